This design comes from an exercise in tuning for a short achievable clock period and few clock cycles on the open sky130 flow, not from production work.
At most, simulation tests tie the RTL to the original design; equivalence was not proved.
The runs stand in the order in which they began. Some may have run side by side, so a run need not build on the results above it, and the first need not be the original design.
Some runs may be left out. An edit can pass the tests and still lose a function that they never use.
Only the layout flow was run in run 2; the RTL was not checked for function there.
Power figures rest on the tool's default switching activity, not on a simulated workload.

`run.sh`:
```
#!/bin/bash
# synth_recipe.tcl (not shown) runs the flow's synth.tcl, then flattens the netlist and writes it again
# the make line also repeats each setting of config.mk as NAME=value (left out here)
make -C /OpenROAD-flow-scripts/flow DESIGN_CONFIG=/design/flow/config.mk WORK_HOME=/design/flow/orfs CLKGATE_MAP_FILE= SYNTH_SCRIPT=/design/flow/synth_recipe.tcl finish
```
`config.mk`:
```
export PLATFORM = sky130hd
export DESIGN_NAME = riscv_core
export DESIGN_NICKNAME = riscv_core
export VERILOG_FILES = /design/flow/design.v
export SDC_FILE = /design/flow/constraint.sdc
export NUM_CORES = 4
export LEC_CHECK = 0
export CAP_MARGIN = 20
export CORE_MARGIN = 2
export CORE_UTILIZATION = 40
export PLACE_DENSITY = 0.6
export SLEW_MARGIN = 20
```
`constraint.sdc`:
```
create_clock -name core_clock -period 10.0 [get_ports {clk}]
set_input_delay 2.0000 -clock core_clock [delete_from_list [all_inputs] [get_ports {clk}]]
set_output_delay 2.0000 -clock core_clock [all_outputs]
set_load 0.01 [all_outputs]
```
`design.v`:
```
typedef enum logic [2:0] { R, I, S, B, U, J, NO_TYPE } instr_format_t;
typedef enum logic [3:0] {
    ADD,     
    SUB,     
    XOR,     
    OR,      
    AND,     
    SLL,     
    SRL,     
    SRA,     
    LT,      
    LTU,     
    EQ,      
    NEQ,     
    GE,      
    GEU,     
    NO_OP    
} alu_op_t;
typedef enum logic [3:0] {
    UNKNOWN,     
    MATH,        
    LOAD,        
    STORE,       
    BRANCH,      
    JAL,         
    JALR,        
    LUI,         
    ENV,         
    NONE         
} instr_type_t;
typedef enum logic [2:0] {
    BYTE,
    HALF,
    WORD,
    BYTE_UNSIGNED,
    HALF_UNSIGNED
} mem_type_t;
module arithmetic_logic_unit (
    input logic clk,
    input logic rst_n,
    input alu_op_t op,
    input logic signed [31:0] src1,
    input logic signed [31:0] src2,
    output logic signed [31:0] res
);
    always_ff @( posedge clk ) begin
        if (rst_n) begin
            case (op)
                ADD: res <= src1 + src2;
                SUB: res <= src1 - src2;
                XOR: res <= src1 ^ src2;
                OR: res <= src1 | src2;
                AND: res <= src1 & src2;
                SLL: res <= src1 << src2[4:0];
                SRL: res <= src1 >> src2[4:0];
                SRA: res <= src1 >>> src2[4:0];
                LT: res <= src1 < src2 ? 32'h1 : 32'h0;
                LTU: res <= $unsigned(src1) < $unsigned(src2) ? 32'h1 : 32'h0;
                EQ: res <= src1 == src2 ? 32'h1 : 32'h0;
                NEQ: res <= src1 != src2 ? 32'h1 : 32'h0;
                GE: res <= src1 >= src2 ? 32'h1 : 32'h0;
                GEU: res <= $unsigned(src1) >= $unsigned(src2) ? 32'h1 : 32'h0;
            endcase
        end else begin
            res <= 32'h0;
        end
    end
endmodule
module executor (
    input logic clk,
    input logic rst_n,
    input logic [31:0] in_addr,
    input instr_type_t in_instr_type,
    input mem_type_t in_mem_type,
    input alu_op_t in_op,
    input logic [4:0] in_dest,
    input logic [31:0] in_src1,
    input logic [31:0] in_src2,
    input logic [31:0] in_rs1_data,
    input logic [31:0] in_rs2_data,
    input logic [31:0] in_imm,
    output instr_type_t out_instr_type,
    output mem_type_t out_mem_type,
    output logic [4:0] out_dest,
    output logic [31:0] out_rs2_data,
    output logic [31:0] out_imm,
    output logic [31:0] out_res,
    output logic jmp,
    output logic [31:0] jmp_addr
);
    arithmetic_logic_unit alu (
        .clk(clk),
        .rst_n(rst_n),
        .op(in_op),
        .src1(in_src1),
        .src2(in_src2),
        .res(out_res)
    );
    logic [31:0] _addr;
    logic [31:0] _rs1_data;
    always_ff @( posedge clk ) begin
        if (rst_n) begin
            out_instr_type  <= jmp ? NONE : in_instr_type;
            out_mem_type    <= in_mem_type;
            out_dest        <= in_dest;
            out_rs2_data    <= in_rs2_data;
            out_imm         <= in_imm;
            _addr <= in_addr;
            _rs1_data <= in_rs1_data;
        end else begin
            out_instr_type  <= NONE;
        end
    end
    logic _res0;  
    assign _res0 = out_res[0];
    always_comb begin
        jmp = 1'b0;
        jmp_addr = _addr + out_imm;
        case (out_instr_type)
            BRANCH: jmp = _res0;
            JAL:    jmp = 1'b1;
            JALR: begin
                jmp = 1'b1;
                jmp_addr = _rs1_data + out_imm;
            end
        endcase
    end
endmodule
module instruction_decoder (
    input logic clk,
    input logic rst_n,
    input logic jmp,
    input logic [31:0] in_addr,
    input logic [31:0] in_instr,
    input instr_type_t in_instr_type,
    input instr_type_t id_instr_type,
    input logic [4:0] id_dest,
    input instr_type_t ex_instr_type,
    input logic [4:0] ex_dest,
    input instr_type_t mem_instr_type,
    input logic [4:0] mem_dest,
    output logic [31:0] out_addr,
    output instr_type_t out_instr_type,
    output mem_type_t out_mem_type,
    output alu_op_t out_op,
    output logic [4:0] out_dest,
    output logic [31:0] out_src1,
    output logic [31:0] out_src2,
    output logic [31:0] out_rs1_data,
    output logic [31:0] out_rs2_data,
    output logic [31:0] out_imm,
    output logic stall,
    output logic halt,
    output logic [4:0] reg_rd1_reg,
    output logic [4:0] reg_rd2_reg,
    input logic [31:0] reg_rd1_data,
    input logic [31:0] reg_rd2_data
);
    logic [6:0] opcode;
    instr_format_t instr_format;
    logic [2:0] funct3;
    logic [6:0] funct7;
    logic [4:0] rd, rs1, rs2;
    logic [31:0] imm;
    assign opcode = in_instr[6:0];
    assign funct3 = in_instr[14:12];
    assign funct7 = in_instr[31:25];
    assign rd = in_instr[11:7];
    always_comb begin
        case (opcode)
            7'b0110011: instr_format = R;
            7'b0010011,
            7'b0000011,
            7'b1100111,
            7'b1110011: instr_format = I;
            7'b0100011: instr_format = S;
            7'b1100011: instr_format = B;
            7'b0110111,
            7'b0010111: instr_format = U;
            7'b1101111: instr_format = J;
            default:    instr_format = NO_TYPE;
        endcase
    end
    logic [4:0] _rs1;
    assign _rs1 = in_instr[19:15];
    always_comb begin
        case (instr_format)
            R, I, S, B: rs1 = _rs1;
            default:    rs1 = 5'b0;
        endcase
    end
    logic [4:0] _rs2;
    assign _rs2 = in_instr[24:20];
    always_comb begin
        case (instr_format)
            R, S, B: rs2 = _rs2;
            default: rs2 = 5'b0;
        endcase
    end
    logic [11:0] _instr_31_20;
    logic  _instr_31;
    logic [4:0] _instr_11_7;
    logic [6:0] _instr_31_25;
    logic [3:0] _instr_11_8;
    logic [5:0] _instr_30_25;
    logic  _instr_7;
    logic [19:0] _instr_31_12;
    logic [9:0] _instr_30_21;
    logic  _instr_20;
    logic [7:0] _instr_19_12;
    assign _instr_31_20 = in_instr[31:20];
    assign _instr_31 = in_instr[31];
    assign _instr_11_7 = in_instr[11:7];
    assign _instr_31_25 = in_instr[31:25];
    assign _instr_11_8 = in_instr[11:8];
    assign _instr_30_25 = in_instr[30:25];
    assign _instr_7 = in_instr[7];
    assign _instr_31_12 = in_instr[31:12];
    assign _instr_30_21 = in_instr[30:21];
    assign _instr_20 = in_instr[20];
    assign _instr_19_12 = in_instr[19:12];
    always_comb begin
        case (instr_format)
            default: begin
                imm[11:0]   = _instr_31_20;
                imm[31:12]  = {20{_instr_31}};
            end
            S: begin
                imm[4:0]    = _instr_11_7;
                imm[11:5]   = _instr_31_25;
                imm[31:12]  = {20{_instr_31}};
            end
            B: begin
                imm[0]      = 1'b0;
                imm[4:1]    = _instr_11_8;
                imm[10:5]   = _instr_30_25;
                imm[11]     = _instr_7;
                imm[31:12]  = {20{_instr_31}};
            end
            U: begin
                imm[11:0]   = 12'h0;
                imm[31:12]  = _instr_31_12;
            end
            J: begin
                imm[0]      = 1'b0;
                imm[10:1]   = _instr_30_21;
                imm[11]     = _instr_20;
                imm[19:12]  = _instr_19_12;
                imm[31:20]  = {12{_instr_31}};
            end
        endcase  
    end
    assign reg_rd1_reg = rs1;
    assign reg_rd2_reg = rs2;
    instr_type_t instr_type;
    mem_type_t mem_type;
    alu_op_t op;
    logic [31:0] src1, src2;
    logic [6:0] imm_high;  
    assign imm_high = imm[11:5];
    always_comb begin
        instr_type = MATH;
        mem_type = BYTE;
        op = NO_OP;
        src1 = reg_rd1_data;
        src2 = reg_rd2_data;
        case (opcode)
            7'b0110011: begin  
                case (funct3)
                    3'h0: if (funct7 == 7'h00) op = ADD;
                        else if (funct7 == 7'h20) op = SUB;
                    3'h1: if (funct7 == 7'h00) op = SLL;
                    3'h2: if (funct7 == 7'h00) op = LT;
                    3'h3: if (funct7 == 7'h00) op = LTU;
                    3'h4: if (funct7 == 7'h00) op = XOR;
                    3'h5: if (funct7 == 7'h00) op = SRL;
                        else if (funct7 == 7'h20) op = SRA;
                    3'h6: if (funct7 == 7'h00) op = OR;
                    3'h7: if (funct7 == 7'h00) op = AND;
                endcase
            end 
            7'b0010011: begin  
                case (funct3)
                    3'h0: op = ADD;
                    3'h1: if (imm_high == 7'h00) op = SLL;
                    3'h2: op = LT;
                    3'h3: op = LTU;
                    3'h4: op = XOR;
                    3'h5: if (imm_high == 7'h00) op = SRL;
                        else if (imm_high == 7'h20) op = SRA;
                    3'h6: op = OR;
                    3'h7: op = AND;
                endcase
                src2 = imm;
                if (op == SLL || op == SRL || op == SRA) begin
                    src2[31:5] = {27{1'b0}};
                end
            end
            7'b0000011: begin  
                instr_type = LOAD;
                src2 = imm;
                op = ADD;
                case (funct3)
                    3'h0: mem_type = BYTE;
                    3'h1: mem_type = HALF;
                    3'h2: mem_type = WORD;
                    3'h4: mem_type = BYTE_UNSIGNED;
                    3'h5: mem_type = HALF_UNSIGNED;
                    default: op = NO_OP;
                endcase
            end
            7'b0100011: begin  
                instr_type = STORE;
                src2 = imm;
                op = ADD;
                case (funct3)
                    3'h0: mem_type = BYTE;
                    3'h1: mem_type = HALF;
                    3'h2: mem_type = WORD;
                    default: op = NO_OP;
                endcase
            end
            7'b1100011: begin  
                instr_type = BRANCH;
                case (funct3)
                    3'h0: op = EQ;
                    3'h1: op = NEQ;
                    3'h4: op = LT;
                    3'h5: op = GE;
                    3'h6: op = LTU;
                    3'h7: op = GEU;
                endcase
            end
            7'b1101111: begin  
                instr_type = JAL;
                op = ADD;
                src1 = in_addr;
                src2 = 32'h4;
            end
            7'b1100111: begin  
                instr_type = JALR;
                if (funct3 == 3'h0) op = ADD;
                src1 = in_addr;
                src2 = 32'h4;
            end
            7'b0110111: begin  
                instr_type = LUI;
                op = ADD;
            end
            7'b0010111: begin  
                op = ADD;
                src1 = in_addr;
                src2 = imm;
            end
            7'b1110011: begin  
                instr_type = ENV;
                if (funct3 == 3'h0 && imm < 32'h2) op = ADD;
            end
        endcase
    end
    always_ff @( posedge clk ) begin
        if (rst_n) begin
            out_addr        <= in_addr;
            out_instr_type  <= jmp || stall || in_instr_type == NONE ? NONE : instr_type;
            out_mem_type    <= mem_type;
            out_op          <= op;
            out_src1        <= src1;
            out_src2        <= src2;
            out_rs1_data    <= reg_rd1_data;
            out_rs2_data    <= reg_rd2_data;
            out_imm         <= imm;
            case (instr_format)
                R, I, U, J: out_dest <= rd;
                default:    out_dest <= 5'b0;
            endcase
            if (op == NO_OP) begin
                halt <= 1'b1;
            end
        end else begin
            halt <= 1'b0;
            out_instr_type <= NONE;
            out_op <= NO_OP;
        end
    end
    logic stall_rs1, stall_rs2;
    assign stall_rs1 = rs1 != 5'h0 && ((id_instr_type != NONE && rs1 == id_dest)
        || (ex_instr_type != NONE && rs1 == ex_dest)
        || (mem_instr_type != NONE && rs1 == mem_dest));
    assign stall_rs2 = rs2 != 5'h0 && ((id_instr_type != NONE && rs2 == id_dest)
        || (ex_instr_type != NONE && rs2 == ex_dest)
        || (mem_instr_type != NONE && rs2 == mem_dest));
    assign stall = stall_rs1 || stall_rs2;
endmodule
module instruction_fetcher (
    input logic clk,
    input logic rst_n,
    input logic stall,
    input logic jmp,
    input logic [31:0] jmp_addr,
    output logic [31:0] out_addr,
    output logic [31:0] out_instr,
    output instr_type_t out_instr_type,
    output logic [31:0] instr_rd_addr,
    input logic [31:0] instr_rd_data
);
    logic [31:0] pc;
    always_ff @( posedge clk ) begin
        if (rst_n) begin
            if (jmp) begin
                pc <= jmp_addr;
                out_instr_type <= NONE;
            end else if (!stall) begin
                pc <= pc + 4;
                out_addr <= pc;
                out_instr_type <= UNKNOWN;
            end
        end else begin
            pc <= 32'h0;
            out_instr_type <= NONE;
        end
    end
    assign instr_rd_addr = stall ? out_addr : pc;
    assign out_instr = instr_rd_data;
endmodule
module memory_access #(
    parameter SIZE = 1024
) (
    input logic clk,
    input logic rst_n,
    input instr_type_t in_instr_type,
    input mem_type_t in_mem_type,
    input logic [4:0] in_dest,
    input logic [31:0] in_rs2_data,
    input logic [31:0] in_imm,
    input logic [31:0] in_res,
    output instr_type_t out_instr_type,
    output mem_type_t out_mem_type,
    output logic [4:0] out_dest,
    output logic [31:0] out_imm,
    output logic [31:0] out_res,
    output logic [31:0] out_mem_rd,
    output logic halt,
    output logic [31:0] data_rd_addr,
    input logic [31:0] data_rd_data,
    output logic [1:0] data_wr,
    output logic [31:0] data_wr_addr,
    output logic [31:0] data_wr_data
);
    always_comb begin
        data_rd_addr = in_res;
        out_mem_rd = data_rd_data;
        data_wr_addr = in_res;
        data_wr_data = in_rs2_data;
        data_wr = 2'h0;
        if (in_instr_type == STORE) begin
            case (in_mem_type)
                BYTE: data_wr = 2'h1;
                HALF: data_wr = 2'h2;
                WORD: data_wr = 2'h3;
            endcase
        end
    end
    always_ff @( posedge clk ) begin
        if (rst_n) begin
            out_instr_type  <= in_instr_type;
            out_mem_type    <= in_mem_type;
            out_dest        <= in_dest;
            out_imm         <= in_imm;
            out_res         <= in_res;
            if ((in_instr_type == LOAD || in_instr_type == STORE) && in_res >= SIZE) begin
                halt <= 1'b1;        
            end
        end else begin
            halt <= 1'b0;
            out_instr_type <= NONE;
        end
    end
endmodule
module register_file (
    input logic clk,
    input logic rst_n,
    input logic [4:0] rd1_reg,
    input logic [4:0] rd2_reg,
    output logic [31:0] rd1_data,
    output logic [31:0] rd2_data,
    input logic wr_en,
    input logic [4:0] wr_reg,
    input logic [31:0] wr_data
);
    logic [31:0] regs [31:0];
    assign rd1_data = rd1_reg == 5'b0 ? 32'b0 : regs[rd1_reg];
    assign rd2_data = rd2_reg == 5'b0 ? 32'b0 : regs[rd2_reg];
    always_ff @( posedge clk ) begin
        if (wr_en && wr_reg != 5'b0) begin
            regs[wr_reg] <= wr_data;
        end
    end
endmodule
module register_writeback (
    input logic clk,
    input logic rst_n,
    input instr_type_t in_instr_type,
    input mem_type_t in_mem_type,
    input logic [4:0] in_dest,
    input logic [31:0] in_imm,
    input logic [31:0] in_res,
    input logic [31:0] in_mem_rd,
    output logic halt,
    output logic reg_wr_en,
    output logic [4:0] reg_wr_reg,
    output logic [31:0] reg_wr_data
);
    logic [7:0] _byte;  
    logic [15:0] _half;
    assign _byte = in_mem_rd[7:0];
    assign _half = in_mem_rd[15:0];
    logic signed [31:0] _mem_rd;
    always_comb begin
        case (in_mem_type)
            BYTE:           _mem_rd = $signed(_byte);
            HALF:           _mem_rd = $signed(_half);
            WORD:           _mem_rd = in_mem_rd;
            BYTE_UNSIGNED:  _mem_rd = $unsigned(_byte);
            HALF_UNSIGNED:  _mem_rd = $unsigned(_half);
            default:        _mem_rd = 32'h0;
        endcase
    end
    always_comb begin
        reg_wr_en = 1'b1;
        reg_wr_reg = in_dest;
        case (in_instr_type)
            MATH,
            JAL,
            JALR: reg_wr_data = in_res;
            LOAD: reg_wr_data = _mem_rd;
            LUI:  reg_wr_data = in_imm;
            default: begin
                reg_wr_en   = 1'b0;
                reg_wr_data = 32'h0;
            end
        endcase
    end
    always_ff @( posedge clk ) begin
        if (rst_n) begin
            if (in_instr_type == ENV) begin
                halt <= 1'b1;
            end
        end else begin
            halt <= 1'b0;
        end
    end
endmodule
module riscv_core #(
    parameter DATA_MEM_SIZE = 1024
) (
    input logic clk,
    input logic rst_n,
    output logic [31:0] instr_rd_addr,
    input logic [31:0] instr_rd_data,
    output logic [31:0] data_rd_addr,
    input logic [31:0] data_rd_data,
    output logic [1:0] data_wr,
    output logic [31:0] data_wr_addr,
    output logic [31:0] data_wr_data,
    output logic [2:0] halt
);    
    logic stall;
    logic jmp;
    logic [31:0] jmp_addr;
    instr_type_t ex_instr_type, mem_instr_type;
    logic [4:0] ex_dest, mem_dest;
    logic reg_wr_en;
    logic [4:0] reg_rd1_reg, reg_rd2_reg, reg_wr_reg;
    logic [31:0] reg_rd1_data, reg_rd2_data, reg_wr_data;
    register_file registers (
        .clk(clk),
        .rst_n(rst_n),
        .rd1_reg(reg_rd1_reg),
        .rd2_reg(reg_rd2_reg),
        .rd1_data(reg_rd1_data),
        .rd2_data(reg_rd2_data),
        .wr_en(reg_wr_en),
        .wr_reg(reg_wr_reg),
        .wr_data(reg_wr_data)
    );
    logic [31:0] if_addr;
    logic [31:0] if_instr;
    instr_type_t if_instr_type;
    instruction_fetcher instr_fetch (
        .clk(clk),
        .rst_n(rst_n),
        .stall(stall),
        .jmp(jmp),
        .jmp_addr(jmp_addr),
        .out_addr(if_addr),
        .out_instr(if_instr),
        .out_instr_type(if_instr_type),
        .instr_rd_addr(instr_rd_addr),
        .instr_rd_data(instr_rd_data)
    );
    logic [31:0] id_addr;
    instr_type_t id_instr_type;
    mem_type_t id_mem_type;
    alu_op_t id_op;
    logic [4:0] id_dest;
    logic [31:0] id_src1, id_src2, id_rs1_data, id_rs2_data, id_imm;
    logic id_halt;
    instruction_decoder id (
        .clk(clk),
        .rst_n(rst_n),
        .jmp(jmp),
        .in_addr(if_addr),
        .in_instr(if_instr),
        .in_instr_type(if_instr_type),
        .id_instr_type(id_instr_type),
        .id_dest(id_dest),
        .ex_instr_type(ex_instr_type),
        .ex_dest(ex_dest),
        .mem_instr_type(mem_instr_type),
        .mem_dest(mem_dest),
        .out_addr(id_addr),
        .out_instr_type(id_instr_type),
        .out_mem_type(id_mem_type),
        .out_op(id_op),
        .out_dest(id_dest),
        .out_src1(id_src1),
        .out_src2(id_src2),
        .out_rs1_data(id_rs1_data),
        .out_rs2_data(id_rs2_data),
        .out_imm(id_imm),
        .stall(stall),
        .halt(id_halt),
        .reg_rd1_reg(reg_rd1_reg),
        .reg_rd2_reg(reg_rd2_reg),
        .reg_rd1_data(reg_rd1_data),
        .reg_rd2_data(reg_rd2_data)
    );
    mem_type_t ex_mem_type;
    logic [31:0] ex_rs2_data, ex_imm, ex_res;
    executor ex (
        .clk(clk),
        .rst_n(rst_n),
        .in_addr(id_addr),
        .in_instr_type(id_instr_type),
        .in_mem_type(id_mem_type),
        .in_op(id_op),
        .in_dest(id_dest),
        .in_src1(id_src1),
        .in_src2(id_src2),
        .in_rs1_data(id_rs1_data),
        .in_rs2_data(id_rs2_data),
        .in_imm(id_imm),
        .out_instr_type(ex_instr_type),
        .out_mem_type(ex_mem_type),
        .out_dest(ex_dest),
        .out_rs2_data(ex_rs2_data),
        .out_imm(ex_imm),
        .out_res(ex_res),
        .jmp(jmp),
        .jmp_addr(jmp_addr)
    );
    mem_type_t mem_mem_type;
    logic [31:0] mem_imm, mem_res, mem_mem_rd;
    logic mem_halt;
    memory_access #(
        .SIZE(DATA_MEM_SIZE)
    ) mem (
        .clk(clk),
        .rst_n(rst_n),
        .in_instr_type(ex_instr_type),
        .in_mem_type(ex_mem_type),
        .in_dest(ex_dest),
        .in_rs2_data(ex_rs2_data),
        .in_imm(ex_imm),
        .in_res(ex_res),
        .out_instr_type(mem_instr_type),
        .out_mem_type(mem_mem_type),
        .out_dest(mem_dest),
        .out_imm(mem_imm),
        .out_res(mem_res),
        .out_mem_rd(mem_mem_rd),
        .halt(mem_halt),
        .data_rd_addr(data_rd_addr),
        .data_rd_data(data_rd_data),
        .data_wr(data_wr),
        .data_wr_addr(data_wr_addr),
        .data_wr_data(data_wr_data)
    );
    logic wb_halt;
    register_writeback wb (
        .clk(clk),
        .rst_n(rst_n),
        .in_instr_type(mem_instr_type),
        .in_mem_type(mem_mem_type),
        .in_dest(mem_dest),
        .in_imm(mem_imm),
        .in_res(mem_res),
        .in_mem_rd(mem_mem_rd),
        .halt(wb_halt),
        .reg_wr_en(reg_wr_en),
        .reg_wr_reg(reg_wr_reg),
        .reg_wr_data(reg_wr_data)
    );
    always_comb begin
        halt[0] = id_halt;
        halt[1] = mem_halt;
        halt[2] = wb_halt;
    end
endmodule
```
==> results of run 1 <==
[cell families (layout without fill, tap and decap cells)]
| group | Yosys count | in the layout | share of synthesized area [%] |
|---|---|---|---|
| mux | 576 | 576 | 10.1 |
| buf+inv | 697 | 846 | 3.78 |
| xor+xnor | 100 | 100 | 1.10 |
| simple gates | 1831 | 1831 | 10.5 |
| fa+ha+maj | 135 | 135 | 2.15 |
| compound gates | 1796 | 1796 | 15.1 |
| flops | 1548 | 1548 | 57.2 |
| other cells | 1 | 42 | 0.00470 |
[cell usage after synthesis (27+ instances only)]
library cell	count
sky130_fd_sc_hd__xnor2_1	79
sky130_fd_sc_hd__mux2_2	87
sky130_fd_sc_hd__edfxtp_1	1464
sky130_fd_sc_hd__a21oi_1	446
sky130_fd_sc_hd__o22ai_1	58
sky130_fd_sc_hd__mux2i_1	292
sky130_fd_sc_hd__a221o_1	59
sky130_fd_sc_hd__a31oi_1	141
sky130_fd_sc_hd__nor2_1	367
sky130_fd_sc_hd__a21o_1	40
sky130_fd_sc_hd__o21ai_0	313
sky130_fd_sc_hd__nor4_1	54
sky130_fd_sc_hd__buf_1	59
sky130_fd_sc_hd__and3_1	93
sky130_fd_sc_hd__nor3_1	75
sky130_fd_sc_hd__clkbuf_1	354
sky130_fd_sc_hd__a32oi_1	52
sky130_fd_sc_hd__buf_4	55
sky130_fd_sc_hd__buf_2	69
sky130_fd_sc_hd__ha_1	132
sky130_fd_sc_hd__nand2_1	802
sky130_fd_sc_hd__o211ai_1	55
sky130_fd_sc_hd__mux4_2	170
sky130_fd_sc_hd__nand4_1	27
sky130_fd_sc_hd__a211oi_1	131
sky130_fd_sc_hd__a221oi_1	92
sky130_fd_sc_hd__mux2_1	27
sky130_fd_sc_hd__nand3_1	185
sky130_fd_sc_hd__inv_1	139
sky130_fd_sc_hd__nand2b_1	34
sky130_fd_sc_hd__dfxtp_1	84
sky130_fd_sc_hd__a22o_1	47
sky130_fd_sc_hd__o221ai_1	70
sky130_fd_sc_hd__nor2b_1	64
sky130_fd_sc_hd__a22oi_1	33
[layout make-up]
class | count | area share, %
timing repair buffer | 399 | 3.96
clock buffer | 206 | 4.87
antenna | 10 | 0.0277
inverter | 147 | 0.617
tap | 2640 | 3.66
sequential | 1548 | 50.6
clock inverter | 94 | 1.10
multi-input combinational | 4470 | 35.2
[path summary, 6_finish.rpt]
path	endpoint
worst max-delay path	instr_rd_addr[17]
worst min-delay path	ex.out_imm[7]$_DFFE_PP_
worst max register to register	ex.alu.res[21]$_SDFFE_PN0P_
worst min register to register	ex.out_imm[7]$_DFFE_PP_
[where the power goes]
group	switching, uW	internal [uW]	total (uW)
sequential	167	7190	7360
combinational	1050	525	1580
clock	2740	3460	6200
total	3960	11200	15100
[worst reg2reg max path, delay by kind of cell (launching register included)]
family | cells | cell delay, ns
buffers and inverters | 3 | 0.90
AOI/OAI and AO/OA | 6 | 3.05
and+or+nand+nor | 3 | 0.24
xor gates and xnor gates | 1 | 0.21
adders and majority gates | 1 | 0.54
DFF | 1 | 0.32
[stage by stage]
stage	hold slack (ns)	utilization, %	area (sq um)
final	0.403	45.6	90300
after global routing	0.409	45.6	90200
after CTS	0.407	45.6	90200
after detailed placement	0.405	42.9	84800
after global placement	0.401	42.9	84800
after floorplan	0.400	-	79900
[routing by layer]
layer	share of wire (%)	wire length [microns]	GRT usage, %	vias up
met3	11	36300	6.97	1053
met4	7.0	23200	19.0	2
li1	-	-	-	26000
met5	0.0042	14	0	-
met1	36	121000	40.0	31500
met2	46	151000	49.9	4525
[cell usage in the layout (no fill, tap or decap), drive strengths merged, types with 114 or more instances in the layout]
cell	n
nand2	802
nor2	367
clkbuf	207
edfxtp	1464
a211oi	132
nand3	185
mux2i	292
o21ai	339
a21oi	447
mux2	114
a31oi	142
ha	132
mux4	170
buf	207
inv	150
clkdlybuf4s50	191
==> results.cfg, run 1 <==
[run_status]
status = complete, no violations

[place]
hpwlAfterDp_mm = 215
post-place-ws_ns = 1.03
place.port_buffers = 198
dp.cells = 9203
finalWeightedCongestion = 0.973

[timing]
pins_over_slew_limit = 0
final-setup-viol-count = 0
timing.slew.headroom_pct = 22.1
timing.fmax_mhz = 111
final_hold_viols = 0
final.period_utilization_pct = 90.3
worst_slack_ns = 0.966
transition_time_of_the_tightest_slew_check_pin_ns = 1.17
finalClockSkew_ns = 0.0599
grt_setup_unrepaired = no
post-route-min-period_ns = 9.03
final.setup.tns_ns = 0

[worst_setup_path]
path_class = in2out
critPathLaunch = instr_rd_data[4]
critPathSlowestCell = sky130_fd_sc_hd__clkdlybuf4s50_1
cp.arrival_ns = 7.03
timing.rr.start = id.out_src2[2]$_DFFE_PP_
critical_path_cell_count = 15
cp_cell_sequence = clkdlybuf4s50_1, and4b_4, and2_1, a21oi_4, ha_1, o311ai_4, buf_4, nand2_1, nor2_1, nor4_4, a21oi_4, nor2b_4, buf_4, mux2_1, clkdlybuf4s50_1
worst_setup_path_start_kind = primary input
required_ns = 8.00
worst-path-buf-inv = 4
cpPeakStageDelay_ns = 0.83
endpoint_kind = output port
crit_family = buffers and inverters
rrSetupSlack_ns = 4.57
worst-r2r-cell-count = 14
path_max_fanout = 35

[grt]
grt_start_max_net_pins = 168
grt_overflow = 0
grtUsageTotal_pct = 31.7
vias_in_the_first_global_route = 59500
grt_antenna_before_repair = 18
grt_first_pass_wirelength_mm = 459

[die]
dieHeight_microns = 451
die_w_microns = 451
core.rowCount = 163
initial_core_util_pct = 40.3
io_pins = 199
core_area_sq_um = 198000
die-area_sq_um = 203000

[power_and_ir_drop]
post-layout-total-power_uw = 15100
max-vdd-ir-drop_v = 0.000207
power-per-cell-area_nw_per_um2 = 168
power.leakage_uw = 0.0306

[clocking]
numClockSinks = 1548
number_of_buffers_added_by_the_clock_tree_synthesis_step = 167
level_count_of_the_clock_h_tree = 4
cts_hold_repair.buffers = 0
cts.repair_timing.setup_buffer_count = 0
cts.path.max_buffers = 3
clock_tree_from_tritoncts = built
clkLatencyLatePin_ns = 0.86
clk_root_buffer_cell = sky130_fd_sc_hd__clkbuf_16
clock_edge_transition_at_the_registers_on_the_reported_setup_and_hold_paths_ns = 0.06
post_cts_resize_count = 0

[cells_and_area]
largest_reg_flops = 1024
fillerInstances = 17800
area.growth.synth_to_final_pct = 13.2
final_net_count = 6934
layoutNonFillerInstCount = 9514
drive_above_1_share_pct = 12.0
regArea_sq_um = 45600
largest-register = registers.regs
multiInputGateArea_sq_um = 31800

[route]
totalWireLength_mm = 332
detailedRoute.firstPassIterationCount = 7
detailroute.via_count = 63100
routed_wire_length_per_instance_microns = 34.9
drt_iter0_markers = 9698
ant_nets = 0
drc = 0
drt-vias-per-instance = 6.63

[synthesis]
post_synth_inst_count = 6684
synth.avg_cell_area_sq_um = 11.9
netlist.area_leader.share_pct = 55.1
synthesis.yosys.warnings = 8
ys.flop_type = sky130_fd_sc_hd__edfxtp_1
top_cells_by_area_synth = sky130_fd_sc_hd__edfxtp_1 (55%), sky130_fd_sc_hd__mux4_2 (4.8%), sky130_fd_sc_hd__nand2_1 (3.8%), sky130_fd_sc_hd__mux2i_1 (3.7%), sky130_fd_sc_hd__a21oi_1 (2.8%)
post_synthesis_cell_area_sq_um = 79700
ys_seq_elements = 1548
synth_sequential_area_ratio_pct = 57.2
post_synth_edffs = 1464
leading_area_contributor_after_synthesis = sky130_fd_sc_hd__edfxtp_1
ys_async_sr_fraction_pct = 0
synthDistinctLibCells = 102

[hold_path]
worstHoldPathCells = 0
min-delay-start = id.out_imm[7]$_DFFE_PP_
hp-class = reg2reg

[job]
cap_violations = 0
Testbench counts, summed over its fixed seeds: cycles 112,371.
==> inputs of run 2 (changes only) <==
==> design.v (replaced) <==
module riscv_core #(
    parameter DATA_MEM_SIZE = 1024
) (
    input  logic        clk,
    input  logic        rst_n,
    output logic [31:0] instr_rd_addr,
    input  logic [31:0] instr_rd_data,
    output logic [31:0] data_rd_addr,
    input  logic [31:0] data_rd_data,
    output logic [1:0]  data_wr,
    output logic [31:0] data_wr_addr,
    output logic [31:0] data_wr_data,
    output logic [2:0]  halt
);
    logic [31:0] f_pc;
    logic        d_valid;
    logic [31:0] d_pc;
    logic        e_valid;
    logic [31:0] e_pc, e_a, e_b, e_sd, e_imm, e_target, e_link;
    logic [4:0]  e_rd;
    logic        e_fa_m, e_fa_w, e_fb_m, e_fb_w, e_fs_m, e_fs_w;
    logic        e_sub, e_sra;
    logic [8:0]  e_sel;       
    logic        e_br, e_jalr, e_pred, e_brskip, e_ld, e_st, e_env;
    logic [2:0]  e_f3;
    logic [31:0] m_res, m_addr, m_wdata;
    logic [1:0]  m_wr;
    logic [4:0]  m_rd;
    logic        m_ld, m_mem;
    logic [2:0]  m_f3;
    logic [31:0] w_res;
    logic [4:0]  w_rd;
    logic        w_ld;
    logic [2:0]  w_f3;
    logic        halt0, halt1, halt2;
    logic [31:0] rf [1:31];
    logic [31:0] ld_val, wb_val;
    always_comb begin
        case (w_f3)
            3'h0:    ld_val = {{24{data_rd_data[7]}}, data_rd_data[7:0]};
            3'h1:    ld_val = {{16{data_rd_data[15]}}, data_rd_data[15:0]};
            3'h4:    ld_val = {24'h0, data_rd_data[7:0]};
            3'h5:    ld_val = {16'h0, data_rd_data[15:0]};
            default: ld_val = data_rd_data;
        endcase
        wb_val = w_ld ? ld_val : w_res;
    end
    always_ff @(posedge clk) begin
        if (w_rd != 5'd0) rf[w_rd] <= wb_val;
    end
    logic [31:0] ins;
    assign ins = instr_rd_data;
    logic [6:0] opc;
    logic [2:0] f3;
    logic [6:0] f7;
    logic [4:0] rd, rs1, rs2;
    assign opc = ins[6:0];
    assign f3  = ins[14:12];
    assign f7  = ins[31:25];
    assign rd  = ins[11:7];
    assign rs1 = ins[19:15];
    assign rs2 = ins[24:20];
    logic is_lui, is_auipc, is_jal, is_jalr, is_br, is_ld, is_st, is_opi, is_op, is_sys;
    assign is_lui   = opc == 7'b0110111;
    assign is_auipc = opc == 7'b0010111;
    assign is_jal   = opc == 7'b1101111;
    assign is_jalr  = opc == 7'b1100111;
    assign is_br    = opc == 7'b1100011;
    assign is_ld    = opc == 7'b0000011;
    assign is_st    = opc == 7'b0100011;
    assign is_opi   = opc == 7'b0010011;
    assign is_op    = opc == 7'b0110011;
    assign is_sys   = opc == 7'b1110011;
    logic legal;
    always_comb begin
        legal = 1'b0;
        if (is_op) begin
            case (f3)
                3'h0, 3'h5: legal = f7 == 7'h00 || f7 == 7'h20;
                default:    legal = f7 == 7'h00;
            endcase
        end
        if (is_opi) begin
            case (f3)
                3'h1:    legal = f7 == 7'h00;
                3'h5:    legal = f7 == 7'h00 || f7 == 7'h20;
                default: legal = 1'b1;
            endcase
        end
        if (is_ld)  legal = f3 != 3'h3 && f3 != 3'h6 && f3 != 3'h7;
        if (is_st)  legal = f3 == 3'h0 || f3 == 3'h1 || f3 == 3'h2;
        if (is_br)  legal = f3 != 3'h2 && f3 != 3'h3;
        if (is_jalr) legal = f3 == 3'h0;
        if (is_jal || is_lui || is_auipc) legal = 1'b1;
        if (is_sys) legal = f3 == 3'h0 && ins[31:21] == 11'h0;
    end
    logic [31:0] imm_i, imm_s, imm_b, imm_u, imm_j, imm;
    assign imm_i = {{20{ins[31]}}, ins[31:20]};
    assign imm_s = {{20{ins[31]}}, ins[31:25], ins[11:7]};
    assign imm_b = {{19{ins[31]}}, ins[31], ins[7], ins[30:25], ins[11:8], 1'b0};
    assign imm_u = {ins[31:12], 12'h0};
    assign imm_j = {{11{ins[31]}}, ins[31], ins[19:12], ins[20], ins[30:21], 1'b0};
    always_comb begin
        if (is_st)                  imm = imm_s;
        else if (is_br)             imm = imm_b;
        else if (is_lui || is_auipc) imm = imm_u;
        else if (is_jal)            imm = imm_j;
        else                        imm = imm_i;
    end
    logic use1, use2, wen;
    assign use1 = is_op || is_opi || is_ld || is_st || is_br || is_jalr;
    assign use2 = is_op || is_st || is_br;
    assign wen  = (is_op || is_opi || is_ld || is_jal || is_jalr || is_lui || is_auipc) && rd != 5'd0;
    logic [31:0] rv1, rv2;
    always_comb begin
        rv1 = rf[rs1];
        if (rs1 == 5'd0) rv1 = 32'h0;
        else if (rs1 == w_rd) rv1 = wb_val;
        rv2 = rf[rs2];
        if (rs2 == 5'd0) rv2 = 32'h0;
        else if (rs2 == w_rd) rv2 = wb_val;
    end
    logic h1_e, h1_m, h2_e, h2_m;
    assign h1_e = use1 && rs1 != 5'd0 && e_valid && rs1 == e_rd;
    assign h1_m = use1 && rs1 != 5'd0 && rs1 == m_rd;
    assign h2_e = use2 && rs2 != 5'd0 && e_valid && rs2 == e_rd;
    assign h2_m = use2 && rs2 != 5'd0 && rs2 == m_rd;
    logic d_stall;
    assign d_stall = d_valid && ((h1_e && e_ld) || (h1_m && m_ld) || (h2_e && e_ld) || (h2_m && m_ld));
    logic [31:0] d_target;
    assign d_target = d_pc + (is_jal ? imm_j : imm_b);
    logic d_pred, d_redirect, off4;
    assign off4 = is_jal ? (imm_j == 32'd4) : (imm_b == 32'd4);
    assign d_pred = (is_jal || (is_br && ins[31])) && !off4;
    assign d_redirect = d_valid && d_pred;
    logic [31:0] a, b, sd;
    assign a  = e_fa_m ? m_res : e_fa_w ? w_res : e_a;
    assign b  = e_fb_m ? m_res : e_fb_w ? w_res : e_b;
    assign sd = e_fs_m ? m_res : e_fs_w ? w_res : e_sd;
    logic [31:0] sum, addr;
    assign sum  = e_sub ? a - b : a + b;
    assign addr = a + e_imm;
    logic [31:0] sll_r, sr_r;
    assign sll_r = a << b[4:0];
    assign sr_r  = $signed({e_sra & a[31], a}) >>> b[4:0];
    logic eq, lt, ltu;
    assign eq  = a == b;
    assign lt  = $signed(a) < $signed(b);
    assign ltu = a < b;
    logic [31:0] res;
    always_comb begin
        res = 32'h0;
        if (e_sel[0]) res = res | sum;
        if (e_sel[1]) res = res | (a ^ b);
        if (e_sel[2]) res = res | (a | b);
        if (e_sel[3]) res = res | (a & b);
        if (e_sel[4]) res = res | sll_r;
        if (e_sel[5]) res = res | sr_r;
        if (e_sel[6]) res = res | {31'h0, lt};
        if (e_sel[7]) res = res | {31'h0, ltu};
        if (e_sel[8]) res = res | e_link;
    end
    logic cond, taken;
    always_comb begin
        case (e_f3[2:1])
            2'b00:   cond = eq;
            2'b10:   cond = lt;
            default: cond = ltu;
        endcase
        taken = cond ^ e_f3[0];
    end
    logic e_redirect;
    logic [31:0] e_tgt;
    always_comb begin
        e_redirect = 1'b0;
        e_tgt = e_target;
        if (e_valid) begin
            if (e_jalr) begin
                e_redirect = 1'b1;
                e_tgt = addr;
            end else if (e_br && !e_brskip) begin
                if (e_pred && !taken) begin
                    e_redirect = 1'b1;
                    e_tgt = e_link;
                end else if (!e_pred && taken) begin
                    e_redirect = 1'b1;
                    e_tgt = e_target;
                end
            end
        end
    end
    always_ff @(posedge clk) begin
        if (!rst_n) begin
            f_pc    <= 32'h0;
            d_valid <= 1'b0;
            e_valid <= 1'b0;
            m_rd    <= 5'd0;
            m_wr    <= 2'd0;
            m_ld    <= 1'b0;
            m_mem   <= 1'b0;
            w_rd    <= 5'd0;
            w_ld    <= 1'b0;
            halt0   <= 1'b0;
            halt1   <= 1'b0;
            halt2   <= 1'b0;
        end else begin
            if (e_redirect)       f_pc <= e_tgt;
            else if (d_stall)     f_pc <= d_pc;
            else if (d_redirect)  f_pc <= d_target;
            else                  f_pc <= f_pc + 32'd4;
            d_valid <= !(e_redirect || d_stall || d_redirect);
            e_valid <= d_valid && !d_stall && !e_redirect;
            m_rd  <= e_valid ? e_rd : 5'd0;
            m_ld  <= e_valid && e_ld;
            m_mem <= e_valid && (e_ld || e_st);
            m_wr  <= (e_valid && e_st) ? (e_f3[1] ? 2'd3 : e_f3[0] ? 2'd2 : 2'd1) : 2'd0;
            w_rd <= m_rd;
            w_ld <= m_ld;
            if (d_valid && !legal) halt0 <= 1'b1;
            if (m_mem && m_addr[31:10] != 22'h0) halt1 <= 1'b1;
            if (e_valid && e_env) halt2 <= 1'b1;
        end
    end
    always_ff @(posedge clk) begin
        d_pc <= f_pc;
        e_pc     <= d_pc;
        e_link   <= d_pc + 32'd4;
        e_target <= d_target;
        e_imm    <= imm;
        e_rd     <= wen ? rd : 5'd0;
        e_a      <= is_lui ? 32'h0 : is_auipc ? d_pc : rv1;
        e_b      <= (is_op || is_br) ? rv2 : imm;
        e_sd     <= rv2;
        e_fa_m   <= use1 && h1_e;
        e_fa_w   <= use1 && !h1_e && h1_m;
        e_fb_m   <= (is_op || is_br) && h2_e;
        e_fb_w   <= (is_op || is_br) && !h2_e && h2_m;
        e_fs_m   <= h2_e;
        e_fs_w   <= !h2_e && h2_m;
        e_sub    <= is_op && f3 == 3'h0 && ins[30];
        e_sra    <= ins[30];
        e_sel[0] <= ((is_op || is_opi) && f3 == 3'h0) || is_lui || is_auipc;
        e_sel[1] <= (is_op || is_opi) && f3 == 3'h4;
        e_sel[2] <= (is_op || is_opi) && f3 == 3'h6;
        e_sel[3] <= (is_op || is_opi) && f3 == 3'h7;
        e_sel[4] <= (is_op || is_opi) && f3 == 3'h1;
        e_sel[5] <= (is_op || is_opi) && f3 == 3'h5;
        e_sel[6] <= (is_op || is_opi) && f3 == 3'h2;
        e_sel[7] <= (is_op || is_opi) && f3 == 3'h3;
        e_sel[8] <= is_jal || is_jalr;
        e_br     <= is_br;
        e_jalr   <= is_jalr;
        e_pred   <= d_pred;
        e_brskip <= off4;
        e_ld     <= is_ld;
        e_st     <= is_st;
        e_env    <= is_sys && legal;
        e_f3     <= f3;
        m_res   <= res;
        m_addr  <= addr;
        m_wdata <= sd;
        m_f3    <= e_f3;
        w_res <= m_res;
        w_f3  <= m_f3;
    end
    assign instr_rd_addr = f_pc;
    assign data_rd_addr  = m_addr;
    assign data_wr_addr  = m_addr;
    assign data_wr_data  = m_wdata;
    assign data_wr       = m_wr;
    assign halt          = {halt2, halt1, halt0};
endmodule
--- a/config.mk
+++ b/config.mk
@@ -5,8 +5,11 @@
 export SDC_FILE = /design/flow/constraint.sdc
 export NUM_CORES = 4
 export LEC_CHECK = 0
+export ABC_AREA = 0
+export ABC_CLOCK_PERIOD_IN_PS = 3000
 export CAP_MARGIN = 20
 export CORE_MARGIN = 2
 export CORE_UTILIZATION = 40
 export PLACE_DENSITY = 0.6
+export SETUP_SLACK_MARGIN = 5
 export SLEW_MARGIN = 20
==> run 2 against run 1 <==
- wire length shrank 17%
- combinational power grew 58%
- final cell count shrank 12%
- die area shrank 7.2%
- total power shrank 1.4%
- synthesized cell count shrank 15%
- clock power shrank 5.3%
- critical endpoint is now f_pc[20]$_SDFF_PN0_
- worst hold slack lost 0.069 ns
- maximum frequency grew 81%
- final area shrank 5.7%
- global-route usage shrank 2.9 points
- clock-buffer cell count grew 2
- still clean on timing, DRC and antenna
==> results.cfg, run 2 <==
[run_status]
status = complete, no violations

[worst_setup_path]
cpMostUsedCell = sky130_fd_sc_hd__a21oi_1
cp.arrival_ns = 5.72
path_max_fanout = 34
worst_setup_path_start_kind = primary input
cpPeakStageDelay_ns = 0.92
required_ns = 10.72
critPathLaunch = instr_rd_data[14]
timing.rr.start = e_fa_w$_DFF_P_
cp_cell_sequence = clkdlybuf4s50_1, or3_1, nor3_1, nand4_1, a22o_1, nand2_2, buf_4, a21oi_1, a21oi_1, o21ai_0, o221a_2
crit_family = buffers and inverters
path_class = in2reg
worst-path-buf-inv = 2
critPathSlowestCell = sky130_fd_sc_hd__clkdlybuf4s50_1
endpoint_kind = flop

[cells_and_area]
regArea_sq_um = 38600
largest_reg_flops = 992
finalInstanceArea_sq_um = 85200
multiInputGateArea_sq_um = 33900
fillerInstances = 16300
drive_above_1_share_pct = 21.2
mostFrequentLayoutCells = sky130_fd_sc_hd__edfxtp_1 (992), sky130_fd_sc_hd__mux4_2 (558), sky130_fd_sc_hd__dfxtp_1 (433)
largest-register = rf
layout_commonest_cell = sky130_fd_sc_hd__edfxtp_1
final_net_count = 5997
area.growth.synth_to_final_pct = 15.1

[power_and_ir_drop]
max-vdd-ir-drop_v = 0.000174
power-per-cell-area_nw_per_um2 = 175
power.leakage_uw = 0.0292

[route]
ant_nets = 0
totalWireLength_mm = 276
detailedRoute.firstPassIterationCount = 6
drt-vias-per-instance = 6.24
routed_wire_length_per_instance_microns = 33.0
detailroute.via_count = 52200
drc = 0
drt_iter0_markers = 6320

[grt]
grt_antenna_before_repair = 21
vias_in_the_first_global_route = 50600
grt_first_pass_wirelength_mm = 385
grt_overflow = 0
grtUsageTotal_pct = 28.8
grt_start_max_net_pins = 119

[die]
io_pins = 199
dieHeight_microns = 434
initial_core_util_pct = 40.3
die_w_microns = 434
core.rowCount = 157
die-area_sq_um = 188000
core_area_sq_um = 183000

[timing]
timing.slew.headroom_pct = 11.2
final-setup-viol-count = 0
final.period_utilization_pct = 50.0
final.setup.tns_ns = 0
grt_setup_unrepaired = yes
final_hold_viols = 0
hold_slack_ns = 0.334
transition_time_of_the_tightest_slew_check_pin_ns = 1.33
post-route-min-period_ns = 5.00
finalClockSkew_ns = 0.0737
pins_over_slew_limit = 0
timing.fmax_mhz = 200

[hold_path]
min-delay-start = m_f3[1]$_DFF_P_
hp-class = reg2reg

[place]
hpwlAfterDp_mm = 187
dpl-instance-area_sq_um = 78600
place.port_buffers = 198
finalWeightedCongestion = 1.03

[synthesis]
netlist.area_leader.share_pct = 40.3
post_synth_edffs = 992
synthMostInstantiatedCell = sky130_fd_sc_hd__edfxtp_1
ys_seq_elements = 1433
leading_area_contributor_after_synthesis = sky130_fd_sc_hd__edfxtp_1
synth_sequential_area_ratio_pct = 52.2
post_synthesis_cell_area_sq_um = 74000
synthDistinctLibCells = 104
top_cells_by_area_synth = sky130_fd_sc_hd__edfxtp_1 (40%), sky130_fd_sc_hd__mux4_2 (17%), sky130_fd_sc_hd__dfxtp_1 (12%), sky130_fd_sc_hd__mux2i_1 (4.3%), sky130_fd_sc_hd__ha_1 (2.7%)
top_cell_types_by_occurrence_after_synthesis = sky130_fd_sc_hd__edfxtp_1 (992), sky130_fd_sc_hd__mux4_2 (558), sky130_fd_sc_hd__nor2_1 (459)
synth.avg_cell_area_sq_um = 13.1
synthesis.yosys.warnings = 1
ys_async_sr_fraction_pct = 0
ys.flop_type = sky130_fd_sc_hd__edfxtp_1
post_synth_inst_count = 5649

[clocking]
clk_root_buffer_cell = sky130_fd_sc_hd__clkbuf_16
clock_tree_from_tritoncts = built
cts_hold_repair.buffers = 0
clock_edge_transition_at_the_registers_on_the_reported_setup_and_hold_paths_ns = 0.06
clkLatencyLatePin_ns = 0.83
cts.path.max_buffers = 3
number_of_buffers_added_by_the_clock_tree_synthesis_step = 155
numClockSinks = 1433
level_count_of_the_clock_h_tree = 4

[job]
cap_violations = 0
[run 2: logic make-up (layout without fill, tap and decap cells)]
group | after synthesis | in the layout | share of synthesized area, %
adder cells (fa/ha/maj) | 165 | 165 | 2.83
flip-flops | 1433 | 1433 | 52.2
buffers and inverters | 554 | 793 | 3.29
multiplexers | 922 | 922 | 22.0
XOR/XNOR | 172 | 172 | 2.04
AO/OA/AOI/OAI | 1164 | 1164 | 10.2
other | 0 | 9 | 0
AND/OR/NAND/NOR | 1239 | 1240 | 7.42
[run 2: timing repair]
| item | 4_1_cts | 5_1_grt |
|---|---|---|
| resized for setup | 97 | 83 |
| pin swaps | 14 | 34 |
| endpoints found under the setup margin | 58 | 47 |
| setup buffers | 19 | 38 |
| cloned | 4 | 4 |
[run 2: cell type report]
class	count	share of cell area, %
sequential	1433	45.4
multi-input combinational	3663	39.9
timing repair buffer	395	4.50
antenna	9	0.0264
inverter	118	0.524
clock buffer	208	5.03
tap	2464	3.62
clock inverter	72	1.07
[run 2: per-layer routing]
metal / track usage (%) / vias up / share of wire [%]
li1: - / 22100 / -
met1: 35.8 / 26700 / 37
met2: 47.2 / 2690 / 48
met3: 4.92 / 636 / 7.9
met4: 17.4 / 10 / 7.2
met5: 0 / - / 0.023
[run 2: worst register-to-register path, stage by stage (launching register included)]
cell and delay (ns):
sky130_fd_sc_hd__dfxtp_4 0.38, sky130_fd_sc_hd__buf_4 0.15, sky130_fd_sc_hd__mux2i_1 0.12, sky130_fd_sc_hd__o21a_2 0.29
sky130_fd_sc_hd__buf_4 0.16, sky130_fd_sc_hd__ha_1 0.37, sky130_fd_sc_hd__or2_1 0.31, sky130_fd_sc_hd__a221oi_2 0.30
sky130_fd_sc_hd__o22ai_1 0.26, sky130_fd_sc_hd__a2111oi_1 0.79, sky130_fd_sc_hd__nor3_1 0.34, sky130_fd_sc_hd__o311ai_0 0.43
sky130_fd_sc_hd__o21ai_0 0.18, sky130_fd_sc_hd__xnor2_1 0.15, sky130_fd_sc_hd__o21ai_0 0.61
[run 2: where the power goes]
group,total [uW],internal [uW],switching [uW]
combinational,2500,990,1510
sequential,6560,6440,119
clock,5870,3350,2520
total,14900,10800,4140
[run 2: worst paths after layout]
kind | endpoint | slack, ns | cells past startpoint
min | w_f3[1]$_DFF_P_ | 0.33 | 0
max reg2reg | m_res[25]$_DFF_P_ | 5.04 | 14
max | f_pc[20]$_SDFF_PN0_ | 5.00 | 11
min reg2reg | w_f3[1]$_DFF_P_ | 0.33 | 0
[run 2: stage by stage]
step                      worst slack, ns  std cells  power (uW)  utilization, %
after floorplan                      4.96       5649        8070               -
after global placement               3.00       8006        9060            42.8
after detailed placement             2.90       8008        9050            42.8
after CTS                            4.95       8311       14900            46.0
after global routing                 4.84       8354       15300            46.4
final                                5.00       8362       14900            46.4
==> inputs of run 3 (changes only) <==
==> design.v (replaced) <==
module riscv_core #(
    parameter DATA_MEM_SIZE = 1024
) (
    input  logic        clk,
    input  logic        rst_n,
    output logic [31:0] instr_rd_addr,
    input  logic [31:0] instr_rd_data,
    output logic [31:0] data_rd_addr,
    input  logic [31:0] data_rd_data,
    output logic [1:0]  data_wr,
    output logic [31:0] data_wr_addr,
    output logic [31:0] data_wr_data,
    output logic [2:0]  halt
);
    function automatic logic [31:0] ksadd(input logic [31:0] x, input logic [31:0] y, input logic ci);
        logic [31:0] g, p, gg, pp, g2, p2;
        g  = x & y;
        p  = x ^ y;
        gg = {g[31:1], g[0] | (p[0] & ci)};
        pp = p;
        for (int k = 1; k < 32; k = k * 2) begin
            g2 = gg;
            p2 = pp;
            for (int i = k; i < 32; i = i + 1) begin
                g2[i] = gg[i] | (pp[i] & gg[i-k]);
                p2[i] = pp[i] & pp[i-k];
            end
            gg = g2;
            pp = p2;
        end
        ksadd = p ^ {gg[30:0], ci};
    endfunction
    function automatic logic [2:0] cmp(input logic [31:0] x, input logic [31:0] y);
        logic [31:0] g, p, gg, pp, g2, p2, ny;
        logic c, ltu;
        ny = ~y;
        g  = x & ny;
        p  = x ^ ny;
        gg = {g[31:1], g[0] | p[0]};
        pp = p;
        for (int k = 1; k < 32; k = k * 2) begin
            g2 = gg;
            p2 = pp;
            for (int i = k; i < 32; i = i + 1) begin
                g2[i] = gg[i] | (pp[i] & gg[i-k]);
                p2[i] = pp[i] & pp[i-k];
            end
            gg = g2;
            pp = p2;
        end
        c   = gg[31];           
        ltu = !c;
        cmp = {x == y, (x[31] != y[31]) ? x[31] : ltu, ltu};
    endfunction
    logic [31:0] fa;
    logic        p_jalr;      
    logic        i_valid, i_hit;
    logic [1:0]  i_ctr;
    logic [31:0] i_pc, i_pn;
    logic        d_valid, d_hit;
    logic [1:0]  d_ctr;
    logic [31:0] d_pc, d_pn, d_pdiff, d_ins;
    logic        e_valid;
    logic [31:0] e_pc, e_a, e_b, e_bx, e_sd, e_imm, e_target, e_link, e_jcmp;
    logic [4:0]  e_rd;
    logic        e_fa, e_fb, e_fs;   
    logic        e_sub, e_sra;
    logic [8:0]  e_sel;       
    logic        e_br, e_jal, e_jalr, e_ld, e_st, e_env, e_auipc;
    logic [31:0] e_uval;      
    logic [31:0] e_unegd;     
    logic        e_hit, e_ptaken, e_off4;
    logic [1:0]  e_ctr;
    logic [2:0]  e_f3;
    logic [31:0] m_res, m_addr, m_wdata;
    logic [1:0]  m_wr;
    logic [4:0]  m_rd;
    logic        m_ld, m_mem;
    logic [2:0]  m_f3;
    logic [31:0] w_res;
    logic [4:0]  w_rd;
    logic        w_ld;
    logic [2:0]  w_f3;
    logic [31:0] x_val;
    logic [4:0]  x_rd;
    logic        halt0, halt1, halt2;
    logic [31:0] rf [1:31];
    logic [31:0] bt_v;
    logic [4:0]  bt_tag [0:31];
    logic [31:0] bt_tgt [0:31];
    logic        bt_j [0:31];
    logic [1:0]  bt_c [0:31];
    logic        u_v, u_j, u_jalr;
    logic [4:0]  u_idx, u_tag;
    logic [31:0] u_tgt;
    logic [1:0]  u_c;
    logic [31:0] fnext;
    logic [4:0]  fi;
    logic        f_hit, f_pt;
    assign fi    = fa[6:2];
    assign f_hit = bt_v[fi] && bt_tag[fi] == fa[11:7];
    assign f_pt  = f_hit && (bt_j[fi] || bt_c[fi][1]);
    assign fnext = f_pt ? bt_tgt[fi] : fa + 32'd4;
    logic [31:0] ld_val;
    always_comb begin
        case (w_f3)
            3'h0:    ld_val = {{24{data_rd_data[7]}}, data_rd_data[7:0]};
            3'h1:    ld_val = {{16{data_rd_data[15]}}, data_rd_data[15:0]};
            3'h4:    ld_val = {24'h0, data_rd_data[7:0]};
            3'h5:    ld_val = {16'h0, data_rd_data[15:0]};
            default: ld_val = data_rd_data;
        endcase
    end
    always_ff @(posedge clk) begin
        if (x_rd != 5'd0) rf[x_rd] <= x_val;
    end
    logic [31:0] ins;
    assign ins = d_ins;
    logic [6:0] opc;
    logic [2:0] f3;
    logic [6:0] f7;
    logic [4:0] rd, rs1, rs2;
    assign opc = ins[6:0];
    assign f3  = ins[14:12];
    assign f7  = ins[31:25];
    assign rd  = ins[11:7];
    assign rs1 = ins[19:15];
    assign rs2 = ins[24:20];
    logic is_lui, is_auipc, is_jal, is_jalr, is_br, is_ld, is_st, is_opi, is_op, is_sys;
    assign is_lui   = opc == 7'b0110111;
    assign is_auipc = opc == 7'b0010111;
    assign is_jal   = opc == 7'b1101111;
    assign is_jalr  = opc == 7'b1100111;
    assign is_br    = opc == 7'b1100011;
    assign is_ld    = opc == 7'b0000011;
    assign is_st    = opc == 7'b0100011;
    assign is_opi   = opc == 7'b0010011;
    assign is_op    = opc == 7'b0110011;
    assign is_sys   = opc == 7'b1110011;
    logic legal;
    always_comb begin
        legal = 1'b0;
        if (is_op) begin
            case (f3)
                3'h0, 3'h5: legal = f7 == 7'h00 || f7 == 7'h20;
                default:    legal = f7 == 7'h00;
            endcase
        end
        if (is_opi) begin
            case (f3)
                3'h1:    legal = f7 == 7'h00;
                3'h5:    legal = f7 == 7'h00 || f7 == 7'h20;
                default: legal = 1'b1;
            endcase
        end
        if (is_ld)  legal = f3 != 3'h3 && f3 != 3'h6 && f3 != 3'h7;
        if (is_st)  legal = f3 == 3'h0 || f3 == 3'h1 || f3 == 3'h2;
        if (is_br)  legal = f3 != 3'h2 && f3 != 3'h3;
        if (is_jalr) legal = f3 == 3'h0;
        if (is_jal || is_lui || is_auipc) legal = 1'b1;
        if (is_sys) legal = f3 == 3'h0 && ins[31:21] == 11'h0;
    end
    logic [31:0] imm_i, imm_s, imm_b, imm_u, imm_j, imm, imm_bj;
    assign imm_i = {{20{ins[31]}}, ins[31:20]};
    assign imm_s = {{20{ins[31]}}, ins[31:25], ins[11:7]};
    assign imm_b = {{19{ins[31]}}, ins[31], ins[7], ins[30:25], ins[11:8], 1'b0};
    assign imm_u = {ins[31:12], 12'h0};
    assign imm_j = {{11{ins[31]}}, ins[31], ins[19:12], ins[20], ins[30:21], 1'b0};
    assign imm_bj = is_jal ? imm_j : imm_b;
    always_comb begin
        if (is_st)                   imm = imm_s;
        else if (is_br)              imm = imm_b;
        else if (is_lui || is_auipc) imm = imm_u;
        else if (is_jal)             imm = imm_j;
        else                         imm = imm_i;
    end
    logic use1, use2, wen;
    assign use1 = is_op || is_opi || is_ld || is_st || is_br || is_jalr;
    assign use2 = is_op || is_st || is_br;
    assign wen  = (is_op || is_opi || is_ld || is_jal || is_jalr || is_lui || is_auipc) && rd != 5'd0;
    logic [31:0] wb_now, rv1, rv2;
    assign wb_now = w_ld ? ld_val : w_res;
    always_comb begin
        rv1 = rf[rs1];
        if (rs1 == 5'd0)       rv1 = 32'h0;
        else if (rs1 == m_rd)  rv1 = m_res;
        else if (rs1 == w_rd)  rv1 = wb_now;
        else if (rs1 == x_rd)  rv1 = x_val;
        rv2 = rf[rs2];
        if (rs2 == 5'd0)       rv2 = 32'h0;
        else if (rs2 == m_rd)  rv2 = m_res;
        else if (rs2 == w_rd)  rv2 = wb_now;
        else if (rs2 == x_rd)  rv2 = x_val;
    end
    logic h1_e, h2_e;
    assign h1_e = use1 && rs1 != 5'd0 && e_valid && rs1 == e_rd;
    assign h2_e = use2 && rs2 != 5'd0 && e_valid && rs2 == e_rd;
    logic [31:0] iw;
    logic [4:0]  i_rs1, i_rs2, ld_rd_d, ld_rd_e;
    logic        i_use1, i_use2, nh_e, nh_m, d_he, d_hm;
    assign iw     = instr_rd_data;
    assign i_rs1  = iw[19:15];
    assign i_rs2  = iw[24:20];
    assign i_use1 = iw[6:0] == 7'b0110011 || iw[6:0] == 7'b0010011 || iw[6:0] == 7'b0000011 ||
                    iw[6:0] == 7'b0100011 || iw[6:0] == 7'b1100011 || iw[6:0] == 7'b1100111;
    assign i_use2 = iw[6:0] == 7'b0110011 || iw[6:0] == 7'b0100011 || iw[6:0] == 7'b1100011;
    assign ld_rd_d = (d_valid && is_ld) ? rd : 5'd0;
    assign ld_rd_e = (e_valid && e_ld) ? e_rd : 5'd0;
    assign nh_e = (i_use1 && i_rs1 != 5'd0 && i_rs1 == ld_rd_d) || (i_use2 && i_rs2 != 5'd0 && i_rs2 == ld_rd_d);
    assign nh_m = (i_use1 && i_rs1 != 5'd0 && i_rs1 == ld_rd_e) || (i_use2 && i_rs2 != 5'd0 && i_rs2 == ld_rd_e);
    logic d_stall, d_refetch;
    assign d_stall = d_valid && (d_he || d_hm);
    assign d_refetch = d_stall && i_valid;
    logic pn_tgt, pn_link;
    assign pn_tgt  = d_pdiff == imm_bj;
    assign pn_link = d_pdiff == 32'd4;
    logic [31:0] d_bt, d_link, d_target;
    assign d_bt   = d_pc + imm_bj;
    assign d_link = d_pc + 32'd4;
    logic fuse, br_guess, off4, want_tgt, redir_any;
    assign fuse = is_jalr && rs1 != 5'd0 && e_valid && e_auipc && rs1 == e_rd &&
                  imm_i != e_unegd && !d_hit;
    assign br_guess = (rs1 == rs2) ? (f3 == 3'h0 || (f3[2] && f3[0])) : ins[31];
    assign off4 = imm_bj == 32'd4;
    always_comb begin
        want_tgt = 1'b0;
        if (is_jal)
            redir_any = !pn_tgt;
        else if (is_br) begin
            want_tgt = br_guess;
            redir_any = (!d_hit || !(pn_tgt || pn_link)) && (br_guess ? !pn_tgt : !pn_link);
        end else if (is_jalr)
            redir_any = fuse;
        else
            redir_any = !pn_link;
    end
    logic d_redirect;
    assign d_redirect = d_valid && !d_stall && redir_any;
    always_comb begin
        if (is_jalr)                 d_target = e_uval + imm_i;
        else if (is_jal || want_tgt) d_target = d_bt;
        else                         d_target = d_link;
    end
    logic [31:0] a, b, sd;
    assign a  = e_fa ? m_res : e_a;
    assign b  = e_fb ? m_res : e_b;
    assign sd = e_fs ? m_res : e_sd;
    logic [31:0] sum, addr, mx;
    assign mx = m_res ^ {32{e_sub}};
    always_comb begin
        case ({e_fa, e_fb})
            2'b00:   sum = e_a + e_bx + {31'h0, e_sub};
            2'b10:   sum = ksadd(m_res, e_bx, e_sub);
            2'b01:   sum = ksadd(e_a, mx, e_sub);
            default: sum = ksadd(m_res, mx, e_sub);
        endcase
    end
    assign addr = e_fa ? ksadd(m_res, e_imm, 1'b0) : e_a + e_imm;
    logic [31:0] sll_r, sr_r;
    assign sll_r = a << b[4:0];
    assign sr_r  = 32'($signed({e_sra & a[31], a}) >>> b[4:0]);
    logic [2:0] c00, c10, c01, c11, c;
    assign c00 = cmp(e_a, e_b);
    assign c10 = cmp(m_res, e_b);
    assign c01 = cmp(e_a, m_res);
    assign c11 = 3'b100;
    always_comb begin
        case ({e_fa, e_fb})
            2'b00:   c = c00;
            2'b10:   c = c10;
            2'b01:   c = c01;
            default: c = c11;
        endcase
    end
    logic eq, lt, ltu;
    assign {eq, lt, ltu} = c;
    logic [31:0] res;
    always_comb begin
        res = 32'h0;
        if (e_sel[0]) res = res | sum;
        if (e_sel[1]) res = res | (a ^ b);
        if (e_sel[2]) res = res | (a | b);
        if (e_sel[3]) res = res | (a & b);
        if (e_sel[4]) res = res | sll_r;
        if (e_sel[5]) res = res | sr_r;
        if (e_sel[6]) res = res | {31'h0, lt};
        if (e_sel[7]) res = res | {31'h0, ltu};
        if (e_sel[8]) res = res | e_link;
    end
    logic cond, taken;
    always_comb begin
        case (e_f3[2:1])
            2'b00:   cond = eq;
            2'b10:   cond = lt;
            default: cond = ltu;
        endcase
        taken = cond ^ e_f3[0];
    end
    logic jalr_ok, e_bmis, e_jmis, e_redirect;
    assign jalr_ok = e_fa ? (m_res == e_jcmp) : (e_a == e_jcmp);
    assign e_bmis  = e_valid && e_br && !e_off4 && (taken != e_ptaken);
    assign e_jmis  = e_valid && e_jalr && !jalr_ok;
    assign e_redirect = e_bmis || e_jmis;
    logic bt_upd;
    assign bt_upd = e_valid && (e_jal || e_jalr || (e_br && (taken || e_hit)));
    always_ff @(posedge clk) begin
        if (!rst_n) begin
            fa      <= 32'h0;
            p_jalr  <= 1'b0;
            i_valid <= 1'b0;
            d_valid <= 1'b0;
            e_valid <= 1'b0;
            m_rd    <= 5'd0;
            m_wr    <= 2'd0;
            m_ld    <= 1'b0;
            m_mem   <= 1'b0;
            w_rd    <= 5'd0;
            w_ld    <= 1'b0;
            x_rd    <= 5'd0;
            halt0   <= 1'b0;
            halt1   <= 1'b0;
            halt2   <= 1'b0;
            bt_v    <= 32'h0;
            u_v     <= 1'b0;
        end else begin
            if (e_bmis)          fa <= e_ptaken ? e_link : e_target;
            else if (p_jalr)     fa <= m_addr;
            else if (d_refetch)  fa <= i_pc;
            else if (d_redirect) fa <= d_target;
            else                 fa <= fnext;
            p_jalr  <= e_jmis;
            i_valid <= !(e_redirect || d_refetch || d_redirect);
            if (e_redirect)    d_valid <= 1'b0;
            else if (!d_stall) d_valid <= i_valid && !d_redirect;
            e_valid <= d_valid && !d_stall && !e_redirect;
            m_rd  <= e_valid ? e_rd : 5'd0;
            m_ld  <= e_valid && e_ld;
            m_mem <= e_valid && (e_ld || e_st);
            m_wr  <= (e_valid && e_st) ? (e_f3[1] ? 2'd3 : e_f3[0] ? 2'd2 : 2'd1) : 2'd0;
            w_rd <= m_rd;
            w_ld <= m_ld;
            x_rd <= w_rd;
            if (d_valid && !legal) halt0 <= 1'b1;
            if (m_mem && m_addr[31:10] != 22'h0) halt1 <= 1'b1;
            if (e_valid && e_env) halt2 <= 1'b1;
            u_v <= bt_upd;
            if (u_v) bt_v[u_idx] <= 1'b1;
        end
    end
    always_ff @(posedge clk) begin
        i_pc  <= fa;
        i_pn  <= fnext;
        i_hit <= f_hit;
        i_ctr <= bt_c[fi];
        if (!d_stall) begin
            d_he    <= nh_e;
            d_hm    <= nh_m;
            d_ins   <= instr_rd_data;
            d_pc    <= i_pc;
            d_pn    <= i_pn;
            d_pdiff <= i_pn - i_pc;
            d_hit   <= i_hit;
            d_ctr   <= i_ctr;
        end else begin
            d_he  <= 1'b0;
            d_hm  <= d_he;
        end
        e_pc      <= d_pc;
        e_link    <= d_link;
        e_target  <= d_bt;
        e_imm     <= imm;
        e_rd      <= wen ? rd : 5'd0;
        e_a       <= is_lui ? 32'h0 : is_auipc ? d_pc : rv1;
        e_b       <= (is_op || is_br) ? rv2 : imm;
        e_bx      <= (is_op && f3 == 3'h0 && ins[30]) ? ~rv2 : (is_op || is_br) ? rv2 : imm;
        e_sd      <= rv2;
        e_fa      <= h1_e;
        e_fb      <= (is_op || is_br) && h2_e;
        e_fs      <= h2_e;
        e_sub     <= is_op && f3 == 3'h0 && ins[30];
        e_sra     <= ins[30];
        e_sel[0]  <= ((is_op || is_opi) && f3 == 3'h0) || is_lui || is_auipc;
        e_sel[1]  <= (is_op || is_opi) && f3 == 3'h4;
        e_sel[2]  <= (is_op || is_opi) && f3 == 3'h6;
        e_sel[3]  <= (is_op || is_opi) && f3 == 3'h7;
        e_sel[4]  <= (is_op || is_opi) && f3 == 3'h1;
        e_sel[5]  <= (is_op || is_opi) && f3 == 3'h5;
        e_sel[6]  <= (is_op || is_opi) && f3 == 3'h2;
        e_sel[7]  <= (is_op || is_opi) && f3 == 3'h3;
        e_sel[8]  <= is_jal || is_jalr;
        e_br      <= is_br;
        e_jal     <= is_jal;
        e_jalr    <= is_jalr;
        e_ld      <= is_ld;
        e_st      <= is_st;
        e_env     <= is_sys && legal;
        e_f3      <= f3;
        e_hit     <= d_hit;
        e_ctr     <= d_ctr;
        e_ptaken  <= redir_any ? want_tgt : pn_tgt;
        e_off4    <= off4;
        e_jcmp    <= redir_any ? e_uval : d_pn - imm_i;
        e_auipc   <= is_auipc;
        e_uval    <= d_pc + imm_u;
        e_unegd   <= 32'd8 - imm_u;
        m_res   <= res;
        m_addr  <= addr;
        m_wdata <= sd;
        m_f3    <= e_f3;
        w_res <= m_res;
        w_f3  <= m_f3;
        x_val <= wb_now;
        u_idx  <= e_pc[6:2];
        u_tag  <= e_pc[11:7];
        u_tgt  <= e_target;
        u_jalr <= e_jalr;
        u_j    <= !e_br;
        if (!e_hit)       u_c <= taken ? 2'b10 : 2'b01;
        else if (taken)   u_c <= e_ctr == 2'b11 ? 2'b11 : e_ctr + 2'b01;
        else              u_c <= e_ctr == 2'b00 ? 2'b00 : e_ctr - 2'b01;
        if (u_v) begin
            bt_tag[u_idx] <= u_tag;
            bt_tgt[u_idx] <= u_jalr ? m_addr : u_tgt;
            bt_j[u_idx]   <= u_j;
            bt_c[u_idx]   <= u_c;
        end
    end
    assign instr_rd_addr = fa;
    assign data_rd_addr  = m_addr;
    assign data_wr_addr  = m_addr;
    assign data_wr_data  = m_wdata;
    assign data_wr       = m_wr;
    assign halt          = {halt2, halt1, halt0};
endmodule
==> flow/run.sh (new file) <==
#!/bin/bash
set -euo pipefail
export SETUP_SLACK_MARGIN=${MARGIN:-6.5}
export BUFFER_PORTS_ARGS="-buffer_cell sky130_fd_sc_hd__buf_4"
bash standard.sh > standard_flow.log 2>&1
==> standard.sh (new file) <==
#!/bin/bash
# synth_recipe.tcl (not shown) runs the flow's synth.tcl, then flattens the netlist and writes it again
# the make line also repeats each setting of config.mk as NAME=value (left out here)
make -C /OpenROAD-flow-scripts/flow DESIGN_CONFIG=/design/flow/config.mk WORK_HOME=/design/flow/orfs CLKGATE_MAP_FILE= SYNTH_SCRIPT=/design/flow/synth_recipe.tcl "${@:-finish}"
--- a/config.mk
+++ b/config.mk
@@ -11,5 +11,4 @@
 export CORE_MARGIN = 2
 export CORE_UTILIZATION = 40
 export PLACE_DENSITY = 0.6
-export SETUP_SLACK_MARGIN = 5
 export SLEW_MARGIN = 20
removed: run.sh
==> run 3 against run 2 <==
- final area up 120%
- first-iteration DRC count rose by 150%
- die area increased by 100%
- critical endpoint is now fa[15]$_SDFF_PN0_
==> results.cfg, run 3 <==
[clocking]
cts_hold_repair.buffers = 0
cts.path.max_buffers = 4
clock_edge_transition_at_the_registers_on_the_reported_setup_and_hold_paths_ns = 0.07
clk_root_buffer_cell = sky130_fd_sc_hd__clkbuf_16
level_count_of_the_clock_h_tree = 5
number_of_buffers_added_by_the_clock_tree_synthesis_step = 340
clock_tree_from_tritoncts = built
clkLatencyLatePin_ns = 0.96
numClockSinks = 3124

[timing]
timing.fmax_mhz = 238
pins_over_slew_limit = 0
final-setup-viol-count = 0
timing.slew.headroom_pct = 19.9
hold_slack_ns = 0.326
final.period_utilization_pct = 42.0
transition_time_of_the_tightest_slew_check_pin_ns = 1.19
finalClockSkew_ns = 0.0550
final_hold_viols = 0
post-route-min-period_ns = 4.20
final.setup.tns_ns = 0
grt_setup_unrepaired = yes

[synthesis]
ys.flop_type = sky130_fd_sc_hd__edfxtp_1
fraction_of_the_mapped_netlist_area_in_compound_gates_pct = 8.89
synthesis.yosys.warnings = 1
top_cells_by_area_synth = sky130_fd_sc_hd__edfxtp_1 (48%), sky130_fd_sc_hd__mux4_2 (14%), sky130_fd_sc_hd__dfxtp_1 (9.5%), sky130_fd_sc_hd__ha_1 (4.2%), sky130_fd_sc_hd__mux2i_1 (2.2%)
yosys-mux-area-fraction_pct = 17.7
synth.avg_cell_area_sq_um = 14.0
netlist.area_leader.share_pct = 47.6
yosys.area_share.xor_xnor_pct = 2.99
post_synthesis_cell_area_sq_um = 151000
synthMostInstantiatedCell = sky130_fd_sc_hd__edfxtp_1
top_cell_types_by_occurrence_after_synthesis = sky130_fd_sc_hd__edfxtp_1 (2403), sky130_fd_sc_hd__mux4_2 (961), sky130_fd_sc_hd__dfxtp_1 (721)
synth_top_family_by_area = multiplexers
ys_seq_elements = 3124
synth_adder_area_share_pct = 4.32
ys_async_sr_fraction_pct = 0
synth_sequential_area_ratio_pct = 57.2
synthDistinctLibCells = 98
leading_area_contributor_after_synthesis = sky130_fd_sc_hd__edfxtp_1
synth_simple_gate_area_share_pct = 6.24
post_synth_inst_count = 10800
post_synth_edffs = 2403

[route]
detailedRoute.firstPassIterationCount = 8
drt-vias-per-instance = 6.34
drt_iter0_markers = 15600
drc = 0
ant_nets = 0
totalWireLength_mm = 608
detailroute.via_count = 107000
routed_wire_length_per_instance_microns = 36.0

[place]
finalWeightedCongestion = 0.987
place.port_buffers = 198
hpwlAfterDp_mm = 381

[cells_and_area]
area.growth.synth_to_final_pct = 21.4
mostFrequentLayoutCells = sky130_fd_sc_hd__edfxtp_1 (2403), sky130_fd_sc_hd__mux4_2 (961), sky130_fd_sc_hd__buf_4 (700)
layout.core_utilization_pct = 48.9
largestRegisters = bt_tgt: 1024 flops, rf: 992 flops, bt_tag: 160 flops
largest-register = bt_tgt
final_net_count = 12200
largest_reg_flops = 1024
layout_commonest_cell = sky130_fd_sc_hd__edfxtp_1
drive_above_1_share_pct = 30.6

[die]
die-area_sq_um = 384000
initial_core_util_pct = 40.2
io_pins = 199
die_w_microns = 619
dieHeight_microns = 619
core.rowCount = 225
core_area_sq_um = 376000

[worst_setup_path]
path_max_fanout = 8
endpoint_kind = flop
required_ns = 10.83
worst_setup_path_start_kind = flop
path_class = reg2reg
cp.arrival_ns = 5.03

[grt]
vias_in_the_first_global_route = 104000
grt_first_pass_wirelength_mm = 829
grt_overflow = 0
grt_start_max_net_pins = 130
grt_antenna_before_repair = 50
grtUsageTotal_pct = 30.8

[hold_path]
hp-class = reg2reg

[power_and_ir_drop]
max-vdd-ir-drop_v = 0.000163
post-layout-total-power_uw = 33500
power-per-cell-area_nw_per_um2 = 182
power.leakage_uw = 0.0663

[run_status]
status = complete, no violations

[job]
cap_violations = 0
## run 3: cell count changes after synthesis, moves of 242 or more
cell	previous run	this run
sky130_fd_sc_hd__dfxtp_1	441	721
sky130_fd_sc_hd__edfxtp_1	992	2403
sky130_fd_sc_hd__mux4_2	558	961
sky130_fd_sc_hd__o21ai_0	235	522
sky130_fd_sc_hd__nand2_1	430	678
sky130_fd_sc_hd__ha_1	161	503
sky130_fd_sc_hd__inv_1	114	356
sky130_fd_sc_hd__a21oi_1	337	612
## run 3: logic make-up (layout without fill, tap and decap cells)
family | after synthesis | in the layout
fa+ha+maj | 516 | 516
flops | 3124 | 3124
buf+inv | 993 | 2055
simple gates | 2070 | 2072
mux | 1456 | 1457
compound gates | 2131 | 2131
xor+xnor | 518 | 518
other cells | 0 | 34
## run 3: area by class of cell
| cell class | instances | area (sq um) |
|---|---|---|
| repair inverters | 1 | 8.76 |
| inverters | 366 | 1460 |
| clock inverters | 170 | 1750 |
| clock buffers | 456 | 9390 |
| fillers | 31800 | 192000 |
| multi-input cells | 6694 | 66000 |
| flip-flops and latches | 3124 | 87100 |
| repair buffers | 1062 | 11900 |
| well taps | 4994 | 6250 |
| diodes | 34 | 85.1 |
## run 3: critical path, stage by stage, from the launching register on
cell,delay (ns)
sky130_fd_sc_hd__dfxtp_4,0.45
sky130_fd_sc_hd__ha_4,0.30
sky130_fd_sc_hd__nand4_1,0.13
sky130_fd_sc_hd__or4_4,0.53
sky130_fd_sc_hd__o22ai_4,0.15
sky130_fd_sc_hd__o31a_1,0.34
sky130_fd_sc_hd__o21ai_4,0.11
sky130_fd_sc_hd__buf_4,0.17
sky130_fd_sc_hd__o31ai_2,0.27
sky130_fd_sc_hd__nor2_1,0.12
sky130_fd_sc_hd__a211oi_4,0.26
sky130_fd_sc_hd__buf_12,0.18
sky130_fd_sc_hd__mux2i_4,0.30
sky130_fd_sc_hd__buf_12,0.19
sky130_fd_sc_hd__buf_8,0.12
sky130_fd_sc_hd__buf_12,0.10
sky130_fd_sc_hd__buf_16,0.14
sky130_fd_sc_hd__o2111ai_2,0.12
sky130_fd_sc_hd__o31ai_1,0.09
## run 3: path summary, 6_finish.rpt
kind                                          end  slack (ns)  cells past startpoint                  from
worst min register to register  u_tgt[29]$_DFF_P_        0.33                      0  e_target[29]$_DFF_P_
worst max register to register  fa[15]$_SDFF_PN0_        5.80                     18     e_a[9]$_SDFF_PP0_
worst max-delay path            fa[15]$_SDFF_PN0_        5.80                     18     e_a[9]$_SDFF_PP0_
worst min-delay path            u_tgt[29]$_DFF_P_        0.33                      0  e_target[29]$_DFF_P_
## run 3: report_power, final
group,switching [uW],internal (uW)
clock network,5470,7180
registers,526,14400
logic,3460,2490
total,9450,24000
## run 3: timing repair
action	in CTS	in global routing
setup endpoints to repair	497	409
cloned	59	16
setup buffers	338	202
pin swaps	186	194
resized for setup	1138	450
## run 3: per-layer routing
layer | wire (microns) | track usage, %
met5 | 215 | 0.278
met4 | 38900 | 16.7
met3 | 62100 | 5.88
met2 | 268000 | 46.4
met1 | 239000 | 42.2
## run 3: per-stage QoR
stage          instances  area (sq um)  worst slack (ns)
2_1_floorplan      10800        152000              6.12
3_3_place_gp       15600        160000              3.88
3_5_place_dp       15600        160000              3.74
4_1_cts            16600        180000              5.81
5_1_grt            16900        184000              5.74
6_report           16900        184000              5.80
Testbench counts for the RTL of run 3, summed over its fixed seeds: cycles 59,432.
==> inputs of run 4 (changes only) <==
--- a/design.v
+++ b/design.v
@@ -30,6 +30,24 @@
         end
         ksadd = p ^ {gg[30:0], ci};
     endfunction
+    function automatic logic [12:0] add12(input logic [11:0] x, input logic [11:0] y);
+        logic [11:0] g, p, gg, pp, g2, p2;
+        g  = x & y;
+        p  = x ^ y;
+        gg = g;
+        pp = p;
+        for (int k = 1; k < 12; k = k * 2) begin
+            g2 = gg;
+            p2 = pp;
+            for (int i = k; i < 12; i = i + 1) begin
+                g2[i] = gg[i] | (pp[i] & gg[i-k]);
+                p2[i] = pp[i] & pp[i-k];
+            end
+            gg = g2;
+            pp = p2;
+        end
+        add12 = {gg[11], p ^ {gg[10:0], 1'b0}};
+    endfunction
     function automatic logic [2:0] cmp(input logic [31:0] x, input logic [31:0] y);
         logic [31:0] g, p, gg, pp, g2, p2, ny;
         logic c, ltu;
@@ -52,14 +70,17 @@
         ltu = !c;
         cmp = {x == y, (x[31] != y[31]) ? x[31] : ltu, ltu};
     endfunction
-    logic [31:0] fa;
+    logic [31:0] fa_o;        
+    logic [31:0] fa;          
+    logic        fx;          
+    logic [31:0] t_full;      
     logic        p_jalr;      
     logic        i_valid, i_hit;
     logic [1:0]  i_ctr;
     logic [31:0] i_pc, i_pn;
-    logic        d_valid, d_hit;
+    logic        d_valid, d_hit, d_ired;
     logic [1:0]  d_ctr;
-    logic [31:0] d_pc, d_pn, d_pdiff, d_ins;
+    logic [31:0] d_pc, d_pn, d_pdiff, d_ins, d_immbj;
     logic        e_valid;
     logic [31:0] e_pc, e_a, e_b, e_bx, e_sd, e_imm, e_target, e_link, e_jcmp;
     logic [4:0]  e_rd;
@@ -86,6 +107,7 @@
     logic        halt0, halt1, halt2;
     logic [31:0] rf [1:31];
     logic [31:0] bt_v;
+    logic [31:0] bt_pt;       
     logic [4:0]  bt_tag [0:31];
     logic [31:0] bt_tgt [0:31];
     logic        bt_j [0:31];
@@ -94,13 +116,18 @@
     logic [4:0]  u_idx, u_tag;
     logic [31:0] u_tgt;
     logic [1:0]  u_c;
-    logic [31:0] fnext;
+    logic [31:0] fnext, fa_full, fa4, tf4, hv;
     logic [4:0]  fi;
     logic        f_hit, f_pt;
-    assign fi    = fa[6:2];
-    assign f_hit = bt_v[fi] && bt_tag[fi] == fa[11:7];
-    assign f_pt  = f_hit && (bt_j[fi] || bt_c[fi][1]);
-    assign fnext = f_pt ? bt_tgt[fi] : fa + 32'd4;
+    assign fi      = fa[6:2];
+    always_comb
+        for (int k = 0; k < 32; k++) hv[k] = bt_v[k] && bt_tag[k] == fa[11:7];
+    assign f_hit   = hv[fi];
+    assign f_pt    = hv[fi] && bt_pt[fi];
+    assign fa4     = fa + 32'd4;
+    assign tf4     = t_full + 32'd4;
+    assign fa_full = fx ? t_full : fa;
+    assign fnext   = f_pt ? bt_tgt[fi] : fx ? tf4 : fa4;
     logic [31:0] ld_val;
     always_comb begin
         case (w_f3)
@@ -166,7 +193,7 @@
     assign imm_b = {{19{ins[31]}}, ins[31], ins[7], ins[30:25], ins[11:8], 1'b0};
     assign imm_u = {ins[31:12], 12'h0};
     assign imm_j = {{11{ins[31]}}, ins[31], ins[19:12], ins[20], ins[30:21], 1'b0};
-    assign imm_bj = is_jal ? imm_j : imm_b;
+    assign imm_bj = d_immbj;
     always_comb begin
         if (is_st)                   imm = imm_s;
         else if (is_br)              imm = imm_b;
@@ -212,14 +239,40 @@
     assign d_stall = d_valid && (d_he || d_hm);
     assign d_refetch = d_stall && i_valid;
     logic pn_tgt, pn_link;
-    assign pn_tgt  = d_pdiff == imm_bj;
-    assign pn_link = d_pdiff == 32'd4;
+    assign pn_tgt  = d_ired || d_pdiff == imm_bj;
+    assign pn_link = !d_ired && d_pdiff == 32'd4;
+    logic        i_isjal, i_isbr, i_isjalr, i_guess, i_fuse, i_small, i_off4, i_redirect;
+    logic [31:0] i_immbj, i_immi, i_imm, i_tgt;
+    logic [12:0] s_b, s_j, s_i;
+    assign i_isjal  = iw[6:0] == 7'b1101111;
+    assign i_isbr   = iw[6:0] == 7'b1100011;
+    assign i_isjalr = iw[6:0] == 7'b1100111;
+    assign i_immbj  = i_isjal ? {{11{iw[31]}}, iw[31], iw[19:12], iw[20], iw[30:21], 1'b0} :
+                                {{19{iw[31]}}, iw[31], iw[7], iw[30:25], iw[11:8], 1'b0};
+    assign i_immi   = {{20{iw[31]}}, iw[31:20]};
+    assign i_guess  = (i_rs1 == i_rs2) ? (iw[14:12] == 3'h0 || (iw[14] && iw[12])) : iw[31];
+    assign i_fuse   = i_isjalr && iw[14:12] == 3'h0 && d_valid && is_auipc && rd != 5'd0 &&
+                      rd == i_rs1 && ins[31:12] == 20'h0;
+    assign i_imm    = i_isjalr ? i_immi : i_immbj;
+    assign s_b      = {1'b0, i_pc[11:0]} + {1'b0, iw[7], iw[30:25], iw[11:8], 1'b0};
+    assign s_j      = add12(i_pc[11:0], {iw[20], iw[30:21], 1'b0});
+    assign s_i      = add12(d_pc[11:0], iw[31:20]);
+    logic [31:0] t_b, t_j, t_i;
+    assign t_b   = {iw[31] ? (s_b[12] ? i_pc[31:12] : i_pc_hi_m) : (s_b[12] ? i_pc_hi_p : i_pc[31:12]), s_b[11:0]};
+    assign t_j   = {iw[31] ? (s_j[12] ? i_pc[31:12] : i_pc_hi_m) : (s_j[12] ? i_pc_hi_p : i_pc[31:12]), s_j[11:0]};
+    assign t_i   = {iw[31] ? (s_i[12] ? d_pc[31:12] : d_pc_hi_m) : (s_i[12] ? d_pc_hi_p : d_pc[31:12]), s_i[11:0]};
+    assign i_tgt = i_isjalr ? t_i : i_isjal ? t_j : t_b;
+    assign i_small  = i_imm[31:11] == 21'h0 || i_imm[31:11] == 21'h1fffff;
+    assign i_off4   = i_isjalr ? i_immi == 32'd8 : i_immbj == 32'd4;
+    assign i_redirect = i_valid && !i_hit && !d_stall && i_small && !i_off4 &&
+                        (i_isjal || (i_isbr && i_guess) || i_fuse);
+    logic [19:0] i_pc_hi_p, i_pc_hi_m, d_pc_hi_p, d_pc_hi_m;
     logic [31:0] d_bt, d_link, d_target;
     assign d_bt   = d_pc + imm_bj;
     assign d_link = d_pc + 32'd4;
     logic fuse, br_guess, off4, want_tgt, redir_any;
     assign fuse = is_jalr && rs1 != 5'd0 && e_valid && e_auipc && rs1 == e_rd &&
-                  imm_i != e_unegd && !d_hit;
+                  imm_i != e_unegd && !d_hit && !d_ired;
     assign br_guess = (rs1 == rs2) ? (f3 == 3'h0 || (f3[2] && f3[0])) : ins[31];
     assign off4 = imm_bj == 32'd4;
     always_comb begin
@@ -236,23 +289,30 @@
     end
     logic d_redirect;
     assign d_redirect = d_valid && !d_stall && redir_any;
+    logic [11:0] d_tlo;       
     always_comb begin
-        if (is_jalr)                 d_target = e_uval + imm_i;
-        else if (is_jal || want_tgt) d_target = d_bt;
-        else                         d_target = d_link;
+        if (is_jalr) begin
+            d_target = e_uval + imm_i;
+            d_tlo    = e_uval[11:0] + imm_i[11:0];
+        end else if (is_jal || want_tgt) begin
+            d_target = d_bt;
+            d_tlo    = d_pc[11:0] + imm_bj[11:0];
+        end else begin
+            d_target = d_link;
+            d_tlo    = d_pc[11:0] + 12'd4;
+        end
     end
     logic [31:0] a, b, sd;
     assign a  = e_fa ? m_res : e_a;
     assign b  = e_fb ? m_res : e_b;
     assign sd = e_fs ? m_res : e_sd;
-    logic [31:0] sum, addr, mx;
-    assign mx = m_res ^ {32{e_sub}};
+    logic [31:0] sum, addr;
     always_comb begin
         case ({e_fa, e_fb})
             2'b00:   sum = e_a + e_bx + {31'h0, e_sub};
             2'b10:   sum = ksadd(m_res, e_bx, e_sub);
-            2'b01:   sum = ksadd(e_a, mx, e_sub);
-            default: sum = ksadd(m_res, mx, e_sub);
+            2'b01:   sum = e_sub ? ksadd(e_a, ~m_res, 1'b1) : ksadd(e_a, m_res, 1'b0);
+            default: sum = e_sub ? 32'h0 : {m_res[30:0], 1'b0};
         endcase
     end
     assign addr = e_fa ? ksadd(m_res, e_imm, 1'b0) : e_a + e_imm;
@@ -301,11 +361,15 @@
     assign e_bmis  = e_valid && e_br && !e_off4 && (taken != e_ptaken);
     assign e_jmis  = e_valid && e_jalr && !jalr_ok;
     assign e_redirect = e_bmis || e_jmis;
+    logic sel_i;
+    assign sel_i = i_redirect && !e_bmis && !p_jalr && !d_refetch && !d_redirect;
     logic bt_upd;
     assign bt_upd = e_valid && (e_jal || e_jalr || (e_br && (taken || e_hit)));
     always_ff @(posedge clk) begin
         if (!rst_n) begin
             fa      <= 32'h0;
+            fa_o    <= 32'h0;
+            fx      <= 1'b0;
             p_jalr  <= 1'b0;
             i_valid <= 1'b0;
             d_valid <= 1'b0;
@@ -321,15 +385,24 @@
             halt1   <= 1'b0;
             halt2   <= 1'b0;
             bt_v    <= 32'h0;
+            bt_pt   <= 32'h0;
             u_v     <= 1'b0;
         end else begin
-            if (e_bmis)          fa <= e_ptaken ? e_link : e_target;
+            if (sel_i)           fa <= i_tgt;
+            else if (e_bmis)     fa <= e_ptaken ? e_link : e_target;
             else if (p_jalr)     fa <= m_addr;
             else if (d_refetch)  fa <= i_pc;
-            else if (d_redirect) fa <= d_target;
+            else if (d_redirect) fa <= {d_pc[31:12], d_tlo};
             else                 fa <= fnext;
+            fx <= !e_bmis && !p_jalr && !d_refetch && d_redirect;
+            fa_o <= ({32{e_bmis}} & (e_ptaken ? e_link : e_target)) |
+                    ({32{!e_bmis && p_jalr}} & m_addr) |
+                    ({32{!e_bmis && !p_jalr && d_refetch}} & i_pc) |
+                    ({32{!e_bmis && !p_jalr && !d_refetch && d_redirect}} & {d_pc[31:12], d_tlo}) |
+                    ({32{sel_i}} & i_tgt) |
+                    ({32{!e_bmis && !p_jalr && !d_refetch && !d_redirect && !i_redirect}} & fnext);
             p_jalr  <= e_jmis;
-            i_valid <= !(e_redirect || d_refetch || d_redirect);
+            i_valid <= !(e_redirect || d_refetch || d_redirect || i_redirect);
             if (e_redirect)    d_valid <= 1'b0;
             else if (!d_stall) d_valid <= i_valid && !d_redirect;
             e_valid <= d_valid && !d_stall && !e_redirect;
@@ -344,11 +417,17 @@
             if (m_mem && m_addr[31:10] != 22'h0) halt1 <= 1'b1;
             if (e_valid && e_env) halt2 <= 1'b1;
             u_v <= bt_upd;
-            if (u_v) bt_v[u_idx] <= 1'b1;
+            if (u_v) begin
+                bt_v[u_idx]  <= 1'b1;
+                bt_pt[u_idx] <= u_j || u_c[1];
+            end
         end
     end
     always_ff @(posedge clk) begin
-        i_pc  <= fa;
+        t_full <= d_target;
+        i_pc  <= fa_full;
+        i_pc_hi_p <= fa_full[31:12] + 20'd1;
+        i_pc_hi_m <= fa_full[31:12] - 20'd1;
         i_pn  <= fnext;
         i_hit <= f_hit;
         i_ctr <= bt_c[fi];
@@ -356,9 +435,15 @@
             d_he    <= nh_e;
             d_hm    <= nh_m;
             d_ins   <= instr_rd_data;
+            d_immbj <= (iw[6:0] == 7'b1101111) ?
+                       {{11{iw[31]}}, iw[31], iw[19:12], iw[20], iw[30:21], 1'b0} :
+                       {{19{iw[31]}}, iw[31], iw[7], iw[30:25], iw[11:8], 1'b0};
             d_pc    <= i_pc;
             d_pn    <= i_pn;
             d_pdiff <= i_pn - i_pc;
+            d_ired  <= i_redirect;
+            d_pc_hi_p <= i_pc_hi_p;
+            d_pc_hi_m <= i_pc_hi_m;
             d_hit   <= i_hit;
             d_ctr   <= i_ctr;
         end else begin
@@ -399,7 +484,7 @@
         e_ctr     <= d_ctr;
         e_ptaken  <= redir_any ? want_tgt : pn_tgt;
         e_off4    <= off4;
-        e_jcmp    <= redir_any ? e_uval : d_pn - imm_i;
+        e_jcmp    <= (redir_any || d_ired) ? e_uval : d_pn - imm_i;
         e_auipc   <= is_auipc;
         e_uval    <= d_pc + imm_u;
         e_unegd   <= 32'd8 - imm_u;
@@ -425,7 +510,7 @@
             bt_c[u_idx]   <= u_c;
         end
     end
-    assign instr_rd_addr = fa;
+    assign instr_rd_addr = fa_o;
     assign data_rd_addr  = m_addr;
     assign data_wr_addr  = m_addr;
     assign data_wr_data  = m_wdata;
==> run 4 against run 3 <==
- maximum frequency is 11% lower
- non-clock buffer count up 21
- final area up 4.4%
- sequential power grew 5%
- critical path depth grew 5
- largest cell class unchanged
- setup slack lost 0.53 ns
- synthesized cell count is 7.4% higher
- largest power group unchanged
- clock skew grew 0.045 ns
- final cell count increased by 6.0%
- die area is 4.4% higher
==> results.cfg, run 4 <==
[cells_and_area]
fillerInstances = 33600
largestRegisters = bt_tgt: 1024 flops, rf: 992 flops, bt_tag: 160 flops
drive_above_1_share_pct = 29.5
layoutNonFillerInstCount = 17900
regArea_sq_um = 90400
area.growth.synth_to_final_pct = 21.4
largest_reg_flops = 1024
layout_commonest_cell = sky130_fd_sc_hd__edfxtp_1
multiInputGateArea_sq_um = 69800
largest-register = bt_tgt
mostFrequentLayoutCells = sky130_fd_sc_hd__edfxtp_1 (2424), sky130_fd_sc_hd__mux4_2 (931), sky130_fd_sc_hd__nor2_1 (701)
final_net_count = 12900

[synthesis]
post_synth_inst_count = 11600
post_synth_edffs = 2424
synth_sequential_area_ratio_pct = 56.9
top_cell_types_by_occurrence_after_synthesis = sky130_fd_sc_hd__edfxtp_1 (2424), sky130_fd_sc_hd__mux4_2 (931), sky130_fd_sc_hd__dfxtp_1 (857)
top_cells_by_area_synth = sky130_fd_sc_hd__edfxtp_1 (46%), sky130_fd_sc_hd__mux4_2 (13%), sky130_fd_sc_hd__dfxtp_1 (11%), sky130_fd_sc_hd__ha_1 (3.9%), sky130_fd_sc_hd__xnor2_1 (2.6%)
ys.flop_type = sky130_fd_sc_hd__edfxtp_1
synthesis.yosys.warnings = 1
synth.avg_cell_area_sq_um = 13.6
synthDistinctLibCells = 106
post_synthesis_cell_area_sq_um = 158000
ys_async_sr_fraction_pct = 0
synthMostInstantiatedCell = sky130_fd_sc_hd__edfxtp_1
netlist.area_leader.share_pct = 46.0
ys_seq_elements = 3281
leading_area_contributor_after_synthesis = sky130_fd_sc_hd__edfxtp_1

[grt]
grt_start_max_net_pins = 84
groute.layer.met2.usage_pct = 48.1
grtUsageTotal_pct = 31.2
grt_first_pass_wirelength_mm = 874
grt_use_met3_pct = 6.60
grt_antenna_before_repair = 45
vias_in_the_first_global_route = 109000
grt.busiest_layer = met2
grtUsageMet1_pct = 40.6
grt_overflow = 0

[power_and_ir_drop]
max-vdd-ir-drop_v = 0.000151
power_switching_share_pct = 28.9
power_report.internal_total_uw = 25600
power.leakage_uw = 0.0689
pwr-share-clk_pct = 37.2
power.combinational.fraction_pct = 19.2
total_switching_power_uw = 10400
power_frac_seq_pct = 43.6
power-per-cell-area_nw_per_um2 = 188
post-layout-total-power_uw = 36000

[worst_setup_path]
critPathLaunch = e_a[0]$_SDFF_PP0_
required_ns = 10.87
worst-r2r-cell-count = 23
timing.rr.start = e_a[0]$_SDFF_PP0_
critical_path.reg2reg.endpoint = fa[21]$_SDFF_PN0_
cp.arrival_ns = 5.60
worst_setup_path_start_kind = flop
setup.worst_path.end = fa[21]$_SDFF_PN0_
path_class = reg2reg
path_max_fanout = 6
endpoint_kind = flop
rrSetupSlack_ns = 5.28

[place]
finalWeightedCongestion = 0.998
place.port_buffers = 198
dp.cells = 16600
hpwlAfterDp_mm = 408

[route]
ant_nets = 0
drt_iter0_markers = 14200
detailroute.via_count = 112000
detailedRoute.firstPassIterationCount = 6
routed_wire_length_per_instance_microns = 36.2
drc = 0
totalWireLength_mm = 648
drt-vias-per-instance = 6.25

[timing]
transition_time_of_the_tightest_slew_check_pin_ns = 1.17
timing.fmax_mhz = 212
timing.slew.headroom_pct = 20.9
post-route-min-period_ns = 4.72
final_hold_viols = 0
final.period_utilization_pct = 47.2
hold_slack_ns = 0.314
finalClockSkew_ns = 0.100
grt_setup_unrepaired = yes
final-setup-viol-count = 0
final.setup.tns_ns = 0
pins_over_slew_limit = 0

[die]
dieHeight_microns = 633
core_area_sq_um = 393000
die_w_microns = 633
core.rowCount = 230
io_pins = 199
die-area_sq_um = 400000
initial_core_util_pct = 40.2

[clocking]
level_count_of_the_clock_h_tree = 5
numClockSinks = 3281
cts.path.max_buffers = 4
cts_hold_repair.buffers = 0
clkLatencyLatePin_ns = 1.01
number_of_buffers_added_by_the_clock_tree_synthesis_step = 358
clock_tree_from_tritoncts = built
clk_root_buffer_cell = sky130_fd_sc_hd__clkbuf_16
clock_edge_transition_at_the_registers_on_the_reported_setup_and_hold_paths_ns = 0.06

[hold_path]
hp-class = reg2reg
worstHoldPathCells = 0

[job]
cap_violations = 0

[run_status]
status = complete, no violations
run 4: cell types whose count changed after synthesis, moves of 29 or more:
cell,change
sky130_fd_sc_hd__a22oi_1,-30
sky130_fd_sc_hd__xnor2_1,+156
sky130_fd_sc_hd__nor3_1,+61
sky130_fd_sc_hd__nand3_1,+42
sky130_fd_sc_hd__a211oi_1,+29
sky130_fd_sc_hd__a21oi_1,+80
sky130_fd_sc_hd__o221ai_1,+35
sky130_fd_sc_hd__nor2_1,+141
sky130_fd_sc_hd__mux2i_1,+33
sky130_fd_sc_hd__clkbuf_1,+57
sky130_fd_sc_hd__mux4_2,-30
sky130_fd_sc_hd__dfxtp_1,+136
sky130_fd_sc_hd__mux2_2,-31
sky130_fd_sc_hd__o21ai_0,-45
run 4: logic make-up (layout without fill, tap and decap cells):
family | count (synthesis) | after routing | share of synthesized area [%]
AO/OA/AOI/OAI | 2239 | 2240 | 9.06
buffers and inverters | 1081 | 2124 | 2.74
XOR/XNOR | 683 | 683 | 3.79
AND/OR/NAND/NOR | 2382 | 2384 | 6.91
flip-flops | 3281 | 3281 | 56.9
other | 0 | 33 | 0
multiplexers | 1428 | 1428 | 16.5
adder cells (fa/ha/maj) | 514 | 514 | 4.14
run 4: what timing repair did:
item	in CTS	in global routing
gates cloned	46	28
pin swaps	242	284
setup endpoints to repair	616	321
buffers inserted	328	178
gates resized for setup	1231	502
run 4: worst min path at each step:
stage | start | end
after floorplan | m_f3[0]$_DFF_P_ | w_f3[0]$_DFF_P_
after global placement | m_f3[1]$_DFF_P_ | w_f3[1]$_DFF_P_
after detailed placement | m_f3[1]$_DFF_P_ | w_f3[1]$_DFF_P_
after global routing | m_f3[1]$_DFF_P_ | w_f3[1]$_DFF_P_
after CTS | m_f3[1]$_DFF_P_ | w_f3[1]$_DFF_P_
final | m_f3[1]$_DFF_P_ | w_f3[1]$_DFF_P_
run 4: per-stage QoR:
stage,worst slack [ns],area [sq um],util [%]
4_1_cts,5.35,188000,47.7
2_1_floorplan,5.08,159000,-
5_1_grt,5.21,192000,48.8
3_3_place_gp,3.42,167000,42.4
3_5_place_dp,3.41,167000,42.4
6_report,5.28,192000,48.8
run 4: routing by layer:
layer	part of all wire (%)	wire, microns
met5	0.019	125
met4	7.5	48800
met3	9.5	61700
met2	45	288000
met1	38	249000
run 4: critical path, stage by stage (launching register included):
cell and delay, ns:
sky130_fd_sc_hd__dfxtp_4 0.37, sky130_fd_sc_hd__inv_4 0.04, sky130_fd_sc_hd__ha_4 0.15, sky130_fd_sc_hd__fa_2 0.37
sky130_fd_sc_hd__nor2b_4 0.17, sky130_fd_sc_hd__o311ai_4 0.13, sky130_fd_sc_hd__a211oi_4 0.35, sky130_fd_sc_hd__o211ai_4 0.17
sky130_fd_sc_hd__o21ai_4 0.20, sky130_fd_sc_hd__a31oi_4 0.13, sky130_fd_sc_hd__a2111oi_4 0.33, sky130_fd_sc_hd__buf_6 0.19
sky130_fd_sc_hd__nor3_4 0.05, sky130_fd_sc_hd__o31ai_4 0.28, sky130_fd_sc_hd__buf_12 0.18, sky130_fd_sc_hd__xnor2_4 0.18
sky130_fd_sc_hd__o21ai_4 0.14, sky130_fd_sc_hd__nor3b_4 0.32, sky130_fd_sc_hd__buf_12 0.18, sky130_fd_sc_hd__buf_4 0.13
sky130_fd_sc_hd__buf_12 0.09, sky130_fd_sc_hd__buf_16 0.14, sky130_fd_sc_hd__a21oi_2 0.05, sky130_fd_sc_hd__a211oi_1 0.29
run 4: power groups by stage:
| stage | sequential (uW) | clock (uW) | combinational, uW |
|---|---|---|---|
| after CTS | 15700 | 13500 | 6420 |
| after detailed placement | 16100 | 0 | 5400 |
| final | 15700 | 13400 | 6910 |
| after global placement | 16100 | 0 | 5380 |
| after floorplan | 15600 | 0 | 3390 |
| after global routing | 15700 | 14100 | 7210 |
run 4: final cells by class:
class	instances	area share, %
clock buffers	488	5.17
repair buffers	1083	6.28
diodes	33	0.0430
well taps	5220	3.40
flip-flops and latches	3281	47.1
inverters	376	0.770
clock inverters	176	0.932
repair inverters	1	0.00261
multi-input cells	7249	36.3
Testbench counts for the RTL of run 4, summed over its fixed seeds: cycles 57,892.
==> inputs of run 5 (changes only) <==
--- a/design.v
+++ b/design.v
@@ -93,7 +93,8 @@
     logic        e_hit, e_ptaken, e_off4;
     logic [1:0]  e_ctr;
     logic [2:0]  e_f3;
-    logic [31:0] m_res, m_addr, m_wdata;
+    logic [31:0] m_res, m_addr, m_wdata, m_btgt;
+    logic        m_brv, m_taken, m_ptaken;
     logic [1:0]  m_wr;
     logic [4:0]  m_rd;
     logic        m_ld, m_mem;
@@ -309,9 +310,9 @@
     logic [31:0] sum, addr;
     always_comb begin
         case ({e_fa, e_fb})
-            2'b00:   sum = e_a + e_bx + {31'h0, e_sub};
-            2'b10:   sum = ksadd(m_res, e_bx, e_sub);
-            2'b01:   sum = e_sub ? ksadd(e_a, ~m_res, 1'b1) : ksadd(e_a, m_res, 1'b0);
+            2'b00:   sum = e_sub ? e_a + e_bx + 32'd1 : e_a + e_b;
+            2'b10:   sum = e_sub ? m_res + e_bx + 32'd1 : m_res + e_b;
+            2'b01:   sum = e_sub ? e_a + ~m_res + 32'd1 : e_a + m_res;
             default: sum = e_sub ? 32'h0 : {m_res[30:0], 1'b0};
         endcase
     end
@@ -334,18 +335,18 @@
     end
     logic eq, lt, ltu;
     assign {eq, lt, ltu} = c;
-    logic [31:0] res;
+    logic [31:0] res, res_o;
+    assign res = e_sel[0] ? sum : res_o;
     always_comb begin
-        res = 32'h0;
-        if (e_sel[0]) res = res | sum;
-        if (e_sel[1]) res = res | (a ^ b);
-        if (e_sel[2]) res = res | (a | b);
-        if (e_sel[3]) res = res | (a & b);
-        if (e_sel[4]) res = res | sll_r;
-        if (e_sel[5]) res = res | sr_r;
-        if (e_sel[6]) res = res | {31'h0, lt};
-        if (e_sel[7]) res = res | {31'h0, ltu};
-        if (e_sel[8]) res = res | e_link;
+        res_o = 32'h0;
+        if (e_sel[1]) res_o = res_o | (a ^ b);
+        if (e_sel[2]) res_o = res_o | (a | b);
+        if (e_sel[3]) res_o = res_o | (a & b);
+        if (e_sel[4]) res_o = res_o | sll_r;
+        if (e_sel[5]) res_o = res_o | sr_r;
+        if (e_sel[6]) res_o = res_o | {31'h0, lt};
+        if (e_sel[7]) res_o = res_o | {31'h0, ltu};
+        if (e_sel[8]) res_o = res_o | e_link;
     end
     logic cond, taken;
     always_comb begin
@@ -356,15 +357,16 @@
         endcase
         taken = cond ^ e_f3[0];
     end
-    logic jalr_ok, e_bmis, e_jmis, e_redirect;
+    logic jalr_ok, m_bmis, ev, e_jmis, e_redirect;
+    assign m_bmis  = m_brv && (m_taken != m_ptaken);
+    assign ev      = e_valid && !m_bmis;
     assign jalr_ok = e_fa ? (m_res == e_jcmp) : (e_a == e_jcmp);
-    assign e_bmis  = e_valid && e_br && !e_off4 && (taken != e_ptaken);
-    assign e_jmis  = e_valid && e_jalr && !jalr_ok;
-    assign e_redirect = e_bmis || e_jmis;
+    assign e_jmis  = ev && e_jalr && !jalr_ok;
+    assign e_redirect = m_bmis || e_jmis;
     logic sel_i;
-    assign sel_i = i_redirect && !e_bmis && !p_jalr && !d_refetch && !d_redirect;
+    assign sel_i = i_redirect && !m_bmis && !p_jalr && !d_refetch && !d_redirect;
     logic bt_upd;
-    assign bt_upd = e_valid && (e_jal || e_jalr || (e_br && (taken || e_hit)));
+    assign bt_upd = ev && (e_jal || e_jalr || (e_br && (taken || e_hit)));
     always_ff @(posedge clk) begin
         if (!rst_n) begin
             fa      <= 32'h0;
@@ -375,6 +377,7 @@
             d_valid <= 1'b0;
             e_valid <= 1'b0;
             m_rd    <= 5'd0;
+            m_brv   <= 1'b0;
             m_wr    <= 2'd0;
             m_ld    <= 1'b0;
             m_mem   <= 1'b0;
@@ -389,33 +392,34 @@
             u_v     <= 1'b0;
         end else begin
             if (sel_i)           fa <= i_tgt;
-            else if (e_bmis)     fa <= e_ptaken ? e_link : e_target;
+            else if (m_bmis)     fa <= m_btgt;
             else if (p_jalr)     fa <= m_addr;
             else if (d_refetch)  fa <= i_pc;
             else if (d_redirect) fa <= {d_pc[31:12], d_tlo};
             else                 fa <= fnext;
-            fx <= !e_bmis && !p_jalr && !d_refetch && d_redirect;
-            fa_o <= ({32{e_bmis}} & (e_ptaken ? e_link : e_target)) |
-                    ({32{!e_bmis && p_jalr}} & m_addr) |
-                    ({32{!e_bmis && !p_jalr && d_refetch}} & i_pc) |
-                    ({32{!e_bmis && !p_jalr && !d_refetch && d_redirect}} & {d_pc[31:12], d_tlo}) |
+            fx <= !m_bmis && !p_jalr && !d_refetch && d_redirect;
+            fa_o <= ({32{m_bmis}} & m_btgt) |
+                    ({32{!m_bmis && p_jalr}} & m_addr) |
+                    ({32{!m_bmis && !p_jalr && d_refetch}} & i_pc) |
+                    ({32{!m_bmis && !p_jalr && !d_refetch && d_redirect}} & {d_pc[31:12], d_tlo}) |
                     ({32{sel_i}} & i_tgt) |
-                    ({32{!e_bmis && !p_jalr && !d_refetch && !d_redirect && !i_redirect}} & fnext);
+                    ({32{!m_bmis && !p_jalr && !d_refetch && !d_redirect && !i_redirect}} & fnext);
             p_jalr  <= e_jmis;
             i_valid <= !(e_redirect || d_refetch || d_redirect || i_redirect);
             if (e_redirect)    d_valid <= 1'b0;
             else if (!d_stall) d_valid <= i_valid && !d_redirect;
             e_valid <= d_valid && !d_stall && !e_redirect;
-            m_rd  <= e_valid ? e_rd : 5'd0;
-            m_ld  <= e_valid && e_ld;
-            m_mem <= e_valid && (e_ld || e_st);
-            m_wr  <= (e_valid && e_st) ? (e_f3[1] ? 2'd3 : e_f3[0] ? 2'd2 : 2'd1) : 2'd0;
+            m_rd  <= ev ? e_rd : 5'd0;
+            m_ld  <= ev && e_ld;
+            m_mem <= ev && (e_ld || e_st);
+            m_wr  <= (ev && e_st) ? (e_f3[1] ? 2'd3 : e_f3[0] ? 2'd2 : 2'd1) : 2'd0;
+            m_brv <= ev && e_br && !e_off4;
             w_rd <= m_rd;
             w_ld <= m_ld;
             x_rd <= w_rd;
             if (d_valid && !legal) halt0 <= 1'b1;
             if (m_mem && m_addr[31:10] != 22'h0) halt1 <= 1'b1;
-            if (e_valid && e_env) halt2 <= 1'b1;
+            if (ev && e_env) halt2 <= 1'b1;
             u_v <= bt_upd;
             if (u_v) begin
                 bt_v[u_idx]  <= 1'b1;
@@ -489,6 +493,9 @@
         e_uval    <= d_pc + imm_u;
         e_unegd   <= 32'd8 - imm_u;
         m_res   <= res;
+        m_taken <= taken;
+        m_ptaken <= e_ptaken;
+        m_btgt  <= e_ptaken ? e_link : e_target;
         m_addr  <= addr;
         m_wdata <= sd;
         m_f3    <= e_f3;
==> run 5 against run 4 <==
- sequential cell count up 34
- clock power about the same
- die area up 4.0%
- still clean
- critical path type is now in2reg
- global-route usage down 2.1 points
- via count up 4.1%
==> results.cfg, run 5 <==
[run_status]
status = complete, no violations

[worst_setup_path]
critical_path_cell_count = 15
cp.arrival_ns = 4.89
required_ns = 10.89
rrSetupSlack_ns = 6.11
cpMostUsedCell = sky130_fd_sc_hd__a21o_1
path_max_fanout = 12
setup.worst_path.end = fa_o[30]$_SDFF_PN0_
worst_setup_path_start_kind = primary input
critPathLaunch = instr_rd_data[22]
critPathSlowestCell = sky130_fd_sc_hd__a2111oi_4
cpPeakStageDelay_ns = 0.35
endpoint_kind = flop
worst-path-buf-inv = 3
timing.rr.start = fa[3]$_SDFF_PN0_
cp_cell_sequence = buf_16, ha_4, a21o_1, a21o_1, a211oi_2, nor2b_4, o21ai_4, a21oi_4, buf_12, mux2i_4, xnor2_4, buf_4, a2111oi_4, a21oi_2, o211a_1
crit_family = compound AO/OA/AOI/OAI gates
worst-r2r-cell-count = 9
critical_path.reg2reg.endpoint = fa_o[20]$_SDFF_PN0_
path_class = in2reg

[route]
detailedRoute.firstPassIterationCount = 9
drt-vias-per-instance = 6.21
totalWireLength_mm = 631
detailroute.via_count = 117000
routed_wire_length_per_instance_microns = 33.6
drt_iter0_markers = 16500
drc = 0
ant_nets = 0

[cells_and_area]
largestRegisters = bt_tgt: 1024 flops, rf: 992 flops, bt_tag: 160 flops
layout_commonest_cell = sky130_fd_sc_hd__edfxtp_1
largest-register = bt_tgt
largest_reg_flops = 1024
drive_above_1_share_pct = 28.1
multiInputGateArea_sq_um = 74800
fillerInstances = 35100
mostFrequentLayoutCells = sky130_fd_sc_hd__edfxtp_1 (2424), sky130_fd_sc_hd__mux4_2 (943), sky130_fd_sc_hd__nor2_1 (781)
area.growth.synth_to_final_pct = 20.2
regArea_sq_um = 91100
finalInstanceArea_sq_um = 198000
final_net_count = 13600

[hold_path]
hp-class = reg2reg

[timing]
final-setup-viol-count = 0
timing.fmax_mhz = 250
finalClockSkew_ns = 0.117
timing.slew.headroom_pct = 8.16
final.period_utilization_pct = 40.0
final.setup.tns_ns = 0
grt_setup_unrepaired = yes
post-route-min-period_ns = 4.00
final_hold_viols = 0
transition_time_of_the_tightest_slew_check_pin_ns = 1.36
pins_over_slew_limit = 0

[synthesis]
top_cell_types_by_occurrence_after_synthesis = sky130_fd_sc_hd__edfxtp_1 (2424), sky130_fd_sc_hd__mux4_2 (943), sky130_fd_sc_hd__dfxtp_1 (891)
ys_seq_elements = 3315
synthesis.yosys.warnings = 1
ys.flop_type = sky130_fd_sc_hd__edfxtp_1
synthMostInstantiatedCell = sky130_fd_sc_hd__edfxtp_1
synthDistinctLibCells = 111
ys_async_sr_fraction_pct = 0
top_cells_by_area_synth = sky130_fd_sc_hd__edfxtp_1 (44%), sky130_fd_sc_hd__mux4_2 (13%), sky130_fd_sc_hd__dfxtp_1 (11%), sky130_fd_sc_hd__ha_1 (4.3%), sky130_fd_sc_hd__xnor2_1 (3.0%)
synth.avg_cell_area_sq_um = 13.4
netlist.area_leader.share_pct = 44.3
post_synthesis_cell_area_sq_um = 164000
post_synth_edffs = 2424
post_synth_inst_count = 12300
leading_area_contributor_after_synthesis = sky130_fd_sc_hd__edfxtp_1
synth_sequential_area_ratio_pct = 55.1

[die]
die-area_sq_um = 416000
io_pins = 199
core_area_sq_um = 410000
dieHeight_microns = 645
die_w_microns = 645
core.rowCount = 235
initial_core_util_pct = 40.2

[clocking]
number_of_buffers_added_by_the_clock_tree_synthesis_step = 363
clkLatencyLatePin_ns = 1.02
clock_edge_transition_at_the_registers_on_the_reported_setup_and_hold_paths_ns = 0.07
clock_tree_from_tritoncts = built
cts.path.max_buffers = 4
cts_hold_repair.buffers = 0
numClockSinks = 3315
clk_root_buffer_cell = sky130_fd_sc_hd__clkbuf_16
level_count_of_the_clock_h_tree = 5

[power_and_ir_drop]
power.leakage_uw = 0.0706
max-vdd-ir-drop_v = 0.000200
power-per-cell-area_nw_per_um2 = 189
post-layout-total-power_uw = 37300

[grt]
grtUsageTotal_pct = 29.1
grt_start_max_net_pins = 131
vias_in_the_first_global_route = 110000
grt_antenna_before_repair = 48
grt_overflow = 0
grt_first_pass_wirelength_mm = 860

[place]
hpwlAfterDp_mm = 394
place.port_buffers = 198
dpl-instance-area_sq_um = 173000
finalWeightedCongestion = 0.998

[job]
cap_violations = 0
[run 5: cell types whose count changed in the layout (fill, tap and decap cells not counted), moves of 34 or more]
cell                       previous run  this run
sky130_fd_sc_hd__o21ai_0            322       473
sky130_fd_sc_hd__a21oi_2            104        66
sky130_fd_sc_hd__buf_6              195       141
sky130_fd_sc_hd__nand2_1            672       751
sky130_fd_sc_hd__nor2_1             701       781
sky130_fd_sc_hd__a211oi_1            84        46
sky130_fd_sc_hd__inv_1              345       398
sky130_fd_sc_hd__a211o_1              9        49
sky130_fd_sc_hd__a221oi_1            15        49
sky130_fd_sc_hd__xnor2_1            456       548
sky130_fd_sc_hd__xor2_1             216       176
sky130_fd_sc_hd__o21ai_2             79        41
sky130_fd_sc_hd__mux2i_1            283       376
sky130_fd_sc_hd__mux2_2             123       170
[run 5: worst min path at each step]
stage                         startpoint                 to  slack (ns)  cells after the start
floorplan                m_f3[0]$_DFF_P_    w_f3[0]$_DFF_P_        0.31                      0
global placement         m_f3[0]$_DFF_P_    w_f3[0]$_DFF_P_        0.31                      0
detailed placement       m_f3[0]$_DFF_P_    w_f3[0]$_DFF_P_        0.32                      0
CTS                 e_target[17]$_DFF_P_  u_tgt[17]$_DFF_P_        0.30                      0
global route        e_target[17]$_DFF_P_  u_tgt[17]$_DFF_P_        0.33                      0
finish              e_target[17]$_DFF_P_  u_tgt[17]$_DFF_P_        0.31                      0
[run 5: what timing repair did]
action,in CTS,in global routing
endpoints found under the setup margin,791,446
gates resized for setup,1130,479
gates cloned,38,24
pin swaps,203,245
buffers inserted,300,174
[run 5: worst register-to-register path, stage by stage, from the launching register on]
cell	delay (ns)
sky130_fd_sc_hd__dfxtp_4	0.56
sky130_fd_sc_hd__buf_6	0.52
sky130_fd_sc_hd__mux4_2	0.43
sky130_fd_sc_hd__mux4_2	0.52
sky130_fd_sc_hd__mux2i_2	0.70
sky130_fd_sc_hd__mux2i_1	0.22
sky130_fd_sc_hd__or3b_1	0.39
sky130_fd_sc_hd__o21ai_1	0.08
sky130_fd_sc_hd__o22ai_1	0.13
sky130_fd_sc_hd__and3_1	0.22
[run 5: area by class of cell]
cell class                      instances  area share, %
Sequential cell                      3315           46.1
Multi-Input combinational cell       7844           37.8
Timing Repair Buffer                 1033           5.76
Clock buffer                          492           5.16
Tap cell                             5451           3.45
Clock inverter                        182          0.876
Inverter                              433          0.862
Antenna cell                           20         0.0253
Timing Repair inverter                  3         0.0127
[run 5: metrics by stage]
step                      setup WS, ns  cells  util, %  hold slack [ns]
after floorplan                   5.37  12300        -            0.310
after global placement            4.32  17500     42.3            0.314
after detailed placement          4.31  17500     42.3            0.318
after CTS                         6.03  18600     47.2            0.299
after global routing              5.92  18800     48.3            0.326
final                             6.00  18800     48.3            0.309
[run 5: where the power goes]
part	switching (uW)	internal [uW]	leakage (uW)
sequential	812	15500	0.0302
clock	5750	7810	0.00583
combinational	4320	3080	0.0346
total	10900	26400	0.0706
[run 5: cells by family after synthesis]
group,count (synthesis),share of synthesized area [%]
AO/OA/AOI/OAI,2340,9.33
XOR/XNOR,736,3.92
adder cells (fa/ha/maj),578,4.47
buffers and inverters,1162,2.98
flip-flops,3315,55.1
multiplexers,1553,16.8
AND/OR/NAND/NOR,2634,7.45
[run 5: metal layers]
metal / vias up / GRT usage [%] / part of all wire, %
met4: 30 / 16.2 / 6.7
met3: 1450 / 6.16 / 10
li1: 48800 / - / -
met1: 59300 / 39.3 / 39
met2: 6961 / 43.8 / 44
met5: - / 0 / 0.029
Testbench counts for the RTL of run 5, summed over its fixed seeds: cycles 58,757.
==> inputs of run 6 (changes only) <==
--- a/design.v
+++ b/design.v
@@ -48,6 +48,24 @@
         end
         add12 = {gg[11], p ^ {gg[10:0], 1'b0}};
     endfunction
+    function automatic logic [19:0] add20(input logic [19:0] x, input logic [19:0] y, input logic ci);
+        logic [19:0] g, p, gg, pp, g2, p2;
+        g  = x & y;
+        p  = x ^ y;
+        gg = {g[19:1], g[0] | (p[0] & ci)};
+        pp = p;
+        for (int k = 1; k < 20; k = k * 2) begin
+            g2 = gg;
+            p2 = pp;
+            for (int i = k; i < 20; i = i + 1) begin
+                g2[i] = gg[i] | (pp[i] & gg[i-k]);
+                p2[i] = pp[i] & pp[i-k];
+            end
+            gg = g2;
+            pp = p2;
+        end
+        add20 = p ^ {gg[18:0], ci};
+    endfunction
     function automatic logic [2:0] cmp(input logic [31:0] x, input logic [31:0] y);
         logic [31:0] g, p, gg, pp, g2, p2, ny;
         logic c, ltu;
@@ -72,8 +90,8 @@
     endfunction
     logic [31:0] fa_o;        
     logic [31:0] fa;          
-    logic        fx;          
-    logic [31:0] t_full;      
+    logic        p_d, p_d2;   
+    logic [31:0] t_base, t_off, t_full;   
     logic        p_jalr;      
     logic        i_valid, i_hit;
     logic [1:0]  i_ctr;
@@ -82,12 +100,14 @@
     logic [1:0]  d_ctr;
     logic [31:0] d_pc, d_pn, d_pdiff, d_ins, d_immbj;
     logic        e_valid;
-    logic [31:0] e_pc, e_a, e_b, e_bx, e_sd, e_imm, e_target, e_link, e_jcmp;
+    logic [31:0] e_pc, e_a, e_b, e_bx, e_sd, e_imm, e_immbj, e_link, e_jcmp;
     logic [4:0]  e_rd;
     logic        e_fa, e_fb, e_fs;   
     logic        e_sub, e_sra;
     logic [8:0]  e_sel;       
-    logic        e_br, e_jal, e_jalr, e_ld, e_st, e_env, e_auipc;
+    logic        e_br, e_jal, e_jalr, e_ld, e_st, e_env, e_auipc, e_addi;
+    logic [31:0] e_nimm;      
+    logic [31:0] d_lnk;       
     logic [31:0] e_uval;      
     logic [31:0] e_unegd;     
     logic        e_hit, e_ptaken, e_off4;
@@ -113,11 +133,19 @@
     logic [31:0] bt_tgt [0:31];
     logic        bt_j [0:31];
     logic [1:0]  bt_c [0:31];
+    logic        m_bu, m_bbr, m_hit, m_jalr;
+    logic [1:0]  m_ctr;
+    logic [31:0] m_bt, m_pc;
     logic        u_v, u_j, u_jalr;
     logic [4:0]  u_idx, u_tag;
     logic [31:0] u_tgt;
     logic [1:0]  u_c;
-    logic [31:0] fnext, fa_full, fa4, tf4, hv;
+    logic        hfix_v;
+    logic [19:0] hfix_val;
+    logic [1:0]  hfix_lo2;
+    logic [31:0] fa_eff;
+    assign fa_eff = hfix_v ? {hfix_val, fa[11:2], hfix_lo2} : fa;
+    logic [31:0] fnext, fa4, hv;
     logic [4:0]  fi;
     logic        f_hit, f_pt;
     assign fi      = fa[6:2];
@@ -125,10 +153,8 @@
         for (int k = 0; k < 32; k++) hv[k] = bt_v[k] && bt_tag[k] == fa[11:7];
     assign f_hit   = hv[fi];
     assign f_pt    = hv[fi] && bt_pt[fi];
-    assign fa4     = fa + 32'd4;
-    assign tf4     = t_full + 32'd4;
-    assign fa_full = fx ? t_full : fa;
-    assign fnext   = f_pt ? bt_tgt[fi] : fx ? tf4 : fa4;
+    assign fa4     = fa_eff + 32'd4;
+    assign fnext   = f_pt ? bt_tgt[fi] : fa4;
     logic [31:0] ld_val;
     always_comb begin
         case (w_f3)
@@ -242,8 +268,8 @@
     logic pn_tgt, pn_link;
     assign pn_tgt  = d_ired || d_pdiff == imm_bj;
     assign pn_link = !d_ired && d_pdiff == 32'd4;
-    logic        i_isjal, i_isbr, i_isjalr, i_guess, i_fuse, i_small, i_off4, i_redirect;
-    logic [31:0] i_immbj, i_immi, i_imm, i_tgt;
+    logic        i_isjal, i_isbr, i_isjalr, i_guess, i_fuse, i_off4, i_redirect;
+    logic [31:0] i_immbj, i_immi, i_imm;
     logic [12:0] s_b, s_j, s_i;
     assign i_isjal  = iw[6:0] == 7'b1101111;
     assign i_isbr   = iw[6:0] == 7'b1100011;
@@ -258,18 +284,20 @@
     assign s_b      = {1'b0, i_pc[11:0]} + {1'b0, iw[7], iw[30:25], iw[11:8], 1'b0};
     assign s_j      = add12(i_pc[11:0], {iw[20], iw[30:21], 1'b0});
     assign s_i      = add12(d_pc[11:0], iw[31:20]);
-    logic [31:0] t_b, t_j, t_i;
-    assign t_b   = {iw[31] ? (s_b[12] ? i_pc[31:12] : i_pc_hi_m) : (s_b[12] ? i_pc_hi_p : i_pc[31:12]), s_b[11:0]};
-    assign t_j   = {iw[31] ? (s_j[12] ? i_pc[31:12] : i_pc_hi_m) : (s_j[12] ? i_pc_hi_p : i_pc[31:12]), s_j[11:0]};
-    assign t_i   = {iw[31] ? (s_i[12] ? d_pc[31:12] : d_pc_hi_m) : (s_i[12] ? d_pc_hi_p : d_pc[31:12]), s_i[11:0]};
-    assign i_tgt = i_isjalr ? t_i : i_isjal ? t_j : t_b;
-    assign i_small  = i_imm[31:11] == 21'h0 || i_imm[31:11] == 21'h1fffff;
+    logic [12:0] i_tlo;       
+    logic [19:0] i_thi;
+    assign i_tlo = i_isjalr ? s_i : i_isjal ? s_j : s_b;
+    logic [19:0] j_thi0, j_thi1, b_thi, r_thi;
+    assign j_thi0 = i_pc[31:12] + {{12{iw[31]}}, iw[19:12]};
+    assign j_thi1 = add20(i_pc[31:12], {{12{iw[31]}}, iw[19:12]}, 1'b1);
+    assign b_thi  = iw[31] ? (s_b[12] ? i_pc[31:12] : i_pc_hi_m) : (s_b[12] ? i_pc_hi_p : i_pc[31:12]);
+    assign r_thi  = iw[31] ? (s_i[12] ? d_pc[31:12] : d_pc_hi_m) : (s_i[12] ? d_pc_hi_p : d_pc[31:12]);
+    assign i_thi  = i_isjalr ? r_thi : i_isjal ? (s_j[12] ? j_thi1 : j_thi0) : b_thi;
+    logic [19:0] i_pc_hi_p, i_pc_hi_m, d_pc_hi_p, d_pc_hi_m;
     assign i_off4   = i_isjalr ? i_immi == 32'd8 : i_immbj == 32'd4;
-    assign i_redirect = i_valid && !i_hit && !d_stall && i_small && !i_off4 &&
+    assign i_redirect = i_valid && !i_hit && !d_stall && !i_off4 &&
                         (i_isjal || (i_isbr && i_guess) || i_fuse);
-    logic [19:0] i_pc_hi_p, i_pc_hi_m, d_pc_hi_p, d_pc_hi_m;
-    logic [31:0] d_bt, d_link, d_target;
-    assign d_bt   = d_pc + imm_bj;
+    logic [31:0] d_link;
     assign d_link = d_pc + 32'd4;
     logic fuse, br_guess, off4, want_tgt, redir_any;
     assign fuse = is_jalr && rs1 != 5'd0 && e_valid && e_auipc && rs1 == e_rd &&
@@ -290,17 +318,17 @@
     end
     logic d_redirect;
     assign d_redirect = d_valid && !d_stall && redir_any;
-    logic [11:0] d_tlo;       
+    logic [31:0] d_tb, d_to;
     always_comb begin
         if (is_jalr) begin
-            d_target = e_uval + imm_i;
-            d_tlo    = e_uval[11:0] + imm_i[11:0];
+            d_tb = e_uval;
+            d_to = imm_i;
         end else if (is_jal || want_tgt) begin
-            d_target = d_bt;
-            d_tlo    = d_pc[11:0] + imm_bj[11:0];
+            d_tb = d_pc;
+            d_to = imm_bj;
         end else begin
-            d_target = d_link;
-            d_tlo    = d_pc[11:0] + 12'd4;
+            d_tb = d_pc;
+            d_to = 32'd4;
         end
     end
     logic [31:0] a, b, sd;
@@ -363,15 +391,34 @@
     assign jalr_ok = e_fa ? (m_res == e_jcmp) : (e_a == e_jcmp);
     assign e_jmis  = ev && e_jalr && !jalr_ok;
     assign e_redirect = m_bmis || e_jmis;
+    logic [31:0] f_rest;
+    always_comb begin
+        if (m_bmis)          f_rest = m_btgt;
+        else if (p_jalr)     f_rest = m_addr;
+        else if (p_d2)       f_rest = t_full;
+        else if (d_refetch)  f_rest = i_pc;
+        else if (dz_fire)    f_rest = d_lnk;
+        else                 f_rest = fnext;
+    end
+    logic d_z, dz_fire;
+    assign d_z = e_fa ? (m_res == e_nimm) : (e_a == e_nimm);
+    assign dz_fire = d_valid && !d_stall && !redir_any && is_br && f3[2:1] == 2'b00 &&
+                     rs2 == 5'd0 && rs1 != 5'd0 && e_valid && e_addi && e_rd == rs1 &&
+                     pn_tgt && !pn_link && (f3[0] ? d_z : !d_z);
     logic sel_i;
-    assign sel_i = i_redirect && !m_bmis && !p_jalr && !d_refetch && !d_redirect;
+    assign sel_i = i_redirect && !m_bmis && !p_jalr && !p_d2 && !d_refetch && !d_redirect && !dz_fire;
+    logic [31:0] e_bt;        
+    assign e_bt = e_pc + e_immbj;
     logic bt_upd;
-    assign bt_upd = ev && (e_jal || e_jalr || (e_br && (taken || e_hit)));
+    assign bt_upd = m_bu && (!m_bbr || m_taken || m_hit);
     always_ff @(posedge clk) begin
         if (!rst_n) begin
             fa      <= 32'h0;
             fa_o    <= 32'h0;
-            fx      <= 1'b0;
+            p_d     <= 1'b0;
+            hfix_v  <= 1'b0;
+            p_d2    <= 1'b0;
+            m_bu    <= 1'b0;
             p_jalr  <= 1'b0;
             i_valid <= 1'b0;
             d_valid <= 1'b0;
@@ -391,23 +438,22 @@
             bt_pt   <= 32'h0;
             u_v     <= 1'b0;
         end else begin
-            if (sel_i)           fa <= i_tgt;
-            else if (m_bmis)     fa <= m_btgt;
-            else if (p_jalr)     fa <= m_addr;
-            else if (d_refetch)  fa <= i_pc;
-            else if (d_redirect) fa <= {d_pc[31:12], d_tlo};
-            else                 fa <= fnext;
-            fx <= !m_bmis && !p_jalr && !d_refetch && d_redirect;
+            fa <= {f_rest[31:12], sel_i ? i_tlo[11:2] : f_rest[11:2], f_rest[1:0]};
+            p_d  <= d_redirect && !e_redirect;
+            hfix_v <= sel_i;
+            p_d2 <= p_d && !e_redirect;
             fa_o <= ({32{m_bmis}} & m_btgt) |
                     ({32{!m_bmis && p_jalr}} & m_addr) |
-                    ({32{!m_bmis && !p_jalr && d_refetch}} & i_pc) |
-                    ({32{!m_bmis && !p_jalr && !d_refetch && d_redirect}} & {d_pc[31:12], d_tlo}) |
-                    ({32{sel_i}} & i_tgt) |
-                    ({32{!m_bmis && !p_jalr && !d_refetch && !d_redirect && !i_redirect}} & fnext);
+                    ({32{!m_bmis && !p_jalr && p_d2}} & t_full) |
+                    ({32{!m_bmis && !p_jalr && !p_d2 && d_refetch}} & i_pc) |
+                    ({32{sel_i}} & {20'h0, i_tlo[11:0]}) |
+                    ({32{!m_bmis && !p_jalr && !p_d2 && !d_refetch && dz_fire}} & d_lnk) |
+                    ({32{!m_bmis && !p_jalr && !p_d2 && !d_refetch && !dz_fire && !i_redirect}} & fnext);
             p_jalr  <= e_jmis;
-            i_valid <= !(e_redirect || d_refetch || d_redirect || i_redirect);
+            i_valid <= !(e_redirect || p_jalr || d_refetch || d_redirect || i_redirect || p_d || p_d2 || dz_fire);
+            m_bu    <= ev && (e_jal || e_jalr || e_br);
             if (e_redirect)    d_valid <= 1'b0;
-            else if (!d_stall) d_valid <= i_valid && !d_redirect;
+            else if (!d_stall) d_valid <= i_valid && !d_redirect && !dz_fire;
             e_valid <= d_valid && !d_stall && !e_redirect;
             m_rd  <= ev ? e_rd : 5'd0;
             m_ld  <= ev && e_ld;
@@ -428,10 +474,13 @@
         end
     end
     always_ff @(posedge clk) begin
-        t_full <= d_target;
-        i_pc  <= fa_full;
-        i_pc_hi_p <= fa_full[31:12] + 20'd1;
-        i_pc_hi_m <= fa_full[31:12] - 20'd1;
+        t_base <= d_tb;
+        t_off  <= d_to;
+        i_pc  <= fa_eff;
+        hfix_val  <= i_thi;
+        i_pc_hi_p <= fa_eff[31:12] + 20'd1;
+        i_pc_hi_m <= fa_eff[31:12] - 20'd1;
+        hfix_lo2  <= i_tlo[1:0];
         i_pn  <= fnext;
         i_hit <= f_hit;
         i_ctr <= bt_c[fi];
@@ -445,6 +494,7 @@
             d_pc    <= i_pc;
             d_pn    <= i_pn;
             d_pdiff <= i_pn - i_pc;
+            d_lnk   <= i_pc + 32'd4;
             d_ired  <= i_redirect;
             d_pc_hi_p <= i_pc_hi_p;
             d_pc_hi_m <= i_pc_hi_m;
@@ -456,7 +506,7 @@
         end
         e_pc      <= d_pc;
         e_link    <= d_link;
-        e_target  <= d_bt;
+        e_immbj   <= imm_bj;
         e_imm     <= imm;
         e_rd      <= wen ? rd : 5'd0;
         e_a       <= is_lui ? 32'h0 : is_auipc ? d_pc : rv1;
@@ -486,38 +536,46 @@
         e_f3      <= f3;
         e_hit     <= d_hit;
         e_ctr     <= d_ctr;
-        e_ptaken  <= redir_any ? want_tgt : pn_tgt;
+        e_ptaken  <= dz_fire ? 1'b0 : redir_any ? want_tgt : pn_tgt;
         e_off4    <= off4;
         e_jcmp    <= (redir_any || d_ired) ? e_uval : d_pn - imm_i;
         e_auipc   <= is_auipc;
+        e_addi    <= is_opi && f3 == 3'h0;
+        e_nimm    <= 32'd0 - imm_i;
         e_uval    <= d_pc + imm_u;
         e_unegd   <= 32'd8 - imm_u;
         m_res   <= res;
+        m_pc    <= e_pc;
         m_taken <= taken;
         m_ptaken <= e_ptaken;
-        m_btgt  <= e_ptaken ? e_link : e_target;
+        m_btgt  <= e_ptaken ? e_link : e_bt;
         m_addr  <= addr;
         m_wdata <= sd;
         m_f3    <= e_f3;
         w_res <= m_res;
         w_f3  <= m_f3;
         x_val <= wb_now;
-        u_idx  <= e_pc[6:2];
-        u_tag  <= e_pc[11:7];
-        u_tgt  <= e_target;
-        u_jalr <= e_jalr;
-        u_j    <= !e_br;
-        if (!e_hit)       u_c <= taken ? 2'b10 : 2'b01;
-        else if (taken)   u_c <= e_ctr == 2'b11 ? 2'b11 : e_ctr + 2'b01;
-        else              u_c <= e_ctr == 2'b00 ? 2'b00 : e_ctr - 2'b01;
+        t_full <= t_base + t_off;
+        m_bbr  <= e_br;
+        m_hit  <= e_hit;
+        m_ctr  <= e_ctr;
+        m_jalr <= e_jalr;
+        m_bt   <= e_bt;
+        u_idx  <= m_pc[6:2];
+        u_tag  <= m_pc[11:7];
+        u_tgt  <= m_jalr ? m_addr : m_bt;
+        u_j    <= !m_bbr;
+        if (!m_hit)         u_c <= m_taken ? 2'b10 : 2'b01;
+        else if (m_taken)   u_c <= m_ctr == 2'b11 ? 2'b11 : m_ctr + 2'b01;
+        else                u_c <= m_ctr == 2'b00 ? 2'b00 : m_ctr - 2'b01;
         if (u_v) begin
             bt_tag[u_idx] <= u_tag;
-            bt_tgt[u_idx] <= u_jalr ? m_addr : u_tgt;
+            bt_tgt[u_idx] <= u_tgt;
             bt_j[u_idx]   <= u_j;
             bt_c[u_idx]   <= u_c;
         end
     end
-    assign instr_rd_addr = fa_o;
+    assign instr_rd_addr = {fa[31:12], fa_o[11:2], fa[1:0]};
     assign data_rd_addr  = m_addr;
     assign data_wr_addr  = m_addr;
     assign data_wr_data  = m_wdata;
==> run 6 against run 5 <==
- sequential power hardly changed
- synthesized cell count is 3.0% higher
- worst hold slack better by 0.016 ns
- clock power is 3% higher
- maximum frequency is 2.3% lower
- total power is 2.9% lower
- critical path depth is 1 lower
- critical path type unchanged
==> results.cfg, run 6 <==
[route]
ant_nets = 0
drt_iter0_markers = 15400
routed_wire_length_per_instance_microns = 33.5
drc = 0
detailroute.via_count = 118000
drt-vias-per-instance = 6.12
detailedRoute.firstPassIterationCount = 8
totalWireLength_mm = 646

[clocking]
level_count_of_the_clock_h_tree = 5
clock_edge_transition_at_the_registers_on_the_reported_setup_and_hold_paths_ns = 0.06
clock_tree_from_tritoncts = built
clkLatencyLatePin_ns = 1.01
number_of_buffers_added_by_the_clock_tree_synthesis_step = 374
clk_root_buffer_cell = sky130_fd_sc_hd__clkbuf_16
cts.path.max_buffers = 4
numClockSinks = 3468
cts_hold_repair.buffers = 0

[timing]
grt_setup_unrepaired = yes
pins_over_slew_limit = 0
timing.slew.headroom_pct = 17.5
transition_time_of_the_tightest_slew_check_pin_ns = 1.24
final_hold_viols = 0
finalClockSkew_ns = 0.116
final.period_utilization_pct = 40.9
final.setup.tns_ns = 0
final-setup-viol-count = 0
hold_slack_ns = 0.325
post-route-min-period_ns = 4.09
timing.fmax_mhz = 244

[die]
io_pins = 199
die_w_microns = 652
core.rowCount = 237
initial_core_util_pct = 40.2
die-area_sq_um = 425000
dieHeight_microns = 652
core_area_sq_um = 417000

[synthesis]
ys.flop_type = sky130_fd_sc_hd__edfxtp_1
ys_seq_elements = 3468
post_synthesis_cell_area_sq_um = 168000
post_synth_inst_count = 12700
synthesis.yosys.warnings = 1
synthDistinctLibCells = 96
synth_sequential_area_ratio_pct = 56.0
netlist.area_leader.share_pct = 43.9
leading_area_contributor_after_synthesis = sky130_fd_sc_hd__edfxtp_1
top_cells_by_area_synth = sky130_fd_sc_hd__edfxtp_1 (44%), sky130_fd_sc_hd__mux4_2 (13%), sky130_fd_sc_hd__dfxtp_1 (12%), sky130_fd_sc_hd__ha_1 (4.4%), sky130_fd_sc_hd__xnor2_1 (3.2%)
post_synth_edffs = 2454
top_cell_types_by_occurrence_after_synthesis = sky130_fd_sc_hd__edfxtp_1 (2454), sky130_fd_sc_hd__dfxtp_1 (1014), sky130_fd_sc_hd__mux4_2 (935)
synth.avg_cell_area_sq_um = 13.2
ys_async_sr_fraction_pct = 0
synthMostInstantiatedCell = sky130_fd_sc_hd__edfxtp_1

[cells_and_area]
mostFrequentLayoutCells = sky130_fd_sc_hd__edfxtp_1 (2454), sky130_fd_sc_hd__mux4_2 (935), sky130_fd_sc_hd__nor2_1 (838)
area.growth.synth_to_final_pct = 20.5
layout_commonest_cell = sky130_fd_sc_hd__edfxtp_1
largest_reg_flops = 1024
drive_above_1_share_pct = 28.3
largest-register = bt_tgt
fillerInstances = 35900
largestRegisters = bt_tgt: 1024 flops, rf: 992 flops, bt_tag: 160 flops
final_net_count = 14100

[worst_setup_path]
cp.arrival_ns = 4.94
timing.rr.start = m_res[0]$_DFF_P_
cp_cell_sequence = buf_8, ha_4, and3_4, nand3_4, nand3b_1, a2111oi_4, o211ai_1, o31ai_2, o22ai_2, a41oi_2, a21boi_2, a2111o_1, o21ai_2, a211oi_2
critPathLaunch = instr_rd_data[29]
required_ns = 10.85
critPathSlowestCell = sky130_fd_sc_hd__a2111oi_4
critical_path.reg2reg.endpoint = m_taken$_DFF_P_
worst-r2r-cell-count = 18
rrSetupSlack_ns = 6.10
cpPeakStageDelay_ns = 0.48
endpoint_kind = flop
worst_setup_path_start_kind = primary input
path_max_fanout = 5
path_class = in2reg

[place]
hpwlAfterDp_mm = 404
place.port_buffers = 198
finalWeightedCongestion = 0.982

[grt]
grt_first_pass_wirelength_mm = 883
grt_antenna_before_repair = 49
grt_overflow = 0
grt_start_max_net_pins = 78
grtUsageTotal_pct = 29.3
vias_in_the_first_global_route = 113000

[run_status]
status = complete, no violations

[hold_path]
worstHoldPathCells = 0
min-delay-start = m_pc[8]$_DFF_P_
hp-class = reg2reg
holdPathEnd = u_tag[1]$_DFF_P_

[job]
cap_violations = 0

[power_and_ir_drop]
post-layout-total-power_uw = 36200
power-per-cell-area_nw_per_um2 = 179
max-vdd-ir-drop_v = 0.000152
power.leakage_uw = 0.0728
## run 6: what timing repair did
item / 4_1_cts / 5_1_grt
hold endpoints to repair: 0 / 0
pin swaps: 268 / 302
setup buffers: 384 / 187
gates cloned: 43 / 19
gates resized for setup: 1261 / 480
setup endpoints to repair: 506 / 312
## run 6: layout make-up
type	count	area (sq um)	share of cell area (%)
clock buffer	521	10500	5.21
antenna	39	97.6	0.0482
clock inverter	178	1780	0.881
sequential	3468	94500	46.7
timing repair buffer	1094	11700	5.78
multi-input combinational	8034	75000	37.1
tap	5497	6880	3.40
inverter	440	1780	0.879
## run 6: worst max-delay path by stage
stage | end | slack [ns] | depth (start not counted)
2_1_floorplan | hfix_val[19]$_DFF_P_ | 5.34 | 13
3_3_place_gp | fa_o[11]$_SDFF_PN0_ | 3.85 | 11
3_5_place_dp | fa_o[11]$_SDFF_PN0_ | 3.81 | 11
4_1_cts | hfix_val[19]$_DFF_P_ | 5.93 | 14
5_1_grt | hfix_val[19]$_DFF_P_ | 5.83 | 14
6_report | hfix_val[19]$_DFF_P_ | 5.91 | 14
## run 6: per-layer routing
metal	GRT usage, %	up-vias	wire, microns
li1	-	49900	-
met4	19.5	16	52400
met5	0	-	104
met3	4.96	1594	57400
met2	45.2	6588	290000
met1	38.1	59900	247000
## run 6: kinds of logic (layout without fill, tap and decap cells)
kind of cell	count (synthesis)	after routing	share of synthesized area, %
xor+xnor	814	814	4.25
compound gates	2415	2415	9.04
buf+inv	1187	2233	2.88
other cells	0	39	0
simple gates	2743	2746	7.48
mux	1456	1456	15.8
flops	3468	3468	56.0
fa+ha+maj	603	603	4.57
## run 6: critical path, delay by kind of cell
kind / cells / cell delay (ns)
simple gates: 3 / 0.50
buf+inv: 1 / 0.11
fa+ha+maj: 1 / 0.28
compound gates: 9 / 2.05
## run 6: where the power goes
part | switching (uW) | internal, uW | leakage [uW]
logic | 3150 | 2430 | 0.0352
clock network | 5980 | 8040 | 0.00608
registers | 787 | 15800 | 0.0315
total | 9920 | 26300 | 0.0728
## run 6: per-stage QoR
stage	setup WS (ns)	cell area, sq um	util (%)	cells
CTS	5.93	198000	47.5	19000
global route	5.83	202000	48.5	19300
floorplan	5.34	168000	-	12700
detailed placement	3.81	176000	42.2	17900
global placement	3.85	176000	42.2	17900
finish	5.91	202000	48.5	19300
Testbench counts for the RTL of run 6, summed over its fixed seeds: cycles 57,942.
==> inputs of run 7 (changes only) <==
--- a/design.v
+++ b/design.v
@@ -96,6 +96,10 @@
     logic        i_valid, i_hit;
     logic [1:0]  i_ctr;
     logic [31:0] i_pc, i_pn;
+    logic        s_v, s_hit, s_ired;       
+    logic [1:0]  s_ctr;
+    logic [31:0] s_ins, s_pc, s_pn;
+    logic [19:0] s_pc_hi_p, s_pc_hi_m;
     logic        d_valid, d_hit, d_ired;
     logic [1:0]  d_ctr;
     logic [31:0] d_pc, d_pn, d_pdiff, d_ins, d_immbj;
@@ -252,19 +256,25 @@
     logic [31:0] iw;
     logic [4:0]  i_rs1, i_rs2, ld_rd_d, ld_rd_e;
     logic        i_use1, i_use2, nh_e, nh_m, d_he, d_hm;
+    logic [31:0] q;           
+    logic [4:0]  q_rs1, q_rs2;
     assign iw     = instr_rd_data;
     assign i_rs1  = iw[19:15];
     assign i_rs2  = iw[24:20];
-    assign i_use1 = iw[6:0] == 7'b0110011 || iw[6:0] == 7'b0010011 || iw[6:0] == 7'b0000011 ||
-                    iw[6:0] == 7'b0100011 || iw[6:0] == 7'b1100011 || iw[6:0] == 7'b1100111;
-    assign i_use2 = iw[6:0] == 7'b0110011 || iw[6:0] == 7'b0100011 || iw[6:0] == 7'b1100011;
+    assign q      = s_v ? s_ins : iw;
+    assign q_rs1  = q[19:15];
+    assign q_rs2  = q[24:20];
+    assign i_use1 = q[6:0] == 7'b0110011 || q[6:0] == 7'b0010011 || q[6:0] == 7'b0000011 ||
+                    q[6:0] == 7'b0100011 || q[6:0] == 7'b1100011 || q[6:0] == 7'b1100111;
+    assign i_use2 = q[6:0] == 7'b0110011 || q[6:0] == 7'b0100011 || q[6:0] == 7'b1100011;
     assign ld_rd_d = (d_valid && is_ld) ? rd : 5'd0;
     assign ld_rd_e = (e_valid && e_ld) ? e_rd : 5'd0;
-    assign nh_e = (i_use1 && i_rs1 != 5'd0 && i_rs1 == ld_rd_d) || (i_use2 && i_rs2 != 5'd0 && i_rs2 == ld_rd_d);
-    assign nh_m = (i_use1 && i_rs1 != 5'd0 && i_rs1 == ld_rd_e) || (i_use2 && i_rs2 != 5'd0 && i_rs2 == ld_rd_e);
-    logic d_stall, d_refetch;
-    assign d_stall = d_valid && (d_he || d_hm);
-    assign d_refetch = d_stall && i_valid;
+    assign nh_e = (i_use1 && q_rs1 != 5'd0 && q_rs1 == ld_rd_d) || (i_use2 && q_rs2 != 5'd0 && q_rs2 == ld_rd_d);
+    assign nh_m = (i_use1 && q_rs1 != 5'd0 && q_rs1 == ld_rd_e) || (i_use2 && q_rs2 != 5'd0 && q_rs2 == ld_rd_e);
+    logic d_stall, d_refetch, f_hold;
+    assign d_stall   = d_valid && (d_he || d_hm);
+    assign d_refetch = d_stall && s_v && i_valid;
+    assign f_hold    = d_stall && d_he && (s_v || i_valid) && !d_refetch;
     logic pn_tgt, pn_link;
     assign pn_tgt  = d_ired || d_pdiff == imm_bj;
     assign pn_link = !d_ired && d_pdiff == 32'd4;
@@ -278,7 +288,7 @@
                                 {{19{iw[31]}}, iw[31], iw[7], iw[30:25], iw[11:8], 1'b0};
     assign i_immi   = {{20{iw[31]}}, iw[31:20]};
     assign i_guess  = (i_rs1 == i_rs2) ? (iw[14:12] == 3'h0 || (iw[14] && iw[12])) : iw[31];
-    assign i_fuse   = i_isjalr && iw[14:12] == 3'h0 && d_valid && is_auipc && rd != 5'd0 &&
+    assign i_fuse   = i_isjalr && iw[14:12] == 3'h0 && !s_v && d_valid && is_auipc && rd != 5'd0 &&
                       rd == i_rs1 && ins[31:12] == 20'h0;
     assign i_imm    = i_isjalr ? i_immi : i_immbj;
     assign s_b      = {1'b0, i_pc[11:0]} + {1'b0, iw[7], iw[30:25], iw[11:8], 1'b0};
@@ -397,6 +407,7 @@
         else if (p_jalr)     f_rest = m_addr;
         else if (p_d2)       f_rest = t_full;
         else if (d_refetch)  f_rest = i_pc;
+        else if (f_hold)     f_rest = fa_eff;
         else if (dz_fire)    f_rest = d_lnk;
         else                 f_rest = fnext;
     end
@@ -421,6 +432,7 @@
             m_bu    <= 1'b0;
             p_jalr  <= 1'b0;
             i_valid <= 1'b0;
+            s_v     <= 1'b0;
             d_valid <= 1'b0;
             e_valid <= 1'b0;
             m_rd    <= 5'd0;
@@ -447,13 +459,17 @@
                     ({32{!m_bmis && !p_jalr && p_d2}} & t_full) |
                     ({32{!m_bmis && !p_jalr && !p_d2 && d_refetch}} & i_pc) |
                     ({32{sel_i}} & {20'h0, i_tlo[11:0]}) |
+                    ({32{!m_bmis && !p_jalr && !p_d2 && !d_refetch && f_hold}} & fa_eff) |
                     ({32{!m_bmis && !p_jalr && !p_d2 && !d_refetch && dz_fire}} & d_lnk) |
-                    ({32{!m_bmis && !p_jalr && !p_d2 && !d_refetch && !dz_fire && !i_redirect}} & fnext);
+                    ({32{!m_bmis && !p_jalr && !p_d2 && !d_refetch && !f_hold && !dz_fire && !i_redirect}} & fnext);
             p_jalr  <= e_jmis;
-            i_valid <= !(e_redirect || p_jalr || d_refetch || d_redirect || i_redirect || p_d || p_d2 || dz_fire);
+            i_valid <= !(e_redirect || p_jalr || d_refetch || d_redirect || i_redirect || p_d || p_d2 || dz_fire || f_hold);
+            if (e_redirect || d_redirect || dz_fire) s_v <= 1'b0;
+            else if (!d_stall)                       s_v <= s_v && i_valid;
+            else                                     s_v <= s_v || i_valid;
             m_bu    <= ev && (e_jal || e_jalr || e_br);
             if (e_redirect)    d_valid <= 1'b0;
-            else if (!d_stall) d_valid <= i_valid && !d_redirect && !dz_fire;
+            else if (!d_stall) d_valid <= (s_v || i_valid) && !d_redirect && !dz_fire;
             e_valid <= d_valid && !d_stall && !e_redirect;
             m_rd  <= ev ? e_rd : 5'd0;
             m_ld  <= ev && e_ld;
@@ -484,22 +500,32 @@
         i_pn  <= fnext;
         i_hit <= f_hit;
         i_ctr <= bt_c[fi];
+        if (s_v ? !d_stall : d_stall) begin
+            s_ins     <= instr_rd_data;
+            s_pc      <= i_pc;
+            s_pn      <= i_pn;
+            s_ired    <= i_redirect;
+            s_pc_hi_p <= i_pc_hi_p;
+            s_pc_hi_m <= i_pc_hi_m;
+            s_hit     <= i_hit;
+            s_ctr     <= i_ctr;
+        end
         if (!d_stall) begin
             d_he    <= nh_e;
             d_hm    <= nh_m;
-            d_ins   <= instr_rd_data;
-            d_immbj <= (iw[6:0] == 7'b1101111) ?
-                       {{11{iw[31]}}, iw[31], iw[19:12], iw[20], iw[30:21], 1'b0} :
-                       {{19{iw[31]}}, iw[31], iw[7], iw[30:25], iw[11:8], 1'b0};
-            d_pc    <= i_pc;
-            d_pn    <= i_pn;
-            d_pdiff <= i_pn - i_pc;
-            d_lnk   <= i_pc + 32'd4;
-            d_ired  <= i_redirect;
-            d_pc_hi_p <= i_pc_hi_p;
-            d_pc_hi_m <= i_pc_hi_m;
-            d_hit   <= i_hit;
-            d_ctr   <= i_ctr;
+            d_ins   <= q;
+            d_immbj <= (q[6:0] == 7'b1101111) ?
+                       {{11{q[31]}}, q[31], q[19:12], q[20], q[30:21], 1'b0} :
+                       {{19{q[31]}}, q[31], q[7], q[30:25], q[11:8], 1'b0};
+            d_pc    <= s_v ? s_pc : i_pc;
+            d_pn    <= s_v ? s_pn : i_pn;
+            d_pdiff <= s_v ? s_pn - s_pc : i_pn - i_pc;
+            d_lnk   <= s_v ? s_pc + 32'd4 : i_pc + 32'd4;
+            d_ired  <= s_v ? s_ired : i_redirect;
+            d_pc_hi_p <= s_v ? s_pc_hi_p : i_pc_hi_p;
+            d_pc_hi_m <= s_v ? s_pc_hi_m : i_pc_hi_m;
+            d_hit   <= s_v ? s_hit : i_hit;
+            d_ctr   <= s_v ? s_ctr : i_ctr;
         end else begin
             d_he  <= 1'b0;
             d_hm  <= d_he;
==> run 7 against run 6 <==
- still clean
- critical path depth grew 3
- non-clock buffer count shrank 28
- area after synthesis grew 5.0%
- clock-buffer cell count shrank 26
- combinational power grew 3.8%
- critical endpoint is now fa[1]$_SDFF_PN0_
- largest cell class unchanged
==> results.cfg, run 7 <==
[cells_and_area]
finalInstanceArea_sq_um = 210000
largest-register = bt_tgt
final_net_count = 14800
layout_commonest_cell = sky130_fd_sc_hd__edfxtp_1
largest_reg_flops = 1024
layout.core_utilization_pct = 47.9
mostFrequentLayoutCells = sky130_fd_sc_hd__edfxtp_1 (2593), sky130_fd_sc_hd__mux4_2 (938), sky130_fd_sc_hd__nor2_1 (914)
area.growth.synth_to_final_pct = 19.3
largestRegisters = bt_tgt: 1024 flops, rf: 992 flops, bt_tag: 160 flops
layoutNonFillerInstCount = 20300
drive_above_1_share_pct = 27.2

[run_status]
status = complete, no violations

[timing]
final.setup.tns_ns = 0
finalClockSkew_ns = 0.0754
timing.fmax_mhz = 242
grt_setup_unrepaired = yes
transition_time_of_the_tightest_slew_check_pin_ns = 1.22
timing.slew.headroom_pct = 17.8
pins_over_slew_limit = 0
post-route-min-period_ns = 4.13
final_hold_viols = 0
hold_slack_ns = 0.328
final.period_utilization_pct = 41.3
final-setup-viol-count = 0

[power_and_ir_drop]
power-per-cell-area_nw_per_um2 = 177
max-vdd-ir-drop_v = 0.000142
power.leakage_uw = 0.0759

[clocking]
level_count_of_the_clock_h_tree = 5
cts.path.max_buffers = 4
clk_root_buffer_cell = sky130_fd_sc_hd__clkbuf_16
clkLatencyLatePin_ns = 0.99
clock_tree_from_tritoncts = built
number_of_buffers_added_by_the_clock_tree_synthesis_step = 370
numClockSinks = 3608
clock_edge_transition_at_the_registers_on_the_reported_setup_and_hold_paths_ns = 0.06

[route]
detailroute.via_count = 123000
drt_iter0_markers = 16100
ant_nets = 0
detailedRoute.firstPassIterationCount = 8
totalWireLength_mm = 663
routed_wire_length_per_instance_microns = 32.7
drt-vias-per-instance = 6.08
drc = 0

[worst_setup_path]
path_max_fanout = 7
path_class = reg2reg
endpoint_kind = flop
required_ns = 10.84
cp.arrival_ns = 4.96
worst_setup_path_start_kind = flop

[synthesis]
synthMostInstantiatedCell = sky130_fd_sc_hd__edfxtp_1
ys_async_sr_fraction_pct = 0
top_cells_by_area_synth = sky130_fd_sc_hd__edfxtp_1 (44%), sky130_fd_sc_hd__mux4_2 (12%), sky130_fd_sc_hd__dfxtp_1 (12%), sky130_fd_sc_hd__ha_1 (4.4%), sky130_fd_sc_hd__xnor2_1 (3.0%)
yosys-mux-area-fraction_pct = 15.9
ys.flop_type = sky130_fd_sc_hd__edfxtp_1
post_synth_inst_count = 13400
ys_seq_elements = 3608
top_cell_types_by_occurrence_after_synthesis = sky130_fd_sc_hd__edfxtp_1 (2593), sky130_fd_sc_hd__nor2_1 (1018), sky130_fd_sc_hd__dfxtp_1 (1015)
synthDistinctLibCells = 109
yosys.area_share.xor_xnor_pct = 4.14
synth_top_family_by_area = multiplexers
synthesis.yosys.warnings = 1
leading_area_contributor_after_synthesis = sky130_fd_sc_hd__edfxtp_1
synth_simple_gate_area_share_pct = 7.54
fraction_of_the_mapped_netlist_area_in_compound_gates_pct = 9.19
post_synth_edffs = 2593
post_synthesis_cell_area_sq_um = 176000
netlist.area_leader.share_pct = 44.2
synth.avg_cell_area_sq_um = 13.1
synth_adder_area_share_pct = 4.60
synth_sequential_area_ratio_pct = 55.7

[hold_path]
hp-class = reg2reg

[grt]
grt_first_pass_wirelength_mm = 910
grt_antenna_before_repair = 49
grt_overflow = 0
vias_in_the_first_global_route = 118000
grt_start_max_net_pins = 166
grt.busiest_layer = met2
grtUsageTotal_pct = 28.7
grtUsageMet1_pct = 37.3
groute.layer.met2.usage_pct = 44.9
grt_use_met3_pct = 5.36

[job]
cap_violations = 0

[die]
core_area_sq_um = 438000
core.rowCount = 243
die_w_microns = 668
dieHeight_microns = 668
die-area_sq_um = 446000
initial_core_util_pct = 40.2
io_pins = 199

[place]
dpl-instance-area_sq_um = 185000
dp.cells = 19000
place.port_buffers = 198
hpwlAfterDp_mm = 422
finalWeightedCongestion = 0.991
## run 7: changes by cell type after synthesis, moves of 28 or more
cell	previous run	this run
sky130_fd_sc_hd__xor2_1	192	233
sky130_fd_sc_hd__o21ai_0	521	631
sky130_fd_sc_hd__mux2_2	183	250
sky130_fd_sc_hd__o21a_1	88	60
sky130_fd_sc_hd__a31oi_1	113	81
sky130_fd_sc_hd__mux2i_1	327	377
sky130_fd_sc_hd__ha_1	585	617
sky130_fd_sc_hd__o22ai_1	69	26
sky130_fd_sc_hd__a21o_1	163	204
sky130_fd_sc_hd__edfxtp_1	2454	2593
sky130_fd_sc_hd__nand2_1	817	879
sky130_fd_sc_hd__inv_1	429	487
sky130_fd_sc_hd__nor2_1	924	1018
## run 7: routing by layer
layer,part of all wire [%],wire length (microns)
met2,45,301000
met3,9.0,60000
met4,7.2,48000
met1,38,254000
met5,0.030,198
## run 7: what timing repair did
| item | CTS | global route |
|---|---|---|
| setup buffers | 374 | 134 |
| resized for setup | 1197 | 464 |
| gates cloned | 48 | 15 |
| setup endpoints to repair | 753 | 372 |
| hold buffers | 0 | 0 |
| pin swaps | 283 | 290 |
## run 7: layout make-up
class	count	area [sq um]
fillers	38200	228000
flip-flops and latches	3608	98800
multi-input cells	8538	78400
repair buffers	1066	11400
clock buffers	495	10300
well taps	5880	7360
clock inverters	191	2020
inverters	499	1950
diodes	14	35.0
## run 7: final timing paths
path,from,endpoint,slack [ns],depth (start not counted)
worst min register to register,m_f3[1]$_DFF_P_,w_f3[1]$_DFF_P_,0.33,0
worst max register to register,e_fa$_DFF_P_,fa[1]$_SDFF_PN0_,5.87,17
worst min-delay path,m_f3[1]$_DFF_P_,w_f3[1]$_DFF_P_,0.33,0
worst max-delay path,e_fa$_DFF_P_,fa[1]$_SDFF_PN0_,5.87,17
## run 7: logic make-up (layout without fill, tap and decap cells)
kind of cell               count (synthesis)  in the layout
DFF                                     3608           3608
and+or+nand+nor                         2917           2921
muxes                                   1578           1578
AOI/OAI and AO/OA                       2569           2570
adders and majority gates                636            636
xor gates and xnor gates                 833            833
buffers and inverters                   1274           2251
other                                      0             14
## run 7: worst max-delay path, cell delays in order (launching register included)
cell                        delay, ns
sky130_fd_sc_hd__dfxtp_4         0.47
sky130_fd_sc_hd__buf_8           0.17
sky130_fd_sc_hd__buf_6           0.11
sky130_fd_sc_hd__mux2i_4         0.31
sky130_fd_sc_hd__nand4_1         0.14
sky130_fd_sc_hd__mux2i_2         0.26
sky130_fd_sc_hd__nand4_1         0.34
sky130_fd_sc_hd__a2111oi_4       0.64
sky130_fd_sc_hd__xnor2_2         0.21
sky130_fd_sc_hd__nand4_4         0.19
sky130_fd_sc_hd__nor2_4          0.25
sky130_fd_sc_hd__buf_6           0.13
sky130_fd_sc_hd__buf_8           0.12
sky130_fd_sc_hd__buf_16          0.16
sky130_fd_sc_hd__mux2i_2         0.24
sky130_fd_sc_hd__nand2_1         0.07
sky130_fd_sc_hd__o21ai_1         0.10
sky130_fd_sc_hd__o21ai_1         0.08
## run 7: through the flow
step / total power, uW / setup slack (ns)
finish: 37200 / 5.87
global route: 38200 / 5.86
CTS: 37000 / 6.01
detailed placement: 22100 / 3.94
global placement: 22100 / 4.02
floorplan: 20100 / 5.42
## run 7: where the power goes
part | switching (uW) | total [uW] | internal, uW | leakage, uW
registers | 713 | 17200 | 16500 | 0.0329
logic | 3330 | 5790 | 2460 | 0.0370
clock network | 6100 | 14200 | 8130 | 0.00601
Testbench counts for the RTL of run 7, summed over its fixed seeds: cycles 57,716.
==> inputs of run 8 (changes only) <==
--- a/design.v
+++ b/design.v
@@ -48,24 +48,6 @@
         end
         add12 = {gg[11], p ^ {gg[10:0], 1'b0}};
     endfunction
-    function automatic logic [19:0] add20(input logic [19:0] x, input logic [19:0] y, input logic ci);
-        logic [19:0] g, p, gg, pp, g2, p2;
-        g  = x & y;
-        p  = x ^ y;
-        gg = {g[19:1], g[0] | (p[0] & ci)};
-        pp = p;
-        for (int k = 1; k < 20; k = k * 2) begin
-            g2 = gg;
-            p2 = pp;
-            for (int i = k; i < 20; i = i + 1) begin
-                g2[i] = gg[i] | (pp[i] & gg[i-k]);
-                p2[i] = pp[i] & pp[i-k];
-            end
-            gg = g2;
-            pp = p2;
-        end
-        add20 = p ^ {gg[18:0], ci};
-    endfunction
     function automatic logic [2:0] cmp(input logic [31:0] x, input logic [31:0] y);
         logic [31:0] g, p, gg, pp, g2, p2, ny;
         logic c, ltu;
@@ -90,28 +72,22 @@
     endfunction
     logic [31:0] fa_o;        
     logic [31:0] fa;          
-    logic        p_d, p_d2;   
-    logic [31:0] t_base, t_off, t_full;   
+    logic        fx;          
+    logic [31:0] t_full;      
     logic        p_jalr;      
     logic        i_valid, i_hit;
     logic [1:0]  i_ctr;
     logic [31:0] i_pc, i_pn;
-    logic        s_v, s_hit, s_ired;       
-    logic [1:0]  s_ctr;
-    logic [31:0] s_ins, s_pc, s_pn;
-    logic [19:0] s_pc_hi_p, s_pc_hi_m;
     logic        d_valid, d_hit, d_ired;
     logic [1:0]  d_ctr;
     logic [31:0] d_pc, d_pn, d_pdiff, d_ins, d_immbj;
     logic        e_valid;
-    logic [31:0] e_pc, e_a, e_b, e_bx, e_sd, e_imm, e_immbj, e_link, e_jcmp;
+    logic [31:0] e_pc, e_a, e_b, e_bx, e_sd, e_imm, e_target, e_link, e_jcmp;
     logic [4:0]  e_rd;
     logic        e_fa, e_fb, e_fs;   
     logic        e_sub, e_sra;
     logic [8:0]  e_sel;       
-    logic        e_br, e_jal, e_jalr, e_ld, e_st, e_env, e_auipc, e_addi;
-    logic [31:0] e_nimm;      
-    logic [31:0] d_lnk;       
+    logic        e_br, e_jal, e_jalr, e_ld, e_st, e_env, e_auipc;
     logic [31:0] e_uval;      
     logic [31:0] e_unegd;     
     logic        e_hit, e_ptaken, e_off4;
@@ -137,19 +113,11 @@
     logic [31:0] bt_tgt [0:31];
     logic        bt_j [0:31];
     logic [1:0]  bt_c [0:31];
-    logic        m_bu, m_bbr, m_hit, m_jalr;
-    logic [1:0]  m_ctr;
-    logic [31:0] m_bt, m_pc;
     logic        u_v, u_j, u_jalr;
     logic [4:0]  u_idx, u_tag;
     logic [31:0] u_tgt;
     logic [1:0]  u_c;
-    logic        hfix_v;
-    logic [19:0] hfix_val;
-    logic [1:0]  hfix_lo2;
-    logic [31:0] fa_eff;
-    assign fa_eff = hfix_v ? {hfix_val, fa[11:2], hfix_lo2} : fa;
-    logic [31:0] fnext, fa4, hv;
+    logic [31:0] fnext, fa_full, fa4, tf4, hv;
     logic [4:0]  fi;
     logic        f_hit, f_pt;
     assign fi      = fa[6:2];
@@ -157,8 +125,10 @@
         for (int k = 0; k < 32; k++) hv[k] = bt_v[k] && bt_tag[k] == fa[11:7];
     assign f_hit   = hv[fi];
     assign f_pt    = hv[fi] && bt_pt[fi];
-    assign fa4     = fa_eff + 32'd4;
-    assign fnext   = f_pt ? bt_tgt[fi] : fa4;
+    assign fa4     = fa + 32'd4;
+    assign tf4     = t_full + 32'd4;
+    assign fa_full = fx ? t_full : fa;
+    assign fnext   = f_pt ? bt_tgt[fi] : fx ? tf4 : fa4;
     logic [31:0] ld_val;
     always_comb begin
         case (w_f3)
@@ -256,30 +226,24 @@
     logic [31:0] iw;
     logic [4:0]  i_rs1, i_rs2, ld_rd_d, ld_rd_e;
     logic        i_use1, i_use2, nh_e, nh_m, d_he, d_hm;
-    logic [31:0] q;           
-    logic [4:0]  q_rs1, q_rs2;
     assign iw     = instr_rd_data;
     assign i_rs1  = iw[19:15];
     assign i_rs2  = iw[24:20];
-    assign q      = s_v ? s_ins : iw;
-    assign q_rs1  = q[19:15];
-    assign q_rs2  = q[24:20];
-    assign i_use1 = q[6:0] == 7'b0110011 || q[6:0] == 7'b0010011 || q[6:0] == 7'b0000011 ||
-                    q[6:0] == 7'b0100011 || q[6:0] == 7'b1100011 || q[6:0] == 7'b1100111;
-    assign i_use2 = q[6:0] == 7'b0110011 || q[6:0] == 7'b0100011 || q[6:0] == 7'b1100011;
+    assign i_use1 = iw[6:0] == 7'b0110011 || iw[6:0] == 7'b0010011 || iw[6:0] == 7'b0000011 ||
+                    iw[6:0] == 7'b0100011 || iw[6:0] == 7'b1100011 || iw[6:0] == 7'b1100111;
+    assign i_use2 = iw[6:0] == 7'b0110011 || iw[6:0] == 7'b0100011 || iw[6:0] == 7'b1100011;
     assign ld_rd_d = (d_valid && is_ld) ? rd : 5'd0;
     assign ld_rd_e = (e_valid && e_ld) ? e_rd : 5'd0;
-    assign nh_e = (i_use1 && q_rs1 != 5'd0 && q_rs1 == ld_rd_d) || (i_use2 && q_rs2 != 5'd0 && q_rs2 == ld_rd_d);
-    assign nh_m = (i_use1 && q_rs1 != 5'd0 && q_rs1 == ld_rd_e) || (i_use2 && q_rs2 != 5'd0 && q_rs2 == ld_rd_e);
-    logic d_stall, d_refetch, f_hold;
-    assign d_stall   = d_valid && (d_he || d_hm);
-    assign d_refetch = d_stall && s_v && i_valid;
-    assign f_hold    = d_stall && d_he && (s_v || i_valid) && !d_refetch;
+    assign nh_e = (i_use1 && i_rs1 != 5'd0 && i_rs1 == ld_rd_d) || (i_use2 && i_rs2 != 5'd0 && i_rs2 == ld_rd_d);
+    assign nh_m = (i_use1 && i_rs1 != 5'd0 && i_rs1 == ld_rd_e) || (i_use2 && i_rs2 != 5'd0 && i_rs2 == ld_rd_e);
+    logic d_stall, d_refetch;
+    assign d_stall = d_valid && (d_he || d_hm);
+    assign d_refetch = d_stall && i_valid;
     logic pn_tgt, pn_link;
     assign pn_tgt  = d_ired || d_pdiff == imm_bj;
     assign pn_link = !d_ired && d_pdiff == 32'd4;
-    logic        i_isjal, i_isbr, i_isjalr, i_guess, i_fuse, i_off4, i_redirect;
-    logic [31:0] i_immbj, i_immi, i_imm;
+    logic        i_isjal, i_isbr, i_isjalr, i_guess, i_fuse, i_small, i_off4, i_redirect;
+    logic [31:0] i_immbj, i_immi, i_imm, i_tgt;
     logic [12:0] s_b, s_j, s_i;
     assign i_isjal  = iw[6:0] == 7'b1101111;
     assign i_isbr   = iw[6:0] == 7'b1100011;
@@ -288,26 +252,24 @@
                                 {{19{iw[31]}}, iw[31], iw[7], iw[30:25], iw[11:8], 1'b0};
     assign i_immi   = {{20{iw[31]}}, iw[31:20]};
     assign i_guess  = (i_rs1 == i_rs2) ? (iw[14:12] == 3'h0 || (iw[14] && iw[12])) : iw[31];
-    assign i_fuse   = i_isjalr && iw[14:12] == 3'h0 && !s_v && d_valid && is_auipc && rd != 5'd0 &&
+    assign i_fuse   = i_isjalr && iw[14:12] == 3'h0 && d_valid && is_auipc && rd != 5'd0 &&
                       rd == i_rs1 && ins[31:12] == 20'h0;
     assign i_imm    = i_isjalr ? i_immi : i_immbj;
     assign s_b      = {1'b0, i_pc[11:0]} + {1'b0, iw[7], iw[30:25], iw[11:8], 1'b0};
     assign s_j      = add12(i_pc[11:0], {iw[20], iw[30:21], 1'b0});
     assign s_i      = add12(d_pc[11:0], iw[31:20]);
-    logic [12:0] i_tlo;       
-    logic [19:0] i_thi;
-    assign i_tlo = i_isjalr ? s_i : i_isjal ? s_j : s_b;
-    logic [19:0] j_thi0, j_thi1, b_thi, r_thi;
-    assign j_thi0 = i_pc[31:12] + {{12{iw[31]}}, iw[19:12]};
-    assign j_thi1 = add20(i_pc[31:12], {{12{iw[31]}}, iw[19:12]}, 1'b1);
-    assign b_thi  = iw[31] ? (s_b[12] ? i_pc[31:12] : i_pc_hi_m) : (s_b[12] ? i_pc_hi_p : i_pc[31:12]);
-    assign r_thi  = iw[31] ? (s_i[12] ? d_pc[31:12] : d_pc_hi_m) : (s_i[12] ? d_pc_hi_p : d_pc[31:12]);
-    assign i_thi  = i_isjalr ? r_thi : i_isjal ? (s_j[12] ? j_thi1 : j_thi0) : b_thi;
-    logic [19:0] i_pc_hi_p, i_pc_hi_m, d_pc_hi_p, d_pc_hi_m;
+    logic [31:0] t_b, t_j, t_i;
+    assign t_b   = {iw[31] ? (s_b[12] ? i_pc[31:12] : i_pc_hi_m) : (s_b[12] ? i_pc_hi_p : i_pc[31:12]), s_b[11:0]};
+    assign t_j   = {iw[31] ? (s_j[12] ? i_pc[31:12] : i_pc_hi_m) : (s_j[12] ? i_pc_hi_p : i_pc[31:12]), s_j[11:0]};
+    assign t_i   = {iw[31] ? (s_i[12] ? d_pc[31:12] : d_pc_hi_m) : (s_i[12] ? d_pc_hi_p : d_pc[31:12]), s_i[11:0]};
+    assign i_tgt = i_isjalr ? t_i : i_isjal ? t_j : t_b;
+    assign i_small  = i_imm[31:11] == 21'h0 || i_imm[31:11] == 21'h1fffff;
     assign i_off4   = i_isjalr ? i_immi == 32'd8 : i_immbj == 32'd4;
-    assign i_redirect = i_valid && !i_hit && !d_stall && !i_off4 &&
+    assign i_redirect = i_valid && !i_hit && !d_stall && i_small && !i_off4 &&
                         (i_isjal || (i_isbr && i_guess) || i_fuse);
-    logic [31:0] d_link;
+    logic [19:0] i_pc_hi_p, i_pc_hi_m, d_pc_hi_p, d_pc_hi_m;
+    logic [31:0] d_bt, d_link, d_target;
+    assign d_bt   = d_pc + imm_bj;
     assign d_link = d_pc + 32'd4;
     logic fuse, br_guess, off4, want_tgt, redir_any;
     assign fuse = is_jalr && rs1 != 5'd0 && e_valid && e_auipc && rs1 == e_rd &&
@@ -328,17 +290,17 @@
     end
     logic d_redirect;
     assign d_redirect = d_valid && !d_stall && redir_any;
-    logic [31:0] d_tb, d_to;
+    logic [11:0] d_tlo;       
     always_comb begin
         if (is_jalr) begin
-            d_tb = e_uval;
-            d_to = imm_i;
+            d_target = e_uval + imm_i;
+            d_tlo    = e_uval[11:0] + imm_i[11:0];
         end else if (is_jal || want_tgt) begin
-            d_tb = d_pc;
-            d_to = imm_bj;
+            d_target = d_bt;
+            d_tlo    = d_pc[11:0] + imm_bj[11:0];
         end else begin
-            d_tb = d_pc;
-            d_to = 32'd4;
+            d_target = d_link;
+            d_tlo    = d_pc[11:0] + 12'd4;
         end
     end
     logic [31:0] a, b, sd;
@@ -401,38 +363,17 @@
     assign jalr_ok = e_fa ? (m_res == e_jcmp) : (e_a == e_jcmp);
     assign e_jmis  = ev && e_jalr && !jalr_ok;
     assign e_redirect = m_bmis || e_jmis;
-    logic [31:0] f_rest;
-    always_comb begin
-        if (m_bmis)          f_rest = m_btgt;
-        else if (p_jalr)     f_rest = m_addr;
-        else if (p_d2)       f_rest = t_full;
-        else if (d_refetch)  f_rest = i_pc;
-        else if (f_hold)     f_rest = fa_eff;
-        else if (dz_fire)    f_rest = d_lnk;
-        else                 f_rest = fnext;
-    end
-    logic d_z, dz_fire;
-    assign d_z = e_fa ? (m_res == e_nimm) : (e_a == e_nimm);
-    assign dz_fire = d_valid && !d_stall && !redir_any && is_br && f3[2:1] == 2'b00 &&
-                     rs2 == 5'd0 && rs1 != 5'd0 && e_valid && e_addi && e_rd == rs1 &&
-                     pn_tgt && !pn_link && (f3[0] ? d_z : !d_z);
     logic sel_i;
-    assign sel_i = i_redirect && !m_bmis && !p_jalr && !p_d2 && !d_refetch && !d_redirect && !dz_fire;
-    logic [31:0] e_bt;        
-    assign e_bt = e_pc + e_immbj;
+    assign sel_i = i_redirect && !m_bmis && !p_jalr && !d_refetch && !d_redirect;
     logic bt_upd;
-    assign bt_upd = m_bu && (!m_bbr || m_taken || m_hit);
+    assign bt_upd = ev && (e_jal || e_jalr || (e_br && (taken || e_hit)));
     always_ff @(posedge clk) begin
         if (!rst_n) begin
             fa      <= 32'h0;
             fa_o    <= 32'h0;
-            p_d     <= 1'b0;
-            hfix_v  <= 1'b0;
-            p_d2    <= 1'b0;
-            m_bu    <= 1'b0;
+            fx      <= 1'b0;
             p_jalr  <= 1'b0;
             i_valid <= 1'b0;
-            s_v     <= 1'b0;
             d_valid <= 1'b0;
             e_valid <= 1'b0;
             m_rd    <= 5'd0;
@@ -450,26 +391,23 @@
             bt_pt   <= 32'h0;
             u_v     <= 1'b0;
         end else begin
-            fa <= {f_rest[31:12], sel_i ? i_tlo[11:2] : f_rest[11:2], f_rest[1:0]};
-            p_d  <= d_redirect && !e_redirect;
-            hfix_v <= sel_i;
-            p_d2 <= p_d && !e_redirect;
+            if (sel_i)           fa <= i_tgt;
+            else if (m_bmis)     fa <= m_btgt;
+            else if (p_jalr)     fa <= m_addr;
+            else if (d_refetch)  fa <= i_pc;
+            else if (d_redirect) fa <= {d_pc[31:12], d_tlo};
+            else                 fa <= fnext;
+            fx <= !m_bmis && !p_jalr && !d_refetch && d_redirect;
             fa_o <= ({32{m_bmis}} & m_btgt) |
                     ({32{!m_bmis && p_jalr}} & m_addr) |
-                    ({32{!m_bmis && !p_jalr && p_d2}} & t_full) |
-                    ({32{!m_bmis && !p_jalr && !p_d2 && d_refetch}} & i_pc) |
-                    ({32{sel_i}} & {20'h0, i_tlo[11:0]}) |
-                    ({32{!m_bmis && !p_jalr && !p_d2 && !d_refetch && f_hold}} & fa_eff) |
-                    ({32{!m_bmis && !p_jalr && !p_d2 && !d_refetch && dz_fire}} & d_lnk) |
-                    ({32{!m_bmis && !p_jalr && !p_d2 && !d_refetch && !f_hold && !dz_fire && !i_redirect}} & fnext);
+                    ({32{!m_bmis && !p_jalr && d_refetch}} & i_pc) |
+                    ({32{!m_bmis && !p_jalr && !d_refetch && d_redirect}} & {d_pc[31:12], d_tlo}) |
+                    ({32{sel_i}} & i_tgt) |
+                    ({32{!m_bmis && !p_jalr && !d_refetch && !d_redirect && !i_redirect}} & fnext);
             p_jalr  <= e_jmis;
-            i_valid <= !(e_redirect || p_jalr || d_refetch || d_redirect || i_redirect || p_d || p_d2 || dz_fire || f_hold);
-            if (e_redirect || d_redirect || dz_fire) s_v <= 1'b0;
-            else if (!d_stall)                       s_v <= s_v && i_valid;
-            else                                     s_v <= s_v || i_valid;
-            m_bu    <= ev && (e_jal || e_jalr || e_br);
+            i_valid <= !(e_redirect || p_jalr || d_refetch || d_redirect || i_redirect);
             if (e_redirect)    d_valid <= 1'b0;
-            else if (!d_stall) d_valid <= (s_v || i_valid) && !d_redirect && !dz_fire;
+            else if (!d_stall) d_valid <= i_valid && !d_redirect;
             e_valid <= d_valid && !d_stall && !e_redirect;
             m_rd  <= ev ? e_rd : 5'd0;
             m_ld  <= ev && e_ld;
@@ -490,49 +428,35 @@
         end
     end
     always_ff @(posedge clk) begin
-        t_base <= d_tb;
-        t_off  <= d_to;
-        i_pc  <= fa_eff;
-        hfix_val  <= i_thi;
-        i_pc_hi_p <= fa_eff[31:12] + 20'd1;
-        i_pc_hi_m <= fa_eff[31:12] - 20'd1;
-        hfix_lo2  <= i_tlo[1:0];
+        t_full <= d_target;
+        i_pc  <= fa_full;
+        i_pc_hi_p <= fa_full[31:12] + 20'd1;
+        i_pc_hi_m <= fa_full[31:12] - 20'd1;
         i_pn  <= fnext;
         i_hit <= f_hit;
         i_ctr <= bt_c[fi];
-        if (s_v ? !d_stall : d_stall) begin
-            s_ins     <= instr_rd_data;
-            s_pc      <= i_pc;
-            s_pn      <= i_pn;
-            s_ired    <= i_redirect;
-            s_pc_hi_p <= i_pc_hi_p;
-            s_pc_hi_m <= i_pc_hi_m;
-            s_hit     <= i_hit;
-            s_ctr     <= i_ctr;
-        end
         if (!d_stall) begin
             d_he    <= nh_e;
             d_hm    <= nh_m;
-            d_ins   <= q;
-            d_immbj <= (q[6:0] == 7'b1101111) ?
-                       {{11{q[31]}}, q[31], q[19:12], q[20], q[30:21], 1'b0} :
-                       {{19{q[31]}}, q[31], q[7], q[30:25], q[11:8], 1'b0};
-            d_pc    <= s_v ? s_pc : i_pc;
-            d_pn    <= s_v ? s_pn : i_pn;
-            d_pdiff <= s_v ? s_pn - s_pc : i_pn - i_pc;
-            d_lnk   <= s_v ? s_pc + 32'd4 : i_pc + 32'd4;
-            d_ired  <= s_v ? s_ired : i_redirect;
-            d_pc_hi_p <= s_v ? s_pc_hi_p : i_pc_hi_p;
-            d_pc_hi_m <= s_v ? s_pc_hi_m : i_pc_hi_m;
-            d_hit   <= s_v ? s_hit : i_hit;
-            d_ctr   <= s_v ? s_ctr : i_ctr;
+            d_ins   <= instr_rd_data;
+            d_immbj <= (iw[6:0] == 7'b1101111) ?
+                       {{11{iw[31]}}, iw[31], iw[19:12], iw[20], iw[30:21], 1'b0} :
+                       {{19{iw[31]}}, iw[31], iw[7], iw[30:25], iw[11:8], 1'b0};
+            d_pc    <= i_pc;
+            d_pn    <= i_pn;
+            d_pdiff <= i_pn - i_pc;
+            d_ired  <= i_redirect;
+            d_pc_hi_p <= i_pc_hi_p;
+            d_pc_hi_m <= i_pc_hi_m;
+            d_hit   <= i_hit;
+            d_ctr   <= i_ctr;
         end else begin
             d_he  <= 1'b0;
             d_hm  <= d_he;
         end
         e_pc      <= d_pc;
         e_link    <= d_link;
-        e_immbj   <= imm_bj;
+        e_target  <= d_bt;
         e_imm     <= imm;
         e_rd      <= wen ? rd : 5'd0;
         e_a       <= is_lui ? 32'h0 : is_auipc ? d_pc : rv1;
@@ -562,46 +486,38 @@
         e_f3      <= f3;
         e_hit     <= d_hit;
         e_ctr     <= d_ctr;
-        e_ptaken  <= dz_fire ? 1'b0 : redir_any ? want_tgt : pn_tgt;
+        e_ptaken  <= redir_any ? want_tgt : pn_tgt;
         e_off4    <= off4;
         e_jcmp    <= (redir_any || d_ired) ? e_uval : d_pn - imm_i;
         e_auipc   <= is_auipc;
-        e_addi    <= is_opi && f3 == 3'h0;
-        e_nimm    <= 32'd0 - imm_i;
         e_uval    <= d_pc + imm_u;
         e_unegd   <= 32'd8 - imm_u;
         m_res   <= res;
-        m_pc    <= e_pc;
         m_taken <= taken;
         m_ptaken <= e_ptaken;
-        m_btgt  <= e_ptaken ? e_link : e_bt;
+        m_btgt  <= e_ptaken ? e_link : e_target;
         m_addr  <= addr;
         m_wdata <= sd;
         m_f3    <= e_f3;
         w_res <= m_res;
         w_f3  <= m_f3;
         x_val <= wb_now;
-        t_full <= t_base + t_off;
-        m_bbr  <= e_br;
-        m_hit  <= e_hit;
-        m_ctr  <= e_ctr;
-        m_jalr <= e_jalr;
-        m_bt   <= e_bt;
-        u_idx  <= m_pc[6:2];
-        u_tag  <= m_pc[11:7];
-        u_tgt  <= m_jalr ? m_addr : m_bt;
-        u_j    <= !m_bbr;
-        if (!m_hit)         u_c <= m_taken ? 2'b10 : 2'b01;
-        else if (m_taken)   u_c <= m_ctr == 2'b11 ? 2'b11 : m_ctr + 2'b01;
-        else                u_c <= m_ctr == 2'b00 ? 2'b00 : m_ctr - 2'b01;
+        u_idx  <= e_pc[6:2];
+        u_tag  <= e_pc[11:7];
+        u_tgt  <= e_target;
+        u_jalr <= e_jalr;
+        u_j    <= !e_br;
+        if (!e_hit)       u_c <= taken ? 2'b10 : 2'b01;
+        else if (taken)   u_c <= e_ctr == 2'b11 ? 2'b11 : e_ctr + 2'b01;
+        else              u_c <= e_ctr == 2'b00 ? 2'b00 : e_ctr - 2'b01;
         if (u_v) begin
             bt_tag[u_idx] <= u_tag;
-            bt_tgt[u_idx] <= u_tgt;
+            bt_tgt[u_idx] <= u_jalr ? m_addr : u_tgt;
             bt_j[u_idx]   <= u_j;
             bt_c[u_idx]   <= u_c;
         end
     end
-    assign instr_rd_addr = {fa[31:12], fa_o[11:2], fa[1:0]};
+    assign instr_rd_addr = fa_o;
     assign data_rd_addr  = m_addr;
     assign data_wr_addr  = m_addr;
     assign data_wr_data  = m_wdata;
==> run 8 against run 7 <==
- global-route usage shrank 0.40 points
- maximum frequency is 5.2% higher
- core utilization is essentially flat
- critical path type is now in2reg
==> results.cfg, run 8 <==
[worst_setup_path]
critical_path.reg2reg.endpoint = u_c[0]$_DFF_P_
critPathSlowestCell = sky130_fd_sc_hd__fa_2
cp.arrival_ns = 4.79
path_class = in2reg
timing.rr.start = e_a[0]$_SDFF_PP0_
endpoint_kind = flop
rrSetupSlack_ns = 6.22
path_max_fanout = 7
cpMostUsedCell = sky130_fd_sc_hd__buf_12
cp_cell_sequence = buf_12, ha_4, fa_2, a21o_1, a21oi_4, o21ai_2, a31oi_2, a21o_2, buf_12, xor2_4, buf_12, a2111oi_4, o21ai_2, a32o_1
worst-r2r-cell-count = 19
cpPeakStageDelay_ns = 0.35
required_ns = 10.87
worst_setup_path_start_kind = primary input

[timing]
pins_over_slew_limit = 0
final.period_utilization_pct = 39.2
final-setup-viol-count = 0
grt_setup_unrepaired = yes
timing.fmax_mhz = 255
final_hold_viols = 0
final.setup.tns_ns = 0
timing.slew.headroom_pct = 13.9
finalClockSkew_ns = 0.0855
post-route-min-period_ns = 3.92
transition_time_of_the_tightest_slew_check_pin_ns = 1.28

[route]
drc = 0
detailroute.via_count = 115000
routed_wire_length_per_instance_microns = 32.8
totalWireLength_mm = 613
ant_nets = 0
drt-vias-per-instance = 6.15
detailedRoute.firstPassIterationCount = 6
drt_iter0_markers = 15500

[cells_and_area]
largest_reg_flops = 1024
layoutNonFillerInstCount = 18700
largestRegisters = bt_tgt: 1024 flops, rf: 992 flops, bt_tag: 160 flops
area.growth.synth_to_final_pct = 19.5
mostFrequentLayoutCells = sky130_fd_sc_hd__edfxtp_1 (2424), sky130_fd_sc_hd__mux4_2 (940), sky130_fd_sc_hd__nor2_1 (806)
final_net_count = 13600
layout_commonest_cell = sky130_fd_sc_hd__edfxtp_1
largest-register = bt_tgt
drive_above_1_share_pct = 27.1
fillerInstances = 35500

[place]
place.port_buffers = 198
dp.cells = 17500
hpwlAfterDp_mm = 393
finalWeightedCongestion = 0.970

[run_status]
status = complete, no violations

[power_and_ir_drop]
power.leakage_uw = 0.0705
max-vdd-ir-drop_v = 0.000150
power-per-cell-area_nw_per_um2 = 182
post-layout-total-power_uw = 35800

[clocking]
clock_tree_from_tritoncts = built
number_of_buffers_added_by_the_clock_tree_synthesis_step = 356
clkLatencyLatePin_ns = 0.99
clk_root_buffer_cell = sky130_fd_sc_hd__clkbuf_16
numClockSinks = 3315
cts.path.max_buffers = 4
level_count_of_the_clock_h_tree = 5
cts_hold_repair.buffers = 0
clock_edge_transition_at_the_registers_on_the_reported_setup_and_hold_paths_ns = 0.07

[synthesis]
ys_seq_elements = 3315
top_cells_by_area_synth = sky130_fd_sc_hd__edfxtp_1 (44%), sky130_fd_sc_hd__mux4_2 (13%), sky130_fd_sc_hd__dfxtp_1 (11%), sky130_fd_sc_hd__ha_1 (4.3%), sky130_fd_sc_hd__xnor2_1 (2.6%)
post_synthesis_cell_area_sq_um = 164000
ys.flop_type = sky130_fd_sc_hd__edfxtp_1
synth_sequential_area_ratio_pct = 55.2
post_synth_inst_count = 12400
synthesis.yosys.warnings = 1
synth.avg_cell_area_sq_um = 13.3
synthDistinctLibCells = 106
leading_area_contributor_after_synthesis = sky130_fd_sc_hd__edfxtp_1
top_cell_types_by_occurrence_after_synthesis = sky130_fd_sc_hd__edfxtp_1 (2424), sky130_fd_sc_hd__mux4_2 (940), sky130_fd_sc_hd__dfxtp_1 (891)
netlist.area_leader.share_pct = 44.3
ys_async_sr_fraction_pct = 0
synthMostInstantiatedCell = sky130_fd_sc_hd__edfxtp_1
post_synth_edffs = 2424

[die]
die-area_sq_um = 416000
initial_core_util_pct = 40.1
core_area_sq_um = 409000
core.rowCount = 235
io_pins = 199
die_w_microns = 645
dieHeight_microns = 645

[grt]
grt_overflow = 0
grt_antenna_before_repair = 37
grt_start_max_net_pins = 148
grtUsageTotal_pct = 28.3
grt_first_pass_wirelength_mm = 841
vias_in_the_first_global_route = 110000

[hold_path]
holdPathEnd = w_f3[1]$_DFF_P_
worstHoldPathCells = 0
hp-class = reg2reg
min-delay-start = m_f3[1]$_DFF_P_

[job]
cap_violations = 0
## run 8: cell types whose count changed in the layout (fill, tap and decap cells not counted), moves of 58 or more
cell / change
sky130_fd_sc_hd__dfxtp_1: -88
sky130_fd_sc_hd__nand2_1: -168
sky130_fd_sc_hd__buf_4: -138
sky130_fd_sc_hd__nor2_1: -108
sky130_fd_sc_hd__edfxtp_1: -169
sky130_fd_sc_hd__o21ai_1: -58
sky130_fd_sc_hd__xnor2_1: -111
sky130_fd_sc_hd__mux2_2: -81
sky130_fd_sc_hd__inv_1: -65
sky130_fd_sc_hd__a21oi_1: -79
## run 8: logic make-up (layout without fill, tap and decap cells)
family | count (synthesis) | after routing | synth area share [%]
xor+xnor | 736 | 736 | 3.92
buf+inv | 1173 | 2050 | 2.99
flops | 3315 | 3315 | 55.2
other cells | 0 | 21 | 0
fa+ha+maj | 578 | 578 | 4.48
compound gates | 2438 | 2438 | 9.54
mux | 1495 | 1495 | 16.4
simple gates | 2625 | 2631 | 7.50
## run 8: repair_timing
item | in CTS | in global routing
gates resized for setup | 1023 | 496
setup buffers | 278 | 159
endpoints found under the setup margin | 710 | 301
pin swaps | 195 | 273
gates cloned | 32 | 18
## run 8: critical path, delay by kind of cell
kind	cells	cell delay [ns]
fa+ha+maj	2	0.51
buf+inv	3	0.48
compound gates	8	1.64
xor+xnor	1	0.12
## run 8: routing by layer
layer  wire, microns  part of all wire, %  vias to the layer above  global-route usage [%]
met4           42500                  6.9                       12                    16.1
met1          240000                   39                    58700                    37.9
met2          274000                   45                     6283                    43.6
li1                -                    -                    48800                       -
met5              76                0.012                        -                       0
met3           56300                  9.2                     1405                    4.89
## run 8: final cells by class
type,count,area [sq um],share of cell area (%)
flip-flops and latches,3315,91100,46.4
diodes,21,52.6,0.0268
repair inverters,2,27.5,0.0140
repair buffers,957,10400,5.28
inverters,430,1720,0.874
clock buffers,474,9890,5.04
clock inverters,187,2120,1.08
multi-input cells,7878,74200,37.8
well taps,5451,6820,3.47
## run 8: worst max-delay path by stage
| stage | from | endpoint | slack [ns] | depth (start not counted) |
|---|---|---|---|---|
| 6_report | instr_rd_data[20] | fa[22]$_SDFF_PN0_ | 6.08 | 14 |
| 5_1_grt | e_a[0]$_SDFF_PP0_ | u_c[0]$_DFF_P_ | 6.06 | 19 |
| 4_1_cts | instr_rd_data[20] | fa_o[13]$_SDFF_PN0_ | 6.12 | 14 |
| 3_5_place_dp | instr_rd_data[20] | fa_o[13]$_SDFF_PN0_ | 4.15 | 14 |
| 3_3_place_gp | instr_rd_data[27] | fa_o[18]$_SDFF_PN0_ | 4.20 | 11 |
| 2_1_floorplan | instr_rd_data[20] | fa[24]$_SDFF_PN0_ | 5.56 | 12 |
## run 8: where the power goes
part	switching, uW	leakage [uW]	total (uW)	internal, uW
clock	5840	0.00585	13600	7800
sequential	592	0.0302	15800	15200
combinational	3620	0.0345	6350	2730
total	10000	0.0705	35800	25700
## run 8: through the flow
step | instance area, sq um | setup slack [ns] | util [%] | hold slack (ns)
after floorplan | 165000 | 5.56 | - | 0.310
after global placement | 173000 | 4.20 | 42.2 | 0.311
after detailed placement | 173000 | 4.15 | 42.2 | 0.312
after CTS | 192000 | 6.12 | 47.0 | 0.326
after global routing | 196000 | 6.06 | 48.0 | 0.333
final | 196000 | 6.08 | 48.0 | 0.326
Testbench counts for the RTL of run 8, summed over its fixed seeds: cycles 58,757.

re-timing with driven ports:
In the flow no input, the clock included, has a driving cell. The finished layouts below were timed again as built, in two steps.
Step 1: set_driving_cell puts a clkbuf_16 on clk and a buf_2 on each other input, an assumption about the parent block.
Step 2 also shifts input and output timing later by t, the mid clock arrival at the registers, as if the neighbouring blocks saw the same clock.
a / b / c = ideal / step 1 / step 2; a / b = the first two.
| run | t (ns) | setup slack, ns | worst register clock-pin slew, ns | pins driven straight from the clock port |
|---|---|---|---|---|
| run 1 | 0.922 | 0.966 / 0.928 / 0.928 | 0.07 / 0.07 | 1 |
| run 2 | 0.879 | 4.998 / 5.038 / 4.176 | 0.08 / 0.08 | 1 |
| run 3 | 1.033 | 5.805 / 5.805 / 5.328 | 0.07 / 0.07 | 1 |
| run 4 | 1.058 | 5.277 / 5.277 / 4.413 | 0.07 / 0.07 | 1 |
| run 5 | 1.058 | 6.004 / 5.870 / 4.812 | 0.07 / 0.07 | 1 |
| run 6 | 1.088 | 5.909 / 5.871 / 4.783 | 0.07 / 0.07 | 1 |
| run 7 | 1.082 | 5.874 / 5.874 / 4.883 | 0.07 / 0.07 | 1 |
| run 8 | 1.066 | 6.078 / 6.086 / 5.021 | 0.08 / 0.08 | 1 |
After both steps every run listed still meets setup and hold. The setup slack of run 5, which loses most, moves by -0.134 ns with the drivers and by -1.192 ns with both steps.
